This is an optimization exercise on Yosys and OpenROAD, whose aim is small area, a short achievable clock period and few clock cycles, not a production implementation. At most, simulation tests tie the RTL to the original design; equivalence was not proved. The runs stand in the order in which they began. Some may have run side by side, so a run need not build on the results above it, and the first need not be the original design. Not every run is shown, and edits may drop behaviour that the tests do not exercise. The RTL of runs 4 to 6 and 10 to 14 was laid out without a check of its function. Power figures rest on the tool's default switching activity, not on a simulated workload.

`flow/constraint.sdc`:
```
create_clock -name core_clock -period 11.0 [get_ports {clk}]
set_input_delay 2.2000 -clock core_clock [delete_from_list [all_inputs] [get_ports {clk}]]
set_output_delay 2.2000 -clock core_clock [all_outputs]
set_load 0.01 [all_outputs]
```
`flow/config.mk`:
```
export PLATFORM = sky130hd
export DESIGN_NAME = nnctrl
export DESIGN_NICKNAME = nnctrl
export VERILOG_FILES = /design/flow/design.v
export SDC_FILE = /design/flow/constraint.sdc
export NUM_CORES = 4
export LEC_CHECK = 0
export CAP_MARGIN = 20
export CORE_MARGIN = 2
export CORE_UTILIZATION = 40
export SLEW_MARGIN = 20
```
`flow/design.v`:
```
module neural ( rst, clk, zero, last_data, isbias, input_data, weight_data, output_data ) ;
	input rst, clk, isbias, zero ;
	input [31:0] last_data ;
	input [31:0] input_data ;
	input [31:0] weight_data ;
	output reg [31:0] output_data ;
	reg a ;
	reg [30:0] b ;
	always@( posedge clk or posedge rst ) begin
		if ( rst ) begin
			output_data <= 0 ;
			a <= 1'b0 ;
			b <= 31'd0 ;
		end
		else
		begin
			if ( zero == 1'b1 ) begin
				output_data <= 0 ;
				a <= 1'b0 ;
				b <= 31'd0 ;
			end
			else if ( isbias == 1'b1 ) begin
				output_data <= last_data+weight_data ;
			end
			else begin
				{ a, output_data, b } <= { {16{input_data[31]}}, input_data }*{ {16{weight_data[31]}}, weight_data }+{ last_data[31], last_data, 31'd0 } ;
			end
		end
	end
endmodule
`timescale 1ns/10ps
module classfier ( rst, clk, enable, data1, data2, category ) ;
	input rst, clk, enable ;
	input signed [31:0] data1, data2 ;
	output reg category ;
	always@( posedge clk or posedge rst ) begin
		if ( rst )
			category <= 1'b0 ;
		else if ( enable )
		begin
			if ( data1 > data2 )
				category <= 1'b0 ;
			else
				category <= 1'b1 ;
		end
	end
endmodule
`timescale 1ns/10ps
module nnctrl ( reset, clk, input_signal, in, category,
                ram_addr, ram_we, ram_wdata, ram_rdata, rom_addr, rom_rdata,
                done, ready, score0, score1 ) ;
	input 		reset, clk ;
	input		input_signal ;
	input[31:0] in ;
	output 		category ;
	output[10:0]	ram_addr ;
	output		ram_we ;
	output[31:0]	ram_wdata ;
	input[31:0]	ram_rdata ;
	output[16:0]	rom_addr ;
	input[31:0]	rom_rdata ;
	output reg	done ;
	output		ready ;
	output[31:0]	score0, score1 ;
	wire[31:0]	doutin ;	 
	reg			wea ;
	reg[10:0]	addrRAM ;
	wire[31:0]	doutweib ;
	reg[16:0]	addrROM ;
	wire[31:0]	curResult ;	 
	reg			isBias ;
	reg 		enClassfy, zero, isInput ;
	reg[31:0]	dataA, dataB ;
	reg[2:0]	layer ;
	reg[6:0]	count ;
	reg[2:0]	delay ;
	assign ram_addr = addrRAM ;
	assign ram_we = wea ;
	assign ram_wdata = dataA ;
	assign doutin = ram_rdata ;
	assign rom_addr = addrROM ;
	assign doutweib = rom_rdata ;
	assign ready = ( layer == 3'd0 ) ;
	assign score0 = dataA ;
	assign score1 = dataB ;
	wire classify = ( layer >= 3'd3 ) && ( count == 7'd2 ) ;
	neural aNeural ( reset, clk, zero, curResult, isBias, doutin, doutweib, curResult ) ;
	classfier classfier ( reset, clk, classify, dataA, dataB, category ) ;
	always@( posedge reset or posedge clk ) begin
		if ( reset ) begin
			wea <= 1'b1 ;		 
			addrRAM <= 11'd0 ;
			addrROM <= 17'd0 ;
			isBias <= 1'b0 ;
			enClassfy <= 1'b0 ;
			zero <= 1'b1 ;
			dataA <= 32'd0 ;
			dataB <= 32'd0 ;
			layer <= 2'd0 ;
			isInput <= 1'b0 ;
			count <= 10'd0 ;
			delay <= 3'b000 ;
			done <= 1'b0 ;
		end
		else begin
		done <= classify ;
		if ( layer == 0 ) begin
			if ( input_signal && isInput == 1'b0 ) begin
				isInput <= 1'b1 ;
				dataA <= in ;
			end
			if ( input_signal == 1'b0 && isInput == 1'b1 ) begin
				isInput <= 1'b0 ;
				addrRAM <= addrRAM+1 ;
			end
			if ( addrRAM == 1000 ) begin
				layer <= 2'd1 ;
				addrRAM <= 11'd0 ;
				addrROM <= 17'd0 ;
				wea <= 1'b0 ;		 
			end
		end
		else if ( layer == 1 ) begin
			if ( addrRAM == 1 )
				zero <= 1'b0 ;
			if ( delay > 0 ) begin
				delay <= delay-1 ;
				if ( delay == 6 || delay == 4 || delay == 2 ) ;
				else if ( delay == 5 )
					isBias <= 1'b1 ;
				else if ( delay == 3 ) begin
					addrRAM <= count+1000 ;
					isInput <= 1'b1 ;
					wea <= 1'b1 ;			 
					dataA <= curResult ;	 
					isBias <= 1'b0 ;
				end
				else begin
					addrRAM <= 0 ;
					wea <= 1'b0 ;
					isInput <= 1'b0 ;
					zero <= 1'b1 ;
					count <= count+1 ;		 
				end
			end
			else if ( count == 100 ) begin
				layer <= 2 ;
				addrRAM <= 1000 ;
				wea <= 1'b0 ;
				count <= 0 ;
			end
			else if ( addrRAM == 999 ) begin
				delay <= 3'b110 ; 
				addrRAM <= addrRAM+1 ;
				addrROM <= addrROM+1 ;
			end
			else begin
				addrRAM <= addrRAM+1 ;
				addrROM <= addrROM+1 ;
			end
		end
		else if ( layer == 2 ) begin
			if ( addrRAM == 1001 )
				zero <= 1'b0 ;
			if ( delay > 0 ) begin
				delay <= delay-1 ;
				if ( delay == 6 || delay == 4 || delay == 2 ) ;
				else if ( delay == 5 )
					isBias <= 1'b1 ;
				else if ( delay == 3 ) begin
					addrRAM <= count ;
					isInput <= 1'b1 ;
					wea <= 1'b1 ;			 
					dataA <= curResult ;	 
					isBias <= 1'b0 ;
				end
				else begin
					addrRAM <= 1000 ;
					wea <= 1'b0 ;
					isInput <= 1'b0 ;
					zero <= 1'b1 ;
					count <= count+1 ;		 
				end
			end
			else if ( count == 2 ) begin
				layer <= 3 ;
				addrRAM <= 0 ;
				addrROM <= 0 ;
				wea <= 1'b0 ;
				count <= 0 ;
				delay <= 3'b100 ;
			end
			else if ( addrRAM == 1099 ) begin
				delay <= 3'b110 ; 
				addrRAM <= addrRAM+1 ;
				addrROM <= addrROM+1 ;
			end
			else begin
				addrRAM <= addrRAM+1 ;
				addrROM <= addrROM+1 ;
			end
		end
		else begin
			if ( count == 0 ) begin
				if ( delay > 0 ) begin
					delay <= delay-1 ;
				end
				else begin
					dataA <= doutin ;
					addrRAM <= 1 ;
					delay <= 3'b100 ;
					count <= 1 ;
				end
			end
			else if ( count == 1 ) begin
				if ( delay > 0 ) begin
					delay <= delay-1 ;
				end
				else begin
					dataB <= doutin ;
					addrRAM <= 1 ;
					delay <= 3'b100 ;
					count <= 2 ;
				end
			end
			else if ( count == 2 ) begin
				enClassfy <= 1'b1 ;
				count <= 3 ;
				delay <= 2 ;
			end
			else begin
				if ( delay > 0 )
					delay <= delay-1 ;
				else begin
					wea <= 1'b1 ;		 
					addrRAM <= 11'd0 ;
					addrROM <= 17'd0 ;
					isBias <= 1'b0 ;
					enClassfy <= 1'b0 ;
					zero <= 1'b1 ;
					dataA <= 32'd0 ;
					dataB <= 32'd0 ;
					layer <= 2'd0 ;
					isInput <= 1'b0 ;
					count <= 10'd0 ;
					delay <= 3'b000 ;
				end
			end
		end
		end
	end
endmodule
```
`flow/run.sh`:
```
#!/bin/bash
# synth_recipe.tcl (not shown) runs the flow's synth.tcl, then flattens the netlist and writes it again
# the make line also repeats each setting of config.mk as NAME=value (left out here)
make -C /OpenROAD-flow-scripts/flow DESIGN_CONFIG=/design/flow/config.mk WORK_HOME=/design/flow/orfs CLKGATE_MAP_FILE= SYNTH_SCRIPT=/design/flow/synth_recipe.tcl finish
```
==> results of run 1 <==
stage by stage:
step | setup TNS [ps] | setup WS [ps] | hold slack [ps] | util
CTS | 0 | 13.60 | 493.1 | 0.4447
floorplan | 0 | 499.6 | 499.1 | -
global placement | -3678 | -424.4 | 456.2 | 0.4404
detailed placement | -3343 | -408.7 | 464.7 | 0.4404
global route | 0 | 17.19 | 510.3 | 0.4448
finish | 0 | 372.0 | 486.7 | 0.4449
kinds of logic after synthesis:
group / after synthesis / synth area share
xor gates and xnor gates: 124 / 0.01976
DFF: 142 / 0.06471
buffers and inverters: 1827 / 0.1271
adders and majority gates: 1717 / 0.5760
AOI/OAI and AO/OA: 569 / 0.06402
muxes: 26 / 0.004759
and+or+nand+nor: 1551 / 0.1436
flip-flops by register name, indices dropped and copies added (netlist names), 2 cells and up:
name and cells:
aNeural.output_data 32, dataA 32, dataB 32, addrROM 17, addrRAM 11, count 7
delay 3, layer 2
metal layers:
metal	routed length, um	vias to the layer above
met5	11	-
met4	4254	2
met3	13320	204
met2	75540	1523
met1	75690	21204
li1	-	17757
worst register-to-register path: stages (launching register included):
cell	delay (ps)
dfrtp_1	510
fa_1	580
inv_1	50
fa_1	520
inv_1	50
fa_1	550
inv_1	90
fa_1	530
inv_1	50
fa_1	470
fa_1	460
fa_1	540
inv_1	60
fa_1	480
inv_1	40
ha_1	330
a21oi_1	200
o211ai_1	110
a21oi_1	210
o21ai_1	120
and2_1	270
a21oi_1	350
o21ai_1	130
buf_4	180
o31ai_1	210
buf_4	160
xor2_1	170
a211oi_1	100
cell type report:
class / count / area share
Clock inverter: 9 / 0.001807
Tap cell: 1794 / 0.03683
Timing Repair Buffer: 423 / 0.07196
Antenna cell: 3 / 0.0001232
Clock buffer: 23 / 0.007843
Sequential cell: 142 / 0.05835
Inverter: 1517 / 0.09352
Multi-Input combinational cell: 3987 / 0.7296
how the worst min path moves through the flow:
| stage | start | end | slack [ps] |
|---|---|---|---|
| floorplan | wea$_DFFE_PP1P_ | wea$_DFFE_PP1P_ | 500 |
| global placement | classfier.category$_DFFE_PP0P_ | classfier.category$_DFFE_PP0P_ | 460 |
| detailed placement | classfier.category$_DFFE_PP0P_ | classfier.category$_DFFE_PP0P_ | 460 |
| CTS | classfier.category$_DFFE_PP0P_ | classfier.category$_DFFE_PP0P_ | 490 |
| global route | classfier.category$_DFFE_PP0P_ | classfier.category$_DFFE_PP0P_ | 510 |
| finish | classfier.category$_DFFE_PP0P_ | classfier.category$_DFFE_PP0P_ | 490 |
layout by cell type (no fill, tap or decap), types with 25 or more instances in the layout:
| cell type | count |
|---|---|
| and2_1 | 628 |
| a21o_1 | 54 |
| xnor2_1 | 71 |
| o21ai_0 | 94 |
| mux2i_1 | 25 |
| o21ai_1 | 39 |
| nand3_1 | 52 |
| fa_1 | 1354 |
| nor2_1 | 129 |
| inv_1 | 1514 |
| nand2_1 | 595 |
| buf_4 | 143 |
| and3_1 | 25 |
| ha_1 | 360 |
| xor2_1 | 53 |
| clkdlybuf4s50_1 | 220 |
| buf_12 | 53 |
| a21oi_1 | 209 |
| dfrtp_1 | 140 |
| a211oi_1 | 32 |
repair_timing:
action / 4_1_cts / 5_1_grt
endpoints found under the setup margin: 0 / 13
resized for setup: 0 / 7
setup buffers: 0 / 0
==> flow_summary.yaml, run 1 <==
cells_and_area:
  fillers: 13244
  fin_nets: 7903
  area_delta_synth_final_pct: 10.90
  drive_gt1_frac: 0.04245
  seq_area_um2: 3556
  finalInstanceArea_um2: 60940
  multi_input_area_um2: 44460
  stdcell_count: 7898
global_route:
  grt_max_degree: 90
  met1_usage: 0.3598
  grt_pass1_vias: 44456
  grt-busiest-layer: "met2"
  track_usage: 0.2487
  use_met3: 0.04444
  grt_antenna_before_repair: 7
  grt_remaining_overflow: 0
  use_met2: 0.3871
  grt_pass1_wl_mm: 267.9
setup_path:
  reg2reg_from: "aNeural.output_data[1]$_DFF_PP0_"
  path_buf_inv: 8
  crit_required_ps: 11300
  worstSetupPathType: "input port to flop"
  crit-reg2reg-capture: "aNeural.output_data[28]$_DFF_PP0_"
  reg2regPathDepth: 27
  rrSetupSlack_ps: 3320
  worstPathArrival_ps: 10920
  timing.critical_path.max_delay_family: "adder cells"
  cp-end-kind: "flop"
  cpMaxStageDelayCell: "clkdlybuf4s50_1"
  cp-startpoint: "rom_rdata[0]"
  critPathMostFrequentCell: "fa_1"
  slowest_delay_ps: 670
  cp.depth: 29
  crit_path_start_kind: "input port"
  endpoint: "aNeural.output_data[28]$_DFF_PP0_"
  crit_fanout: 20
timing:
  setup_viol: 0
  timing_worst_slew_pin_value_ps: 1015
  rsz0062_at_grt: "no"
  fmax_mhz: 94.09
  final.period_utilization: 0.9662
  slew-limit-headroom: 0.3209
  final_max_slew_viol_count: 0
  hold_viol_final: 0
  min_period_ps: 10630
  fin_skew_ps: 16.68
min_path:
  whs_path_depth: 2
  hold_class: "flop to flop"
logic_synthesis:
  synth_seq_cells: 142
  netlist_area_um2: 54950
  synth_most_common_cell: "inv_1"
  synth_cell_type_count: 82
  synthFlopType: "dfrtp_1"
  synth.area.top_cells: "fa_1 49%, inv_1 10%, ha_1 8.2%"
  synthCells: 5956
  yosys.area.top_type: "fa_1"
  syn_area_per_cell_um2: 9.227
  syn-num-nets: 7771
  synth.top_cell.area_share: 0.4936
  yosys_warnings: 3
  async_flop_share: 1.000
  synth-edff-count: 0
  seq_area_frac_synth: 0.06471
  synth_commonest_cells: "1515 x inv_1, 1355 x fa_1, 628 x and2_1"
clocking:
  clk_latency_ps: 450
  tritoncts: "yes"
  clk_pin_slew_ps: 60
  numCtsBuffers: 17
  cts_htree_levels: 4
  hold_buffers: 0
  cts.sinks: 142
  clockBufferDepth: 2
  clockRootBuffer: "clkbuf_16"
routing:
  drtAntennaViolNets: 0
  drt-initial-drc-count: 2900
  dr.pass1.iters: 6
  wirelength_mm: 168.8
  via_per_inst: 5.152
  post-route-drc-count: 0
  wl_per_cell_um: 21.37
  via_count: 40690
placed_design:
  port_buffers: 226
  dp_cells: 7863
  place_congestion: 0.9117
  dpl.hpwl_mm: 143.0
  placed_area_um2: 60320
floorplanning:
  die_width_um: 374.7
  die_h_um: 374.7
  rows: 136
  fp.coreArea_um2: 137000
  design.portCount: 227
  start_util: 0.4012
  die_area_um2: 140400
run:
  drv_cap: 0
run_status:
  status: "no timing/DRC/antenna violations"
Testbench counts, summed over its fixed seeds: cycles 1,233,930.
Power of run 1 is not shown: default switching activity piles up to over one toggle a cycle in this logic, so the estimate is an artifact.
--- run 2: outline of the changes from run 1 ---
flow/design.v: 252 -> 3426 lines; modules unchanged: 1
  neural: edited, 30 -> 3255 lines, shown in part
  nnctrl: edited, 204 -> 153 lines
==> module neural, changes in run 2, first 91 of 3285 lines <==
@@ -1,30 +1,3255 @@
-module neural ( rst, clk, zero, last_data, isbias, input_data, weight_data, output_data ) ;
-	input rst, clk, isbias, zero ;
-	input [31:0] last_data ;
-	input [31:0] input_data ;
-	input [31:0] weight_data ;
-	output reg [31:0] output_data ;
-	reg a ;
-	reg [30:0] b ;
-	always@( posedge clk or posedge rst ) begin
-		if ( rst ) begin
-			output_data <= 0 ;
-			a <= 1'b0 ;
-			b <= 31'd0 ;
-		end
-		else
-		begin
-			if ( zero == 1'b1 ) begin
-				output_data <= 0 ;
-				a <= 1'b0 ;
-				b <= 31'd0 ;
-			end
-			else if ( isbias == 1'b1 ) begin
-				output_data <= last_data+weight_data ;
-			end
-			else begin
-				{ a, output_data, b } <= { {16{input_data[31]}}, input_data }*{ {16{weight_data[31]}}, weight_data }+{ last_data[31], last_data, 31'd0 } ;
-			end
-		end
-	end
+module neural ( x, w, en, bias, s, c ) ;
+	input [31:0] x, w ;
+	input en, bias ;
+	output [62:0] s, c ;
+	wire one0 ;
+	wire two0 ;
+	wire neg0 ;
+	wire pp0_0 ;
+	wire pp0_1 ;
+	wire pp0_2 ;
+	wire pp0_3 ;
+	wire pp0_4 ;
+	wire pp0_5 ;
+	wire pp0_6 ;
+	wire pp0_7 ;
+	wire pp0_8 ;
+	wire pp0_9 ;
+	wire pp0_10 ;
+	wire pp0_11 ;
+	wire pp0_12 ;
+	wire pp0_13 ;
+	wire pp0_14 ;
+	wire pp0_15 ;
+	wire pp0_16 ;
+	wire pp0_17 ;
+	wire pp0_18 ;
+	wire pp0_19 ;
+	wire pp0_20 ;
+	wire pp0_21 ;
+	wire pp0_22 ;
+	wire pp0_23 ;
+	wire pp0_24 ;
+	wire pp0_25 ;
+	wire pp0_26 ;
+	wire pp0_27 ;
+	wire pp0_28 ;
+	wire pp0_29 ;
+	wire pp0_30 ;
+	wire pp0_31 ;
+	wire pp0_32 ;
+	wire one1 ;
+	wire two1 ;
+	wire neg1 ;
+	wire pp1_0 ;
+	wire pp1_1 ;
+	wire pp1_2 ;
+	wire pp1_3 ;
+	wire pp1_4 ;
+	wire pp1_5 ;
+	wire pp1_6 ;
+	wire pp1_7 ;
+	wire pp1_8 ;
+	wire pp1_9 ;
+	wire pp1_10 ;
+	wire pp1_11 ;
+	wire pp1_12 ;
+	wire pp1_13 ;
+	wire pp1_14 ;
+	wire pp1_15 ;
+	wire pp1_16 ;
+	wire pp1_17 ;
==> module nnctrl as of run 2 <==
module nnctrl ( reset, clk, input_signal, in, category,
                ram_addr, ram_we, ram_wdata, ram_rdata, rom_addr, rom_rdata,
                done, ready, score0, score1 ) ;
	input 		reset, clk ;
	input		input_signal ;
	input[31:0] in ;
	output 		category ;
	output[10:0]	ram_addr ;
	output		ram_we ;
	output[31:0]	ram_wdata ;
	input[31:0]	ram_rdata ;
	output[16:0]	rom_addr ;
	input[31:0]	rom_rdata ;
	output reg	done ;
	output reg	ready ;
	output[31:0]	score0, score1 ;
	localparam INIT = 2'd0, IN = 2'd1, COMP = 2'd2, FIN = 2'd3 ;
	reg [1:0]	state ;
	reg [1:0]	icnt ;
	reg		isig_d ;
	reg		we ;
	reg		f0_en, f0_bias ;	 
	reg [3:1]	f_en ;
	reg [5:1]	f_bias ;
	reg [10:0]	addr_ram ;
	reg [16:0]	addr_rom ;
	reg [6:0]	m ;			 
	reg [31:0]	xr, wr ;
	reg [62:0]	sr, cr ;
	reg [31:0]	acc, res ;
	assign ram_addr = addr_ram ;
	assign ram_we = we ;
	assign ram_wdata = res ;
	assign rom_addr = addr_rom ;
	assign score0 = res ;
	assign score1 = acc ;
	wire [62:0]	ts, tc ;
	neural aNeural ( .x(xr), .w(wr), .en(f_en[3]), .bias(f_bias[3]), .s(ts), .c(tc) ) ;
	wire [30:0]	lo_sum ;
	wire		lo_c ;
	assign { lo_c, lo_sum } = { 1'b0, sr[30:0] } + { 1'b0, cr[30:0] } ;
	wire		resolve = f_bias[5] ;
	wire		clr = ( resolve && state != FIN ) || done || state == INIT ;
	wire [31:0]	a0 = clr ? 32'd0 : acc ;
	wire [31:0]	hs = sr[62:31], hc = cr[62:31] ;
	wire [31:0]	x1 = a0 ^ hs ^ hc ;
	wire [31:0]	y1 = ( a0 & hs ) | ( a0 & hc ) | ( hs & hc ) ;
	wire [31:0]	acc_next = x1 + { y1[30:0], lo_c } ;
	classfier classfier ( reset, clk, state == FIN && resolve, res, acc, category ) ;
	wire rise = input_signal & ~isig_d ;
	wire last = f0_en && ( addr_ram == 11'd999 || addr_ram == 11'd1124 ) ;
	always @( posedge clk ) begin
		xr <= ram_rdata ;
		wr <= rom_rdata ;
		sr <= ts ;
		cr <= tc ;
		acc <= acc_next ;
		if ( input_signal )
			res <= in ;
		else if ( resolve && state == COMP )
			res <= acc ;
	end
	always @( posedge clk ) begin
		if ( state == INIT || ( state == FIN && resolve ) ) begin
			addr_ram <= 11'd0 ;
			addr_rom <= 17'd0 ;
			m <= 7'd0 ;
		end
		else if ( state == IN || state == COMP ) begin
			if ( last ) begin
				addr_ram <= { 4'b1000, m } ;
				addr_rom <= addr_rom+1 ;
				m <= m+1 ;
			end
			else if ( f0_bias )
				addr_ram <= ( m >= 7'd100 ) ? 11'd1025 : 11'd0 ;
			else if ( f0_en ) begin
				addr_ram <= addr_ram+1 ;
				addr_rom <= addr_rom+1 ;
			end
		end
	end
	always @( posedge clk or posedge reset ) begin
		if ( reset ) begin
			state <= INIT ;
			icnt <= 2'd0 ;
			isig_d <= 1'b0 ;
			we <= 1'b0 ;
			f0_en <= 1'b0 ;
			f0_bias <= 1'b0 ;
			f_en <= 3'd0 ;
			f_bias <= 5'd0 ;
			done <= 1'b0 ;
			ready <= 1'b0 ;
		end
		else begin
			isig_d <= input_signal ;
			f_en <= { f_en[2:1], f0_en } ;
			f_bias <= { f_bias[4:1], f0_bias } ;
			done <= 1'b0 ;
			case ( state )
			INIT: begin
				icnt <= icnt+1 ;
				if ( icnt == 2'd3 ) begin
					state <= IN ;
					ready <= 1'b1 ;
				end
			end
			IN: begin
				if ( last ) begin
					f0_en <= 1'b0 ;
					f0_bias <= 1'b1 ;
					we <= 1'b1 ;
					state <= COMP ;
					ready <= 1'b0 ;
				end
				else begin
					f0_en <= rise ;
					we <= rise ;
				end
			end
			COMP: begin
				if ( last ) begin
					f0_en <= 1'b0 ;
					f0_bias <= 1'b1 ;
					we <= 1'b1 ;
				end
				else if ( f0_bias ) begin
					f0_bias <= 1'b0 ;
					we <= 1'b0 ;
					if ( m == 7'd102 ) begin
						f0_en <= 1'b0 ;
						state <= FIN ;
					end
					else
						f0_en <= 1'b1 ;
				end
				else begin
					f0_en <= 1'b1 ;
					we <= ( addr_ram == 11'd1123 ) && !m[0] ;
				end
			end
			FIN: begin
				if ( resolve ) begin
					done <= 1'b1 ;
					ready <= 1'b1 ;
					state <= IN ;
				end
			end
			endcase
		end
	end
endmodule
==> run 2 against run 1 <==
Still clean on timing, DRC and antenna. Clock skew rose by 26 ps. Flip-flop and latch count grew 165. Non-clock buffer count fell by 121. Die area decreased by 37%. Critical endpoint is now cr[36]$_DFF_P_. Worst setup slack better by 4700 ps. Sequential share of layout area rose by 11 points. Worst hold slack worse by 150 ps. Critical path depth fell by 11. First-iteration DRC count rose by 0.31%. Utilization rose by 0.92 points.
==> flow_summary.yaml, run 2 <==
run_status:
  status: "no timing/DRC/antenna violations"
setup_path:
  cpMaxStageDelayCell: "clkinv_1"
  crit_path_start_kind: "flop"
  timing.critical_path.max_delay_family: "adder cells"
  crit_required_ps: 11470
  critPathMostFrequentCell: "fa_1"
  crit_fanout: 94
  cp-end-kind: "flop"
  crit_path_cell_trace: "buf_4 > nand3b_1 > buf_4 > clkinv_1 > xnor2_1 > fa_1 > inv_1 > fa_1 > inv_1 > fa_1 > inv_1 > fa_1 > inv_1 > fa_1 > inv_1 > fa_1 > inv_1 > fa_1"
  worstPathArrival_ps: 6410
  slowest_delay_ps: 910
  path_buf_inv: 9
  worstSetupPathType: "flop to flop"
clocking:
  clockBufferDepth: 3
  numCtsBuffers: 40
  hold_buffers: 0
  clk_pin_slew_ps: 70
  clockRootBuffer: "clkbuf_16"
  clk_latency_ps: 600
  cts_htree_levels: 2
  cts.sinks: 307
  tritoncts: "yes"
  post_cts_buffers: 0
  cts_resized: 0
cells_and_area:
  fin_nets: 4370
  regMostFlops: "sr"
  finalInstanceArea_um2: 38730
  fillers: 8241
  largest_register_ffs: 63
  drive_gt1_frac: 0.05293
  final_common_cell: "xnor2_1"
  final_cell_mix: "504 x xnor2_1, 493 x inv_1, 477 x fa_1"
  area_delta_synth_final_pct: 12.23
  reg.largest.list: "sr (63), cr (62)"
  diodes: 0
logic_synthesis:
  async_flop_share: 0.06189
  yosys_warnings: 2
  synth_commonest_cells: "504 x xnor2_1, 493 x inv_1, 477 x fa_1"
  syn_area_per_cell_um2: 9.488
  synth.top_cell.area_share: 0.2767
  synth_seq_cells: 307
  synth-edff-count: 32
  synth_cell_type_count: 67
  yosys.area.top_type: "fa_1"
  synthCells: 3637
  seq_area_frac_synth: 0.1901
  synth.area.top_cells: "fa_1 28%, dfxtp_1 15%, xnor2_1 13%"
  netlist_area_um2: 34510
  syn-num-nets: 4392
  synthFlopType: "dfxtp_1"
  synth_most_common_cell: "xnor2_1"
placed_design:
  dpl.hpwl_mm: 76.22
  preCtsSetupSlack_ps: 5196
  place_congestion: 0.8973
  port_buffers: 226
  placed_area_um2: 37320
timing:
  fmax_mhz: 168.3
  setup_viol: 0
  slew-limit-headroom: 0.2678
  hold_viol_final: 0
  rsz0062_at_grt: "no"
  timing_worst_slew_pin_value_ps: 1090
  setup_total_negative_slack_ps: 0
  final.period_utilization: 0.5400
  fin_skew_ps: 42.45
  whs_ps: 340.2
  final_max_slew_viol_count: 0
  min_period_ps: 5941
  setup_ws_ps: 5059
routing:
  wirelength_mm: 114.2
  drtAntennaViolNets: 0
  drt-initial-drc-count: 2909
  dr.pass1.iters: 6
  via_per_inst: 5.640
  wl_per_cell_um: 23.85
  post-route-drc-count: 0
  via_count: 27014
global_route:
  grt_max_degree: 95
  grt_pass1_vias: 27806
  grt_pass1_wl_mm: 174.5
  track_usage: 0.2565
  grt_remaining_overflow: 0
  grt_antenna_before_repair: 1
floorplanning:
  fp.coreArea_um2: 85280
  die_h_um: 297.7
  die_width_um: 297.7
  design.portCount: 227
  die_area_um2: 88630
  start_util: 0.4046
  rows: 107
min_path:
  hold_class: "flop to flop"
pwr:
  power.leakage_nw: 15.65
  p_per_area_nw_per_um2: 252.1
  ir_worst_vdd_mv: 0.2087
run:
  drv_cap: 0
run 2: cell families (layout without fill, tap and decap cells):
logic type | count (synthesis) | count (layout) | synth area share
AND/OR/NAND/NOR | 470 | 470 | 0.06936
buffers and inverters | 867 | 876 | 0.09801
XOR/XNOR | 573 | 573 | 0.1454
adder cells (fa/ha/maj) | 656 | 656 | 0.3416
flip-flops | 307 | 307 | 0.1901
multiplexers | 13 | 13 | 0.003916
AO/OA/AOI/OAI | 751 | 751 | 0.1515
run 2: final cells by class:
| cell class | count | area (um2) | share of cell area |
|---|---|---|---|
| flip-flops and latches | 307 | 6581 | 0.1699 |
| inverters | 501 | 1881 | 0.04856 |
| clock buffers | 53 | 1110 | 0.02866 |
| clock inverters | 20 | 295.3 | 0.007625 |
| multi-input cells | 2463 | 24600 | 0.6352 |
| well taps | 1144 | 1431 | 0.03696 |
| repair buffers | 302 | 2828 | 0.07302 |
run 2: final timing paths:
check / from / to / slack (ps) / cells past startpoint
max in group asynchronous: reset / f_en[3]$_DFF_PP0_ / 8220 / 2
worst min register to register: f_bias[2]$_DFF_PP0_ / f_bias[3]$_DFF_PP0_ / 340 / 0
worst max-delay path: f_en[3]$_DFF_PP0_ / cr[36]$_DFF_P_ / 5060 / 18
min in group asynchronous: reset / ready$_DFFE_PP0P_ / 2120 / 2
worst min-delay path: f_bias[2]$_DFF_PP0_ / f_bias[3]$_DFF_PP0_ / 340 / 0
worst max register to register: f_en[3]$_DFF_PP0_ / cr[36]$_DFF_P_ / 5060 / 18
run 2: worst reg2reg max path: cells and delay by family (launching register included):
| kind | cells | cell delay [ps] |
|---|---|---|
| AND/OR/NAND/NOR | 1 | 270 |
| XOR/XNOR | 1 | 550 |
| adder cells (fa/ha/maj) | 7 | 2550 |
| flip-flops | 1 | 390 |
| buffers and inverters | 9 | 2070 |
run 2: layer usage:
layer	vias to the layer above	GRT usage	wire length [um]
li1	11767	-	-
met1	13350	0.3470	46930
met2	1566	0.3899	49500
met3	331	0.06592	12690
met4	0	0.1052	5123
met5	-	0	0
run 2: power breakdown:
group          switching [mW]  internal [mW]
Clock                   0.558          0.839
Sequential              0.306           1.60
Combinational            3.64           2.82
Total                    4.50           5.26
run 2: per-stage QoR:
step / std cells / power (mW) / util
2_1_floorplan: 3637 / 6.490 / -
3_3_place_gp: 4717 / 8.292 / 0.4376
3_5_place_dp: 4717 / 8.409 / 0.4376
4_1_cts: 4790 / 9.886 / 0.4541
5_1_grt: 4790 / 10.94 / 0.4541
6_report: 4790 / 9.762 / 0.4541
Testbench counts for the RTL of run 2, summed over its fixed seeds: cycles 1,215,690.
==> run 3: changes to the inputs <==
--- a/flow/config.mk
+++ b/flow/config.mk
@@ -5,7 +5,9 @@
 export SDC_FILE = /design/flow/constraint.sdc
 export NUM_CORES = 4
 export LEC_CHECK = 0
+export ABC_CLOCK_PERIOD_IN_PS = 3000
 export CAP_MARGIN = 20
 export CORE_MARGIN = 2
-export CORE_UTILIZATION = 40
+export CORE_UTILIZATION = 55
+export SETUP_SLACK_MARGIN = 5
 export SLEW_MARGIN = 20
==> run 3 against run 2 <==
Non-clock buffer count is 12 higher. Clock-buffer cell count is 6 lower. Global-route usage is 9.9 points higher.
==> flow_summary.yaml, run 3 <==
logic_synthesis:
  synthCells: 3637
  synth.area.top_cells: "fa_1 28%, dfxtp_1 15%, xnor2_1 13%"
  yosys.area.top_type: "fa_1"
  synth_seq_cells: 307
  syn_area_per_cell_um2: 9.488
  synth_cell_type_count: 67
  synth_most_common_cell: "xnor2_1"
  seq_area_frac_synth: 0.1901
  synth.top_cell.area_share: 0.2767
  synth_commonest_cells: "504 x xnor2_1, 493 x inv_1, 477 x fa_1"
  syn-num-nets: 4392
  netlist_area_um2: 34510
  async_flop_share: 0.06189
  synthFlopType: "dfxtp_1"
  yosys_warnings: 2
  synth-edff-count: 32
clocking:
  numCtsBuffers: 37
  hold_buffers: 0
  cts_htree_levels: 2
  clk_latency_ps: 600
  clockRootBuffer: "clkbuf_16"
  tritoncts: "yes"
  clk_pin_slew_ps: 60
  clockBufferDepth: 3
  cts.sinks: 307
setup_path:
  slowest_delay_ps: 780
  crit_fanout: 82
  crit_required_ps: 11430
  cpMaxStageDelayCell: "nand3b_1"
  worstSetupPathType: "flop to flop"
  crit_path_cell_trace: "buf_4 > nand3b_1 > clkinv_1 > buf_4 > xnor2_1 > fa_1 > fa_1 > inv_1 > fa_1 > inv_1 > fa_1 > inv_1 > fa_1 > inv_1 > fa_1"
  crit_path_start_kind: "flop"
  critPathMostFrequentCell: "fa_1"
  worstPathArrival_ps: 6310
  cp-end-kind: "flop"
routing:
  via_count: 27491
  wirelength_mm: 114.6
  drtAntennaViolNets: 0
  dr.pass1.iters: 9
  wl_per_cell_um: 25.54
  post-route-drc-count: 0
  drt-initial-drc-count: 3642
  via_per_inst: 6.125
floorplanning:
  die_width_um: 254.5
  design.portCount: 227
  fp.coreArea_um2: 61830
  rows: 91
  die_area_um2: 64760
  start_util: 0.5581
  die_h_um: 254.5
timing:
  fmax_mhz: 170.2
  final.period_utilization: 0.5341
  hold_viol_final: 0
  fin_skew_ps: 51.20
  slew-limit-headroom: 0.2997
  rsz0062_at_grt: "no"
  setup_total_negative_slack_ps: 0
  min_period_ps: 5876
  timing_worst_slew_pin_value_ps: 1050
  setup_viol: 0
  setup_ws_ps: 5124
  whs_ps: 347.1
  final_max_slew_viol_count: 0
cells_and_area:
  final_util: 0.6194
  reg.largest.list: "sr (63), cr (62)"
  finalInstanceArea_um2: 38290
  final_common_cell: "xnor2_1"
  fin_nets: 4379
  regMostFlops: "sr"
  final_cell_mix: "504 x xnor2_1, 492 x inv_1, 477 x fa_1"
  area_delta_synth_final_pct: 10.97
  diodes: 0
  largest_register_ffs: 63
  stdcell_count: 4488
  fillers: 5271
  drive_gt1_frac: 0.05505
placed_design:
  placed_area_um2: 36980
  dp_cells: 4417
  preCtsSetupSlack_ps: 5190
  port_buffers: 226
  place_congestion: 0.9091
  dpl.hpwl_mm: 78.41
global_route:
  grt_antenna_before_repair: 2
  grt_max_degree: 83
  grt_pass1_wl_mm: 173.3
  grt_pass1_vias: 28855
  grt_remaining_overflow: 0
  track_usage: 0.3558
pwr:
  p_per_area_nw_per_um2: 255.1
  total_power_mw: 9.769
  power.leakage_nw: 15.64
  ir_worst_vdd_mv: 0.1587
run:
  drv_cap: 0
run_status:
  status: "no timing/DRC/antenna violations"
min_path:
  hold_class: "flop to flop"
==> run 3: cell counts after synthesis <==
Identical to the previous run, type by type.
==> run 3: metal layers <==
layer	GRT usage	up-vias	wire length, um
met5	0.001504	-	11
met4	0.2081	2	7308
met3	0.08604	479	12790
met2	0.5556	1814	51040
met1	0.4510	13421	43480
li1	-	11775	-
==> run 3: final timing paths <==
path	startpoint	end	slack, ps	cells past startpoint
worst max register to register	f_en[3]$_DFF_PP0_	cr[38]$_DFF_P_	5120	15
min in group asynchronous	reset	we$_DFFE_PP0N_	2090	2
worst min-delay path	f_bias[2]$_DFF_PP0_	f_bias[3]$_DFF_PP0_	350	0
worst min register to register	f_bias[2]$_DFF_PP0_	f_bias[3]$_DFF_PP0_	350	0
max in group asynchronous	reset	f_en[3]$_DFF_PP0_	8340	2
worst max-delay path	f_en[3]$_DFF_PP0_	cr[38]$_DFF_P_	5120	15
==> run 3: what timing repair did <==
action                                  4_1_cts  5_1_grt
resized for setup                             0        3
buffers inserted                              0        4
endpoints found under the setup margin        0        5
==> run 3: logic make-up after synthesis <==
| family | after synthesis | synth area share |
|---|---|---|
| buffers and inverters | 867 | 0.09801 |
| AO/OA/AOI/OAI | 751 | 0.1515 |
| adder cells (fa/ha/maj) | 656 | 0.3416 |
| XOR/XNOR | 573 | 0.1454 |
| AND/OR/NAND/NOR | 470 | 0.06936 |
| flip-flops | 307 | 0.1901 |
| multiplexers | 13 | 0.003916 |
==> run 3: worst max-delay path, delay by kind of cell (launching register included) <==
kind | cells | cell delay, ps
buffers and inverters | 7 | 1610
adders and majority gates | 6 | 2670
DFF | 1 | 470
xor gates and xnor gates | 1 | 150
and+or+nand+nor | 1 | 780
==> run 3: power by group <==
part	internal, mW	switching [mW]	total, mW
Clock	0.762	0.518	1.28
Sequential	1.60	0.227	1.83
Combinational	2.90	3.76	6.66
Total	5.27	4.50	9.77
==> run 3: cell type report <==
type / count / area (um2) / share of cell area
inverter: 501 / 1888 / 0.04931
clock inverter: 19 / 232.7 / 0.006078
tap: 837 / 1047 / 0.02735
sequential: 307 / 6580 / 0.1718
multi-input combinational: 2463 / 24590 / 0.6423
clock buffer: 47 / 1026 / 0.02679
timing repair buffer: 314 / 2923 / 0.07633
==> run 4: too many edits to list; what changed since run 3 <==
flow/design.v: 3426 -> 3345 lines; modules unchanged: 1
  neural: edited, 3255 -> 3157 lines, shown in part
  nnctrl: edited, 153 -> 170 lines
==> module neural, changes in run 4, first 109 of 2041 lines <==
@@ -1,10 +1,9 @@
-module neural ( x, w, en, bias, s, c ) ;
-	input [31:0] x, w ;
-	input en, bias ;
+module neural ( one, two, neg, xe, sa, w, s, c ) ;
+	input [15:0] one, two, neg ;
+	input [14:0] xe ;
+	input sa ;
+	input [31:0] w ;
 	output [62:0] s, c ;
-	wire one0 ;
-	wire two0 ;
-	wire neg0 ;
 	wire pp0_0 ;
 	wire pp0_1 ;
 	wire pp0_2 ;
@@ -38,9 +37,6 @@
 	wire pp0_30 ;
 	wire pp0_31 ;
 	wire pp0_32 ;
-	wire one1 ;
-	wire two1 ;
-	wire neg1 ;
 	wire pp1_0 ;
 	wire pp1_1 ;
 	wire pp1_2 ;
@@ -74,9 +70,6 @@
 	wire pp1_30 ;
 	wire pp1_31 ;
 	wire pp1_32 ;
-	wire one2 ;
-	wire two2 ;
-	wire neg2 ;
 	wire pp2_0 ;
 	wire pp2_1 ;
 	wire pp2_2 ;
@@ -110,9 +103,6 @@
 	wire pp2_30 ;
 	wire pp2_31 ;
 	wire pp2_32 ;
-	wire one3 ;
-	wire two3 ;
-	wire neg3 ;
 	wire pp3_0 ;
 	wire pp3_1 ;
 	wire pp3_2 ;
@@ -146,9 +136,6 @@
 	wire pp3_30 ;
 	wire pp3_31 ;
 	wire pp3_32 ;
-	wire one4 ;
-	wire two4 ;
-	wire neg4 ;
 	wire pp4_0 ;
 	wire pp4_1 ;
 	wire pp4_2 ;
@@ -182,9 +169,6 @@
 	wire pp4_30 ;
 	wire pp4_31 ;
 	wire pp4_32 ;
-	wire one5 ;
-	wire two5 ;
-	wire neg5 ;
 	wire pp5_0 ;
 	wire pp5_1 ;
 	wire pp5_2 ;
@@ -218,9 +202,6 @@
 	wire pp5_30 ;
 	wire pp5_31 ;
 	wire pp5_32 ;
-	wire one6 ;
-	wire two6 ;
-	wire neg6 ;
 	wire pp6_0 ;
 	wire pp6_1 ;
 	wire pp6_2 ;
@@ -254,9 +235,6 @@
 	wire pp6_30 ;
 	wire pp6_31 ;
 	wire pp6_32 ;
-	wire one7 ;
-	wire two7 ;
-	wire neg7 ;
 	wire pp7_0 ;
 	wire pp7_1 ;
 	wire pp7_2 ;
@@ -290,9 +268,6 @@
 	wire pp7_30 ;
 	wire pp7_31 ;
 	wire pp7_32 ;
-	wire one8 ;
-	wire two8 ;
-	wire neg8 ;
 	wire pp8_0 ;
 	wire pp8_1 ;
 	wire pp8_2 ;
@@ -326,9 +301,6 @@
 	wire pp8_30 ;
 	wire pp8_31 ;
 	wire pp8_32 ;
-	wire one9 ;
-	wire two9 ;
-	wire neg9 ;
 	wire pp9_0 ;
 	wire pp9_1 ;
 	wire pp9_2 ;
@@ -362,9 +334,6 @@
 	wire pp9_30 ;
 	wire pp9_31 ;
==> module nnctrl, changes in run 4 <==
@@ -20,12 +20,15 @@
 	reg		isig_d ;
 	reg		we ;
 	reg		f0_en, f0_bias ;	 
-	reg [3:1]	f_en ;
+	reg [2:1]	f_en ;
 	reg [5:1]	f_bias ;
 	reg [10:0]	addr_ram ;
 	reg [16:0]	addr_rom ;
 	reg [6:0]	m ;			 
-	reg [31:0]	xr, wr ;
+	reg [15:0]	one_r, two_r, neg_r ;	 
+	reg [14:0]	xe_r ;
+	reg		sa_r ;
+	reg [31:0]	wr ;
 	reg [62:0]	sr, cr ;
 	reg [31:0]	acc, res ;
 	assign ram_addr = addr_ram ;
@@ -34,8 +37,18 @@
 	assign rom_addr = addr_rom ;
 	assign score0 = res ;
 	assign score1 = acc ;
+	wire		en = f_en[2] ;
+	wire [32:0]	xb = { ram_rdata, 1'b0 } ;
+	wire [15:0]	one_d, two_d, neg_d ;
+	genvar j ;
+	generate for ( j = 0 ; j < 16 ; j = j+1 ) begin : enc
+		wire x1 = xb[2*j+2], x0 = xb[2*j+1], xm = xb[2*j] ;
+		assign one_d[j] = en & ( x0 ^ xm ) ;
+		assign two_d[j] = ( en & ( ( x1 & ~x0 & ~xm ) | ( ~x1 & x0 & xm ) ) ) | ( j == 15 && f_bias[2] ) ;
+		assign neg_d[j] = en & x1 & ~( x0 & xm ) ;
+	end endgenerate
 	wire [62:0]	ts, tc ;
-	neural aNeural ( .x(xr), .w(wr), .en(f_en[3]), .bias(f_bias[3]), .s(ts), .c(tc) ) ;
+	neural aNeural ( .one(one_r), .two(two_r), .neg(neg_r), .xe(xe_r), .sa(sa_r), .w(wr), .s(ts), .c(tc) ) ;
 	wire [30:0]	lo_sum ;
 	wire		lo_c ;
 	assign { lo_c, lo_sum } = { 1'b0, sr[30:0] } + { 1'b0, cr[30:0] } ;
@@ -50,7 +63,11 @@
 	wire rise = input_signal & ~isig_d ;
 	wire last = f0_en && ( addr_ram == 11'd999 || addr_ram == 11'd1124 ) ;
 	always @( posedge clk ) begin
-		xr <= ram_rdata ;
+		one_r <= one_d ;
+		two_r <= two_d ;
+		neg_r <= neg_d ;
+		xe_r <= en ? ram_rdata[14:0] : 15'd0 ;
+		sa_r <= en & ram_rdata[31] ;
 		wr <= rom_rdata ;
 		sr <= ts ;
 		cr <= tc ;
@@ -88,14 +105,14 @@
 			we <= 1'b0 ;
 			f0_en <= 1'b0 ;
 			f0_bias <= 1'b0 ;
-			f_en <= 3'd0 ;
+			f_en <= 2'd0 ;
 			f_bias <= 5'd0 ;
 			done <= 1'b0 ;
 			ready <= 1'b0 ;
 		end
 		else begin
 			isig_d <= input_signal ;
-			f_en <= { f_en[2:1], f0_en } ;
+			f_en <= { f_en[1], f0_en } ;
 			f_bias <= { f_bias[4:1], f0_bias } ;
 			done <= 1'b0 ;
 			case ( state )
==> run 4 against run 3 <==
Still clean. Global-route usage down 1.7 points. Wire length down 3.1%. Clock-buffer cell count up 8. Power up 8.5%. Flip-flop and latch count up 31. Area after synthesis up 1.1%. Critical path type unchanged. Largest cell class unchanged.
==> flow_summary.yaml, run 4 <==
routing:
  via_count: 27189
  wl_per_cell_um: 25.09
  topRoutingLayerUsed: "met4"
  drt-initial-drc-count: 2510
  dr.pass1.iters: 6
  wl_met1_mm: 43.39
  dr_wl_met3_mm: 12.56
  drtAntennaViolNets: 0
  post-route-drc-count: 0
  via_per_inst: 6.139
  wirelength_mm: 111.1
  met2_length_mm: 50.01
floorplanning:
  die_width_um: 255.9
  die_area_um2: 65470
  fp.coreArea_um2: 62850
  die_h_um: 255.9
  design.portCount: 227
  rows: 92
  start_util: 0.5552
timing:
  setup_viol: 0
  hold_viol_final: 0
  final_max_slew_viol_count: 0
  fmax_mhz: 187.5
  fin_skew_ps: 24.38
  final.period_utilization: 0.4849
  slew-limit-headroom: 0.3381
  setup_total_negative_slack_ps: 0
  min_period_ps: 5334
  timing_worst_slew_pin_value_ps: 992.8
  rsz0062_at_grt: "no"
setup_path:
  crit-reg2reg-capture: "acc[26]$_DFF_P_"
  cp-end-kind: "flop"
  crit_fanout: 3
  reg2regPathDepth: 19
  crit_path_start_kind: "flop"
  slowest_delay_ps: 470
  rrSetupSlack_ps: 5670
  crit_path_cell_trace: "ha_1 > a41o_1 > a21oi_1 > nor2b_1 > o211ai_1 > a211oi_1 > o31ai_1 > nand3_1 > a211o_1 > ha_1 > fa_1 > a21o_1 > a221oi_2 > o2111ai_2 > a31o_2 > nand3_1 > a31oi_1 > a21oi_1 > xnor2_1"
  worstPathArrival_ps: 5840
  reg2reg_from: "sr[2]$_DFF_P_"
  crit_required_ps: 11500
  cpMaxStageDelayCell: "a221oi_2"
  worstSetupPathType: "flop to flop"
cells_and_area:
  reg.largest.list: "sr (63), cr (62)"
  regMostFlops: "sr"
  diodes: 0
  drive_gt1_frac: 0.06503
  area_delta_synth_final_pct: 11.00
  largest_register_ffs: 63
  final_cell_mix: "498 x a22oi_1, 477 x fa_1, 463 x inv_1"
  fillers: 5403
  fin_nets: 4307
  final_common_cell: "a22oi_1"
  multi_input_area_um2: 24520
  stdcell_count: 4429
  seq_area_um2: 7237
logic_synthesis:
  synth.top_cell.area_share: 0.2737
  synthCells: 3557
  syn-num-nets: 4312
  yosys.area.top_type: "fa_1"
  synth_seq_cells: 338
  seq_area_frac_synth: 0.2057
  synth_commonest_cells: "498 x a22oi_1, 477 x fa_1, 463 x inv_1"
  synth.area.top_cells: "fa_1 27%, dfxtp_1 17%, a22oi_1 11%"
  netlist_area_um2: 34890
  yosys_warnings: 2
  synthFlopType: "dfxtp_1"
  synth-edff-count: 32
  syn_area_per_cell_um2: 9.809
  async_flop_share: 0.05325
  synth_cell_type_count: 79
  synth_most_common_cell: "a22oi_1"
pwr:
  power.leakage_nw: 15.78
  p_seq_frac: 0.187
  p_sw_frac: 0.4650
  p_per_area_nw_per_um2: 273.8
  ir_worst_vdd_mv: 0.1849
  power_frac_clock: 0.125
  total_power_mw: 10.60
  switching_power_mw: 4.930
  p_int_mw: 5.673
  p_comb_frac: 0.689
clocking:
  cts_resized: 0
  numCtsBuffers: 39
  clk_pin_slew_ps: 70
  hold_buffers: 0
  tritoncts: "yes"
  clk_latency_ps: 570
  clockBufferDepth: 3
  clockRootBuffer: "clkbuf_16"
  cts_htree_levels: 2
  post_cts_buffers: 0
  cts.sinks: 338
placed_design:
  dpl.hpwl_mm: 73.16
  place_congestion: 0.8799
  dp_cells: 4357
  port_buffers: 226
run_status:
  status: "no timing/DRC/antenna violations"
run:
  drv_cap: 0
global_route:
  track_usage: 0.3387
  grt_pass1_wl_mm: 171.5
  grt_max_degree: 67
  grt_remaining_overflow: 0
  grt_antenna_before_repair: 2
  grt_pass1_vias: 28873
min_path:
  hp-start: "f_bias[3]$_DFF_PP0_"
  whs_path_depth: 0
  holdPathEnd: "f_bias[4]$_DFF_PP0_"
  hold_class: "flop to flop"
[run 4: cell count changes after synthesis, moves of 16 or more]
cell,change
dfxtp_1,+32
o21ai_0,-26
and3_1,-16
and2_1,+16
inv_1,-30
xor2_1,+231
nand2_1,-60
a22oi_1,+29
xnor2_1,-224
[run 4: metal layers]
layer	GRT usage	up-vias
met5	0	-
li1	-	11616
met4	0.1442	0
met2	0.5306	1673
met3	0.09022	386
met1	0.4446	13514
[run 4: how the worst max path moves through the flow]
stage	slack, ps	depth (start not counted)	startpoint	endpoint
6_report	5670	19	sr[2]$_DFF_P_	acc[26]$_DFF_P_
5_1_grt	5490	19	sr[2]$_DFF_P_	acc[26]$_DFF_P_
4_1_cts	5710	19	sr[2]$_DFF_P_	acc[30]$_DFF_P_
3_5_place_dp	5740	19	sr[2]$_DFF_P_	acc[30]$_DFF_P_
3_3_place_gp	5750	19	sr[2]$_DFF_P_	acc[30]$_DFF_P_
2_1_floorplan	6600	12	neg_r[2]$_DFF_P_	cr[32]$_DFF_P_
[run 4: final cells by class]
class	instances	area share
inverter	466	0.04516
clock inverter	17	0.004975
tap	846	0.02733
clock buffer	55	0.02859
timing repair buffer	307	0.07398
sequential	338	0.1869
multi-input combinational	2400	0.6331
[run 4: kinds of logic (layout without fill, tap and decap cells)]
group,after synthesis,in the layout,share of synthesized area
buffers and inverters,819,845,0.09198
AOI/OAI and AO/OA,755,755,0.1538
adders and majority gates,656,656,0.3379
xor gates and xnor gates,580,580,0.1456
and+or+nand+nor,404,404,0.06354
DFF,338,338,0.2057
muxes,5,5,0.001542
[run 4: power by group through the flow]
stage,Clock (mW),Sequential [mW],Combinational (mW)
after floorplan,0,1.98,5.07
after global placement,0,2.00,7.07
after detailed placement,0,2.01,7.25
after CTS,1.36,1.99,7.32
after global routing,1.40,2.02,8.39
final,1.32,1.98,7.30
[run 4: per-stage QoR]
step	utilization	hold slack, ps	instance area [um2]	worst slack [ps]
floorplan	-	329.0	34890	6604
global placement	0.5955	333.5	37430	5754
detailed placement	0.5956	337.9	37430	5740
CTS	0.6162	349.9	38730	5711
global route	0.6162	356.4	38730	5491
finish	0.6162	349.3	38730	5666
[run 4: critical path, delay by kind of cell, from the launching register on]
family                   cells  cell delay (ps)
XOR/XNOR                     1              130
AO/OA/AOI/OAI               12             3270
AND/OR/NAND/NOR              3              590
adder cells (fa/ha/maj)      3              940
flip-flops                   1              300
==> run 5: changes to the inputs <==
==> flow/flow/run.sh (new file) <==
#!/bin/bash
set -euo pipefail
bash standard.sh synth > synth.log 2>&1
bash standard.sh finish SETUP_SLACK_MARGIN=6.5 TNS_END_PERCENT=100 > layout.log 2>&1
==> flow/standard.sh (new file) <==
#!/bin/bash
# synth_recipe.tcl (not shown) runs the flow's synth.tcl, then flattens the netlist and writes it again
# the make line also repeats each setting of config.mk as NAME=value (left out here)
make -C /OpenROAD-flow-scripts/flow DESIGN_CONFIG=/design/flow/config.mk WORK_HOME=/design/flow/orfs CLKGATE_MAP_FILE= SYNTH_SCRIPT=/design/flow/synth_recipe.tcl "${@:-finish}"
--- a/flow/config.mk
+++ b/flow/config.mk
@@ -9,5 +9,4 @@
 export CAP_MARGIN = 20
 export CORE_MARGIN = 2
 export CORE_UTILIZATION = 55
-export SETUP_SLACK_MARGIN = 5
 export SLEW_MARGIN = 20
removed: flow/run.sh
==> run 5 against run 4 <==
Synthesized cell count unchanged. Cell area up 1.3%. Wire length up 0.22%. Area after synthesis unchanged. Power up 2.1%. Combinational power up 3.0%. Largest cell class unchanged. Critical path type unchanged. First-iteration DRC count up 5.9%. Die area unchanged. Utilization up 0.80 points. Clock-buffer cell count unchanged. Critical path depth unchanged. Register-to-register slack better by 750 ps.
==> flow_summary.yaml, run 5 <==
run_status:
  status: "no timing/DRC/antenna violations"
global_route:
  track_usage: 0.3395
  grt_pass1_wl_mm: 171.8
  grt_antenna_before_repair: 2
  grt_pass1_vias: 28926
  grt_remaining_overflow: 0
  grt_max_degree: 67
setup_path:
  crit_path_cell_trace: "ha_4 > a41o_1 > a21oi_2 > nor2b_1 > o211ai_1 > a211oi_2 > o31ai_2 > nand3_2 > a211o_1 > ha_4 > fa_2 > a21o_1 > a221oi_4 > o2111ai_4 > a31o_4 > nand3_4 > a31oi_4 > and4b_1 > nor3_2"
  crit_fanout: 3
  crit_path_start_kind: "flop"
  worstPathArrival_ps: 5090
  reg2regPathDepth: 19
  crit-reg2reg-capture: "acc[30]$_DFF_P_"
  cpMaxStageDelayCell: "a211o_1"
  worstSetupPathType: "flop to flop"
  crit_required_ps: 11500
  rrSetupSlack_ps: 6410
  reg2reg_from: "cr[2]$_DFF_P_"
  critPathMostFrequentCell: "ha_4"
  cp-end-kind: "flop"
  slowest_delay_ps: 410
clocking:
  cts.sinks: 338
  hold_buffers: 0
  clockBufferDepth: 3
  clk_pin_slew_ps: 70
  tritoncts: "yes"
  clk_latency_ps: 570
  numCtsBuffers: 39
  cts_htree_levels: 2
  clockRootBuffer: "clkbuf_16"
floorplanning:
  die_width_um: 255.9
  start_util: 0.5552
  die_h_um: 255.9
  rows: 92
  fp.coreArea_um2: 62850
  design.portCount: 227
  die_area_um2: 65470
logic_synthesis:
  synthFlopType: "dfxtp_1"
  synth-edff-count: 32
  yosys.area.top_type: "fa_1"
  yosys_warnings: 2
  synth_cell_type_count: 79
  synth_most_common_cell: "a22oi_1"
  async_flop_share: 0.05325
  synth.top_cell.area_share: 0.2737
  synth.area.top_cells: "fa_1 27%, dfxtp_1 17%, a22oi_1 11%"
  seq_area_frac_synth: 0.2057
  synth_commonest_cells: "498 x a22oi_1, 477 x fa_1, 463 x inv_1"
  netlist_area_um2: 34890
  syn-num-nets: 4312
  syn_area_per_cell_um2: 9.809
  synthCells: 3557
  synth_seq_cells: 338
placed_design:
  place_congestion: 0.8799
  placed_area_um2: 37430
  port_buffers: 226
  dpl.hpwl_mm: 73.16
  dp_cells: 4357
  preCtsSetupSlack_ps: 5740
routing:
  wirelength_mm: 111.4
  drtAntennaViolNets: 0
  drt-initial-drc-count: 2657
  wl_per_cell_um: 25.12
  via_count: 27122
  dr.pass1.iters: 6
  via_per_inst: 6.117
  post-route-drc-count: 0
cells_and_area:
  finalInstanceArea_um2: 39240
  regMostFlops: "sr"
  seq_area_um2: 7256
  final_cell_mix: "495 x a22oi_1, 476 x fa_1, 463 x inv_1"
  reg.largest.list: "sr (63), cr (62)"
  largest_register_ffs: 63
  final_util: 0.6243
  multi_input_area_um2: 24690
  area_delta_synth_final_pct: 12.45
  diodes: 0
  fillers: 5347
  drive_gt1_frac: 0.07358
  stdcell_count: 4434
  fin_nets: 4312
  final_common_cell: "a22oi_1"
pwr:
  total_power_mw: 10.82
  ir_worst_vdd_mv: 0.1847
  p_per_area_nw_per_um2: 275.8
  p_comb_frac: 0.695
  p_sw_frac: 0.4659
  p_int_mw: 5.781
  p_seq_frac: 0.183
  power.leakage_nw: 15.90
  switching_power_mw: 5.042
  power_frac_clock: 0.122
min_path:
  hp-start: "f_bias[3]$_DFF_PP0_"
  holdPathEnd: "f_bias[4]$_DFF_PP0_"
  hold_class: "flop to flop"
  whs_path_depth: 0
timing:
  timing_worst_slew_pin_value_ps: 816.0
  whs_ps: 349.3
  slew-limit-headroom: 0.4486
  final.period_utilization: 0.4170
  final_max_slew_viol_count: 0
  setup_viol: 0
  fmax_mhz: 218.0
  min_period_ps: 4587
  setup_total_negative_slack_ps: 0
  hold_viol_final: 0
  rsz0062_at_grt: "yes"
  setup_ws_ps: 6413
  fin_skew_ps: 23.73
run:
  drv_cap: 0
run 5: worst max-delay path, delay by kind of cell (launching register included):
| kind | cells | cell delay [ps] |
|---|---|---|
| compound gates | 11 | 2700 |
| fa+ha+maj | 3 | 760 |
| flops | 1 | 330 |
| simple gates | 5 | 720 |
run 5: how the worst max path moves through the flow:
stage | from | to | slack [ps] | depth (start not counted)
2_1_floorplan | neg_r[2]$_DFF_P_ | cr[32]$_DFF_P_ | 6600 | 12
3_3_place_gp | sr[2]$_DFF_P_ | acc[30]$_DFF_P_ | 5750 | 19
3_5_place_dp | sr[2]$_DFF_P_ | acc[30]$_DFF_P_ | 5740 | 19
4_1_cts | cr[2]$_DFF_P_ | acc[30]$_DFF_P_ | 6410 | 19
5_1_grt | cr[2]$_DFF_P_ | acc[30]$_DFF_P_ | 6300 | 19
6_report | cr[2]$_DFF_P_ | acc[30]$_DFF_P_ | 6410 | 19
run 5: layout make-up:
cell class                      count  share of cell area
Multi-Input combinational cell   2400              0.6294
Sequential cell                   338              0.1849
Timing Repair Buffer              312             0.08093
Inverter                          466             0.04468
Clock buffer                       55             0.02822
Tap cell                          846             0.02698
Clock inverter                     17            0.004911
run 5: what timing repair did:
action / 4_1_cts / 5_1_grt
endpoints found under the setup margin: 55 / 27
buffers inserted: 2 / 3
resized for setup: 40 / 72
pin swaps: 20 / 12
run 5: per-layer routing:
layer,up-vias,wire [um],share of wire,track usage
li1,11629,-,-,-
met1,13402,43220,0.39,0.4443
met2,1681,50250,0.45,0.5329
met3,410,12440,0.11,0.09319
met4,0,5452,0.049,0.1412
met5,-,0,0,0
run 5: logic make-up (layout without fill, tap and decap cells):
kind of cell / Yosys count / after routing / synth area share
buffers and inverters: 819 / 850 / 0.09198
adders and majority gates: 656 / 656 / 0.3379
and+or+nand+nor: 404 / 404 / 0.06354
muxes: 5 / 5 / 0.001542
xor gates and xnor gates: 580 / 580 / 0.1456
DFF: 338 / 338 / 0.2057
AOI/OAI and AO/OA: 755 / 755 / 0.1538
run 5: power by group through the flow:
stage / Sequential [mW] / Clock (mW) / Combinational, mW
5_1_grt: 2.02 / 1.40 / 8.61
6_report: 1.98 / 1.32 / 7.52
3_5_place_dp: 2.01 / 0 / 7.25
2_1_floorplan: 1.98 / 0 / 5.07
3_3_place_gp: 2.00 / 0 / 7.07
4_1_cts: 1.99 / 1.36 / 7.47
==> run 6: changes to the inputs <==
==> flow/flow/run.sh (replaced) <==
#!/bin/bash
set -euo pipefail
bash standard.sh synth > synth.log 2>&1
bash standard.sh finish SETUP_SLACK_MARGIN=7.2 TNS_END_PERCENT=100 > layout.log 2>&1
==> run 6 against run 5 <==
Still clean on timing, DRC and antenna. Global-route usage up 8.2 points. First-iteration DRC count up 50%. Flip-flop and latch count is the same. Clock-buffer cell count up 1. Non-clock buffer count is 235 higher. Clock skew rose by 33 ps. Combinational power rose by 17%. Critical path type unchanged. Critical endpoint is now acc[25]$_DFF_P_.
==> flow_summary.yaml, run 6 <==
pwr:
  power.leakage_nw: 18.31
  p_per_area_nw_per_um2: 265.9
  ir_worst_vdd_mv: 0.1852
global_route:
  grt_antenna_before_repair: 4
  grt_pass1_vias: 31375
  grt_remaining_overflow: 0
  grt_max_degree: 67
  track_usage: 0.4217
  grt_pass1_wl_mm: 204.9
timing:
  hold_viol_final: 0
  fin_skew_ps: 56.73
  timing_worst_slew_pin_value_ps: 932.0
  setup_ws_ps: 6522
  slew-limit-headroom: 0.3702
  min_period_ps: 4478
  setup_viol: 0
  final_max_slew_viol_count: 0
  final.period_utilization: 0.4071
  rsz0062_at_grt: "yes"
  whs_ps: 353.0
  setup_total_negative_slack_ps: 0
  fmax_mhz: 223.3
routing:
  drtAntennaViolNets: 0
  post-route-drc-count: 0
  drt-initial-drc-count: 3983
  via_per_inst: 6.489
  wirelength_mm: 140.4
  wl_per_cell_um: 30.04
  via_count: 30335
  dr.pass1.iters: 10
logic_synthesis:
  yosys.area_share.simple: 0.06354
  seq_area_frac_synth: 0.2057
  synth_compound_area_frac: 0.1538
  synthCells: 3557
  syn-num-nets: 4312
  yosys.area.top_type: "fa_1"
  synth-edff-count: 32
  synth_adder_area_share: 0.3379
  async_flop_share: 0.05325
  synth_top_family_by_area: "adder cells"
  synth_most_common_cell: "a22oi_1"
  syn_area_per_cell_um2: 9.809
  yosys_warnings: 2
  synth.top_cell.area_share: 0.2737
  synthFlopType: "dfxtp_1"
  synth_cell_type_count: 79
  synth.area.top_cells: "fa_1 27%, dfxtp_1 17%, a22oi_1 11%"
  netlist_area_um2: 34890
  synth_xor_xnor_area_share: 0.1456
  synth_seq_cells: 338
  synth_commonest_cells: "498 x a22oi_1, 477 x fa_1, 463 x inv_1"
  synth_mux_area_frac: 0.001542
cells_and_area:
  fin_nets: 4548
  fillers: 4461
  final_cell_mix: "381 x inv_1, 346 x a22oi_1, 316 x fa_1"
  reg.largest.list: "sr (63), cr (62)"
  regMostFlops: "sr"
  area_delta_synth_final_pct: 30.77
  drive_gt1_frac: 0.2668
  final_common_cell: "inv_1"
  largest_register_ffs: 63
  stdcell_count: 4675
placed_design:
  dp_cells: 4349
  dpl.hpwl_mm: 75.69
  preCtsSetupSlack_ps: 5864
  place_congestion: 0.8790
  port_buffers: 226
floorplanning:
  design.portCount: 227
  die_width_um: 255.9
  rows: 92
  die_area_um2: 65470
  fp.coreArea_um2: 62850
  start_util: 0.5552
  die_h_um: 255.9
setup_path:
  crit_required_ps: 11510
  crit_path_start_kind: "flop"
  worstPathArrival_ps: 4990
  crit_fanout: 4
  worstSetupPathType: "flop to flop"
  rrSetupSlack_ps: 6520
  cp-end-kind: "flop"
min_path:
  hold_class: "flop to flop"
clocking:
  tritoncts: "yes"
  cts.sinks: 338
  clockRootBuffer: "clkbuf_16"
  numCtsBuffers: 40
  cts_htree_levels: 2
  clk_pin_slew_ps: 60
  clockBufferDepth: 3
  hold_buffers: 0
  clk_latency_ps: 600
run_status:
  status: "no timing/DRC/antenna violations"
run:
  drv_cap: 0
## run 6: what timing repair did
item | in CTS | in global routing
gates cloned | 55 | 3
buffers inserted | 146 | 44
endpoints found under the setup margin | 124 | 98
resized for setup | 593 | 274
pin swaps | 163 | 180
## run 6: cell type report
type	instances	area (um2)	area share
Multi-Input combinational cell	2400	26590	0.5828
Timing Repair Buffer	547	7441	0.1631
Sequential cell	338	7405	0.1623
Inverter	466	1802	0.03949
Clock buffer	56	1121	0.02457
Tap cell	846	1059	0.02320
Clock inverter	16	195.2	0.004278
Antenna cell	6	15.01	0.0003290
## run 6: path summary, 6_finish.rpt
path	end	cells after the start	start
hold / removal	f_bias[4]$_DFF_PP0_	0	f_bias[3]$_DFF_PP0_
hold reg to reg	f_bias[4]$_DFF_PP0_	0	f_bias[3]$_DFF_PP0_
setup reg to reg	acc[25]$_DFF_P_	21	sr[2]$_DFF_P_
min in group asynchronous	classfier.category$_DFFE_PP0P_	2	reset
max in group asynchronous	f_bias[3]$_DFF_PP0_	2	reset
setup / recovery	acc[25]$_DFF_P_	21	sr[2]$_DFF_P_
## run 6: report_power, final
part	switching (mW)	internal (mW)	leakage [nW]	total [mW]
combinational	4.81	3.96	14.7	8.77
clock	0.560	0.787	0.631	1.35
sequential	0.263	1.75	2.98	2.01
## run 6: metal layers
layer  global-route usage  part of all wire  vias up
li1                     -                 -    12140
met1               0.5115              0.35    14890
met2               0.6166              0.41     2507
met3               0.1784              0.15      794
met4               0.2693             0.083        4
met5             0.005848           0.00071        -
## run 6: cell families after synthesis
| logic type | Yosys count |
|---|---|
| AO/OA/AOI/OAI | 755 |
| XOR/XNOR | 580 |
| adder cells (fa/ha/maj) | 656 |
| buffers and inverters | 819 |
| flip-flops | 338 |
| multiplexers | 5 |
| AND/OR/NAND/NOR | 404 |
## run 6: through the flow
| stage | util | instance area (um2) | total power, mW |
|---|---|---|---|
| after global routing | 0.7258 | 45620 | 13.29 |
| after CTS | 0.7028 | 44170 | 11.47 |
| after detailed placement | 0.5986 | 37620 | 9.283 |
| final | 0.7260 | 45630 | 12.13 |
| after global placement | 0.5986 | 37620 | 9.063 |
| after floorplan | - | 35920 | 7.117 |
## run 6: critical path, stage by stage, from the launching register on
cell and delay [ps]:
dfxtp_2 330, ha_4 220, a41o_1 190, a21oi_2 160
nor2b_1 70, o211ai_1 210, a211oi_2 110, o31ai_2 310
nand3_2 270, a211o_1 400, ha_4 180, buf_4 130
buf_6 110, a211o_1 280, a21oi_4 290, a2111oi_4 110
buf_4 180, a211o_4 300, o21a_1 210, o21ai_2 140
nand3_1 90, o211ai_1 100
==> run 7: changes to the inputs <==
--- a/flow/design.v
+++ b/flow/design.v
@@ -3224,6 +3224,7 @@
 	end endgenerate
 	wire [62:0]	ts, tc ;
 	neural aNeural ( .one(one_r), .two(two_r), .neg(neg_r), .xe(xe_r), .sa(sa_r), .w(wr), .s(ts), .c(tc) ) ;
+	reg		lc ;
 	wire [30:0]	lo_sum ;
 	wire		lo_c ;
 	assign { lo_c, lo_sum } = { 1'b0, sr[30:0] } + { 1'b0, cr[30:0] } ;
@@ -3233,7 +3234,7 @@
 	wire [31:0]	hs = sr[62:31], hc = cr[62:31] ;
 	wire [31:0]	x1 = a0 ^ hs ^ hc ;
 	wire [31:0]	y1 = ( a0 & hs ) | ( a0 & hc ) | ( hs & hc ) ;
-	wire [31:0]	acc_next = x1 + { y1[30:0], lo_c } ;
+	wire [31:0]	acc_next = x1 + { y1[30:0], lc } ;
 	classfier classfier ( reset, clk, state == FIN && resolve, res, acc, category ) ;
 	wire rise = input_signal & ~isig_d ;
 	wire last = f0_en && ( addr_ram == 11'd999 || addr_ram == 11'd1124 ) ;
@@ -3247,6 +3248,7 @@
 		sr <= ts ;
 		cr <= tc ;
 		acc <= acc_next ;
+		lc <= lo_c ;
 		if ( input_signal )
 			res <= in ;
 		else if ( resolve && state == COMP )
==> flow/flow/run.sh (replaced) <==
#!/bin/bash
set -euo pipefail
W=$(pwd)
R=$W/orfs/results/$FLOW_PLATFORM/nnctrl/base
bash standard.sh synth > synth.log 2>&1
cp $R/1_2_yosys.v $W/synth_standard.v
python3 $W/flow/polarity.py $W/synth_standard.v $R/1_2_yosys.v > polarity.log 2>&1
rm -f $R/1_synth.odb
bash standard.sh finish SETUP_SLACK_MARGIN=7.0 TNS_END_PERCENT=100 > layout.log 2>&1
==> flow/flow/polarity.py (new file) <==
#!/usr/bin/env python3
"""Inverter removal around full adders in a flat gate-level Verilog netlist.

A full adder is self-dual: FA(~a, ~b, ~c) = (~sum, ~cout).  An XOR2 can be
swapped for an XNOR2 to complement its output.  This script chooses, for every
full adder and XOR/XNOR gate, whether to complement it so that the number of
inverters needed between cells is smallest, then rewrites the netlist.
Registers and every other cell are left as they are.

usage: polarity.py in.v out.v
"""
import re, sys, random, collections

src = open(sys.argv[1]).read()

# ---- parse the module body into cell instances
mod_m = re.search(r'^module\s+(\S+)\s*\((.*?)\);', src, re.S | re.M)
cell_re = re.compile(r'^(\s*)(sky130_fd_sc_hd__\w+)\s+(\S+)\s*\((.*?)\);\s*$', re.S | re.M)
pin_re = re.compile(r'\.(\w+)\(((?:\\\S+\s)|[^()]*?)\)', re.S)

cells = []          # [type, name, {pin: net}, span]
for m in cell_re.finditer(src):
    pins = {}
    for pm in pin_re.finditer(m.group(4)):
        pins[pm.group(1)] = pm.group(2).strip()
    cells.append([m.group(2), m.group(3), pins, m.span()])

OUTPINS = {'X', 'Y', 'SUM', 'COUT', 'Q', 'Q_N', 'HI', 'LO'}

def base(t):
    return t.split('__')[-1].rsplit('_', 1)[0]

def is_inv(c):
    return base(c[0]) in ('inv', 'clkinv')

def is_buf(c):
    return base(c[0]) in ('buf', 'clkbuf')

# nets used outside cell pins (assign statements, ports): frozen
frozen_nets = set()
for a in re.findall(r'^\s*assign\s+(.*?);', src, re.M | re.S):
    for tok in re.findall(r'(\\\S+|[A-Za-z_][\w$]*(?:\[\d+\])?)', a):
        frozen_nets.add(tok)
port_names = set(re.findall(r'(?:input|output|inout)\s+(?:\[[^\]]*\]\s*)?(\S+?)\s*;', src))

def net_frozen(n):
    b = n.split('[')[0] if not n.startswith('\\') else n
    return n in frozen_nets or b in frozen_nets or b in port_names

driver = {}
loads = collections.defaultdict(list)
for i, c in enumerate(cells):
    for p, n in c[2].items():
        if p in OUTPINS:
            driver[n] = (i, p)
        else:
            loads[n].append((i, p))

# ---- root of every net through inverter chains
def root(n):
    par = 0
    seen = 0
    while n in driver and (is_inv(cells[driver[n][0]]) or is_buf(cells[driver[n][0]])):
        par ^= is_inv(cells[driver[n][0]])
        n = cells[driver[n][0]][2]['A']
        seen += 1
        if seen > 50:
            raise SystemExit('inverter loop')
    return n, par

# ---- signals: root net -> consumers (non-inverter pins) with parity
groups = collections.defaultdict(lambda: {'cons': [], 'nets': set(), 'invs': []})
for i, c in enumerate(cells):
    if is_inv(c) or is_buf(c):
        r, par = root(c[2]['A'])
        g = groups[r]
        g['invs'].append(i)
        g['nets'].add(c[2]['Y' if is_inv(c) else 'X'])
        continue
    for p, n in c[2].items():
        if p in OUTPINS:
            continue
        r, par = root(n)
        groups[r]['cons'].append((i, p, par))
        groups[r]['nets'].add(n)

FLIPFA = lambda c: base(c[0]) == 'fa'
FLIPX = lambda c: base(c[0]) in ('xor2', 'xnor2')

flip = {}
for i, c in enumerate(cells):
    if FLIPFA(c) or FLIPX(c):
        flip[i] = 0

opt_groups = {}
for r, g in groups.items():
    if not g['invs'] and not any(cells[i][0] and FLIPFA(cells[i]) for i, p, q in g['cons']) \
            and not (r in driver and driver[r][0] in flip):
        continue
    nets = set(g['nets']) | {r}
    if any(net_frozen(n) for n in nets) or r not in driver:
        # frozen signal: its driver and consumers keep polarity only if we
        # never flip them; mark them unflippable
        for i, p, q in g['cons']:
            flip.pop(i, None)
        if r in driver:
            flip.pop(driver[r][0], None)
        continue
    opt_groups[r] = g

# consumers that are fixed-polarity are fine; flippable driver of a frozen net removed above
cell_groups = collections.defaultdict(set)
for r, g in opt_groups.items():
    d = driver[r][0]
    cell_groups[d].add(r)
    for i, p, q in g['cons']:
        cell_groups[i].add(r)

def gcost(r):
    g = opt_groups[r]
    fd = flip.get(driver[r][0], 0)
    for i, p, q in g['cons']:
        pc = flip.get(i, 0) if FLIPFA(cells[i]) else 0
        if q ^ fd ^ pc:
            return 1
    return 0

before = sum(len(g['invs']) for g in opt_groups.values())
cur = {r: gcost(r) for r in opt_groups}
random.seed(1)
import math
order = list(flip)
best = dict(flip); bestc = sum(cur.values()); total = bestc
T = 2.0
for step in range(400000):
    i = order[random.randrange(len(order))]
    gs = cell_groups[i]
    old = sum(cur[r] for r in gs)
    flip[i] ^= 1
    new = {r: gcost(r) for r in gs}
    d = sum(new.values()) - old
    if d <= 0 or random.random() < math.exp(-d / T):
        cur.update(new)
        total += d
        if total < bestc:
            bestc = total; best = dict(flip)
    else:
        flip[i] ^= 1
    T = max(0.02, 2.0 * (1 - step / 300000.0))
flip = best
cur = {r: gcost(r) for r in opt_groups}
after = sum(cur.values())
sys.stderr.write('polarity: %d signals, inverters %d -> %d, flipped %d cells\n'
                 % (len(opt_groups), before, after, sum(flip.values())))

# ---- rewrite
remove = set()
newpins = {}           # (cell, pin) -> net
newcells = []
newwires = []
k = 0
for r, g in opt_groups.items():
    remove.update(g['invs'])
    fd = flip.get(driver[r][0], 0)
    inv_net = None
    for i, p, q in g['cons']:
        pc = flip.get(i, 0) if FLIPFA(cells[i]) else 0
        if q ^ fd ^ pc:
            if inv_net is None:
                inv_net = '_pol%d_' % k
                k += 1
                newwires.append(inv_net)
                newcells.append('  sky130_fd_sc_hd__inv_1 %s_i (\n    .A(%s),\n    .Y(%s)\n  );\n'
                                % (inv_net, r + (' ' if r.startswith('\\') else ''), inv_net))
            newpins[(i, p)] = inv_net
        else:
            newpins[(i, p)] = r

out = []
pos = 0
for i, c in enumerate(cells):
    s, e = c[3]
    out.append(src[pos:s])
    pos = e
    if i in remove:
        continue
    t = c[0]
    pins = dict(c[2])
    for p in list(pins):
        if (i, p) in newpins:
            pins[p] = newpins[(i, p)]
    if FLIPX(c) and flip.get(i, 0):
        if base(t) == 'xor2':
            t = t.replace('xor2', 'xnor2')
            pins['Y'] = pins.pop('X')
        else:
            t = t.replace('xnor2', 'xor2')
            pins['X'] = pins.pop('Y')
    body = ',\n'.join('    .%s(%s%s)' % (p, n, ' ' if n.startswith('\\') else '') for p, n in pins.items())
    out.append('  %s %s (\n%s\n  );' % (t, c[1], body))
out.append(src[pos:])
res = ''.join(out)
# declare new wires and add new inverters before endmodule
decl = ''.join('  wire %s;\n' % w for w in newwires)
em = res.rfind('endmodule')
res = res[:em] + decl + ''.join(newcells) + res[em:]
open(sys.argv[2], 'w').write(res)
==> run 7 against run 6 <==
Clock-buffer cell count rose by 5. Utilization fell by 1.5 points. Worst setup slack improved by 380 ps. Die area fell by 7.3%. Clock skew fell by 33 ps. Cell area fell by 9.8%. Flip-flop and latch count rose by 1. Via count fell by 7.2%. Still clean. Register-to-register slack improved by 380 ps. Synthesized cell count fell by 19%. Non-clock buffer count fell by 96.
==> flow_summary.yaml, run 7 <==
run_status:
  status: "no timing/DRC/antenna violations"
setup_path:
  slowest_delay_ps: 530
  cpMaxStageDelayCell: "fa_1"
  crit-reg2reg-capture: "cr[36]$_DFF_P_"
  crit_fanout: 10
  worstSetupPathType: "flop to flop"
  reg2reg_from: "wr[14]$_DFF_P_"
  reg2regPathDepth: 11
  timing.critical_path.max_delay_family: "adder cells"
  rrSetupSlack_ps: 6900
  cp-end-kind: "flop"
  crit_required_ps: 11470
  crit_path_start_kind: "flop"
  crit_path_cell_trace: "buf_12 > buf_12 > a22oi_1 > xor2_1 > fa_2 > fa_2 > fa_2 > fa_1 > fa_1 > fa_1 > inv_1"
  path_buf_inv: 3
  worstPathArrival_ps: 4570
timing:
  timing_worst_slew_pin_value_ps: 941.8
  hold_viol_final: 0
  setup_viol: 0
  fin_skew_ps: 24.08
  whs_ps: 356.9
  min_period_ps: 4100
  fmax_mhz: 243.9
  setup_total_negative_slack_ps: 0
  setup_ws_ps: 6900
  final_max_slew_viol_count: 0
  final.period_utilization: 0.3727
  rsz0062_at_grt: "yes"
  slew-limit-headroom: 0.3679
cells_and_area:
  area_delta_synth_final_pct: 27.35
  largest_register_ffs: 63
  regMostFlops: "sr"
  drive_gt1_frac: 0.1678
  final_cell_mix: "457 x a22oi_1, 411 x xnor2_1, 403 x fa_1"
  fin_nets: 4106
  stdcell_count: 4152
  final_common_cell: "a22oi_1"
  reg.largest.list: "sr (63), cr (62)"
floorplanning:
  die_area_um2: 60720
  rows: 88
  start_util: 0.5581
  die_h_um: 246.4
  design.portCount: 227
  fp.coreArea_um2: 57920
  die_width_um: 246.4
routing:
  dr.pass1.iters: 13
  via_count: 28162
  wirelength_mm: 126.4
  drtAntennaViolNets: 0
  via_per_inst: 6.783
  drt-initial-drc-count: 4366
  wl_per_cell_um: 30.44
  post-route-drc-count: 0
min_path:
  hp-start: "f_bias[3]$_DFF_PP0_"
  whs_path_depth: 0
  hold_class: "flop to flop"
  holdPathEnd: "f_bias[4]$_DFF_PP0_"
logic_synthesis:
  syn-num-nets: 3648
  synthCells: 2893
  yosys_warnings: 2
  syn_area_per_cell_um2: 11.17
  netlist_area_um2: 32320
placed_design:
  preCtsSetupSlack_ps: 6192
  dp_cells: 3900
  dpl.hpwl_mm: 71.87
  place_congestion: 0.8869
  port_buffers: 226
run:
  drv_cap: 0
global_route:
  track_usage: 0.4032
  grt_pass1_vias: 29049
  grt_pass1_wl_mm: 180.9
  grt_max_degree: 67
  grt_remaining_overflow: 0
  grt_antenna_before_repair: 5
clocking:
  cts.sinks: 339
  clk_pin_slew_ps: 60
  cts_htree_levels: 2
  clockBufferDepth: 3
  clk_latency_ps: 590
  clockRootBuffer: "clkbuf_16"
  hold_buffers: 0
  numCtsBuffers: 42
  tritoncts: "yes"
## run 7: cell types whose count changed in the layout (fill, tap and decap cells not counted), moves of 20 or more
| cell | before | now |
|---|---|---|
| inv_1 | 381 | 103 |
| xnor2_1 | 236 | 411 |
| xor2_1 | 279 | 158 |
| a22oi_2 | 152 | 39 |
| a22oi_1 | 346 | 457 |
| fa_1 | 316 | 403 |
| fa_2 | 161 | 74 |
| inv_2 | 81 | 3 |
| buf_6 | 45 | 11 |
| xnor2_2 | 44 | 13 |
| buf_16 | 28 | 0 |
| buf_4 | 114 | 92 |
| o21ai_0 | 80 | 60 |
## run 7: layer usage
metal | routed length, um | vias up | track usage
met3 | 20220 | 720 | 0.1867
met4 | 8529 | 8 | 0.2043
met2 | 52120 | 2352 | 0.5835
met5 | 180 | - | 0
li1 | - | 11260 | -
met1 | 45360 | 13822 | 0.5047
## run 7: worst max-delay path by stage
stage / slack [ps] / from / cells after the start / to
floorplan: 6820 / neg_r[11]$_DFF_P_ / 9 / cr[38]$_DFF_P_
global route: 6810 / wr[14]$_DFF_P_ / 11 / cr[36]$_DFF_P_
finish: 6900 / wr[14]$_DFF_P_ / 11 / cr[36]$_DFF_P_
CTS: 6940 / one_r[7]$_DFF_P_ / 10 / cr[32]$_DFF_P_
detailed placement: 6190 / neg_r[2]$_DFF_P_ / 9 / cr[31]$_DFF_P_
global placement: 6350 / neg_r[2]$_DFF_P_ / 9 / cr[31]$_DFF_P_
## run 7: worst register-to-register path: stages, from the launching register on
cell and delay (ps):
dfxtp_4 380, buf_12 170, buf_12 170, a22oi_1 250, xor2_1 260, fa_2 480
fa_2 360, fa_2 400, fa_1 530, fa_1 440, fa_1 510, inv_1 30
## run 7: what timing repair did
item | in CTS | in global routing
setup endpoints to repair | 88 | 47
gates resized for setup | 208 | 106
gates cloned | 18 | 18
pin swaps | 31 | 40
buffers inserted | 81 | 54
## run 7: final cells by class
type | instances | area [um2]
multi-input cells | 2406 | 25210
fillers | 4225 | 16760
flip-flops and latches | 339 | 7426
repair buffers | 451 | 5704
clock buffers | 61 | 1266
well taps | 765 | 957.2
inverters | 109 | 420.4
clock inverters | 16 | 160.2
repair inverters | 2 | 12.51
diodes | 3 | 7.507
## run 7: metrics by stage
stage                     cell area (um2)    util
after detailed placement            35970  0.6212
after global placement              35970  0.6212
final                               41160  0.7107
after floorplan                     32610       -
after CTS                           39760  0.6865
after global routing                41150  0.7106
Testbench counts for the RTL of run 7, summed over its fixed seeds: cycles 1,215,690.
Power of run 7 is left out: the tool's default activity adds up to more than one toggle a clock period on the data nets, which glitch-free logic cannot reach.
==> run 8: changes to the inputs <==
==> flow/flow/run.sh (replaced) <==
#!/bin/bash
set -euo pipefail
W=$(pwd)
R=$W/orfs/results/$FLOW_PLATFORM/nnctrl/base
bash standard.sh synth > synth.log 2>&1
cp $R/1_2_yosys.v $W/synth_standard.v
python3 $W/flow/polarity.py $W/synth_standard.v $W/synth_polarity.v > polarity.log 2>&1
python3 $W/flow/fastfa.py $W/synth_polarity.v $R/1_2_yosys.v 2.8 '^\\?[sc]r\[' > fastfa.log 2>&1
rm -f $R/1_synth.odb
bash standard.sh finish SETUP_SLACK_MARGIN=7.0 TNS_END_PERCENT=100 > layout.log 2>&1
==> flow/flow/fastfa.py (new file) <==
#!/usr/bin/env python3
"""Replace timing-critical full adders by a faster equivalent.

A sky130 fa cell is slow from every input (about 0.4-0.5 ns).  With
p = a ^ b, a full adder is also  sum = p ^ c,  cout = maj(a, b, c): the late
input c reaches sum through one XOR2 and cout through one MAJ3.
This script estimates arrival times with a simple delay model, and replaces
the full adders on the slowest paths by that form (with the latest input as
c) until the estimated critical path stops improving or reaches TARGET.

usage: fastfa.py in.v out.v [target_ns [endpoint_regex]] [-v]
"""
import re, sys, collections

src = open(sys.argv[1]).read()
TARGET = float(sys.argv[3]) if len(sys.argv) > 3 else 0.0
cell_re = re.compile(r'^(\s*)(sky130_fd_sc_hd__\w+)\s+(\S+)\s*\((.*?)\);\s*$', re.S | re.M)
pin_re = re.compile(r'\.(\w+)\(((?:\\\S+\s)|[^()]*?)\)', re.S)
cells = []
for m in cell_re.finditer(src):
    pins = {}
    for pm in pin_re.finditer(m.group(4)):
        pins[pm.group(1)] = pm.group(2).strip()
    cells.append([m.group(2), m.group(3), pins, m.span()])

OUTPINS = {'X', 'Y', 'SUM', 'COUT', 'Q', 'Q_N', 'HI', 'LO'}
def base(t):
    return t.split('__')[-1].rsplit('_', 1)[0]
SEQ = lambda t: base(t).startswith(('df', 'edf', 'sdf'))

driver = {}
loads = collections.defaultdict(list)
for i, c in enumerate(cells):
    for p, n in c[2].items():
        if not n:
            continue
        if p in OUTPINS:
            driver[n] = (i, p)
        else:
            loads[n].append((i, p))

DFA = {'SUM': 0.47, 'COUT': 0.40}
def cdelay(t, outpin):
    b = base(t)
    if b == 'fa':
        return DFA[outpin]
    if b == 'ha':
        return 0.30 if outpin == 'SUM' else 0.25
    if b in ('inv', 'clkinv'):
        return 0.06
    if b in ('buf', 'clkbuf'):
        return 0.15
    if b in ('xor2', 'xnor2'):
        return 0.17
    if SEQ(t):
        return 0.40
    return 0.22

def fo_pen(n):
    return 0.015 * max(0, len(loads[n]) - 1)

# fast[i] = name of the input pin used as the late input
fast = {}

def arrivals():
    arr = {}
    order = []
    # topological by DFS from each net
    sys.setrecursionlimit(100000)
    def net_arr(n):
        if n in arr:
            return arr[n]
        arr[n] = 0.0
        if n not in driver:
            arr[n] = 0.3   # primary input (port) or constant
            return arr[n]
        i, p = driver[n]
        t = cells[i][0]
        if SEQ(t):
            arr[n] = cdelay(t, p) + fo_pen(n)
            return arr[n]
        ins = {q: net_arr(m) for q, m in cells[i][2].items() if q not in OUTPINS and m}
        if i in fast:
            L = fast[i]
            others = [q for q in ('A', 'B', 'CIN') if q != L]
            tp = max(ins[q] for q in others) + 0.17
            if p == 'SUM':
                v = max(tp, ins[L]) + 0.17
            else:
                v = max(ins.values()) + 0.33
        else:
            v = (max(ins.values()) if ins else 0.0) + cdelay(t, p)
        arr[n] = v + fo_pen(n)
        return arr[n]
    for n in list(driver):
        net_arr(n)
    return arr

EPRE = re.compile(sys.argv[4] if len(sys.argv) > 4 and not sys.argv[4].startswith('-') else '.')
def endpoints():
    eps = []
    for i, c in enumerate(cells):
        if SEQ(c[0]) and EPRE.search(c[1]):
            for p, n in c[2].items():
                if p not in OUTPINS and p not in ('CLK',) and n:
                    eps.append(n)
    return eps

def crit_fas(arr, tmax, eps):
    # required times backward
    req = collections.defaultdict(lambda: 1e9)
    for n in eps:
        req[n] = min(req[n], tmax)
    # process nets in decreasing arrival order
    nets = sorted(arr, key=lambda n: -arr[n])
    crit = []
    for n in nets:
        if n not in driver or req[n] >= 1e9:
            continue
        i, p = driver[n]
        t = cells[i][0]
        if SEQ(t):
            continue
        r_out = req[n] - fo_pen(n)
        for q, m in cells[i][2].items():
            if q in OUTPINS or not m:
                continue
            if i in fast:
                d = (0.17 if q == fast[i] else 0.34) if p == 'SUM' else 0.33
            else:
                d = cdelay(t, p)
            req[m] = min(req[m], r_out - d)
        if base(t) == 'fa' and i not in fast and arr[n] > r_out - 0.02:
            crit.append(i)
    return crit

eps = endpoints()
arr = arrivals()
t0 = max(arr[n] for n in eps if n in arr)
best = t0
for it in range(40):
    arr = arrivals()
    tmax = max(arr[n] for n in eps if n in arr)
    if tmax <= TARGET:
        break
    crit = crit_fas(arr, tmax, eps)
    if not crit:
        break
    for i in set(crit):
        ins = {q: arr.get(m, 0.0) for q, m in cells[i][2].items() if q in ('A', 'B', 'CIN')}
        fast[i] = max(ins, key=ins.get)
arr = arrivals()
t1 = max(arr[n] for n in eps if n in arr)
sys.stderr.write('fastfa: estimated critical %.2f -> %.2f ns, %d of %d full adders replaced\n'
                 % (t0, t1, len(fast), sum(1 for c in cells if base(c[0]) == 'fa')))

def q(n):
    return n + (' ' if n.startswith('\\') else '')
out = []
pos = 0
k = 0
for i, c in enumerate(cells):
    s, e = c[3]
    out.append(src[pos:s])
    pos = e
    if i not in fast:
        out.append(src[s:e])
        continue
    L = fast[i]
    a1, a2 = [c[2][x] for x in ('A', 'B', 'CIN') if x != L]
    cc = c[2][L]
    pn = '_ffp%d_' % k
    k += 1
    nm = c[1].lstrip('\\').strip()
    txt = '  wire %s;\n' % pn
    txt += '  sky130_fd_sc_hd__xor2_1 \\%s_p  (\n    .A(%s),\n    .B(%s),\n    .X(%s)\n  );\n' % (nm, q(a1), q(a2), pn)
    if c[2].get('SUM'):
        txt += '  sky130_fd_sc_hd__xor2_1 \\%s_s  (\n    .A(%s),\n    .B(%s),\n    .X(%s)\n  );\n' % (nm, pn, q(cc), q(c[2]['SUM']))
    if c[2].get('COUT'):
        txt += '  sky130_fd_sc_hd__maj3_1 \\%s_c  (\n    .A(%s),\n    .B(%s),\n    .C(%s),\n    .X(%s)\n  );' % (nm, q(a1), q(a2), q(cc), q(c[2]['COUT']))
    out.append(txt)
out.append(src[pos:])
open(sys.argv[2], 'w').write(''.join(out))
if '-v' in sys.argv:
    n = max((n for n in eps if n in arr), key=lambda n: arr[n])
    while n in driver:
        i, p = driver[n]
        sys.stderr.write('  %.2f %s %s %s%s\n' % (arr[n], cells[i][0].split('__')[-1], cells[i][1], p, ' FAST' if i in fast else ''))
        if SEQ(cells[i][0]):
            break
        ins = [(arr.get(m, 0), m) for q2, m in cells[i][2].items() if q2 not in OUTPINS and m]
        n = max(ins)[1]
==> run 8 against run 7 <==
Die area rose by 3.9%. Worst hold slack got worse by 7.2 ps. Worst setup slack improved by 150 ps. Critical path type unchanged. Critical endpoint is now sr[33]$_DFF_P_.
==> flow_summary.yaml, run 8 <==
run_status:
  status: "no timing/DRC/antenna violations"
timing:
  rsz0062_at_grt: "yes"
  setup_viol: 0
  final.period_utilization: 0.3590
  setup_ws_ps: 7051
  fmax_mhz: 253.2
  final_max_slew_viol_count: 0
  whs_ps: 349.7
  min_period_ps: 3949
  slew-limit-headroom: 0.2078
  setup_total_negative_slack_ps: 0
  fin_skew_ps: 36.15
  timing_worst_slew_pin_value_ps: 1158
  hold_viol_final: 0
routing:
  wirelength_mm: 120.7
  drt-initial-drc-count: 3591
  post-route-drc-count: 0
  dr.pass1.iters: 7
  drtAntennaViolNets: 0
  wl_per_cell_um: 27.40
  via_count: 28798
  via_per_inst: 6.536
floorplanning:
  rows: 90
  die_area_um2: 63110
  die_width_um: 251.2
  design.portCount: 227
  die_h_um: 251.2
  start_util: 0.5569
  fp.coreArea_um2: 60360
setup_path:
  worstPathArrival_ps: 4410
  rrSetupSlack_ps: 7050
  crit_path_start_kind: "flop"
  reg2regPathDepth: 10
  crit_required_ps: 11460
  cp-end-kind: "flop"
  crit_fanout: 35
  crit-reg2reg-capture: "sr[33]$_DFF_P_"
  worstSetupPathType: "flop to flop"
  reg2reg_from: "neg_r[9]$_DFF_P_"
cells_and_area:
  fin_nets: 4174
  fillers: 4808
  finalInstanceArea_um2: 40310
  largest_register_ffs: 63
  regMostFlops: "sr"
  reg.largest.list: "sr (63), cr (62)"
  multi_input_area_um2: 26020
  drive_gt1_frac: 0.08915
  seq_area_um2: 7330
  area_delta_synth_final_pct: 19.93
  final_cell_mix: "507 x xor2_1, 494 x a22oi_1, 423 x xnor2_1"
  final_common_cell: "xor2_1"
global_route:
  grt_pass1_vias: 29825
  grt_antenna_before_repair: 2
  grt_pass1_wl_mm: 180.1
  grt_remaining_overflow: 0
  track_usage: 0.3750
  grt_max_degree: 67
placed_design:
  port_buffers: 226
  preCtsSetupSlack_ps: 6373
  place_congestion: 0.9189
  dpl.hpwl_mm: 75.63
  placed_area_um2: 37160
logic_synthesis:
  syn_area_per_cell_um2: 10.38
  syn-num-nets: 3820
  netlist_area_um2: 33610
  synthCells: 3237
  yosys_warnings: 2
clocking:
  hold_buffers: 0
  cts_htree_levels: 2
  clockRootBuffer: "clkbuf_16"
  clk_pin_slew_ps: 60
  clk_latency_ps: 610
  tritoncts: "yes"
  cts.sinks: 339
  clockBufferDepth: 3
  numCtsBuffers: 42
min_path:
  holdPathEnd: "f_bias[2]$_DFF_PP0_"
  whs_path_depth: 0
  hold_class: "flop to flop"
  hp-start: "f_bias[1]$_DFF_PP0_"
run:
  drv_cap: 0
run 8: how the worst max path moves through the flow:
stage / from / end / slack, ps / cells after the start
finish: neg_r[9]$_DFF_P_ / sr[33]$_DFF_P_ / 7050 / 10
global route: state[0]$_DFFE_PP0P_ / acc[30]$_DFF_P_ / 6930 / 15
CTS: neg_r[6]$_DFF_P_ / sr[33]$_DFF_P_ / 7000 / 10
detailed placement: neg_r[14]$_DFF_P_ / sr[35]$_DFF_P_ / 6370 / 9
global placement: one_r[1]$_DFF_P_ / sr[33]$_DFF_P_ / 6220 / 10
floorplan: wr[2]$_DFF_P_ / sr[33]$_DFF_P_ / 7000 / 9
run 8: through the flow:
step             util  instances
6_report       0.6679       4406
5_1_grt        0.6678       4405
4_1_cts        0.6536       4381
3_5_place_dp   0.6157       4273
3_3_place_gp   0.6156       4273
2_1_floorplan       -       3237
run 8: critical path: stages, from the launching register on:
cell     delay (ps)
dfxtp_2         320
buf_6           470
xnor2_1         230
fa_1            500
xor2_1          230
xor2_2          130
maj3_2          350
maj3_1          400
maj3_1          400
maj3_1          380
maj3_1          350
run 8: area by class of cell:
cell class,instances,area share
clock inverters,22,0.006114
repair buffers,347,0.1012
inverters,109,0.01043
multi-input cells,2750,0.6454
flip-flops and latches,339,0.1818
clock buffers,54,0.03026
diodes,1,0.00006208
repair inverters,2,0.0003725
well taps,782,0.02427
run 8: timing repair:
| action | CTS | global route |
|---|---|---|
| pin swaps | 4 | 18 |
| buffers inserted | 29 | 18 |
| gates cloned | 3 | 6 |
| setup endpoints to repair | 86 | 29 |
| resized for setup | 104 | 139 |
run 8: per-layer routing:
metal	routed length [um]	global-route usage	up-vias
met4	6711	0.1784	0
met2	51320	0.5592	1946
met3	15320	0.1142	470
met5	0	0.003861	-
li1	-	-	12257
met1	47350	0.4966	14125
Power of run 8 is left out for the same reason.
==> run 9: changes to the inputs <==
==> flow/flow/run.sh (replaced) <==
#!/bin/bash
set -euo pipefail
W=$(pwd)
R=$W/orfs/results/$FLOW_PLATFORM/nnctrl/base
bash standard.sh synth > synth.log 2>&1
cp $R/1_2_yosys.v $W/synth_standard.v
python3 $W/flow/polarity.py $W/synth_standard.v $R/1_2_yosys.v > polarity.log 2>&1
rm -f $R/1_synth.odb
bash standard.sh finish SETUP_SLACK_MARGIN=6.6 TNS_END_PERCENT=100 > layout.log 2>&1
removed: flow/flow/fastfa.py
==> run 9 against run 8 <==
Non-clock buffer count is 32 lower. Global-route usage is 0.43 points higher. Cell area is 6.0% lower.
==> flow_summary.yaml, run 9 <==
cells_and_area:
  area_delta_synth_final_pct: 17.18
  regMostFlops: "sr"
  largest_register_ffs: 63
  reg.largest.list: "sr (63), cr (62)"
  final_cell_mix: "496 x a22oi_1, 477 x fa_1, 424 x xnor2_1"
  drive_gt1_frac: 0.06846
  final_common_cell: "a22oi_1"
  fin_nets: 3967
placed_design:
  preCtsSetupSlack_ps: 5913
  place_congestion: 0.9154
  port_buffers: 226
  dpl.hpwl_mm: 72.93
timing:
  hold_viol_final: 0
  timing_worst_slew_pin_value_ps: 1094
  fmax_mhz: 229.8
  final.period_utilization: 0.3955
  min_period_ps: 4351
  setup_total_negative_slack_ps: 0
  fin_skew_ps: 25.38
  final_max_slew_viol_count: 0
  rsz0062_at_grt: "yes"
  setup_viol: 0
  setup_ws_ps: 6649
  slew-limit-headroom: 0.2639
setup_path:
  crit_fanout: 32
  reg2regPathDepth: 10
  crit_required_ps: 11470
  crit_path_cell_trace: "buf_6 > a22oi_1 > xnor2_1 > fa_1 > fa_1 > fa_1 > fa_1 > fa_1 > fa_1 > fa_1"
  worstPathArrival_ps: 4820
  critPathMostFrequentCell: "fa_1"
  cp-end-kind: "flop"
  timing.critical_path.max_delay_family: "adder cells"
  cpMaxStageDelayCell: "fa_1"
  worstSetupPathType: "flop to flop"
  cp.depth: 10
  slowest_delay_ps: 490
  crit_path_start_kind: "flop"
  path_buf_inv: 1
routing:
  drt-initial-drc-count: 3161
  via_count: 26468
  drtAntennaViolNets: 0
  dr.pass1.iters: 7
  via_per_inst: 6.600
  wl_per_cell_um: 28.48
  post-route-drc-count: 0
  wirelength_mm: 114.2
run_status:
  status: "no timing/DRC/antenna violations"
min_path:
  hold_class: "flop to flop"
  whs_path_depth: 0
floorplanning:
  rows: 88
  die_area_um2: 60720
  die_h_um: 246.4
  fp.coreArea_um2: 57920
  design.portCount: 227
  start_util: 0.5581
  die_width_um: 246.4
global_route:
  grt_remaining_overflow: 0
  grt_pass1_wl_mm: 172.8
  track_usage: 0.3793
  grt_pass1_vias: 28587
  grt_max_degree: 67
  grt_antenna_before_repair: 0
clocking:
  hold_buffers: 0
  tritoncts: "yes"
  clk_pin_slew_ps: 70
  cts.sinks: 339
  clockRootBuffer: "clkbuf_16"
  clk_latency_ps: 590
  cts_htree_levels: 2
  numCtsBuffers: 41
  clockBufferDepth: 3
run:
  drv_cap: 0
logic_synthesis:
  syn-num-nets: 3648
  netlist_area_um2: 32320
  synthCells: 2893
  yosys_warnings: 2
  syn_area_per_cell_um2: 11.17
==> run 9: cell types whose count changed in the layout (fill, tap and decap cells not counted), sizes merged <==
cell | before | now
xor2 | 509 | 165
fa | 305 | 477
maj3 | 172 | 0
buf | 109 | 75
inv | 114 | 109
clkbuf | 67 | 71
clkinvlp | 7 | 5
clkinv | 9 | 10
diode | 1 | 2
==> run 9: routing by layer <==
metal,vias up,global-route usage,share of wire
met5,-,0.008170,0.00035
met3,486,0.1127,0.14
met1,13052,0.4963,0.37
li1,10942,-,-
met2,1986,0.5601,0.43
met4,2,0.2155,0.061
==> run 9: final cells by class <==
type                    instances  area [um2]
multi-input cells            2406       24460
fillers                      4655       20040
flip-flops and latches        339        7266
repair buffers                315        3376
clock buffers                  56        1196
well taps                     765       957.2
inverters                     109       421.7
clock inverters                18       191.4
diodes                          2       5.005
==> run 9: repair_timing <==
action / 4_1_cts / 5_1_grt
pin swaps: 0 / 2
gates cloned: 0 / 1
setup buffers: 3 / 8
resized for setup: 30 / 96
endpoints found under the setup margin: 57 / 22
==> run 9: worst register-to-register path, cell delays in order (launching register included) <==
cell	delay, ps
dfxtp_1	330
buf_6	360
a22oi_1	200
xnor2_1	230
fa_1	490
fa_1	480
fa_1	450
fa_1	420
fa_1	460
fa_1	390
fa_1	430
==> run 9: path summary, 6_finish.rpt <==
kind / start / endpoint / slack [ps]
worst max-delay path: two_r[3]$_DFF_P_ / cr[32]$_DFF_P_ / 6650
worst min-delay path: f_bias[4]$_DFF_PP0_ / f_bias[5]$_DFF_PP0_ / 350
worst max register to register: two_r[3]$_DFF_P_ / cr[32]$_DFF_P_ / 6650
worst min register to register: f_bias[4]$_DFF_PP0_ / f_bias[5]$_DFF_PP0_ / 350
max in group asynchronous: reset / state[0]$_DFFE_PP0P_ / 8480
min in group asynchronous: reset / f_bias[1]$_DFF_PP0_ / 2060
==> run 9: per-stage QoR <==
step                hold WS, ps    util  cells  area [um2]
global route              355.7  0.6539   4008       37870
CTS                       350.1  0.6458   3999       37400
detailed placement        336.4  0.6199   3922       35900
global placement          334.7  0.6199   3922       35900
floorplan                 331.2       -   2893       32350
finish                    346.2  0.6539   4010       37870
Power of run 9 is left out for the same reason.
--- run 10: outline of the changes from run 9 ---
flow/design.v: 3347 -> 3499 lines; modules unchanged: 1
  neural: edited, 3157 -> 2760 lines, shown in part
  accum: new, 548 lines, not shown
  nnctrl: edited, 172 -> 173 lines
==> module neural, changes in run 10, first 113 of 2385 lines <==
@@ -1,9 +1,10 @@
-module neural ( one, two, neg, xe, sa, w, s, c ) ;
+module neural ( one, two, neg, xe, sa, w, r0, r1, r2, r3, cl ) ;
 	input [15:0] one, two, neg ;
 	input [14:0] xe ;
 	input sa ;
 	input [31:0] w ;
-	output [62:0] s, c ;
+	output [62:12] r0, r1, r2, r3 ;
+	output cl ;
 	wire pp0_0 ;
 	wire pp0_1 ;
 	wire pp0_2 ;
@@ -630,10 +631,10 @@
 	wire fc22 ;
 	wire fs23 ;
 	wire fc23 ;
-	wire fs24 ;
-	wire fc24 ;
 	wire hs10 ;
 	wire hc10 ;
+	wire fs24 ;
+	wire fc24 ;
 	wire fs25 ;
 	wire fc25 ;
 	wire fs26 ;
@@ -644,12 +645,12 @@
 	wire fc28 ;
 	wire fs29 ;
 	wire fc29 ;
-	wire hs11 ;
-	wire hc11 ;
 	wire fs30 ;
 	wire fc30 ;
 	wire fs31 ;
 	wire fc31 ;
+	wire hs11 ;
+	wire hc11 ;
 	wire fs32 ;
 	wire fc32 ;
 	wire fs33 ;
@@ -670,10 +671,10 @@
 	wire fc39 ;
 	wire fs40 ;
 	wire fc40 ;
-	wire fs41 ;
-	wire fc41 ;
 	wire hs13 ;
 	wire hc13 ;
+	wire fs41 ;
+	wire fc41 ;
 	wire fs42 ;
 	wire fc42 ;
 	wire fs43 ;
@@ -682,20 +683,22 @@
 	wire fc44 ;
 	wire fs45 ;
 	wire fc45 ;
+	wire hs14 ;
+	wire hc14 ;
 	wire fs46 ;
 	wire fc46 ;
 	wire fs47 ;
 	wire fc47 ;
 	wire fs48 ;
 	wire fc48 ;
-	wire hs14 ;
-	wire hc14 ;
 	wire fs49 ;
 	wire fc49 ;
 	wire fs50 ;
 	wire fc50 ;
 	wire fs51 ;
 	wire fc51 ;
+	wire hs15 ;
+	wire hc15 ;
 	wire fs52 ;
 	wire fc52 ;
 	wire fs53 ;
@@ -704,12 +707,12 @@
 	wire fc54 ;
 	wire fs55 ;
 	wire fc55 ;
-	wire hs15 ;
-	wire hc15 ;
 	wire fs56 ;
 	wire fc56 ;
 	wire fs57 ;
 	wire fc57 ;
+	wire hs16 ;
+	wire hc16 ;
 	wire fs58 ;
 	wire fc58 ;
 	wire fs59 ;
@@ -722,10 +725,10 @@
 	wire fc62 ;
 	wire fs63 ;
 	wire fc63 ;
-	wire hs16 ;
-	wire hc16 ;
 	wire fs64 ;
 	wire fc64 ;
+	wire hs17 ;
+	wire hc17 ;
 	wire fs65 ;
 	wire fc65 ;
 	wire fs66 ;
@@ -740,8 +743,8 @@
 	wire fc70 ;
 	wire fs71 ;
 	wire fc71 ;
-	wire hs17 ;
-	wire hc17 ;
==> module nnctrl, changes in run 10 <==
@@ -29,7 +29,8 @@
 	reg [14:0]	xe_r ;
 	reg		sa_r ;
 	reg [31:0]	wr ;
-	reg [62:0]	sr, cr ;
+	reg [62:12]	sr, cr, tr, ur ;	 
+	reg		cl_r ;	 
 	reg [31:0]	acc, res ;
 	assign ram_addr = addr_ram ;
 	assign ram_we = we ;
@@ -47,19 +48,16 @@
 		assign two_d[j] = ( en & ( ( x1 & ~x0 & ~xm ) | ( ~x1 & x0 & xm ) ) ) | ( j == 15 && f_bias[2] ) ;
 		assign neg_d[j] = en & x1 & ~( x0 & xm ) ;
 	end endgenerate
-	wire [62:0]	ts, tc ;
-	neural aNeural ( .one(one_r), .two(two_r), .neg(neg_r), .xe(xe_r), .sa(sa_r), .w(wr), .s(ts), .c(tc) ) ;
+	wire [62:12]	tsr, tcr, ttr, tur ;
+	wire		tcl ;
+	neural aNeural ( .one(one_r), .two(two_r), .neg(neg_r), .xe(xe_r), .sa(sa_r), .w(wr), .r0(tsr), .r1(tcr), .r2(ttr), .r3(tur), .cl(tcl) ) ;
 	reg		lc ;
-	wire [30:0]	lo_sum ;
-	wire		lo_c ;
-	assign { lo_c, lo_sum } = { 1'b0, sr[30:0] } + { 1'b0, cr[30:0] } ;
 	wire		resolve = f_bias[5] ;
 	wire		clr = ( resolve && state != FIN ) || done || state == INIT ;
 	wire [31:0]	a0 = clr ? 32'd0 : acc ;
-	wire [31:0]	hs = sr[62:31], hc = cr[62:31] ;
-	wire [31:0]	x1 = a0 ^ hs ^ hc ;
-	wire [31:0]	y1 = ( a0 & hs ) | ( a0 & hc ) | ( hs & hc ) ;
-	wire [31:0]	acc_next = x1 + { y1[30:0], lc } ;
+	wire		lo_c ;
+	wire [31:0]	acc_next ;
+	accum aAccum ( .r0(sr), .r1(cr), .r2(tr), .r3(ur), .cl(cl_r), .a0(a0), .lc(lc), .acc_next(acc_next), .lo_c(lo_c) ) ;
 	classfier classfier ( reset, clk, state == FIN && resolve, res, acc, category ) ;
 	wire rise = input_signal & ~isig_d ;
 	wire last = f0_en && ( addr_ram == 11'd999 || addr_ram == 11'd1124 ) ;
@@ -70,8 +68,11 @@
 		xe_r <= en ? ram_rdata[14:0] : 15'd0 ;
 		sa_r <= en & ram_rdata[31] ;
 		wr <= rom_rdata ;
-		sr <= ts ;
-		cr <= tc ;
+		sr <= tsr ;
+		cr <= tcr ;
+		tr <= ttr ;
+		ur <= tur ;
+		cl_r <= tcl ;
 		acc <= acc_next ;
 		lc <= lo_c ;
 		if ( input_signal )
==> flow/flow/run.sh (replaced) <==
#!/bin/bash
set -euo pipefail
W=$(pwd)
R=$W/orfs/results/$FLOW_PLATFORM/nnctrl/base
bash standard.sh synth > synth.log 2>&1
cp $R/1_2_yosys.v $W/synth_standard.v
python3 $W/flow/polarity.py $W/synth_standard.v $W/synth_polarity.v > polarity.log 2>&1
python3 $W/flow/fastfa.py $W/synth_polarity.v $R/1_2_yosys.v 2.8 '^\\?[sctu]r\[' > fastfa.log 2>&1
rm -f $R/1_synth.odb
bash standard.sh finish SETUP_SLACK_MARGIN=7.2 TNS_END_PERCENT=100 > layout.log 2>&1
==> flow/flow/fastfa.py: back to that of run 8 <==
==> run 10 against run 9 <==
Synthesized cell count is 13% higher. Die area increased by 7.5%. Area after synthesis increased by 7.6%. Maximum frequency is 12% lower. Cell area is 7.5% higher. Non-clock buffer count fell by 4. Highest routed layer is now met4.
==> flow_summary.yaml, run 10 <==
cells_and_area:
  fillers: 5162
  final_cell_mix: "495 x a22oi_1, 470 x xnor2_1, 381 x xor2_1"
  drive_gt1_frac: 0.08681
  fin_nets: 4198
  area_delta_synth_final_pct: 17.03
  final_util: 0.6476
  final_common_cell: "a22oi_1"
  stdcell_count: 4464
logic_synthesis:
  synthCells: 3257
  syn_area_per_cell_um2: 10.68
  yosys_warnings: 2
  netlist_area_um2: 34780
  syn-num-nets: 3877
setup_path:
  critPathMostFrequentCell: "fa_2"
  timing.critical_path.max_delay_family: "compound AO/OA/AOI/OAI gates"
  crit_required_ps: 11520
  crit_path_start_kind: "flop"
  cpMaxStageDelayCell: "fa_2"
  crit_fanout: 4
  path_buf_inv: 6
  slowest_delay_ps: 450
  crit_path_cell_trace: "ha_2 > inv_2 > a211oi_4 > buf_12 > nand2_4 > inv_2 > fa_1 > fa_2 > fa_2 > fa_2 > a211oi_2 > o21bai_2 > o41a_1 > a221o_2 > a21oi_4 > buf_12 > buf_6 > buf_6 > o21a_1 > o21ai_1 > xor2_1"
  worstPathArrival_ps: 5480
  worstSetupPathType: "flop to flop"
  rrSetupSlack_ps: 6040
  cp-end-kind: "flop"
placed_design:
  dpl.hpwl_mm: 71.51
  dp_cells: 4343
  preCtsSetupSlack_ps: 5501
  port_buffers: 226
  place_congestion: 0.8756
routing:
  drt-initial-drc-count: 2880
  wl_per_cell_um: 26.27
  post-route-drc-count: 0
  drtAntennaViolNets: 0
  wirelength_mm: 117.3
  via_per_inst: 6.311
  via_count: 28174
  dr.pass1.iters: 7
clocking:
  cts_htree_levels: 2
  clk_latency_ps: 630
  cts.sinks: 419
  clk_pin_slew_ps: 60
  tritoncts: "yes"
  numCtsBuffers: 48
  clockBufferDepth: 3
  clockRootBuffer: "clkbuf_16"
timing:
  setup_viol: 0
  setup_total_negative_slack_ps: 0
  setup_ws_ps: 6043
  hold_viol_final: 0
  min_period_ps: 4957
  rsz0062_at_grt: "yes"
  timing_worst_slew_pin_value_ps: 1219
  final_max_slew_viol_count: 0
  slew-limit-headroom: 0.1871
  fin_skew_ps: 63.46
  final.period_utilization: 0.4507
  fmax_mhz: 201.7
global_route:
  grt_max_degree: 67
  grt_antenna_before_repair: 1
  track_usage: 0.3542
  grt_pass1_vias: 29857
  grt_pass1_wl_mm: 178.5
  grt_remaining_overflow: 0
floorplanning:
  rows: 92
  start_util: 0.5534
  design.portCount: 227
  die_width_um: 255.5
  die_area_um2: 65260
  fp.coreArea_um2: 62850
  die_h_um: 255.5
run_status:
  status: "no timing/DRC/antenna violations"
run:
  drv_cap: 0
min_path:
  hold_class: "flop to flop"
-- run 10: final timing paths --
path | from | end | depth (start not counted)
setup / recovery | state[1]$_DFFE_PP0P_ | acc[26]$_DFF_P_ | 21
hold reg to reg | f_bias[4]$_DFF_PP0_ | f_bias[5]$_DFF_PP0_ | 0
max in group asynchronous | reset | f0_en$_DFFE_PP0N_ | 2
min in group asynchronous | reset | isig_d$_DFF_PP0_ | 2
setup reg to reg | state[1]$_DFFE_PP0P_ | acc[26]$_DFF_P_ | 21
hold / removal | f_bias[4]$_DFF_PP0_ | f_bias[5]$_DFF_PP0_ | 0
-- run 10: routing by layer --
metal  up-vias  routed length, um  track usage
li1      12079                  -            -
met1     13831              45630       0.4626
met2      1790              52180       0.5520
met3       474              13490      0.09375
met4         0               5965       0.1607
met5         -                  0            0
-- run 10: stage by stage --
stage,hold slack [ps],area [um2]
3_3_place_gp,332.6,38420
5_1_grt,364.2,40700
2_1_floorplan,331.2,34900
3_5_place_dp,334.7,38420
6_report,347.6,40700
4_1_cts,348.3,40390
-- run 10: repair_timing --
action | 4_1_cts | 5_1_grt
resized for setup | 88 | 57
setup buffers | 17 | 13
hold buffers | 0 | 0
gates cloned | 1 | 0
pin swaps | 19 | 26
endpoints found under the setup margin | 74 | 59
-- run 10: cell type report --
type	instances	area (um2)	area share
Multi-Input combinational cell	2667	25540	0.6276
Sequential cell	419	8945	0.2198
Timing Repair Buffer	311	3038	0.07464
Clock buffer	71	1369	0.03363
Tap cell	846	1059	0.02601
Inverter	131	491.7	0.01208
Clock inverter	18	251.5	0.006179
Antenna cell	1	2.502	0.00006148
-- run 10: worst reg2reg max path, stage by stage, from the launching register on --
cell and delay, ps:
dfrtp_1 400, ha_2 210, inv_2 50, a211oi_4 270, buf_12 170, nand2_4 50
inv_2 50, fa_1 400, fa_2 370, fa_2 450, fa_2 390, a211oi_2 260
o21bai_2 120, o41a_1 350, a221o_2 430, a21oi_4 180, buf_12 140, buf_6 90
buf_6 80, o21a_1 140, o21ai_1 100, xor2_1 160
Power of run 10 is left out for the same reason.
--- run 11: outline of the changes from run 10 ---
flow/design.v: 3499 -> 3493 lines; modules unchanged: 1
  neural: edited, 2760 -> 2959 lines, shown in part
  accum: edited, 548 -> 344 lines, not shown
  nnctrl: edited, 173 -> 172 lines
==> module neural, changes in run 11, first 113 of 2197 lines <==
@@ -1,9 +1,9 @@
-module neural ( one, two, neg, xe, sa, w, r0, r1, r2, r3, cl ) ;
+module neural ( one, two, neg, xe, sa, w, r0, r1, r2, cl ) ;
 	input [15:0] one, two, neg ;
 	input [14:0] xe ;
 	input sa ;
 	input [31:0] w ;
-	output [62:12] r0, r1, r2, r3 ;
+	output [62:12] r0, r1, r2 ;
 	output cl ;
 	wire pp0_0 ;
 	wire pp0_1 ;
@@ -631,8 +631,6 @@
 	wire fc22 ;
 	wire fs23 ;
 	wire fc23 ;
-	wire hs10 ;
-	wire hc10 ;
 	wire fs24 ;
 	wire fc24 ;
 	wire fs25 ;
@@ -643,36 +641,36 @@
 	wire fc27 ;
 	wire fs28 ;
 	wire fc28 ;
+	wire hs10 ;
+	wire hc10 ;
 	wire fs29 ;
 	wire fc29 ;
 	wire fs30 ;
 	wire fc30 ;
 	wire fs31 ;
 	wire fc31 ;
-	wire hs11 ;
-	wire hc11 ;
 	wire fs32 ;
 	wire fc32 ;
 	wire fs33 ;
 	wire fc33 ;
+	wire hs11 ;
+	wire hc11 ;
 	wire fs34 ;
 	wire fc34 ;
 	wire fs35 ;
 	wire fc35 ;
-	wire hs12 ;
-	wire hc12 ;
 	wire fs36 ;
 	wire fc36 ;
 	wire fs37 ;
 	wire fc37 ;
 	wire fs38 ;
 	wire fc38 ;
+	wire hs12 ;
+	wire hc12 ;
 	wire fs39 ;
 	wire fc39 ;
 	wire fs40 ;
 	wire fc40 ;
-	wire hs13 ;
-	wire hc13 ;
 	wire fs41 ;
 	wire fc41 ;
 	wire fs42 ;
@@ -681,10 +679,10 @@
 	wire fc43 ;
 	wire fs44 ;
 	wire fc44 ;
+	wire hs13 ;
+	wire hc13 ;
 	wire fs45 ;
 	wire fc45 ;
-	wire hs14 ;
-	wire hc14 ;
 	wire fs46 ;
 	wire fc46 ;
 	wire fs47 ;
@@ -695,10 +693,10 @@
 	wire fc49 ;
 	wire fs50 ;
 	wire fc50 ;
+	wire hs14 ;
+	wire hc14 ;
 	wire fs51 ;
 	wire fc51 ;
-	wire hs15 ;
-	wire hc15 ;
 	wire fs52 ;
 	wire fc52 ;
 	wire fs53 ;
@@ -711,8 +709,8 @@
 	wire fc56 ;
 	wire fs57 ;
 	wire fc57 ;
-	wire hs16 ;
-	wire hc16 ;
+	wire hs15 ;
+	wire hc15 ;
 	wire fs58 ;
 	wire fc58 ;
 	wire fs59 ;
@@ -727,8 +725,8 @@
 	wire fc63 ;
 	wire fs64 ;
 	wire fc64 ;
-	wire hs17 ;
-	wire hc17 ;
+	wire hs16 ;
+	wire hc16 ;
 	wire fs65 ;
 	wire fc65 ;
 	wire fs66 ;
@@ -743,10 +741,10 @@
==> module nnctrl, changes in run 11 <==
@@ -29,7 +29,7 @@
 	reg [14:0]	xe_r ;
 	reg		sa_r ;
 	reg [31:0]	wr ;
-	reg [62:12]	sr, cr, tr, ur ;	 
+	reg [62:12]	sr, cr, tr ;	 
 	reg		cl_r ;	 
 	reg [31:0]	acc, res ;
 	assign ram_addr = addr_ram ;
@@ -48,16 +48,16 @@
 		assign two_d[j] = ( en & ( ( x1 & ~x0 & ~xm ) | ( ~x1 & x0 & xm ) ) ) | ( j == 15 && f_bias[2] ) ;
 		assign neg_d[j] = en & x1 & ~( x0 & xm ) ;
 	end endgenerate
-	wire [62:12]	tsr, tcr, ttr, tur ;
+	wire [62:12]	tsr, tcr, ttr ;
 	wire		tcl ;
-	neural aNeural ( .one(one_r), .two(two_r), .neg(neg_r), .xe(xe_r), .sa(sa_r), .w(wr), .r0(tsr), .r1(tcr), .r2(ttr), .r3(tur), .cl(tcl) ) ;
+	neural aNeural ( .one(one_r), .two(two_r), .neg(neg_r), .xe(xe_r), .sa(sa_r), .w(wr), .r0(tsr), .r1(tcr), .r2(ttr), .cl(tcl) ) ;
 	reg		lc ;
 	wire		resolve = f_bias[5] ;
 	wire		clr = ( resolve && state != FIN ) || done || state == INIT ;
 	wire [31:0]	a0 = clr ? 32'd0 : acc ;
 	wire		lo_c ;
 	wire [31:0]	acc_next ;
-	accum aAccum ( .r0(sr), .r1(cr), .r2(tr), .r3(ur), .cl(cl_r), .a0(a0), .lc(lc), .acc_next(acc_next), .lo_c(lo_c) ) ;
+	accum aAccum ( .r0(sr), .r1(cr), .r2(tr), .cl(cl_r), .a0(a0), .lc(lc), .acc_next(acc_next), .lo_c(lo_c) ) ;
 	classfier classfier ( reset, clk, state == FIN && resolve, res, acc, category ) ;
 	wire rise = input_signal & ~isig_d ;
 	wire last = f0_en && ( addr_ram == 11'd999 || addr_ram == 11'd1124 ) ;
@@ -71,7 +71,6 @@
 		sr <= tsr ;
 		cr <= tcr ;
 		tr <= ttr ;
-		ur <= tur ;
 		cl_r <= tcl ;
 		acc <= acc_next ;
 		lc <= lo_c ;
==> run 11 against run 10 <==
Highest routed layer unchanged. Flip-flop and latch count is 51 lower. Still clean on timing, DRC and antenna. Die area is 1.4% lower. Worst hold slack improved by 4.7 ps. Worst setup slack gained 1000 ps. Largest cell class unchanged.
==> flow_summary.yaml, run 11 <==
cells_and_area:
  fin_nets: 4242
  fillers: 5065
  final_cell_mix: "497 x a22oi_1, 474 x xor2_1, 441 x xnor2_1"
  stdcell_count: 4528
  drive_gt1_frac: 0.08482
  multi_input_area_um2: 26190
  final_common_cell: "a22oi_1"
  reg.largest.list: "cr (51), sr (51), tr (51)"
  area_delta_synth_final_pct: 17.38
  seq_area_um2: 7899
logic_synthesis:
  yosys_warnings: 2
  syn-num-nets: 3911
  synthCells: 3327
  netlist_area_um2: 34290
  syn_area_per_cell_um2: 10.31
pwr:
  power.leakage_nw: 16.52
  total_power_mw: 11.97
  ir_worst_vdd_mv: 0.3452
  p_per_area_nw_per_um2: 297.4
setup_path:
  worstPathArrival_ps: 4410
  rrSetupSlack_ps: 7050
  crit_path_start_kind: "flop"
  crit_required_ps: 11460
  cp-startpoint: "state[0]$_DFFE_PP0P_"
  crit_fanout: 6
  endpoint: "acc[28]$_DFF_P_"
  reg2reg_from: "state[0]$_DFFE_PP0P_"
  cp-end-kind: "flop"
  reg2regPathDepth: 18
  crit-reg2reg-capture: "acc[28]$_DFF_P_"
  worstSetupPathType: "flop to flop"
floorplanning:
  die_width_um: 253.7
  fp.coreArea_um2: 61710
  start_util: 0.5556
  die_h_um: 253.7
  rows: 91
  die_area_um2: 64360
  design.portCount: 227
global_route:
  track_usage: 0.3536
  grt_pass1_wl_mm: 174.5
  grt_max_degree: 67
  grt_remaining_overflow: 0
  grt_antenna_before_repair: 2
  grt_pass1_vias: 29605
placed_design:
  dp_cells: 4416
  port_buffers: 226
  dpl.hpwl_mm: 73.93
  place_congestion: 0.9241
routing:
  drt-initial-drc-count: 3140
  dr.pass1.iters: 7
  wirelength_mm: 115.4
  wl_per_cell_um: 25.48
  drtAntennaViolNets: 0
  via_per_inst: 6.377
  post-route-drc-count: 0
  via_count: 28873
clocking:
  cts.sinks: 368
  cts_htree_levels: 2
  clockRootBuffer: "clkbuf_16"
  clk_pin_slew_ps: 60
  clockBufferDepth: 3
  numCtsBuffers: 43
  tritoncts: "yes"
  clk_latency_ps: 600
timing:
  final_max_slew_viol_count: 0
  min_period_ps: 3949
  rsz0062_at_grt: "yes"
  slew-limit-headroom: 0.3544
  hold_viol_final: 0
  final.period_utilization: 0.3590
  fin_skew_ps: 35.65
  setup_viol: 0
  fmax_mhz: 253.3
  timing_worst_slew_pin_value_ps: 968.4
  setup_total_negative_slack_ps: 0
run_status:
  status: "no timing/DRC/antenna violations"
min_path:
  whs_path_depth: 0
  hold_class: "flop to flop"
run:
  drv_cap: 0
==> run 11: area by class of cell <==
type | count | share of cell area
clock buffer | 61 | 0.03168
clock inverter | 16 | 0.004383
tap | 837 | 0.02602
inverter | 133 | 0.01259
timing repair inverter | 1 | 0.0001865
multi-input combinational | 2787 | 0.6507
sequential | 368 | 0.1963
antenna | 1 | 0.00006217
timing repair buffer | 324 | 0.07809
==> run 11: how the worst min path moves through the flow <==
stage | startpoint | endpoint | slack, ps
2_1_floorplan | f_bias[1]$_DFF_PP0_ | f_bias[2]$_DFF_PP0_ | 330
3_3_place_gp | f_bias[3]$_DFF_PP0_ | f_bias[4]$_DFF_PP0_ | 330
3_5_place_dp | f_en[1]$_DFF_PP0_ | f_en[2]$_DFF_PP0_ | 340
4_1_cts | f_en[1]$_DFF_PP0_ | f_en[2]$_DFF_PP0_ | 360
5_1_grt | f_en[1]$_DFF_PP0_ | f_en[2]$_DFF_PP0_ | 360
6_report | f_en[1]$_DFF_PP0_ | f_en[2]$_DFF_PP0_ | 350
==> run 11: metrics by stage <==
| stage | setup slack (ps) | utilization | instance area, um2 | hold slack, ps |
|---|---|---|---|---|
| final | 7051 | 0.6522 | 40250 | 352.3 |
| after global routing | 6918 | 0.6522 | 40250 | 358.9 |
| after CTS | 6970 | 0.6441 | 39750 | 357.1 |
| after detailed placement | 6544 | 0.6140 | 37890 | 341.9 |
| after global placement | 6609 | 0.6140 | 37890 | 332.7 |
| after floorplan | 7207 | - | 34330 | 331.2 |
==> run 11: timing repair <==
| action | CTS | global route |
|---|---|---|
| hold buffers | 0 | 0 |
| resized for setup | 68 | 78 |
| endpoints found under the setup margin | 94 | 44 |
| buffers inserted | 13 | 17 |
| gates cloned | 3 | 1 |
| pin swaps | 14 | 31 |
==> run 11: layer usage <==
layer / global-route usage / wire [um]
met1: 0.4547 / 44630
met2: 0.5515 / 51380
met3: 0.08256 / 12420
met4: 0.1921 / 6940
met5: 0 / 0
==> run 11: critical path: stages, from the launching register on <==
cell and delay [ps]:
dfrtp_1 390, ha_2 210, inv_2 50, a211oi_4 220, buf_6 170, buf_12 140
buf_4 140, nand2_1 70, inv_1 80, fa_1 400, ha_1 400, a21oi_1 290
o21ai_0 190, a21oi_1 250, o211ai_1 160, buf_4 190, a31oi_4 220, o221ai_2 130
xnor2_1 140
==> run 11: power by group <==
group	total [mW]	switching [mW]	internal [mW]
logic	8.39	4.55	3.84
registers	2.13	0.296	1.83
clock network	1.45	0.591	0.858
## Run 12: large edit since run 11, in outline
flow/design.v: 3493 -> 3505 lines; modules unchanged: 1
  neural: edited, 2959 -> 2760 lines, shown in part
  accum: edited, 344 -> 548 lines, not shown
  nnctrl: edited, 172 -> 179 lines
==> module neural, changes in run 12, first 113 of 2197 lines <==
@@ -1,9 +1,9 @@
-module neural ( one, two, neg, xe, sa, w, r0, r1, r2, cl ) ;
+module neural ( one, two, neg, xe, sa, w, r0, r1, r2, r3, cl ) ;
 	input [15:0] one, two, neg ;
 	input [14:0] xe ;
 	input sa ;
 	input [31:0] w ;
-	output [62:12] r0, r1, r2 ;
+	output [62:12] r0, r1, r2, r3 ;
 	output cl ;
 	wire pp0_0 ;
 	wire pp0_1 ;
@@ -631,6 +631,8 @@
 	wire fc22 ;
 	wire fs23 ;
 	wire fc23 ;
+	wire hs10 ;
+	wire hc10 ;
 	wire fs24 ;
 	wire fc24 ;
 	wire fs25 ;
@@ -641,36 +643,36 @@
 	wire fc27 ;
 	wire fs28 ;
 	wire fc28 ;
-	wire hs10 ;
-	wire hc10 ;
 	wire fs29 ;
 	wire fc29 ;
 	wire fs30 ;
 	wire fc30 ;
 	wire fs31 ;
 	wire fc31 ;
+	wire hs11 ;
+	wire hc11 ;
 	wire fs32 ;
 	wire fc32 ;
 	wire fs33 ;
 	wire fc33 ;
-	wire hs11 ;
-	wire hc11 ;
 	wire fs34 ;
 	wire fc34 ;
 	wire fs35 ;
 	wire fc35 ;
+	wire hs12 ;
+	wire hc12 ;
 	wire fs36 ;
 	wire fc36 ;
 	wire fs37 ;
 	wire fc37 ;
 	wire fs38 ;
 	wire fc38 ;
-	wire hs12 ;
-	wire hc12 ;
 	wire fs39 ;
 	wire fc39 ;
 	wire fs40 ;
 	wire fc40 ;
+	wire hs13 ;
+	wire hc13 ;
 	wire fs41 ;
 	wire fc41 ;
 	wire fs42 ;
@@ -679,10 +681,10 @@
 	wire fc43 ;
 	wire fs44 ;
 	wire fc44 ;
-	wire hs13 ;
-	wire hc13 ;
 	wire fs45 ;
 	wire fc45 ;
+	wire hs14 ;
+	wire hc14 ;
 	wire fs46 ;
 	wire fc46 ;
 	wire fs47 ;
@@ -693,10 +695,10 @@
 	wire fc49 ;
 	wire fs50 ;
 	wire fc50 ;
-	wire hs14 ;
-	wire hc14 ;
 	wire fs51 ;
 	wire fc51 ;
+	wire hs15 ;
+	wire hc15 ;
 	wire fs52 ;
 	wire fc52 ;
 	wire fs53 ;
@@ -709,8 +711,8 @@
 	wire fc56 ;
 	wire fs57 ;
 	wire fc57 ;
-	wire hs15 ;
-	wire hc15 ;
+	wire hs16 ;
+	wire hc16 ;
 	wire fs58 ;
 	wire fc58 ;
 	wire fs59 ;
@@ -725,8 +727,8 @@
 	wire fc63 ;
 	wire fs64 ;
 	wire fc64 ;
-	wire hs16 ;
-	wire hc16 ;
+	wire hs17 ;
+	wire hc17 ;
 	wire fs65 ;
 	wire fc65 ;
 	wire fs66 ;
@@ -741,10 +743,10 @@
==> module nnctrl, changes in run 12 <==
@@ -29,7 +29,7 @@
 	reg [14:0]	xe_r ;
 	reg		sa_r ;
 	reg [31:0]	wr ;
-	reg [62:12]	sr, cr, tr ;	 
+	reg [62:12]	sr, cr, tr, ur ;	 
 	reg		cl_r ;	 
 	reg [31:0]	acc, res ;
 	assign ram_addr = addr_ram ;
@@ -48,16 +48,20 @@
 		assign two_d[j] = ( en & ( ( x1 & ~x0 & ~xm ) | ( ~x1 & x0 & xm ) ) ) | ( j == 15 && f_bias[2] ) ;
 		assign neg_d[j] = en & x1 & ~( x0 & xm ) ;
 	end endgenerate
-	wire [62:12]	tsr, tcr, ttr ;
+	wire [62:12]	tsr, tcr, ttr, tur ;
 	wire		tcl ;
-	neural aNeural ( .one(one_r), .two(two_r), .neg(neg_r), .xe(xe_r), .sa(sa_r), .w(wr), .r0(tsr), .r1(tcr), .r2(ttr), .cl(tcl) ) ;
+	neural aNeural ( .one(one_r), .two(two_r), .neg(neg_r), .xe(xe_r), .sa(sa_r), .w(wr), .r0(tsr), .r1(tcr), .r2(ttr), .r3(tur), .cl(tcl) ) ;
 	reg		lc ;
 	wire		resolve = f_bias[5] ;
-	wire		clr = ( resolve && state != FIN ) || done || state == INIT ;
+	reg		clr ;
+	wire		init_next = state == INIT && icnt != 2'd3 ;
+	wire		fin_next = ( state == COMP && f0_bias && m == 7'd102 ) || ( state == FIN && !resolve ) ;
+	wire		done_next = state == FIN && resolve ;
+	wire		clr_next = ( f_bias[4] && !fin_next ) || done_next || init_next ;
 	wire [31:0]	a0 = clr ? 32'd0 : acc ;
 	wire		lo_c ;
 	wire [31:0]	acc_next ;
-	accum aAccum ( .r0(sr), .r1(cr), .r2(tr), .cl(cl_r), .a0(a0), .lc(lc), .acc_next(acc_next), .lo_c(lo_c) ) ;
+	accum aAccum ( .r0(sr), .r1(cr), .r2(tr), .r3(ur), .cl(cl_r), .a0(a0), .lc(lc), .acc_next(acc_next), .lo_c(lo_c) ) ;
 	classfier classfier ( reset, clk, state == FIN && resolve, res, acc, category ) ;
 	wire rise = input_signal & ~isig_d ;
 	wire last = f0_en && ( addr_ram == 11'd999 || addr_ram == 11'd1124 ) ;
@@ -71,6 +75,7 @@
 		sr <= tsr ;
 		cr <= tcr ;
 		tr <= ttr ;
+		ur <= tur ;
 		cl_r <= tcl ;
 		acc <= acc_next ;
 		lc <= lo_c ;
@@ -111,9 +116,11 @@
 			f_bias <= 5'd0 ;
 			done <= 1'b0 ;
 			ready <= 1'b0 ;
+			clr <= 1'b1 ;
 		end
 		else begin
 			isig_d <= input_signal ;
+			clr <= clr_next ;
 			f_en <= { f_en[1], f0_en } ;
 			f_bias <= { f_bias[4:1], f0_bias } ;
 			done <= 1'b0 ;
==> run 12 against run 11 <==
Via count shrank 0.52%. Cell area grew 1.4%. Largest cell class unchanged. Global-route usage grew 0.10 points. Combinational power grew 9.9%. Wire length grew 2.2%. Area after synthesis grew 2.0%. Clock-buffer cell count grew 5. First-iteration DRC count shrank 2.5%. Cell count shrank 0.93%. Die area grew 1.9%. Clock skew is essentially flat. Utilization shrank 0.41 points.
==> flow_summary.yaml, run 12 <==
floorplanning:
  die_h_um: 256.1
  design.portCount: 227
  start_util: 0.5552
  rows: 92
  die_width_um: 256.1
  fp.coreArea_um2: 62970
  die_area_um2: 65590
routing:
  wirelength_mm: 117.9
  wl_per_cell_um: 26.27
  via_per_inst: 6.403
  dr.pass1.iters: 6
  drt-initial-drc-count: 3062
  via_count: 28723
  post-route-drc-count: 0
  drtAntennaViolNets: 0
pwr:
  ir_worst_vdd_mv: 0.4736
  p_comb_frac: 0.697
  p_sw_frac: 0.4531
  power_frac_clock: 0.121
  switching_power_mw: 5.989
  p_per_area_nw_per_um2: 323.9
  p_seq_frac: 0.182
  p_int_mw: 7.229
  power.leakage_nw: 16.85
timing:
  setup_viol: 0
  fin_skew_ps: 35.55
  hold_viol_final: 0
  timing_worst_slew_pin_value_ps: 1157
  slew-limit-headroom: 0.2287
  fmax_mhz: 240.4
  setup_total_negative_slack_ps: 0
  final_max_slew_viol_count: 0
  final.period_utilization: 0.3782
  setup_ws_ps: 6839
  rsz0062_at_grt: "yes"
  min_period_ps: 4161
setup_path:
  crit_fanout: 8
  cp-end-kind: "flop"
  crit_path_start_kind: "flop"
  slowest_delay_ps: 670
  crit_path_cell_trace: "nand2b_4 > inv_2 > fa_1 > fa_2 > fa_1 > fa_2 > a21oi_2 > o211ai_1 > buf_4 > a211oi_2 > buf_4 > and3b_2 > o221ai_4 > o41a_1 > xnor2_1"
  worstPathArrival_ps: 4710
  cpMaxStageDelayCell: "dfstp_4"
  crit_required_ps: 11550
  rrSetupSlack_ps: 6840
  worstSetupPathType: "flop to flop"
global_route:
  grt_antenna_before_repair: 3
  track_usage: 0.3546
  grt_max_degree: 67
  grt_pass1_wl_mm: 179.2
  grt_pass1_vias: 30238
  grt_remaining_overflow: 0
clocking:
  tritoncts: "yes"
  cts.sinks: 420
  cts_htree_levels: 2
  clockBufferDepth: 3
  hold_buffers: 0
  clk_latency_ps: 620
  numCtsBuffers: 47
  clockRootBuffer: "clkbuf_16"
  clk_pin_slew_ps: 60
cells_and_area:
  fin_nets: 4228
  final_common_cell: "a22oi_1"
  drive_gt1_frac: 0.08551
  area_delta_synth_final_pct: 16.74
  stdcell_count: 4486
  final_cell_mix: "497 x a22oi_1, 488 x xnor2_1, 355 x xor2_1"
  fillers: 5099
placed_design:
  preCtsSetupSlack_ps: 6176
  dpl.hpwl_mm: 74.77
  place_congestion: 0.8660
  port_buffers: 226
  dp_cells: 4367
logic_synthesis:
  syn-num-nets: 3893
  yosys_warnings: 2
  synthCells: 3268
  syn_area_per_cell_um2: 10.70
  netlist_area_um2: 34960
run:
  drv_cap: 0
run_status:
  status: "no timing/DRC/antenna violations"
min_path:
  hold_class: "flop to flop"
## run 12: final timing paths
check	cells past startpoint	end	from
max in group asynchronous	2	f_bias[1]$_DFF_PP0_	reset
min in group asynchronous	2	classfier.category$_DFFE_PP0P_	reset
worst max register to register	15	acc[30]$_DFF_P_	clr$_DFF_PP1_
worst min register to register	0	f_bias[4]$_DFF_PP0_	f_bias[3]$_DFF_PP0_
worst max-delay path	15	acc[30]$_DFF_P_	clr$_DFF_PP1_
worst min-delay path	0	f_bias[4]$_DFF_PP0_	f_bias[3]$_DFF_PP0_
## run 12: critical path, delay by kind of cell, from the launching register on
kind / cells / cell delay [ps]
flip-flops: 1 / 670
AO/OA/AOI/OAI: 5 / 850
AND/OR/NAND/NOR: 2 / 390
buffers and inverters: 3 / 350
adder cells (fa/ha/maj): 4 / 1710
XOR/XNOR: 1 / 110
## run 12: power by group through the flow
stage | clock, mW | combinational (mW) | sequential (mW)
floorplan | 0 | 5.40 | 2.41
global placement | 0 | 7.20 | 2.42
detailed placement | 0 | 7.47 | 2.42
CTS | 1.63 | 8.43 | 2.40
global route | 1.69 | 10.1 | 2.45
finish | 1.60 | 9.22 | 2.40
## run 12: layout make-up
type / count / area [um2] / share of cell area
flip-flops and latches: 420 / 8949 / 0.2193
diodes: 3 / 7.507 / 0.0001840
repair buffers: 325 / 3077 / 0.07539
well taps: 846 / 1059 / 0.02594
inverters: 130 / 488.0 / 0.01196
clock inverters: 17 / 217.7 / 0.005335
clock buffers: 66 / 1349 / 0.03305
multi-input cells: 2679 / 25660 / 0.6289
## run 12: per-layer routing
layer,share of wire,GRT usage,up-vias
li1,-,-,12179
met1,0.38,0.4551,14218
met2,0.45,0.5583,1875
met3,0.12,0.09834,451
met4,0.048,0.1598,0
met5,0,0,-
## run 12: through the flow
stage               utilization  area (um2)  hold slack, ps  power, mW
floorplan                     -       34970           331.2      7.815
global placement         0.6126       38570           334.2      9.613
detailed placement       0.6126       38570           335.5      9.898
CTS                      0.6432       40500           345.2      12.47
global route             0.6481       40810           358.4      14.26
finish                   0.6481       40810           350.2      13.22
## run 12: repair_timing
item,in CTS,in global routing
pin swaps,25,23
buffers inserted,21,12
endpoints found under the setup margin,75,48
gates resized for setup,92,57
## Run 13: large edit since run 12, in outline
flow/design.v: 3505 -> 3499 lines; modules unchanged: 1
  neural: edited, 2760 -> 2959 lines, shown in part
  accum: edited, 548 -> 344 lines, not shown
  nnctrl: edited, 179 -> 178 lines
==> module neural, changes in run 13, first 113 of 2197 lines <==
@@ -1,9 +1,9 @@
-module neural ( one, two, neg, xe, sa, w, r0, r1, r2, r3, cl ) ;
+module neural ( one, two, neg, xe, sa, w, r0, r1, r2, cl ) ;
 	input [15:0] one, two, neg ;
 	input [14:0] xe ;
 	input sa ;
 	input [31:0] w ;
-	output [62:12] r0, r1, r2, r3 ;
+	output [62:12] r0, r1, r2 ;
 	output cl ;
 	wire pp0_0 ;
 	wire pp0_1 ;
@@ -631,8 +631,6 @@
 	wire fc22 ;
 	wire fs23 ;
 	wire fc23 ;
-	wire hs10 ;
-	wire hc10 ;
 	wire fs24 ;
 	wire fc24 ;
 	wire fs25 ;
@@ -643,36 +641,36 @@
 	wire fc27 ;
 	wire fs28 ;
 	wire fc28 ;
+	wire hs10 ;
+	wire hc10 ;
 	wire fs29 ;
 	wire fc29 ;
 	wire fs30 ;
 	wire fc30 ;
 	wire fs31 ;
 	wire fc31 ;
-	wire hs11 ;
-	wire hc11 ;
 	wire fs32 ;
 	wire fc32 ;
 	wire fs33 ;
 	wire fc33 ;
+	wire hs11 ;
+	wire hc11 ;
 	wire fs34 ;
 	wire fc34 ;
 	wire fs35 ;
 	wire fc35 ;
-	wire hs12 ;
-	wire hc12 ;
 	wire fs36 ;
 	wire fc36 ;
 	wire fs37 ;
 	wire fc37 ;
 	wire fs38 ;
 	wire fc38 ;
+	wire hs12 ;
+	wire hc12 ;
 	wire fs39 ;
 	wire fc39 ;
 	wire fs40 ;
 	wire fc40 ;
-	wire hs13 ;
-	wire hc13 ;
 	wire fs41 ;
 	wire fc41 ;
 	wire fs42 ;
@@ -681,10 +679,10 @@
 	wire fc43 ;
 	wire fs44 ;
 	wire fc44 ;
+	wire hs13 ;
+	wire hc13 ;
 	wire fs45 ;
 	wire fc45 ;
-	wire hs14 ;
-	wire hc14 ;
 	wire fs46 ;
 	wire fc46 ;
 	wire fs47 ;
@@ -695,10 +693,10 @@
 	wire fc49 ;
 	wire fs50 ;
 	wire fc50 ;
+	wire hs14 ;
+	wire hc14 ;
 	wire fs51 ;
 	wire fc51 ;
-	wire hs15 ;
-	wire hc15 ;
 	wire fs52 ;
 	wire fc52 ;
 	wire fs53 ;
@@ -711,8 +709,8 @@
 	wire fc56 ;
 	wire fs57 ;
 	wire fc57 ;
-	wire hs16 ;
-	wire hc16 ;
+	wire hs15 ;
+	wire hc15 ;
 	wire fs58 ;
 	wire fc58 ;
 	wire fs59 ;
@@ -727,8 +725,8 @@
 	wire fc63 ;
 	wire fs64 ;
 	wire fc64 ;
-	wire hs17 ;
-	wire hc17 ;
+	wire hs16 ;
+	wire hc16 ;
 	wire fs65 ;
 	wire fc65 ;
 	wire fs66 ;
@@ -743,10 +741,10 @@
==> module nnctrl, changes in run 13 <==
@@ -29,7 +29,7 @@
 	reg [14:0]	xe_r ;
 	reg		sa_r ;
 	reg [31:0]	wr ;
-	reg [62:12]	sr, cr, tr, ur ;	 
+	reg [62:12]	sr, cr, tr ;	 
 	reg		cl_r ;	 
 	reg [31:0]	acc, res ;
 	assign ram_addr = addr_ram ;
@@ -48,9 +48,9 @@
 		assign two_d[j] = ( en & ( ( x1 & ~x0 & ~xm ) | ( ~x1 & x0 & xm ) ) ) | ( j == 15 && f_bias[2] ) ;
 		assign neg_d[j] = en & x1 & ~( x0 & xm ) ;
 	end endgenerate
-	wire [62:12]	tsr, tcr, ttr, tur ;
+	wire [62:12]	tsr, tcr, ttr ;
 	wire		tcl ;
-	neural aNeural ( .one(one_r), .two(two_r), .neg(neg_r), .xe(xe_r), .sa(sa_r), .w(wr), .r0(tsr), .r1(tcr), .r2(ttr), .r3(tur), .cl(tcl) ) ;
+	neural aNeural ( .one(one_r), .two(two_r), .neg(neg_r), .xe(xe_r), .sa(sa_r), .w(wr), .r0(tsr), .r1(tcr), .r2(ttr), .cl(tcl) ) ;
 	reg		lc ;
 	wire		resolve = f_bias[5] ;
 	reg		clr ;
@@ -61,7 +61,7 @@
 	wire [31:0]	a0 = clr ? 32'd0 : acc ;
 	wire		lo_c ;
 	wire [31:0]	acc_next ;
-	accum aAccum ( .r0(sr), .r1(cr), .r2(tr), .r3(ur), .cl(cl_r), .a0(a0), .lc(lc), .acc_next(acc_next), .lo_c(lo_c) ) ;
+	accum aAccum ( .r0(sr), .r1(cr), .r2(tr), .cl(cl_r), .a0(a0), .lc(lc), .acc_next(acc_next), .lo_c(lo_c) ) ;
 	classfier classfier ( reset, clk, state == FIN && resolve, res, acc, category ) ;
 	wire rise = input_signal & ~isig_d ;
 	wire last = f0_en && ( addr_ram == 11'd999 || addr_ram == 11'd1124 ) ;
@@ -75,7 +75,6 @@
 		sr <= tsr ;
 		cr <= tcr ;
 		tr <= ttr ;
-		ur <= tur ;
 		cl_r <= tcl ;
 		acc <= acc_next ;
 		lc <= lo_c ;
==> run 13 against run 12 <==
Still clean. Maximum frequency increased by 10%. Via count down 0.53%. Combinational power down about 10%. Register-to-register slack gained 410 ps. Clock skew decreased by 2.4 ps. Non-clock buffer count rose by 1. Critical path type is now flop to output pin. Largest cell class unchanged. Largest power group unchanged.
==> flow_summary.yaml, run 13 <==
floorplanning:
  fp.coreArea_um2: 61600
  rows: 91
  design.portCount: 227
  die_width_um: 253.2
  die_area_um2: 64110
  die_h_um: 253.2
  start_util: 0.5545
setup_path:
  path_buf_inv: 1
  crit_path_cell_trace: "clkdlybuf4s50_1"
  cp-end-kind: "output pin"
  rrSetupSlack_ps: 7250
  cp-startpoint: "acc[16]$_DFF_P_"
  slowest_delay_ps: 570
  crit_path_start_kind: "flop"
  crit_required_ps: 8800
  timing.critical_path.max_delay_family: "buffers and inverters"
  reg2regPathDepth: 14
  worstPathArrival_ps: 1570
  worstSetupPathType: "flop to output pin"
  reg2reg_from: "clr$_DFF_PP1_"
  cpMaxStageDelayCell: "clkdlybuf4s50_1"
  cp.depth: 1
  crit_fanout: 2
clocking:
  hold_buffers: 0
  numCtsBuffers: 44
  clk_pin_slew_ps: 60
  clockBufferDepth: 3
  clockRootBuffer: "clkbuf_16"
  cts_htree_levels: 2
  cts.sinks: 369
  tritoncts: "yes"
  clk_latency_ps: 600
routing:
  drtAntennaViolNets: 0
  post-route-drc-count: 0
  wirelength_mm: 118.5
  dr.pass1.iters: 8
  via_per_inst: 6.369
  via_count: 28571
  drt-initial-drc-count: 2941
  wl_per_cell_um: 26.42
global_route:
  grt_max_degree: 67
  grt_remaining_overflow: 0
  grt_pass1_wl_mm: 178.1
  use_met2: 0.5728
  use_met3: 0.09910
  grt_pass1_vias: 29969
  grt_antenna_before_repair: 1
  track_usage: 0.3673
  grt-busiest-layer: "met2"
  met1_usage: 0.4681
logic_synthesis:
  yosys_warnings: 2
  synthCells: 3281
  syn_area_per_cell_um2: 10.41
  syn-num-nets: 3867
  netlist_area_um2: 34150
cells_and_area:
  finalInstanceArea_um2: 39950
  reg.largest.list: "cr (51), sr (51), tr (51)"
  final_common_cell: "a22oi_1"
  area_delta_synth_final_pct: 16.97
  drive_gt1_frac: 0.08167
  fin_nets: 4201
  stdcell_count: 4486
  final_cell_mix: "497 x a22oi_1, 466 x xor2_1, 452 x xnor2_1"
  diodes: 0
pwr:
  p_seq_frac: 0.183
  p_per_area_nw_per_um2: 297.9
  p_int_mw: 6.514
  total_power_mw: 11.90
  switching_power_mw: 5.387
  p_comb_frac: 0.694
  p_sw_frac: 0.4527
  power_frac_clock: 0.123
  power.leakage_nw: 16.36
  ir_worst_vdd_mv: 0.2804
run:
  drv_cap: 0
min_path:
  hp-start: "f_bias[3]$_DFF_PP0_"
  hold_class: "flop to flop"
  whs_path_depth: 0
placed_design:
  port_buffers: 226
  dpl.hpwl_mm: 73.88
  placed_area_um2: 37830
  place_congestion: 0.8922
  dp_cells: 4379
  preCtsSetupSlack_ps: 6375
timing:
  hold_viol_final: 0
  timing_worst_slew_pin_value_ps: 991.2
  final.period_utilization: 0.3427
  final_max_slew_viol_count: 0
  setup_total_negative_slack_ps: 0
  slew-limit-headroom: 0.3392
  fin_skew_ps: 33.19
  fmax_mhz: 265.3
  min_period_ps: 3770
  setup_ws_ps: 7230
  setup_viol: 0
  rsz0062_at_grt: "yes"
run_status:
  status: "no timing/DRC/antenna violations"
[run 13: per-stage QoR]
stage | utilization | hold slack (ps)
2_1_floorplan | - | 331.2
3_3_place_gp | 0.6141 | 331.8
6_report | 0.6486 | 349.2
4_1_cts | 0.6418 | 347.8
5_1_grt | 0.6486 | 355.5
3_5_place_dp | 0.6141 | 335.6
[run 13: power by group through the flow]
stage,logic [mW],clock network (mW),registers [mW]
after global routing,9.11,1.54,2.22
after CTS,7.77,1.49,2.19
after global placement,7.20,0,2.20
after detailed placement,7.41,0,2.21
after floorplan,5.32,0,2.25
final,8.26,1.47,2.18
[run 13: final cells by class]
| type | instances | area, um2 |
|---|---|---|
| fill | 5060 | 21650 |
| clock inverter | 17 | 172.7 |
| multi-input combinational | 2763 | 25900 |
| timing repair inverter | 1 | 7.507 |
| timing repair buffer | 326 | 3188 |
| tap | 837 | 1047 |
| sequential | 369 | 7933 |
| clock buffer | 63 | 1284 |
| inverter | 110 | 422.9 |
[run 13: timing repair]
item                                    4_1_cts  5_1_grt
buffers inserted                             15       11
endpoints found under the setup margin      100       45
cloned                                        1        0
hold endpoints to repair                      0        0
resized for setup                            53       69
pin swaps                                     8       21
[run 13: per-layer routing]
layer / vias to the layer above / wire [um]
met2: 1879 / 52620
met1: 13890 / 44700
met4: 2 / 6919
met3: 524 / 14240
met5: - / 13
li1: 12276 / -
[run 13: path summary, 6_finish.rpt]
check | endpoint
setup reg to reg | acc[31]$_DFF_P_
hold reg to reg | f_bias[4]$_DFF_PP0_
hold / removal | f_bias[4]$_DFF_PP0_
min in group asynchronous | classfier.category$_DFFE_PP0P_
setup / recovery | score1[16]
max in group asynchronous | f_bias[5]$_DFF_PP0_
## Run 14: large edit since run 13, in outline
flow/design.v: 3499 -> 3505 lines; modules unchanged: 1
  neural: edited, 2959 -> 2760 lines, shown in part
  accum: edited, 344 -> 548 lines, not shown
  nnctrl: edited, 178 -> 179 lines
==> module neural, changes in run 14, first 113 of 2197 lines <==
@@ -1,9 +1,9 @@
-module neural ( one, two, neg, xe, sa, w, r0, r1, r2, cl ) ;
+module neural ( one, two, neg, xe, sa, w, r0, r1, r2, r3, cl ) ;
 	input [15:0] one, two, neg ;
 	input [14:0] xe ;
 	input sa ;
 	input [31:0] w ;
-	output [62:12] r0, r1, r2 ;
+	output [62:12] r0, r1, r2, r3 ;
 	output cl ;
 	wire pp0_0 ;
 	wire pp0_1 ;
@@ -631,6 +631,8 @@
 	wire fc22 ;
 	wire fs23 ;
 	wire fc23 ;
+	wire hs10 ;
+	wire hc10 ;
 	wire fs24 ;
 	wire fc24 ;
 	wire fs25 ;
@@ -641,36 +643,36 @@
 	wire fc27 ;
 	wire fs28 ;
 	wire fc28 ;
-	wire hs10 ;
-	wire hc10 ;
 	wire fs29 ;
 	wire fc29 ;
 	wire fs30 ;
 	wire fc30 ;
 	wire fs31 ;
 	wire fc31 ;
+	wire hs11 ;
+	wire hc11 ;
 	wire fs32 ;
 	wire fc32 ;
 	wire fs33 ;
 	wire fc33 ;
-	wire hs11 ;
-	wire hc11 ;
 	wire fs34 ;
 	wire fc34 ;
 	wire fs35 ;
 	wire fc35 ;
+	wire hs12 ;
+	wire hc12 ;
 	wire fs36 ;
 	wire fc36 ;
 	wire fs37 ;
 	wire fc37 ;
 	wire fs38 ;
 	wire fc38 ;
-	wire hs12 ;
-	wire hc12 ;
 	wire fs39 ;
 	wire fc39 ;
 	wire fs40 ;
 	wire fc40 ;
+	wire hs13 ;
+	wire hc13 ;
 	wire fs41 ;
 	wire fc41 ;
 	wire fs42 ;
@@ -679,10 +681,10 @@
 	wire fc43 ;
 	wire fs44 ;
 	wire fc44 ;
-	wire hs13 ;
-	wire hc13 ;
 	wire fs45 ;
 	wire fc45 ;
+	wire hs14 ;
+	wire hc14 ;
 	wire fs46 ;
 	wire fc46 ;
 	wire fs47 ;
@@ -693,10 +695,10 @@
 	wire fc49 ;
 	wire fs50 ;
 	wire fc50 ;
-	wire hs14 ;
-	wire hc14 ;
 	wire fs51 ;
 	wire fc51 ;
+	wire hs15 ;
+	wire hc15 ;
 	wire fs52 ;
 	wire fc52 ;
 	wire fs53 ;
@@ -709,8 +711,8 @@
 	wire fc56 ;
 	wire fs57 ;
 	wire fc57 ;
-	wire hs15 ;
-	wire hc15 ;
+	wire hs16 ;
+	wire hc16 ;
 	wire fs58 ;
 	wire fc58 ;
 	wire fs59 ;
@@ -725,8 +727,8 @@
 	wire fc63 ;
 	wire fs64 ;
 	wire fc64 ;
-	wire hs16 ;
-	wire hc16 ;
+	wire hs17 ;
+	wire hc17 ;
 	wire fs65 ;
 	wire fc65 ;
 	wire fs66 ;
@@ -741,10 +743,10 @@
==> module nnctrl, changes in run 14 <==
@@ -29,7 +29,7 @@
 	reg [14:0]	xe_r ;
 	reg		sa_r ;
 	reg [31:0]	wr ;
-	reg [62:12]	sr, cr, tr ;	 
+	reg [62:12]	sr, cr, tr, ur ;	 
 	reg		cl_r ;	 
 	reg [31:0]	acc, res ;
 	assign ram_addr = addr_ram ;
@@ -48,20 +48,20 @@
 		assign two_d[j] = ( en & ( ( x1 & ~x0 & ~xm ) | ( ~x1 & x0 & xm ) ) ) | ( j == 15 && f_bias[2] ) ;
 		assign neg_d[j] = en & x1 & ~( x0 & xm ) ;
 	end endgenerate
-	wire [62:12]	tsr, tcr, ttr ;
+	wire [62:12]	tsr, tcr, ttr, tur ;
 	wire		tcl ;
-	neural aNeural ( .one(one_r), .two(two_r), .neg(neg_r), .xe(xe_r), .sa(sa_r), .w(wr), .r0(tsr), .r1(tcr), .r2(ttr), .cl(tcl) ) ;
+	neural aNeural ( .one(one_r), .two(two_r), .neg(neg_r), .xe(xe_r), .sa(sa_r), .w(wr), .r0(tsr), .r1(tcr), .r2(ttr), .r3(tur), .cl(tcl) ) ;
 	reg		lc ;
 	wire		resolve = f_bias[5] ;
-	reg		clr ;
+	reg		keep ;
 	wire		init_next = state == INIT && icnt != 2'd3 ;
 	wire		fin_next = ( state == COMP && f0_bias && m == 7'd102 ) || ( state == FIN && !resolve ) ;
 	wire		done_next = state == FIN && resolve ;
 	wire		clr_next = ( f_bias[4] && !fin_next ) || done_next || init_next ;
-	wire [31:0]	a0 = clr ? 32'd0 : acc ;
+	wire [31:0]	a0 = keep ? acc : 32'd0 ;
 	wire		lo_c ;
 	wire [31:0]	acc_next ;
-	accum aAccum ( .r0(sr), .r1(cr), .r2(tr), .cl(cl_r), .a0(a0), .lc(lc), .acc_next(acc_next), .lo_c(lo_c) ) ;
+	accum aAccum ( .r0(sr), .r1(cr), .r2(tr), .r3(ur), .cl(cl_r), .a0(a0), .lc(lc), .acc_next(acc_next), .lo_c(lo_c) ) ;
 	classfier classfier ( reset, clk, state == FIN && resolve, res, acc, category ) ;
 	wire rise = input_signal & ~isig_d ;
 	wire last = f0_en && ( addr_ram == 11'd999 || addr_ram == 11'd1124 ) ;
@@ -75,6 +75,7 @@
 		sr <= tsr ;
 		cr <= tcr ;
 		tr <= ttr ;
+		ur <= tur ;
 		cl_r <= tcl ;
 		acc <= acc_next ;
 		lc <= lo_c ;
@@ -115,11 +116,11 @@
 			f_bias <= 5'd0 ;
 			done <= 1'b0 ;
 			ready <= 1'b0 ;
-			clr <= 1'b1 ;
+			keep <= 1'b0 ;
 		end
 		else begin
 			isig_d <= input_signal ;
-			clr <= clr_next ;
+			keep <= !clr_next ;
 			f_en <= { f_en[1], f0_en } ;
 			f_bias <= { f_bias[4:1], f0_bias } ;
 			done <= 1'b0 ;
--- a/flow/flow/run.sh
+++ b/flow/flow/run.sh
@@ -7,4 +7,4 @@
 python3 $W/flow/polarity.py $W/synth_standard.v $W/synth_polarity.v > polarity.log 2>&1
 python3 $W/flow/fastfa.py $W/synth_polarity.v $R/1_2_yosys.v 2.8 '^\\?[sctu]r\[' > fastfa.log 2>&1
 rm -f $R/1_synth.odb
-bash standard.sh finish SETUP_SLACK_MARGIN=7.2 TNS_END_PERCENT=100 > layout.log 2>&1
+bash standard.sh finish SETUP_SLACK_MARGIN=7.4 TNS_END_PERCENT=100 "BUFFER_PORTS_ARGS=-buffer_cell sky130_fd_sc_hd__buf_2" > layout.log 2>&1
--- a/flow/flow/fastfa.py
+++ b/flow/flow/fastfa.py
@@ -3,7 +3,8 @@
 
 A sky130 fa cell is slow from every input (about 0.4-0.5 ns).  With
 p = a ^ b, a full adder is also  sum = p ^ c,  cout = maj(a, b, c): the late
-input c reaches sum through one XOR2 and cout through one MAJ3.
+input c reaches sum through one XOR2 and cout through one MAJ3.  Half adders
+on those paths become XOR2 + AND2.
 This script estimates arrival times with a simple delay model, and replaces
 the full adders on the slowest paths by that form (with the latest input as
 c) until the estimated critical path stops improving or reaches TARGET.
@@ -80,7 +81,9 @@
             arr[n] = cdelay(t, p) + fo_pen(n)
             return arr[n]
         ins = {q: net_arr(m) for q, m in cells[i][2].items() if q not in OUTPINS and m}
-        if i in fast:
+        if i in fast and fast[i] == 'HA':
+            v = max(ins.values()) + (0.17 if p == 'SUM' else 0.15)
+        elif i in fast:
             L = fast[i]
             others = [q for q in ('A', 'B', 'CIN') if q != L]
             tp = max(ins[q] for q in others) + 0.17
@@ -125,12 +128,14 @@
         for q, m in cells[i][2].items():
             if q in OUTPINS or not m:
                 continue
-            if i in fast:
+            if i in fast and fast[i] == 'HA':
+                d = 0.17 if p == 'SUM' else 0.15
+            elif i in fast:
                 d = (0.17 if q == fast[i] else 0.34) if p == 'SUM' else 0.33
             else:
                 d = cdelay(t, p)
             req[m] = min(req[m], r_out - d)
-        if base(t) == 'fa' and i not in fast and arr[n] > r_out - 0.02:
+        if base(t) in ('fa', 'ha') and i not in fast and arr[n] > r_out - 0.02:
             crit.append(i)
     return crit
 
@@ -147,12 +152,16 @@
     if not crit:
         break
     for i in set(crit):
+        if base(cells[i][0]) == 'ha':
+            fast[i] = 'HA'
+            continue
         ins = {q: arr.get(m, 0.0) for q, m in cells[i][2].items() if q in ('A', 'B', 'CIN')}
         fast[i] = max(ins, key=ins.get)
 arr = arrivals()
 t1 = max(arr[n] for n in eps if n in arr)
-sys.stderr.write('fastfa: estimated critical %.2f -> %.2f ns, %d of %d full adders replaced\n'
-                 % (t0, t1, len(fast), sum(1 for c in cells if base(c[0]) == 'fa')))
+sys.stderr.write('fastfa: estimated critical %.2f -> %.2f ns, %d of %d full adders and %d of %d half adders replaced\n'
+                 % (t0, t1, sum(1 for v in fast.values() if v != 'HA'), sum(1 for c in cells if base(c[0]) == 'fa'),
+                    sum(1 for v in fast.values() if v == 'HA'), sum(1 for c in cells if base(c[0]) == 'ha')))
 
 def q(n):
     return n + (' ' if n.startswith('\\') else '')
@@ -165,6 +174,15 @@
     pos = e
     if i not in fast:
         out.append(src[s:e])
+        continue
+    if fast[i] == 'HA':
+        nm = c[1].lstrip('\\').strip()
+        txt = ''
+        if c[2].get('SUM'):
+            txt += '  sky130_fd_sc_hd__xor2_1 \\%s_s  (\n    .A(%s),\n    .B(%s),\n    .X(%s)\n  );\n' % (nm, q(c[2]['A']), q(c[2]['B']), q(c[2]['SUM']))
+        if c[2].get('COUT'):
+            txt += '  sky130_fd_sc_hd__and2_1 \\%s_c  (\n    .A(%s),\n    .B(%s),\n    .X(%s)\n  );' % (nm, q(c[2]['A']), q(c[2]['B']), q(c[2]['COUT']))
+        out.append(txt)
         continue
     L = fast[i]
     a1, a2 = [c[2][x] for x in ('A', 'B', 'CIN') if x != L]
==> run 14 against run 13 <==
Via count rose by 1.7%. Sequential share of layout area up 2.1 points. Area after synthesis rose by 2.8%. Critical path depth increased by 11. Maximum frequency fell by 6.7%. Synthesized cell count is 1.5% higher. Global-route usage is 1.2 points lower. Die area rose by 2.8%. Cell area up 2.2%. Register-to-register slack got worse by 290 ps. Worst setup slack worse by 270 ps. Critical path type is now flop to flop. Largest cell class unchanged.
==> flow_summary.yaml, run 14 <==
run_status:
  status: "no timing/DRC/antenna violations"
floorplanning:
  rows: 92
  die_width_um: 256.7
  design.portCount: 227
  die_area_um2: 65900
  die_h_um: 256.7
  start_util: 0.5568
  fp.coreArea_um2: 63080
setup_path:
  rrSetupSlack_ps: 6960
  cp-end-kind: "flop"
  crit_required_ps: 11490
  crit_fanout: 4
  endpoint: "acc[26]$_DFF_P_"
  reg2regPathDepth: 12
  crit-reg2reg-capture: "acc[26]$_DFF_P_"
  worstSetupPathType: "flop to flop"
  critPathMostFrequentCell: "fa_1"
  slowest_delay_ps: 550
  cpMaxStageDelayCell: "fa_1"
  worstPathArrival_ps: 4530
  crit_path_cell_trace: "fa_1 > fa_1 > fa_1 > ha_4 > a2111o_1 > a31oi_4 > o21ai_4 > and4_4 > o211ai_1 > nand2_1 > a311oi_2 > xnor2_1"
  crit_path_start_kind: "flop"
  cp-startpoint: "tr[35]$_DFF_P_"
  reg2reg_from: "tr[35]$_DFF_P_"
timing:
  final.period_utilization: 0.3671
  setup_ws_ps: 6962
  setup_viol: 0
  timing_worst_slew_pin_value_ps: 1152
  final_max_slew_viol_count: 0
  fin_skew_ps: 35.50
  fmax_mhz: 247.6
  min_period_ps: 4038
  slew-limit-headroom: 0.2318
  setup_total_negative_slack_ps: 0
  hold_viol_final: 0
  rsz0062_at_grt: "yes"
routing:
  drt-initial-drc-count: 3123
  via_per_inst: 6.348
  via_count: 29063
  wl_per_cell_um: 26.17
  post-route-drc-count: 0
  drtAntennaViolNets: 0
  wirelength_mm: 119.8
  dr.pass1.iters: 8
min_path:
  hold_class: "flop to flop"
  hp-start: "f_bias[3]$_DFF_PP0_"
cells_and_area:
  final_cell_mix: "490 x a22oi_1, 480 x xnor2_1, 456 x xor2_1"
  stdcell_count: 4578
  drive_gt1_frac: 0.1501
  area_delta_synth_final_pct: 16.18
  final_common_cell: "a22oi_1"
  diodes: 0
  finalInstanceArea_um2: 40810
  fin_nets: 4261
global_route:
  grt_pass1_vias: 29990
  grt_max_degree: 67
  grt_remaining_overflow: 0
  grt_pass1_wl_mm: 180.1
  track_usage: 0.3552
  grt_antenna_before_repair: 2
clocking:
  clockBufferDepth: 3
  numCtsBuffers: 46
  clk_latency_ps: 610
  hold_buffers: 0
  clockRootBuffer: "clkbuf_16"
  cts_htree_levels: 2
  cts.sinks: 420
  clk_pin_slew_ps: 70
  tritoncts: "yes"
logic_synthesis:
  yosys_warnings: 2
  syn_area_per_cell_um2: 10.55
  netlist_area_um2: 35130
  synthCells: 3331
  syn-num-nets: 3898
placed_design:
  preCtsSetupSlack_ps: 6452
  dp_cells: 4426
  place_congestion: 0.8912
  placed_area_um2: 37680
  port_buffers: 226
  dpl.hpwl_mm: 72.05
run:
  drv_cap: 0
run 14: worst min-delay path by stage:
stage / endpoint / slack [ps] / cells past startpoint
after detailed placement: f_bias[2]$_DFF_PP0_ / 340 / 0
after CTS: f_bias[4]$_DFF_PP0_ / 350 / 0
final: f_bias[4]$_DFF_PP0_ / 350 / 0
after global routing: f_bias[4]$_DFF_PP0_ / 350 / 0
after floorplan: f_bias[2]$_DFF_PP0_ / 330 / 0
after global placement: f_bias[4]$_DFF_PP0_ / 330 / 0
run 14: metal layers:
metal | routed length (um) | part of all wire | track usage
met1 | 46060 | 0.38 | 0.4602
met2 | 52320 | 0.44 | 0.5488
met3 | 14290 | 0.12 | 0.09440
met4 | 7071 | 0.059 | 0.1747
met5 | 59 | 0.00049 | 0.009503
run 14: repair_timing:
item,4_1_cts,5_1_grt
buffers inserted,27,28
hold endpoints to repair,0,0
pin swaps,21,39
cloned,6,5
gates resized for setup,98,67
endpoints found under the setup margin,23,55
run 14: per-stage QoR:
step                        util  hold slack, ps
final                     0.6470           347.3
after global placement    0.5973           333.8
after global routing      0.6470           354.3
after floorplan                -           331.2
after CTS                 0.6379           348.5
after detailed placement  0.5973           341.0
run 14: cell type report:
cell class	count	area, um2
multi-input cells	2775	26150
fillers	5169	22270
flip-flops and latches	420	8946
repair buffers	355	2674
clock buffers	73	1385
well taps	846	1059
inverters	96	360.3
clock inverters	13	239.0
run 14: worst max-delay path: cells and delay by family (launching register included):
family                   cells  cell delay (ps)
adder cells (fa/ha/maj)      4             1730
AO/OA/AOI/OAI                5             1400
AND/OR/NAND/NOR              2              390
flip-flops                   1              320
XOR/XNOR                     1              100
Power of run 14 is not shown: the default activity estimate is doubtful for this run.
--- run 15: outline of the changes from run 14 ---
flow/design.v: 3505 -> 3499 lines; modules unchanged: 1
  neural: edited, 2760 -> 2959 lines, shown in part
  accum: edited, 548 -> 344 lines, not shown
  nnctrl: edited, 179 -> 178 lines
==> module neural, changes in run 15, first 113 of 2197 lines <==
@@ -1,9 +1,9 @@
-module neural ( one, two, neg, xe, sa, w, r0, r1, r2, r3, cl ) ;
+module neural ( one, two, neg, xe, sa, w, r0, r1, r2, cl ) ;
 	input [15:0] one, two, neg ;
 	input [14:0] xe ;
 	input sa ;
 	input [31:0] w ;
-	output [62:12] r0, r1, r2, r3 ;
+	output [62:12] r0, r1, r2 ;
 	output cl ;
 	wire pp0_0 ;
 	wire pp0_1 ;
@@ -631,8 +631,6 @@
 	wire fc22 ;
 	wire fs23 ;
 	wire fc23 ;
-	wire hs10 ;
-	wire hc10 ;
 	wire fs24 ;
 	wire fc24 ;
 	wire fs25 ;
@@ -643,36 +641,36 @@
 	wire fc27 ;
 	wire fs28 ;
 	wire fc28 ;
+	wire hs10 ;
+	wire hc10 ;
 	wire fs29 ;
 	wire fc29 ;
 	wire fs30 ;
 	wire fc30 ;
 	wire fs31 ;
 	wire fc31 ;
-	wire hs11 ;
-	wire hc11 ;
 	wire fs32 ;
 	wire fc32 ;
 	wire fs33 ;
 	wire fc33 ;
+	wire hs11 ;
+	wire hc11 ;
 	wire fs34 ;
 	wire fc34 ;
 	wire fs35 ;
 	wire fc35 ;
-	wire hs12 ;
-	wire hc12 ;
 	wire fs36 ;
 	wire fc36 ;
 	wire fs37 ;
 	wire fc37 ;
 	wire fs38 ;
 	wire fc38 ;
+	wire hs12 ;
+	wire hc12 ;
 	wire fs39 ;
 	wire fc39 ;
 	wire fs40 ;
 	wire fc40 ;
-	wire hs13 ;
-	wire hc13 ;
 	wire fs41 ;
 	wire fc41 ;
 	wire fs42 ;
@@ -681,10 +679,10 @@
 	wire fc43 ;
 	wire fs44 ;
 	wire fc44 ;
+	wire hs13 ;
+	wire hc13 ;
 	wire fs45 ;
 	wire fc45 ;
-	wire hs14 ;
-	wire hc14 ;
 	wire fs46 ;
 	wire fc46 ;
 	wire fs47 ;
@@ -695,10 +693,10 @@
 	wire fc49 ;
 	wire fs50 ;
 	wire fc50 ;
+	wire hs14 ;
+	wire hc14 ;
 	wire fs51 ;
 	wire fc51 ;
-	wire hs15 ;
-	wire hc15 ;
 	wire fs52 ;
 	wire fc52 ;
 	wire fs53 ;
@@ -711,8 +709,8 @@
 	wire fc56 ;
 	wire fs57 ;
 	wire fc57 ;
-	wire hs16 ;
-	wire hc16 ;
+	wire hs15 ;
+	wire hc15 ;
 	wire fs58 ;
 	wire fc58 ;
 	wire fs59 ;
@@ -727,8 +725,8 @@
 	wire fc63 ;
 	wire fs64 ;
 	wire fc64 ;
-	wire hs17 ;
-	wire hc17 ;
+	wire hs16 ;
+	wire hc16 ;
 	wire fs65 ;
 	wire fc65 ;
 	wire fs66 ;
@@ -743,10 +741,10 @@
==> module nnctrl, changes in run 15 <==
@@ -29,7 +29,7 @@
 	reg [14:0]	xe_r ;
 	reg		sa_r ;
 	reg [31:0]	wr ;
-	reg [62:12]	sr, cr, tr, ur ;	 
+	reg [62:12]	sr, cr, tr ;	 
 	reg		cl_r ;	 
 	reg [31:0]	acc, res ;
 	assign ram_addr = addr_ram ;
@@ -48,9 +48,9 @@
 		assign two_d[j] = ( en & ( ( x1 & ~x0 & ~xm ) | ( ~x1 & x0 & xm ) ) ) | ( j == 15 && f_bias[2] ) ;
 		assign neg_d[j] = en & x1 & ~( x0 & xm ) ;
 	end endgenerate
-	wire [62:12]	tsr, tcr, ttr, tur ;
+	wire [62:12]	tsr, tcr, ttr ;
 	wire		tcl ;
-	neural aNeural ( .one(one_r), .two(two_r), .neg(neg_r), .xe(xe_r), .sa(sa_r), .w(wr), .r0(tsr), .r1(tcr), .r2(ttr), .r3(tur), .cl(tcl) ) ;
+	neural aNeural ( .one(one_r), .two(two_r), .neg(neg_r), .xe(xe_r), .sa(sa_r), .w(wr), .r0(tsr), .r1(tcr), .r2(ttr), .cl(tcl) ) ;
 	reg		lc ;
 	wire		resolve = f_bias[5] ;
 	reg		keep ;
@@ -61,7 +61,7 @@
 	wire [31:0]	a0 = keep ? acc : 32'd0 ;
 	wire		lo_c ;
 	wire [31:0]	acc_next ;
-	accum aAccum ( .r0(sr), .r1(cr), .r2(tr), .r3(ur), .cl(cl_r), .a0(a0), .lc(lc), .acc_next(acc_next), .lo_c(lo_c) ) ;
+	accum aAccum ( .r0(sr), .r1(cr), .r2(tr), .cl(cl_r), .a0(a0), .lc(lc), .acc_next(acc_next), .lo_c(lo_c) ) ;
 	classfier classfier ( reset, clk, state == FIN && resolve, res, acc, category ) ;
 	wire rise = input_signal & ~isig_d ;
 	wire last = f0_en && ( addr_ram == 11'd999 || addr_ram == 11'd1124 ) ;
@@ -75,7 +75,6 @@
 		sr <= tsr ;
 		cr <= tcr ;
 		tr <= ttr ;
-		ur <= tur ;
 		cl_r <= tcl ;
 		acc <= acc_next ;
 		lc <= lo_c ;
==> run 15 against run 14 <==
Still clean. Die area is 1.6% lower. Critical path depth stayed put. Global-route usage is 0.81 points higher. Non-clock buffer count is 3 higher. Synthesized cell count is 2.3% higher. Largest cell class unchanged.
==> flow_summary.yaml, run 15 <==
global_route:
  grt_pass1_wl_mm: 178.7
  grt_antenna_before_repair: 4
  grt_remaining_overflow: 0
  track_usage: 0.3633
  grt_max_degree: 67
  grt_pass1_vias: 30086
setup_path:
  worstSetupPathType: "flop to flop"
  slowest_delay_ps: 560
  crit_required_ps: 11470
  worstPathArrival_ps: 4150
  crit_path_cell_trace: "buf_12 > a22oi_1 > xnor2_1 > fa_1 > fa_1 > ha_1 > ha_1 > ha_1 > ha_4 > o211a_1 > a221oi_2 > o21ai_1"
  cp-end-kind: "flop"
  crit_path_start_kind: "flop"
  timing.critical_path.max_delay_family: "adder cells"
  path_buf_inv: 1
  cpMaxStageDelayCell: "fa_1"
  crit_fanout: 16
  critPathMostFrequentCell: "ha_1"
clocking:
  cts_htree_levels: 2
  tritoncts: "yes"
  clockRootBuffer: "clkbuf_16"
  clk_latency_ps: 610
  cts.sinks: 369
  clk_pin_slew_ps: 60
  clockBufferDepth: 3
  numCtsBuffers: 42
routing:
  post-route-drc-count: 0
  drt-initial-drc-count: 3247
  wl_per_cell_um: 26.02
  via_count: 29445
  wirelength_mm: 120.9
  drtAntennaViolNets: 0
  via_per_inst: 6.335
  dr.pass1.iters: 7
timing:
  final.period_utilization: 0.3346
  timing_worst_slew_pin_value_ps: 863.1
  final_max_slew_viol_count: 0
  setup_total_negative_slack_ps: 0
  fmax_mhz: 271.7
  min_period_ps: 3681
  setup_viol: 0
  slew-limit-headroom: 0.4246
  hold_viol_final: 0
  rsz0062_at_grt: "yes"
  fin_skew_ps: 44.36
run_status:
  status: "no timing/DRC/antenna violations"
floorplanning:
  rows: 91
  start_util: 0.5582
  die_h_um: 254.7
  die_width_um: 254.7
  fp.coreArea_um2: 61940
  design.portCount: 227
  die_area_um2: 64880
logic_synthesis:
  netlist_area_um2: 34570
  syn_area_per_cell_um2: 10.14
  synthCells: 3409
  syn-num-nets: 3916
  yosys_warnings: 2
cells_and_area:
  final_cell_mix: "611 x xor2_1, 491 x a22oi_1, 442 x xnor2_1"
  area_delta_synth_final_pct: 16.03
  drive_gt1_frac: 0.1436
  final_common_cell: "xor2_1"
  finalInstanceArea_um2: 40110
  reg.largest.list: "cr (51), sr (51), tr (51)"
  fin_nets: 4283
placed_design:
  placed_area_um2: 37090
  dpl.hpwl_mm: 74.36
  place_congestion: 0.8738
  port_buffers: 226
run:
  drv_cap: 0
min_path:
  hold_class: "flop to flop"
## run 15: path summary, 6_finish.rpt
check                                    start             endpoint  slack, ps  cells after the start
max                           two_r[3]$_DFF_P_         cl_r$_DFF_P_       7320                     12
min                        f_bias[3]$_DFF_PP0_  f_bias[4]$_DFF_PP0_        350                      0
max reg2reg                   two_r[3]$_DFF_P_         cl_r$_DFF_P_       7320                     12
min reg2reg                f_bias[3]$_DFF_PP0_  f_bias[4]$_DFF_PP0_        350                      0
max in group asynchronous                reset       keep$_DFF_PP0_       8750                      2
min in group asynchronous                reset       we$_DFFE_PP0P_       1730                      2
## run 15: timing repair
item                                    CTS  global route
pin swaps                                 8            24
endpoints found under the hold margin     0             0
gates cloned                             13             8
setup buffers                            22            21
resized for setup                       115            67
endpoints found under the setup margin  107            23
hold buffers                              0             0
## run 15: through the flow
stage | utilization | hold WS (ps) | setup slack (ps) | instances
after floorplan | - | 331.2 | 7212 | 3409
after global placement | 0.5988 | 332.6 | 6520 | 4505
after detailed placement | 0.5988 | 339.4 | 6479 | 4505
after CTS | 0.6358 | 353.8 | 7401 | 4616
after global routing | 0.6476 | 362.9 | 7189 | 4647
final | 0.6476 | 350.2 | 7319 | 4648
## run 15: routing by layer
metal	share of wire	vias up	track usage	routed length, um
met2	0.44	1807	0.5710	52900
met5	0.000083	-	0	10
met1	0.39	14346	0.4592	47140
met4	0.062	2	0.2048	7557
li1	-	12785	-	-
met3	0.11	505	0.08583	13330
## run 15: cell type report
| class | count | area [um2] |
|---|---|---|
| timing repair buffer | 358 | 2919 |
| clock buffer | 59 | 1267 |
| multi-input combinational | 2890 | 26360 |
| tap | 837 | 1047 |
| clock inverter | 17 | 118.9 |
| timing repair inverter | 4 | 30.03 |
| fill | 5180 | 21830 |
| antenna | 3 | 7.507 |
| inverter | 111 | 431.7 |
| sequential | 369 | 7934 |
## run 15: worst reg2reg max path: cells and delay by family, from the launching register on
kind / cells / cell delay [ps]
fa+ha+maj: 6 / 1960
compound gates: 4 / 860
flops: 1 / 390
buf+inv: 1 / 170
xor+xnor: 1 / 160
Testbench counts for the RTL of run 15, summed over its fixed seeds: cycles 1,215,690.
Power of run 15 is left out: the tool's default activity adds up to more than one toggle a clock period on the data nets, which glitch-free logic cannot reach.
==> run 16: changes to the inputs <==
==> flow/flow/run.sh (replaced) <==
#!/bin/bash
set -euo pipefail
W=$(pwd)
R=$W/orfs/results/$FLOW_PLATFORM/nnctrl/base
bash standard.sh synth > synth.log 2>&1
cp $R/1_2_yosys.v $W/synth_standard.v
python3 $W/flow/polarity.py $W/synth_standard.v $W/synth_polarity.v > polarity.log 2>&1
python3 $W/flow/fastfa.py $W/synth_polarity.v $R/1_2_yosys.v 2.8 '^\\?[sctu]r\[' > fastfa.log 2>&1
rm -f $R/1_synth.odb
bash standard.sh finish SETUP_SLACK_MARGIN=7.35 TNS_END_PERCENT=10 "BUFFER_PORTS_ARGS=-buffer_cell sky130_fd_sc_hd__buf_2" > layout.log 2>&1
--- a/flow/config.mk
+++ b/flow/config.mk
@@ -8,5 +8,7 @@
 export ABC_CLOCK_PERIOD_IN_PS = 3000
 export CAP_MARGIN = 20
 export CORE_MARGIN = 2
-export CORE_UTILIZATION = 55
+export CORE_UTILIZATION = 62
+export CTS_BUF_LIST = sky130_fd_sc_hd__clkbuf_8
+export CTS_CLUSTER_SIZE = 20
 export SLEW_MARGIN = 20
==> run 16 against run 15 <==
Still clean. Critical path depth decreased by 3. Maximum frequency is 1.0% lower. Worst hold slack got worse by 3.5 ps. Register-to-register slack worse by 40 ps. First-iteration DRC count up 12%. Sequential share of layout area grew 0.49 points. Area after synthesis unchanged. Global-route usage is 1.5 points higher. Clock-buffer cell count up 24. Die area is 11% lower. Worst setup slack lost 38 ps.
==> flow_summary.yaml, run 16 <==
floorplanning:
  start_util: 0.6275
  fp.coreArea_um2: 55090
  die_h_um: 240.1
  die_area_um2: 57660
  rows: 86
  die_width_um: 240.1
  design.portCount: 227
routing:
  drtAntennaViolNets: 0
  via_count: 29445
  via_per_inst: 6.453
  wirelength_mm: 113.0
  wl_per_cell_um: 24.76
  post-route-drc-count: 0
  dr.pass1.iters: 8
  drt-initial-drc-count: 3641
global_route:
  grt_antenna_before_repair: 6
  grt_remaining_overflow: 0
  track_usage: 0.3781
  grt_pass1_vias: 29476
  grt_max_degree: 67
  grt_pass1_wl_mm: 167.6
logic_synthesis:
  syn-num-nets: 3916
  netlist_area_um2: 34570
  syn_area_per_cell_um2: 10.14
  yosys_warnings: 2
  synthCells: 3409
clocking:
  tritoncts: "yes"
  numCtsBuffers: 66
  cts_htree_levels: 3
  clk_pin_slew_ps: 60
  clockBufferDepth: 3
  clk_latency_ps: 670
  cts.sinks: 369
  clockRootBuffer: "clkbuf_8"
  hold_buffers: 0
cells_and_area:
  reg.largest.list: "cr (51), sr (51), tr (51)"
  final_cell_mix: "613 x xor2_1, 491 x a22oi_1, 443 x xnor2_1"
  final_common_cell: "xor2_1"
  drive_gt1_frac: 0.1325
  fillers: 4207
  area_delta_synth_final_pct: 13.23
  fin_nets: 4272
  final_util: 0.7106
setup_path:
  cp-end-kind: "flop"
  crit_path_start_kind: "flop"
  rrSetupSlack_ps: 7280
  crit-reg2reg-capture: "cr[31]$_DFF_P_"
  worstSetupPathType: "flop to flop"
  worstPathArrival_ps: 4240
  crit_required_ps: 11520
  reg2reg_from: "one_r[8]$_DFF_P_"
  reg2regPathDepth: 9
  crit_fanout: 33
timing:
  timing_worst_slew_pin_value_ps: 878.5
  whs_ps: 346.7
  setup_viol: 0
  slew-limit-headroom: 0.4144
  final.period_utilization: 0.3381
  min_period_ps: 3719
  fin_skew_ps: 44.85
  final_max_slew_viol_count: 0
  fmax_mhz: 268.9
  rsz0062_at_grt: "yes"
  hold_viol_final: 0
  setup_total_negative_slack_ps: 0
min_path:
  whs_path_depth: 0
  hp-start: "f_bias[3]$_DFF_PP0_"
  holdPathEnd: "f_bias[4]$_DFF_PP0_"
  hold_class: "flop to flop"
placed_design:
  dpl.hpwl_mm: 71.96
  place_congestion: 0.8899
  port_buffers: 226
run_status:
  status: "no timing/DRC/antenna violations"
run:
  drv_cap: 0
-- run 16: changes by cell type in the layout (fill, tap and decap cells not counted), moves of 6 or more --
cell	delta
dfxtp_2	-13
buf_6	-8
clkbuf_8	+71
clkinvlp_4	-7
inv_1	+23
buf_4	-7
clkbuf_16	-43
ha_4	-6
ha_1	+7
bufbuf_16	-9
dfxtp_1	+8
-- run 16: timing repair --
| item | 4_1_cts | 5_1_grt |
|---|---|---|
| gates resized for setup | 46 | 90 |
| buffers inserted | 4 | 19 |
| gates cloned | 1 | 9 |
| pin swaps | 5 | 7 |
| endpoints found under the setup margin | 101 | 35 |
-- run 16: worst max-delay path by stage --
stage                                start         endpoint  slack [ps]  cells past startpoint
final                     one_r[8]$_DFF_P_   cr[31]$_DFF_P_        7280                      9
after global routing        tr[34]$_DFF_P_  acc[25]$_DFF_P_        7220                     10
after CTS                 two_r[0]$_DFF_P_     cl_r$_DFF_P_        7270                     11
after detailed placement  neg_r[4]$_DFF_P_     cl_r$_DFF_P_        6370                     11
after global placement      keep$_DFF_PP0_  acc[25]$_DFF_P_        6330                     10
after floorplan           neg_r[9]$_DFF_P_   cr[31]$_DFF_P_        7180                      7
-- run 16: metal layers --
layer | vias up | wire length [um] | track usage
li1 | 12744 | - | -
met2 | 2005 | 49250 | 0.5797
met4 | 2 | 7008 | 0.2163
met1 | 14136 | 43030 | 0.4905
met3 | 558 | 13680 | 0.08783
met5 | - | 13 | 0
-- run 16: critical path, cell delays in order, from the launching register on --
cell,delay (ps)
dfxtp_2,310
buf_4,550
a22oi_1,230
xnor2_1,220
maj3_1,450
maj3_1,430
maj3_1,410
maj3_1,390
maj3_1,400
and2_1,180
-- run 16: metrics by stage --
| stage | cells | instance area (um2) | worst slack [ps] |
|---|---|---|---|
| after global routing | 4562 | 39140 | 7221 |
| after detailed placement | 4412 | 36940 | 6374 |
| after CTS | 4531 | 38440 | 7274 |
| after floorplan | 3409 | 34580 | 7182 |
| final | 4563 | 39150 | 7281 |
| after global placement | 4412 | 36940 | 6331 |
-- run 16: final cells by class --
cell class	instances	area, um2	area share
Timing Repair inverter	1	7.507	0.0001918
Multi-Input combinational cell	2890	26190	0.6691
Antenna cell	4	10.01	0.0002557
Clock inverter	31	162.7	0.004155
Clock buffer	83	1142	0.02918
Inverter	111	425.4	0.01087
Tap cell	748	935.9	0.02391
Sequential cell	369	7936	0.2027
Timing Repair Buffer	326	2332	0.05958
Power of run 16 is left out for the same reason.
==> run 17: changes to the inputs <==
==> flow/flow/run.sh (replaced) <==
#!/bin/bash
set -euo pipefail
W=$(pwd)
R=$W/orfs/results/$FLOW_PLATFORM/nnctrl/base
bash standard.sh synth > synth.log 2>&1
cp $R/1_2_yosys.v $W/synth_standard.v
python3 $W/flow/polarity.py $W/synth_standard.v $W/synth_polarity.v > polarity.log 2>&1
python3 $W/flow/fastfa.py $W/synth_polarity.v $R/1_2_yosys.v 2.8 '^\\?[sctu]r\[' > fastfa.log 2>&1
rm -f $R/1_synth.odb
bash standard.sh finish SETUP_SLACK_MARGIN=7.6 TNS_END_PERCENT=100 "BUFFER_PORTS_ARGS=-buffer_cell sky130_fd_sc_hd__buf_2" > layout.log 2>&1
==> run 17 against run 16 <==
Area after synthesis did not move. Via count is 4.3% higher. Wire length up 6.8%. Cell count is 3.3% higher. Synthesized cell count is the same. Clock-buffer cell count fell by 3. Non-clock buffer count rose by 147.
==> flow_summary.yaml, run 17 <==
routing:
  met2_length_mm: 51.55
  post-route-drc-count: 0
  drt-initial-drc-count: 4023
  via_per_inst: 6.516
  drtAntennaViolNets: 0
  via_count: 30717
  wl_met1_mm: 44.53
  wirelength_mm: 120.7
  dr.pass1.iters: 8
  wl_per_cell_um: 25.61
  topRoutingLayerUsed: "met4"
  dr_wl_met3_mm: 15.51
run_status:
  status: "no timing/DRC/antenna violations"
logic_synthesis:
  syn-num-nets: 3916
  syn_area_per_cell_um2: 10.14
  synthCells: 3409
  netlist_area_um2: 34570
  yosys_warnings: 2
setup_path:
  reg2regPathDepth: 13
  crit_path_start_kind: "flop"
  slowest_delay_ps: 500
  crit-reg2reg-capture: "cl_r$_DFF_P_"
  timing.critical_path.max_delay_family: "adder cells"
  critPathMostFrequentCell: "ha_4"
  cp-end-kind: "flop"
  path_buf_inv: 2
  rrSetupSlack_ps: 7440
  worstSetupPathType: "flop to flop"
  reg2reg_from: "wr[6]$_DFF_P_"
  crit_path_cell_trace: "buf_12 > buf_4 > a22oi_2 > xnor2_1 > fa_1 > fa_1 > ha_2 > ha_4 > ha_4 > ha_4 > o211a_1 > a221oi_2 > o21ai_1"
  cpMaxStageDelayCell: "fa_1"
  worstPathArrival_ps: 4140
  crit_fanout: 5
  crit_required_ps: 11580
clocking:
  tritoncts: "yes"
  clk_latency_ps: 730
  clockBufferDepth: 3
  hold_buffers: 0
  clockRootBuffer: "clkbuf_8"
  cts.sinks: 369
  cts_htree_levels: 2
  clk_pin_slew_ps: 60
  numCtsBuffers: 61
floorplanning:
  die_width_um: 240.1
  die_h_um: 240.1
  rows: 86
  fp.coreArea_um2: 55090
  die_area_um2: 57660
  start_util: 0.6275
  design.portCount: 227
global_route:
  track_usage: 0.4036
  grt_remaining_overflow: 0
  grt_antenna_before_repair: 5
  grt_pass1_wl_mm: 177.4
  grt_max_degree: 67
  grt_pass1_vias: 30412
min_path:
  holdPathEnd: "f_en[2]$_DFF_PP0_"
  hp-start: "f_en[1]$_DFF_PP0_"
  whs_path_depth: 0
  hold_class: "flop to flop"
cells_and_area:
  drive_gt1_frac: 0.2002
  final_cell_mix: "606 x xor2_1, 484 x a22oi_1, 436 x xnor2_1"
  fin_nets: 4416
  final_common_cell: "xor2_1"
  reg.largest.list: "cr (51), sr (51), tr (51)"
  area_delta_synth_final_pct: 20.47
timing:
  setup_ws_ps: 7440
  slew-limit-headroom: 0.3131
  fin_skew_ps: 60.36
  final_max_slew_viol_count: 0
  setup_viol: 0
  fmax_mhz: 280.9
  hold_viol_final: 0
  final.period_utilization: 0.3236
  min_period_ps: 3560
  setup_total_negative_slack_ps: 0
  rsz0062_at_grt: "yes"
  timing_worst_slew_pin_value_ps: 1030
placed_design:
  preCtsSetupSlack_ps: 6502
  place_congestion: 0.8863
  dpl.hpwl_mm: 71.71
  port_buffers: 226
run:
  drv_cap: 0
-- run 17: worst max path at each step --
stage,startpoint,endpoint,slack (ps),cells after the start
finish,wr[6]$_DFF_P_,cl_r$_DFF_P_,7440,13
global route,tr[31]$_DFF_P_,acc[28]$_DFF_P_,7380,13
CTS,res[18]$_DFFE_PP_,score0[18],7470,1
detailed placement,keep$_DFF_PP0_,acc[25]$_DFF_P_,6500,10
global placement,keep$_DFF_PP0_,acc[25]$_DFF_P_,6460,10
floorplan,neg_r[4]$_DFF_P_,cl_r$_DFF_P_,7420,10
-- run 17: metrics by stage --
| stage | area (um2) | hold WS, ps | util | std cells |
|---|---|---|---|---|
| after global placement | 36970 | 332.7 | 0.6711 | 4403 |
| after global routing | 41650 | 356.0 | 0.7560 | 4713 |
| after CTS | 40360 | 350.6 | 0.7326 | 4638 |
| final | 41650 | 342.5 | 0.7560 | 4714 |
| after floorplan | 34710 | 331.2 | - | 3409 |
| after detailed placement | 36970 | 337.1 | 0.6711 | 4403 |
-- run 17: repair_timing --
| item | 4_1_cts | 5_1_grt |
|---|---|---|
| setup buffers | 110 | 66 |
| resized for setup | 221 | 127 |
| setup endpoints to repair | 235 | 126 |
| cloned | 9 | 6 |
| pin swaps | 26 | 37 |
-- run 17: routing by layer --
layer	vias to the layer above	global-route usage
li1	13071	-
met2	2218	0.6181
met5	-	0
met3	711	0.1203
met4	0	0.2360
met1	14717	0.5051
-- run 17: layout make-up --
type	instances	area (um2)
clock inverters	36	316.6
well taps	748	935.9
multi-input cells	2890	26540
inverters	111	431.7
repair inverters	3	22.52
clock buffers	80	1101
repair buffers	473	4205
fillers	3952	13440
diodes	4	10.01
flip-flops and latches	369	8083
Power of run 17 is left out for the same reason.
==> run 18: changes to the inputs <==
==> flow/flow/run.sh (replaced) <==
#!/bin/bash
set -euo pipefail
W=$(pwd)
R=$W/orfs/results/$FLOW_PLATFORM/nnctrl/base
bash standard.sh synth > synth.log 2>&1
cp $R/1_2_yosys.v $W/synth_standard.v
python3 $W/flow/polarity.py $W/synth_standard.v $W/synth_polarity.v > polarity.log 2>&1
python3 $W/flow/fastfa.py $W/synth_polarity.v $R/1_2_yosys.v 2.8 '^\\?[sctu]r\[' > fastfa.log 2>&1
rm -f $R/1_synth.odb
bash standard.sh finish SETUP_SLACK_MARGIN=7.4 TNS_END_PERCENT=100 "BUFFER_PORTS_ARGS=-buffer_cell sky130_fd_sc_hd__buf_2" > layout.log 2>&1
==> run 18 against run 17 <==
Still clean. First-iteration DRC count down 14%. Clock skew down 20 ps. Wire length down 4.0%. Worst hold slack better by 6.2 ps. Maximum frequency down 1.2%. Cell count down 2.6%.
==> flow_summary.yaml, run 18 <==
run_status:
  status: "no timing/DRC/antenna violations"
timing:
  final.period_utilization: 0.3274
  min_period_ps: 3602
  hold_viol_final: 0
  slew-limit-headroom: 0.4510
  setup_viol: 0
  fmax_mhz: 277.7
  fin_skew_ps: 40.36
  final_max_slew_viol_count: 0
  timing_worst_slew_pin_value_ps: 823.6
  rsz0062_at_grt: "yes"
  setup_total_negative_slack_ps: 0
routing:
  drt-initial-drc-count: 3443
  wirelength_mm: 115.9
  wl_per_cell_um: 25.25
  via_count: 29851
  post-route-drc-count: 0
  via_per_inst: 6.503
  drtAntennaViolNets: 0
  dr.pass1.iters: 8
setup_path:
  crit_required_ps: 11550
  slowest_delay_ps: 620
  timing.critical_path.max_delay_family: "adder cells"
  worstSetupPathType: "flop to flop"
  cp-end-kind: "flop"
  cp.depth: 8
  cpMaxStageDelayCell: "buf_4"
  worstPathArrival_ps: 4150
  rrSetupSlack_ps: 7400
  critPathMostFrequentCell: "maj3_1"
  cp-startpoint: "neg_r[12]$_DFF_P_"
  reg2reg_from: "neg_r[12]$_DFF_P_"
  crit_fanout: 35
  path_buf_inv: 1
  endpoint: "cr[32]$_DFF_P_"
  crit-reg2reg-capture: "cr[32]$_DFF_P_"
  crit_path_start_kind: "flop"
  crit_path_cell_trace: "buf_4 > xnor2_1 > maj3_1 > maj3_1 > maj3_1 > maj3_1 > maj3_1 > and2_1"
  reg2regPathDepth: 8
clocking:
  clockRootBuffer: "clkbuf_8"
  numCtsBuffers: 60
  clk_latency_ps: 690
  tritoncts: "yes"
  clockBufferDepth: 3
  cts_htree_levels: 2
  clk_pin_slew_ps: 60
  cts.sinks: 369
  hold_buffers: 0
floorplanning:
  design.portCount: 227
  start_util: 0.6275
  fp.coreArea_um2: 55090
  die_h_um: 240.1
  rows: 86
  die_area_um2: 57660
  die_width_um: 240.1
global_route:
  met1_usage: 0.5041
  grt_remaining_overflow: 0
  use_met3: 0.1000
  grt_pass1_vias: 30407
  grt_antenna_before_repair: 3
  track_usage: 0.3950
  grt_pass1_wl_mm: 174.4
  grt-busiest-layer: "met2"
  use_met2: 0.6062
  grt_max_degree: 67
logic_synthesis:
  yosys_warnings: 2
  netlist_area_um2: 34570
  syn-num-nets: 3916
  syn_area_per_cell_um2: 10.14
  synthCells: 3409
run:
  drv_cap: 0
placed_design:
  port_buffers: 226
  dpl.hpwl_mm: 71.80
  place_congestion: 0.9045
cells_and_area:
  fin_nets: 4293
  final_common_cell: "xor2_1"
  drive_gt1_frac: 0.1459
  area_delta_synth_final_pct: 15.22
  fillers: 4214
  final_cell_mix: "611 x xor2_1, 487 x a22oi_1, 440 x xnor2_1"
  reg.largest.list: "cr (51), sr (51), tr (51)"
min_path:
  hold_class: "flop to flop"
run 18: how the worst min path moves through the flow:
stage,startpoint,end,slack [ps],cells past startpoint
3_3_place_gp,f_bias[3]$_DFF_PP0_,f_bias[4]$_DFF_PP0_,340,0
6_report,f_bias[3]$_DFF_PP0_,f_bias[4]$_DFF_PP0_,350,0
4_1_cts,f_bias[3]$_DFF_PP0_,f_bias[4]$_DFF_PP0_,350,0
2_1_floorplan,f_bias[1]$_DFF_PP0_,f_bias[2]$_DFF_PP0_,330,0
3_5_place_dp,f_bias[3]$_DFF_PP0_,f_bias[4]$_DFF_PP0_,330,0
5_1_grt,f_bias[1]$_DFF_PP0_,f_bias[2]$_DFF_PP0_,370,0
run 18: layer usage:
metal	vias up	wire length, um
li1	12801	-
met1	14337	43350
met2	2101	50150
met3	612	14640
met4	0	7752
met5	-	0
run 18: area by class of cell:
class                      count  area, um2  area share
antenna                        5      12.51   0.0003141
clock buffer                  76       1046     0.02626
clock inverter                37      336.6    0.008450
inverter                     111      431.7     0.01084
multi-input combinational   2890      26340      0.6612
sequential                   369       7916      0.1987
tap                          748      935.9     0.02350
timing repair buffer         350       2788     0.06998
timing repair inverter         4      30.03   0.0007539
run 18: timing repair:
| item | 4_1_cts | 5_1_grt |
|---|---|---|
| gates cloned | 13 | 4 |
| resized for setup | 107 | 68 |
| setup endpoints to repair | 103 | 31 |
| setup buffers | 31 | 9 |
| pin swaps | 9 | 21 |
run 18: stage by stage:
stage          area (um2)  hold slack (ps)  setup WS, ps    util  std cells
2_1_floorplan       34610            331.2          7212       -       3409
3_3_place_gp        36970            336.7          6291  0.6710       4415
3_5_place_dp        36970            334.7          6500  0.6710       4415
4_1_cts             39300            349.8          7401  0.7134       4572
5_1_grt             39830            368.5          7313  0.7229       4588
6_report            39830            348.7          7398  0.7230       4590
Power of run 18 is left out for the same reason.
==> run 19: changes to the inputs <==
==> flow/flow/run.sh (replaced) <==
#!/bin/bash
set -euo pipefail
W=$(pwd)
R=$W/orfs/results/$FLOW_PLATFORM/nnctrl/base
bash standard.sh synth > synth.log 2>&1
cp $R/1_2_yosys.v $W/synth_standard.v
python3 $W/flow/polarity.py $W/synth_standard.v $W/synth_polarity.v > polarity.log 2>&1
python3 $W/flow/fastfa.py $W/synth_polarity.v $R/1_2_yosys.v 2.8 '^\\?[sctu]r\[' > fastfa.log 2>&1
rm -f $R/1_synth.odb
bash standard.sh finish SETUP_SLACK_MARGIN=7.3 TNS_END_PERCENT=100 "BUFFER_PORTS_ARGS=-buffer_cell sky130_fd_sc_hd__buf_2" > layout.log 2>&1
==> run 19 against run 18 <==
First-iteration DRC count is 17% higher. Critical path depth is 3 higher. Flip-flop and latch count stayed put. Area after synthesis stayed put. Worst setup slack worse by 61 ps. Clock-buffer cell count is 3 lower. Utilization is 0.92 points lower. Die area stayed put. Clock skew is 5.2 ps lower. Critical endpoint unchanged. Largest cell class unchanged.
==> flow_summary.yaml, run 19 <==
routing:
  topRoutingLayerUsed: "met4"
  drt-initial-drc-count: 4044
  wl_per_cell_um: 25.05
  dr_wl_met3_mm: 14.08
  dr.pass1.iters: 10
  drtAntennaViolNets: 0
  wl_met1_mm: 43.39
  via_count: 29448
  met2_length_mm: 50.07
  via_per_inst: 6.438
  wirelength_mm: 114.6
  post-route-drc-count: 0
placed_design:
  dp_cells: 4418
  dpl.hpwl_mm: 71.56
  port_buffers: 226
  place_congestion: 0.8933
  placed_area_um2: 36990
global_route:
  grt_max_degree: 67
  track_usage: 0.3825
  grt_pass1_vias: 29562
  grt_pass1_wl_mm: 169.0
  grt_remaining_overflow: 0
  grt_antenna_before_repair: 5
timing:
  timing_worst_slew_pin_value_ps: 869.9
  fin_skew_ps: 35.11
  setup_viol: 0
  hold_viol_final: 0
  final_max_slew_viol_count: 0
  slew-limit-headroom: 0.4201
  final.period_utilization: 0.3329
  setup_total_negative_slack_ps: 0
  fmax_mhz: 273.0
  min_period_ps: 3662
  rsz0062_at_grt: "no"
clocking:
  tritoncts: "yes"
  clockBufferDepth: 3
  clk_latency_ps: 690
  clk_pin_slew_ps: 60
  cts.sinks: 369
  cts_htree_levels: 2
  clockRootBuffer: "clkbuf_8"
  numCtsBuffers: 60
logic_synthesis:
  synthCells: 3409
  yosys_warnings: 2
  syn-num-nets: 3916
  syn_area_per_cell_um2: 10.14
  netlist_area_um2: 34570
setup_path:
  endpoint: "cr[32]$_DFF_P_"
  worstPathArrival_ps: 4220
  crit-reg2reg-capture: "cr[32]$_DFF_P_"
  rrSetupSlack_ps: 7340
  reg2regPathDepth: 11
  cp-end-kind: "flop"
  crit_required_ps: 11550
  worstSetupPathType: "flop to flop"
  crit_path_start_kind: "flop"
  cp-startpoint: "neg_r[11]$_DFF_P_"
  crit_fanout: 21
  reg2reg_from: "neg_r[11]$_DFF_P_"
floorplanning:
  start_util: 0.6275
  design.portCount: 227
  die_width_um: 240.1
  fp.coreArea_um2: 55090
  die_area_um2: 57660
  die_h_um: 240.1
  rows: 86
cells_and_area:
  area_delta_synth_final_pct: 13.75
  fin_nets: 4282
  stdcell_count: 4574
  finalInstanceArea_um2: 39330
  drive_gt1_frac: 0.1381
  reg.largest.list: "cr (51), sr (51), tr (51)"
  final_cell_mix: "613 x xor2_1, 486 x a22oi_1, 441 x xnor2_1"
  final_util: 0.7138
  final_common_cell: "xor2_1"
run_status:
  status: "no timing/DRC/antenna violations"
min_path:
  hold_class: "flop to flop"
  whs_path_depth: 0
run:
  drv_cap: 0
run 19: layout make-up:
type                       count  area [um2]
multi-input combinational   2890       26220
clock buffer                  73        1005
fill                        4242       15770
antenna                        4       10.01
timing repair buffer         341        2569
timing repair inverter         2       15.01
inverter                     111       427.9
clock inverter                36       209.0
sequential                   369        7940
tap                          748       935.9
run 19: worst min path at each step:
stage	to	startpoint
global route	f_en[2]$_DFF_PP0_	f_en[1]$_DFF_PP0_
global placement	f_bias[4]$_DFF_PP0_	f_bias[3]$_DFF_PP0_
floorplan	f_bias[2]$_DFF_PP0_	f_bias[1]$_DFF_PP0_
finish	f_bias[4]$_DFF_PP0_	f_bias[3]$_DFF_PP0_
CTS	f_bias[4]$_DFF_PP0_	f_bias[3]$_DFF_PP0_
detailed placement	f_bias[4]$_DFF_PP0_	f_bias[3]$_DFF_PP0_
run 19: critical path: stages, from the launching register on:
cell	delay, ps
dfxtp_1	320
buf_6	270
clkinv_1	220
buf_6	290
xor2_1	230
maj3_1	390
xor2_1	160
xor2_1	190
maj3_1	420
maj3_1	440
maj3_1	410
and2_1	170
run 19: repair_timing:
item / CTS / global route
hold buffers: 0 / 0
resized for setup: 65 / 79
setup endpoints to repair: 76 / 29
gates cloned: 4 / 12
hold endpoints to repair: 0 / 0
buffers inserted: 5 / 22
pin swaps: 2 / 12
run 19: layer usage:
layer,vias to the layer above,global-route usage
li1,12773,-
met1,14176,0.4890
met2,1975,0.6014
met3,524,0.08519
met4,0,0.2108
met5,-,0
run 19: metrics by stage:
stage                     worst slack, ps  hold slack, ps
final                                7338           345.0
after global routing                 7180           370.3
after CTS                            7292           349.2
after detailed placement             6499           334.7
after global placement               6408           337.1
after floorplan                      7212           331.2
Power of run 19 is left out for the same reason.
==> run 20: changes to the inputs <==
==> flow/flow/run.sh (replaced) <==
#!/bin/bash
set -euo pipefail
W=$(pwd)
R=$W/orfs/results/$FLOW_PLATFORM/nnctrl/base
bash standard.sh synth > synth.log 2>&1
cp $R/1_2_yosys.v $W/synth_standard.v
python3 $W/flow/polarity.py $W/synth_standard.v $W/synth_polarity.v > polarity.log 2>&1
python3 $W/flow/fastfa.py $W/synth_polarity.v $R/1_2_yosys.v 2.8 '^\\?[sctu]r\[' > fastfa.log 2>&1
rm -f $R/1_synth.odb
bash standard.sh finish SETUP_SLACK_MARGIN=7.4 TNS_END_PERCENT=100 "BUFFER_PORTS_ARGS=-buffer_cell sky130_fd_sc_hd__buf_2" > layout.log 2>&1
--- a/flow/config.mk
+++ b/flow/config.mk
@@ -8,7 +8,7 @@
 export ABC_CLOCK_PERIOD_IN_PS = 3000
 export CAP_MARGIN = 20
 export CORE_MARGIN = 2
-export CORE_UTILIZATION = 62
+export CORE_UTILIZATION = 70
 export CTS_BUF_LIST = sky130_fd_sc_hd__clkbuf_8
 export CTS_CLUSTER_SIZE = 20
 export SLEW_MARGIN = 20
==> run 20 against run 19 <==
Via count rose by 3.4%. Critical path depth stayed put. Largest cell class unchanged. Still clean on timing, DRC and antenna. Highest routed layer is now met5. Clock-buffer cell count rose by 2. First-iteration DRC count grew 7.1%. Clock skew increased by 13 ps. Global-route usage is 4.5 points higher. Critical endpoint is now cl_r$_DFF_P_. Area after synthesis unchanged.
==> flow_summary.yaml, run 20 <==
run_status:
  status: "no timing/DRC/antenna violations"
setup_path:
  worstSetupPathType: "flop to flop"
  crit_path_start_kind: "flop"
  reg2reg_from: "wr[10]$_DFF_P_"
  timing.critical_path.max_delay_family: "adder cells"
  slowest_delay_ps: 500
  crit-reg2reg-capture: "cl_r$_DFF_P_"
  cp-end-kind: "flop"
  cpMaxStageDelayCell: "fa_2"
  cp.depth: 11
  crit_fanout: 17
  crit_path_cell_trace: "buf_12 > a22oi_2 > xnor2_1 > fa_2 > fa_1 > fa_1 > ha_1 > ha_1 > o211a_1 > a221oi_2 > o21ai_1"
  path_buf_inv: 1
  rrSetupSlack_ps: 7340
  reg2regPathDepth: 11
  worstPathArrival_ps: 4230
  crit_required_ps: 11570
floorplanning:
  start_util: 0.7077
  fp.coreArea_um2: 48850
  design.portCount: 227
  rows: 81
  die_h_um: 226.2
  die_area_um2: 51180
  die_width_um: 226.2
run:
  drv_cap: 0
logic_synthesis:
  syn-num-nets: 3916
  yosys_warnings: 2
  netlist_area_um2: 34570
  synthCells: 3409
  syn_area_per_cell_um2: 10.14
routing:
  post-route-drc-count: 0
  wl_per_cell_um: 25.41
  drt-initial-drc-count: 4330
  dr.pass1.iters: 8
  drtAntennaViolNets: 0
  via_per_inst: 6.770
  wirelength_mm: 114.3
  via_count: 30452
min_path:
  whs_path_depth: 0
  hold_class: "flop to flop"
  hp-start: "f_bias[3]$_DFF_PP0_"
  holdPathEnd: "f_bias[4]$_DFF_PP0_"
clocking:
  numCtsBuffers: 60
  clk_pin_slew_ps: 60
  cts.sinks: 369
  clockBufferDepth: 3
  clk_latency_ps: 700
  tritoncts: "yes"
  clockRootBuffer: "clkbuf_8"
  cts_htree_levels: 2
cells_and_area:
  reg.largest.list: "cr (51), sr (51), tr (51)"
  area_delta_synth_final_pct: 14.17
  final_cell_mix: "613 x xor2_1, 490 x a22oi_1, 442 x xnor2_1"
  drive_gt1_frac: 0.1388
  fillers: 3167
  fin_nets: 4289
  final_util: 0.8080
  final_common_cell: "xor2_1"
timing:
  setup_viol: 0
  fin_skew_ps: 47.91
  rsz0062_at_grt: "yes"
  setup_total_negative_slack_ps: 0
  whs_ps: 347.4
  timing_worst_slew_pin_value_ps: 797.3
  slew-limit-headroom: 0.4685
  fmax_mhz: 273.6
  final_max_slew_viol_count: 0
  hold_viol_final: 0
  final.period_utilization: 0.3323
  min_period_ps: 3655
global_route:
  grt_max_degree: 67
  grt_antenna_before_repair: 8
  grt_pass1_vias: 30808
  grt_remaining_overflow: 0
  track_usage: 0.4270
  grt_pass1_wl_mm: 168.9
placed_design:
  port_buffers: 226
  dpl.hpwl_mm: 70.78
  place_congestion: 0.9794
[run 20: layer usage]
metal	vias up	GRT usage	share of wire
met4	2	0.2750	0.075
met2	2426	0.6489	0.43
li1	12802	-	-
met1	14484	0.5289	0.36
met3	738	0.1275	0.14
met5	-	0	0.00011
[run 20: what timing repair did]
action,CTS,global route
resized for setup,76,100
cloned,7,11
hold buffers,0,0
pin swaps,8,22
setup buffers,25,10
hold endpoints to repair,0,0
endpoints found under the setup margin,106,19
[run 20: stage by stage]
stage          area [um2]  instances  setup WS (ps)
2_1_floorplan       34610       3409           7212
3_3_place_gp        36850       4331           6609
3_5_place_dp        36850       4331           6529
4_1_cts             38710       4470           7346
5_1_grt             39460       4495           7271
6_report            39470       4498           7345
[run 20: area by class of cell]
class | count | area, um2 | share of cell area
inverter | 111 | 431.7 | 0.01094
multi-input combinational | 2890 | 26300 | 0.6662
timing repair buffer | 346 | 2688 | 0.06809
sequential | 369 | 7923 | 0.2007
clock buffer | 75 | 1032 | 0.02615
antenna | 7 | 17.52 | 0.0004438
tap | 664 | 830.8 | 0.02105
timing repair inverter | 4 | 30.03 | 0.0007608
clock inverter | 32 | 221.5 | 0.005611
[run 20: how the worst max path moves through the flow]
stage	from	endpoint	slack, ps
floorplan	neg_r[4]$_DFF_P_	cl_r$_DFF_P_	7210
global placement	neg_r[4]$_DFF_P_	cl_r$_DFF_P_	6610
detailed placement	neg_r[4]$_DFF_P_	cl_r$_DFF_P_	6530
CTS	wr[0]$_DFF_P_	cl_r$_DFF_P_	7350
global route	wr[10]$_DFF_P_	cl_r$_DFF_P_	7270
finish	wr[10]$_DFF_P_	cl_r$_DFF_P_	7340
Power of run 20 is left out for the same reason.
==> run 21: changes to the inputs <==
--- a/flow/config.mk
+++ b/flow/config.mk
@@ -8,7 +8,8 @@
 export ABC_CLOCK_PERIOD_IN_PS = 3000
 export CAP_MARGIN = 20
 export CORE_MARGIN = 2
-export CORE_UTILIZATION = 70
+export CORE_UTILIZATION = 62
 export CTS_BUF_LIST = sky130_fd_sc_hd__clkbuf_8
-export CTS_CLUSTER_SIZE = 20
+export CTS_CLUSTER_DIAMETER = 60
+export CTS_CLUSTER_SIZE = 25
 export SLEW_MARGIN = 20
==> run 21 against run 20 <==
Still clean. Utilization decreased by 9.3 points. Wire length rose by 0.44%. Cell count rose by 1.2%. Critical endpoint unchanged. Largest cell class unchanged.
==> flow_summary.yaml, run 21 <==
run_status:
  status: "no timing/DRC/antenna violations"
clocking:
  clk_latency_ps: 690
  cts.sinks: 369
  clockRootBuffer: "clkbuf_8"
  clk_pin_slew_ps: 110
  tritoncts: "yes"
  numCtsBuffers: 36
  clockBufferDepth: 3
  hold_buffers: 0
  cts_htree_levels: 2
timing:
  min_period_ps: 3616
  setup_total_negative_slack_ps: 0
  timing_worst_slew_pin_value_ps: 778.7
  final_max_slew_viol_count: 0
  final.period_utilization: 0.3287
  rsz0062_at_grt: "yes"
  fin_skew_ps: 64.84
  hold_viol_final: 0
  slew-limit-headroom: 0.4809
  setup_viol: 0
  fmax_mhz: 276.5
global_route:
  track_usage: 0.3940
  grt-busiest-layer: "met2"
  grt_antenna_before_repair: 5
  met1_usage: 0.5021
  grt_pass1_wl_mm: 173.6
  grt_pass1_vias: 30099
  grt_max_degree: 67
  grt_remaining_overflow: 0
  use_met2: 0.6041
  use_met3: 0.1099
cells_and_area:
  reg.largest.list: "cr (51), sr (51), tr (51)"
  fillers: 4296
  area_delta_synth_final_pct: 13.92
  drive_gt1_frac: 0.1400
  fin_nets: 4278
  final_common_cell: "xor2_1"
  final_cell_mix: "611 x xor2_1, 489 x a22oi_1, 441 x xnor2_1"
setup_path:
  crit_required_ps: 11560
  critPathMostFrequentCell: "ha_1"
  path_buf_inv: 1
  slowest_delay_ps: 500
  worstPathArrival_ps: 4180
  crit_path_start_kind: "flop"
  cpMaxStageDelayCell: "fa_1"
  crit_path_cell_trace: "buf_12 > a22oi_1 > xnor2_1 > fa_1 > fa_1 > ha_1 > ha_1 > ha_1 > ha_1 > a21o_1 > a221oi_2 > o21ai_1"
  cp-end-kind: "flop"
  timing.critical_path.max_delay_family: "adder cells"
  crit_fanout: 17
  worstSetupPathType: "flop to flop"
floorplanning:
  design.portCount: 227
  die_width_um: 240.1
  start_util: 0.6275
  die_area_um2: 57660
  rows: 86
  die_h_um: 240.1
  fp.coreArea_um2: 55090
placed_design:
  dpl.hpwl_mm: 71.80
  port_buffers: 226
  place_congestion: 0.9045
routing:
  post-route-drc-count: 0
  drtAntennaViolNets: 0
  wirelength_mm: 114.8
  via_count: 29737
  drt-initial-drc-count: 3452
  wl_per_cell_um: 25.22
  via_per_inst: 6.534
  dr.pass1.iters: 9
min_path:
  hold_class: "flop to flop"
run:
  drv_cap: 0
logic_synthesis:
  syn-num-nets: 3916
  synthCells: 3409
  netlist_area_um2: 34570
  yosys_warnings: 2
  syn_area_per_cell_um2: 10.14
## run 21: routing by layer
metal | share of wire | wire length (um)
met4 | 0.061 | 6949
met5 | 0.00031 | 36
met3 | 0.12 | 13980
met1 | 0.38 | 43870
met2 | 0.44 | 49950
## run 21: area by class of cell
| cell class | instances | area [um2] | area share |
|---|---|---|---|
| Sequential cell | 369 | 7924 | 0.2012 |
| Clock inverter | 27 | 286.5 | 0.007275 |
| Inverter | 111 | 431.7 | 0.01096 |
| Multi-Input combinational cell | 2890 | 26340 | 0.6687 |
| Timing Repair inverter | 4 | 30.03 | 0.0007624 |
| Timing Repair Buffer | 359 | 2895 | 0.07351 |
| Antenna cell | 4 | 10.01 | 0.0002541 |
| Clock buffer | 39 | 536.8 | 0.01363 |
| Tap cell | 748 | 935.9 | 0.02376 |
## run 21: through the flow
step | cell area (um2) | hold slack (ps) | std cells | setup slack [ps] | util
floorplan | 34610 | 331.2 | 3409 | 7212 | -
global placement | 36970 | 336.7 | 4415 | 6291 | 0.6710
detailed placement | 36970 | 334.7 | 4415 | 6500 | 0.6710
CTS | 38800 | 353.3 | 4524 | 7356 | 0.7043
global route | 39380 | 360.5 | 4550 | 7263 | 0.7148
finish | 39390 | 348.9 | 4551 | 7384 | 0.7149
## run 21: worst paths after layout
path / start / end / slack (ps) / cells past startpoint
min in group asynchronous: reset / f0_bias$_DFFE_PP0P_ / 1640 / 2
worst min register to register: f_bias[1]$_DFF_PP0_ / f_bias[2]$_DFF_PP0_ / 350 / 0
max in group asynchronous: reset / keep$_DFF_PP0_ / 8840 / 2
worst min-delay path: f_bias[1]$_DFF_PP0_ / f_bias[2]$_DFF_PP0_ / 350 / 0
worst max-delay path: wr[7]$_DFF_P_ / cl_r$_DFF_P_ / 7380 / 12
worst max register to register: wr[7]$_DFF_P_ / cl_r$_DFF_P_ / 7380 / 12
## run 21: timing repair
| action | in CTS | in global routing |
|---|---|---|
| pin swaps | 12 | 21 |
| gates cloned | 14 | 2 |
| resized for setup | 117 | 64 |
| setup buffers | 29 | 21 |
| setup endpoints to repair | 107 | 38 |
Power of run 21 is left out for the same reason.

-- afterwards: timing with drivers on the ports --
How much do the figures lean on ideal ports? The routed layouts below were timed once more, with nothing changed but the port constraints.
Step 1, drivers: a clkbuf_16 drives clk and a buf_2 each remaining input, both assumed.
Step 2 moves the port delays by t, midway between the first and last clock arrival at a register: inputs arrive t later, outputs are due t later. That takes back most of the time a late clock gives input paths.
Three values: ideal, step 1, step 2; two values: the first two.
run	t, ns	slack for setup (ns)	hold slack, ns	worst register clock-pin slew, ns	pins driven straight from the clock port
run 1	0.484	0.372 / 0.379 / -0.106	0.487 / 0.487 / 0.487	0.07 / 0.07	1
run 2	0.647	5.059 / 5.059 / 5.059	0.340 / 0.340 / 0.340	0.07 / 0.07	1
run 3	0.633	5.124 / 5.124 / 5.124	0.347 / 0.347 / 0.347	0.07 / 0.07	1
run 4	0.625	5.666 / 5.666 / 5.666	0.349 / 0.349 / 0.349	0.07 / 0.07	1
run 5	0.629	6.413 / 6.413 / 6.413	0.349 / 0.349 / 0.349	0.07 / 0.07	1
run 6	0.641	6.522 / 6.522 / 6.522	0.353 / 0.353 / 0.353	0.08 / 0.08	1
run 7	0.639	6.900 / 6.900 / 6.900	0.357 / 0.357 / 0.357	0.07 / 0.07	1
run 8	0.661	7.051 / 7.046 / 7.051	0.350 / 0.350 / 0.350	0.07 / 0.07	1
run 9	0.642	6.649 / 6.649 / 6.649	0.346 / 0.346 / 0.346	0.07 / 0.07	1
run 10	0.668	6.043 / 6.043 / 6.043	0.348 / 0.348 / 0.348	0.07 / 0.07	1
run 11	0.648	7.051 / 7.051 / 7.051	0.352 / 0.352 / 0.352	0.07 / 0.07	1
run 12	0.669	6.839 / 6.839 / 6.839	0.350 / 0.350 / 0.350	0.07 / 0.07	1
run 13	0.655	7.230 / 7.162 / 6.909	0.349 / 0.349 / 0.349	0.06 / 0.06	1
run 14	0.660	6.962 / 6.962 / 6.962	0.347 / 0.347 / 0.347	0.07 / 0.07	1
run 15	0.651	7.319 / 7.319 / 7.117	0.350 / 0.350 / 0.350	0.07 / 0.07	1
run 16	0.707	7.281 / 7.281 / 7.123	0.347 / 0.347 / 0.347	0.07 / 0.07	1
run 17	0.763	7.440 / 7.439 / 7.149	0.343 / 0.343 / 0.343	0.09 / 0.09	1
run 18	0.738	7.398 / 7.398 / 7.132	0.349 / 0.349 / 0.349	0.07 / 0.07	1
run 19	0.734	7.338 / 7.338 / 7.135	0.345 / 0.345 / 0.345	0.07 / 0.07	1
run 20	0.736	7.345 / 7.345 / 7.127	0.347 / 0.347 / 0.347	0.08 / 0.08	1
run 21	0.716	7.384 / 7.384 / 7.140	0.349 / 0.349 / 0.349	0.11 / 0.11	1
Met with ideal ports but missed after step 2: setup timing in run 1. The setup slack of run 1, which loses most, moves by +0.007 ns with the drivers and by -0.478 ns with both steps.
